Background: an optimization exercise with open tools, aiming at small area. Do not read the settings as production practice. Where RTL was checked, it was by simulation tests only, not by an equivalence proof against the original. The runs stand in the order in which they began. Some may have run side by side, so a run need not build on the results above it, and the first need not be the original design. The series may have gaps, and a smaller design here may also do less where the tests do not look. For run 12, only the layout was checked, not whether the RTL still works. The clock port is modelled as an ideal driver; clocking choices that lean on that would not hold on a real chip.

## flow/design.v

```verilog
`timescale 1ns / 1ps
module spi_interface(
	input wire	       SCLK,
	input wire	       MOSI,
	input wire	       CSN,
	input wire	       rst_n,
	input wire [15:0]  reg_read_data,
	output reg	       MISO,
	output reg	       MISO_enable,
	output reg [7:0]   reg_addr,
	output reg [15:0]  reg_write_data,
	output reg	       reg_write_enable,
	output reg         reg_read_enable
);
	reg [15:0]			   spi_shift_reg_current;
	reg [2:0]			   state_current;
	reg [5:0]			   bit_count_current;
	reg				       reg_rw_current;   
	reg				       MISO_pos_edge;
	reg				       MISO_enable_pos_edge;
	reg [3:0]              counter;
	reg [15:0]			   spi_shift_reg_next;			       
	reg [2:0]			   state_next;
	reg [5:0]			   bit_count_next;
	reg				       reg_rw_next;
	reg [7:0]			   reg_addr_next;
	reg [15:0]			   reg_write_data_next;
	reg				       reg_write_enable_next;
	reg				       reg_read_enable_next;
	reg				       MISO_next;
	reg				       MISO_enable_next;
	reg [3:0]              counter_next;
	parameter [2:0] S0_IDLE          = 3'd0;
	parameter [2:0] S1_RW            = 3'd1;
	parameter [2:0] S2_8_REG_ADDR    = 3'd2;
	parameter [2:0] S3_DUMMY_STATE   = 3'd3;  
    parameter [2:0] S4_READ          = 3'd4;
	parameter [2:0] S5_REG_DATA      = 3'd5;
	parameter [2:0] S6_DUMMY_STATE   = 3'd6;
    always @(posedge SCLK or negedge rst_n)
    begin
		if (rst_n == 1'b0) begin
			state_current         <= S0_IDLE;
			spi_shift_reg_current <= 15'h0000;
			bit_count_current     <= 6'd33;
			reg_rw_current        <= 1'b0;
			reg_addr              <= 8'h00;
			MISO_pos_edge         <= 1'b0;
			MISO_enable_pos_edge  <= 1'b0;
			reg_write_data        <= 16'h0000;
			reg_write_enable      <= 1'b0;
			reg_read_enable       <= 1'b0;
			counter               <= 4'b0;
		end else begin
			state_current         <= state_next;
			spi_shift_reg_current <= spi_shift_reg_next;
			bit_count_current     <= bit_count_next;
			reg_rw_current        <= reg_rw_next;
			reg_addr              <= reg_addr_next;
			MISO_pos_edge         <= MISO_next;
			MISO_enable_pos_edge  <= MISO_enable_next;
			reg_write_data        <= reg_write_data_next;
			reg_write_enable      <= reg_write_enable_next;
			reg_read_enable       <= reg_read_enable_next;
			counter               <= counter_next;
		end
    end  
    always @(negedge SCLK or negedge rst_n)
    begin
		if (rst_n == 1'b0) begin
			MISO                  <= 1'b0;
			MISO_enable           <= 1'b0;
		end else begin
			MISO                  <= MISO_pos_edge;
			MISO_enable           <= MISO_enable_pos_edge;
		end
    end  
    always @(*)
    begin
		spi_shift_reg_next = {spi_shift_reg_current[14:0], MOSI};
    end
    always @(*)
    begin
		state_next            = state_current;
		bit_count_next        = bit_count_current;
		reg_rw_next           = reg_rw_current;
		reg_addr_next         = reg_addr;
		MISO_next             = 1'b0;
		MISO_enable_next      = 1'b0;
		reg_write_data_next   = reg_write_data;
		reg_write_enable_next = 1'b0;
		reg_read_enable_next  = 1'b0;
		counter_next          = counter;
		case(state_current)
			S0_IDLE: 
			begin
				if (CSN == 1'b0) begin
					state_next     = S1_RW;
					bit_count_next = bit_count_current - 1'b1;
				end
			end
			S1_RW:
			begin
				reg_rw_next    = spi_shift_reg_current[0];
				state_next     = S2_8_REG_ADDR;
				bit_count_next = bit_count_current - 1'b1;
			end
			S2_8_REG_ADDR: 
			begin
				bit_count_next = bit_count_current - 1'b1;
				if(bit_count_current == 6'd24) begin
					reg_addr_next = spi_shift_reg_current[7:0];
					state_next = S3_DUMMY_STATE;
				end
			end
			S3_DUMMY_STATE:
			begin
				bit_count_next = bit_count_current - 1'b1;
				counter_next = 4'd15;
				if(reg_rw_current == 1'b1) begin
					reg_write_enable_next = 1'b1;
					if(bit_count_current == 6'd19) begin
						state_next = S5_REG_DATA;
					end
				end
				if(reg_rw_current == 1'b0) begin
					reg_read_enable_next = 1'b1;
					if(bit_count_current == 6'd21) begin
						state_next = S4_READ;
					end
				end
			end
			S4_READ:
			begin
				reg_read_enable_next = 1'b1;
				MISO_enable_next = 1'b1;
				counter_next = counter - 1;
				MISO_next = reg_read_data[counter];
				bit_count_next = bit_count_current - 1'b1;
				if (counter == 4'd0) begin
					state_next = S6_DUMMY_STATE;
				end
			end
			S5_REG_DATA: 
			begin
				reg_write_enable_next = 1'b1;
				bit_count_next = bit_count_current - 1'b1;
				if (bit_count_current == 6'd3) begin
					state_next = S6_DUMMY_STATE;    
					reg_write_data_next = spi_shift_reg_current[15:0];
				end
			end
			S6_DUMMY_STATE : begin
				bit_count_next = bit_count_current - 1'b1;
				if(bit_count_current == 6'd0) begin
					state_next = S0_IDLE;
					bit_count_next = 6'd33;
				end
			end
		endcase  
    end  
endmodule  
`timescale 1ns / 1ps
module register_array(
    input wire clk,
    input wire rst_n,
    input wire [7:0] reg_addr,
    input wire [15:0] reg_write_data,
    input wire reg_write_enable,
    input wire reg_read_enable,
    output reg [15:0] reg_read_data
);
wire [16*256-1:0] reg_flat;
genvar g;
generate
    for (g = 0; g < 256; g = g + 1) begin : row
        reg [15:0] data;
        always @(posedge clk or negedge rst_n)
        begin
            if (rst_n == 1'b0) begin
                data <= 16'b0;
            end else if (reg_write_enable && reg_addr == g) begin
                data <= reg_write_data;
            end
        end
        assign reg_flat[16*g +: 16] = data;
    end
endgenerate
always @(posedge clk or negedge rst_n)
begin
    if (rst_n == 1'b0) begin
        reg_read_data <= 16'b0;
    end else if (reg_read_enable) begin
        if (reg_write_enable)
            reg_read_data <= reg_write_data;
        else
            reg_read_data <= reg_flat[16*reg_addr +: 16];
    end
end
endmodule
`timescale 1 ns / 1 ps 
module rst_syn(
    input wire clk,
    input wire rst_n,
    output reg rst_n_syn
);
reg out1;
always @(posedge clk or negedge rst_n)
begin
    if(rst_n == 0) begin
        out1 <= 1'b0;
        rst_n_syn <= 1'b0;
    end else begin
        out1 <= 1'b1;
        rst_n_syn <= out1;
    end
end
endmodule
`timescale 1ns / 1ps
module proj9_top(
	input wire  SCLK,
	input wire  MOSI,
	input wire  CSN,
	input wire  rst_n,
	output wire MISO,
	output wire MISO_enable		     
);
   wire [15:0]	reg_read_data;   
   wire [7:0]	reg_addr;   
   wire [15:0]	reg_write_data;
   wire	        reg_write_enable;
   wire		reg_read_enable;
   wire         rst_n_syn;
   spi_interface cmd_interface(			       
		.SCLK(SCLK),
		.MOSI(MOSI),
		.CSN(CSN),
		.rst_n(rst_n_syn),
		.reg_read_data(reg_read_data),
		.MISO(MISO),
		.MISO_enable(MISO_enable),
		.reg_addr(reg_addr),
		.reg_write_data(reg_write_data),
		.reg_write_enable(reg_write_enable),
		.reg_read_enable(reg_read_enable)
	);
   register_array regi_modu(
		.clk(SCLK),
		.rst_n(rst_n_syn),
		.reg_addr(reg_addr),
		.reg_write_data(reg_write_data),
		.reg_write_enable(reg_write_enable),
		.reg_read_enable(reg_read_enable),
		.reg_read_data(reg_read_data)
   );
   rst_syn reset_s(
		.clk(SCLK),
		.rst_n(rst_n),
		.rst_n_syn(rst_n_syn)
   );
endmodule  
```

## flow/run.sh

```bash
#!/bin/bash
# synth_recipe.tcl (not shown) runs the flow's synth.tcl, then flattens the netlist and writes it again
# the make line also repeats each setting of config.mk as NAME=value (left out here)
make -C /OpenROAD-flow-scripts/flow DESIGN_CONFIG=/design/flow/config.mk WORK_HOME=/design/flow/orfs CLKGATE_MAP_FILE= SYNTH_SCRIPT=/design/flow/synth_recipe.tcl finish
```

## flow/config.mk

```make
export PLATFORM = sky130hd
export DESIGN_NAME = proj9_top
export DESIGN_NICKNAME = proj9_top
export VERILOG_FILES = /design/flow/design.v
export SDC_FILE = /design/flow/constraint.sdc
export NUM_CORES = 8
export LEC_CHECK = 0
export CAP_MARGIN = 35
export CORE_MARGIN = 2
export CORE_UTILIZATION = 55
export SLEW_MARGIN = 35
```

## flow/constraint.sdc

```tcl
create_clock -name core_clock -period 10.0 [get_ports {SCLK}]
set_input_delay 2.0000 -clock core_clock [delete_from_list [all_inputs] [get_ports {SCLK}]]
set_output_delay 2.0000 -clock core_clock [all_outputs]
set_load 0.01 [all_outputs]
```

==> results of run 1 <==
[how the worst max path moves through the flow]
stage / startpoint / endpoint / depth (start not counted)
2_1_floorplan: reset_s.rst_n_syn / cmd_interface.MISO / 0
3_3_place_gp: cmd_interface.MISO / MISO / 1
3_5_place_dp: cmd_interface.MISO / MISO / 1
4_1_cts: cmd_interface.MISO / MISO / 1
5_1_grt: cmd_interface.MISO / MISO / 1
6_report: cmd_interface.MISO / MISO / 1
[cell families (layout without fill, tap and decap cells)]
kind of cell / after synthesis / after routing / synth area share
AO/OA/AOI/OAI: 648 / 648 / 0.0239
other: 1 / 16 / 0.0000200
adder cells (fa/ha/maj): 5 / 5 / 0.000333
flip-flops: 4174 / 4174 / 0.557
multiplexers: 5250 / 5250 / 0.382
buffers and inverters: 1130 / 1247 / 0.0270
AND/OR/NAND/NOR: 439 / 439 / 0.0102
XOR/XNOR: 4 / 4 / 0.000187
[through the flow]
step | setup slack [ns] | utilization | instance area, um2
4_1_cts | 1.12 | 0.611 | 208000
6_report | 1.17 | 0.613 | 208000
2_1_floorplan | -33.67 | - | 188000
5_1_grt | 1.11 | 0.613 | 208000
3_5_place_dp | 2.08 | 0.567 | 193000
3_3_place_gp | 2.06 | 0.565 | 192000
[final cells by class]
| type | instances | area (um2) |
|---|---|---|
| fillers | 24800 | 131000 |
| flip-flops and latches | 4174 | 105000 |
| multi-input cells | 6347 | 79000 |
| clock buffers | 682 | 13500 |
| well taps | 4536 | 5680 |
| repair buffers | 418 | 4120 |
| clock inverters | 136 | 1480 |
| inverters | 11 | 41.3 |
| diodes | 15 | 37.5 |
[sequential cells by signal, indices dropped and copies added, names as in the netlist, 3 cells and up]
signal / flops
cmd_interface.reg_write_data: 16
cmd_interface.spi_shift_reg_current: 16
cmd_interface.bit_count_current: 6
cmd_interface.state_current: 3
regi_modu.row.data: 4096
regi_modu.reg_read_data: 16
cmd_interface.counter: 4
cmd_interface.reg_addr: 8
[per-layer routing]
layer / global-route usage / up-vias / share of wire
li1: - / 43100 / -
met1: 0.442 / 59100 / 0.43
met2: 0.491 / 2811 / 0.47
met3: 0.0522 / 832 / 0.058
met4: 0.109 / 8 / 0.037
met5: 0 / - / 0.000099
[cells in the final DEF (no fill, tap or decap), types with 8 or more instances in the layout]
master | synthesis | layout
o41ai_2 | 0 | 9
mux2_2 | 4074 | 4074
mux2_1 | 53 | 53
a21oi_1 | 188 | 180
buf_4 | 99 | 317
nor2b_1 | 13 | 9
clkbuf_1 | 679 | 103
bufinv_16 | 0 | 30
o22a_1 | 11 | 11
diode_2 | 0 | 15
nor2_2 | 10 | 58
buf_12 | 0 | 33
nor3_1 | 11 | 11
o41ai_1 | 45 | 33
mux2i_1 | 8 | 8
dfrtp_1 | 4170 | 4146
nand3_2 | 0 | 13
inv_6 | 0 | 10
buf_6 | 16 | 41
a41oi_1 | 11 | 11
a22oi_1 | 361 | 361
dfrtp_4 | 0 | 21
inv_1 | 10 | 10
nand2_2 | 10 | 72
clkinv_2 | 0 | 93
nand3_1 | 27 | 14
buf_16 | 0 | 19
clkbuf_8 | 0 | 122
nand2_1 | 125 | 63
clkbuf_16 | 0 | 457
nand2b_1 | 11 | 9
mux4_2 | 1115 | 1115
nor2_1 | 200 | 123
nor2_4 | 0 | 29
==> impl_metrics.yaml, run 1 <==
outcome:
  status: "timing/DRC/antenna clean"
timing:
  tightest_slew_ns: 1.06
  maxSlewViolCount: 0
  hold_slack_ns: 0.285
  hold_violations: 0
  skew_ns: 0.0707
  fin_tns_setup_ns: 0
  maxSlewHeadroom: 0.288
  setup_viol: 0
  rsz0062_at_grt: "false"
logic_synthesis:
  syn_area_per_cell_um2: 16.1
  synth_top_area_frac: 0.556
  synth_area_leaders: "dfrtp_1, mux2_2, mux4_2"
  synth_edf_count: 0
  synth_top_area_cell: "dfrtp_1"
  synth-warning-count: 3
  synth.most_common_cell: "dfrtp_1"
  netlist_area_um2: 188000
  synth_common_cells: "dfrtp_1, mux2_2, mux4_2"
  netlist_instances: 11700
  seq_area_frac_synth: 0.557
  synthesis.nets: 11700
  async_flop_share: 1.00
  synth_ff_type: "dfrtp_1"
  ys_ff_latch: 4174
  synth_cell_type_count: 59
critical_path:
  crit_slowest_cell: "clkdlybuf4s50_1"
  reg2reg_slack_ns: 4.32
  r2r-start: "reset_s.rst_n_syn"
  path_buf_inv: 1
  worstSetupPathType: "reg -> out"
  critical-path-max-stage-delay_ns: 0.53
  path_max_fanout: 1
  crit_path_cell_trace: "clkdlybuf4s50_1"
  crit_path_start_kind: "flip-flop"
  r2r_end: "cmd_interface.MISO_enable"
  critPathArrivalTime_ns: 6.83
  required_ns: 8.00
  cp-end-kind: "primary output"
  worst-r2r-cell-count: 0
  critPathTopFamily: "buffers and inverters"
place:
  port_buffers: 5
  dpl.hpwl_mm: 322
  placedCellCount: 15500
  place_congestion: 0.813
clocking:
  cts_tree: "yes"
  cts_root_buf: "clkbuf_16"
  clk-insertion-delay-late_ns: 0.96
  clkSinkCount: 4174
  cts_hold_buffers: 0
  postCtsSetupBuffers: 0
  clkTransAtPathRegs_ns: 0.06
  cts_buffers: 442
  postCtsResizedCells: 0
  clockBufferDepth: 4
  htreeDepth: 5
route:
  drt-pass1-iter-count: 5
  drc: 0
  detail_route.iter0.violations: 8121
  vias_per_cell: 6.49
  routed_wl_mm: 535
  vias: 106000
  ant_nets: 0
  routedWlPerCell_um: 32.8
finish:
  drive_above_1_share: 0.557
  finalNonFillerCells: 16300
  areaGrowthSynthToFinish_pct: 11.0
  layout.nets: 11400
grt:
  grt_pass1_wl_mm: 789
  grt_pass1_vias: 113000
  grt.total_usage: 0.311
  grt_max_degree: 187
  grt_remaining_overflow: 0
  antenna_found_initial: 23
die:
  die_w_um: 588
  std_cell_rows: 214
  die_h_um: 588
  ios: 6
  initial_core_util: 0.552
  core_um2: 340000
  die_area_um2: 346000
flow_run:
  drv_cap: 0
hold_path:
  hold_path_class: "reg -> async"
Power of run 1 is not shown: the default activity estimate is doubtful for this run.
==> inputs of run 2 (changes only) <==
==> flow/design.v (replaced) <==
`timescale 1ns / 1ps
module spi_interface(
	input wire	       SCLK,
	input wire	       MOSI,
	input wire	       CSN,
	input wire	       rst_n,
	input wire         tap,
	output reg	       MISO,
	output reg	       MISO_enable,
	output wire        clr,
	output wire        ins_act,
	output wire        ins_bit,
	output reg [7:0]   wadr,
	output reg [7:0]   radr,
	output wire [1:0]  rq
);
	reg [5:0]  pos;       
	reg        rw;        
	reg [3:0]  ph;        
	reg        done;      
	reg [3:0]  e;         
	reg [3:0]  z;         
	reg [15:0] sr;        
	reg [3:0]  k;         
	reg        wact;      
	wire start    = (pos == 6'd0 || pos == 6'd34) && !CSN;
	wire in_data  = pos >= 6'd14 && pos <= 6'd29;    
	wire win_go   = rw && pos >= 6'd15 && pos <= 6'd30 && ph == 4'd0;
	assign clr     = !done;
	assign ins_act = wact | win_go;
	assign ins_bit = sr[k] & done;
	assign rq      = e[3:2];
	always @(posedge SCLK or negedge rst_n)
	begin
		if (rst_n == 1'b0) begin
			pos  <= 6'd0;
			ph   <= 4'd0;
			done <= 1'b0;
			wact <= 1'b0;
		end else begin
			if (start)
				pos <= 6'd1;
			else if (pos == 6'd0 || pos == 6'd34)
				pos <= 6'd0;
			else
				pos <= pos + 1'b1;
			ph <= ph + 1'b1;
			if (ph == 4'd13)
				done <= 1'b1;
			if (win_go)
				wact <= 1'b1;
			else if (ph == 4'd15)
				wact <= 1'b0;
		end
	end
	always @(posedge SCLK)
	begin
		if (start)
			rw <= MOSI;
		if (pos >= 6'd1 && pos <= 6'd8)
			radr <= {radr[6:0], MOSI};
		if (pos == 6'd9)
			e <= ph + 4'd3;
		if (pos == 6'd14) begin
			k    <= ~ph;
			wadr <= radr;
		end
		sr <= {sr[14:0], in_data ? MOSI : sr[15]};
		z  <= {z[2:0], tap & done};
	end
	always @(negedge SCLK or negedge rst_n)
	begin
		if (rst_n == 1'b0) begin
			MISO        <= 1'b0;
			MISO_enable <= 1'b0;
		end else begin
			MISO_enable <= !rw && pos >= 6'd14 && pos <= 6'd29;
			MISO        <= !rw && pos >= 6'd14 && pos <= 6'd29 && z[e[1:0]];
		end
	end
endmodule  
`timescale 1ns / 1ps
module register_array(
    input wire clk,
    input wire clr,           
    input wire ins_act,       
    input wire ins_bit,       
    input wire [7:0] wadr,
    input wire [7:0] radr,
    input wire [1:0] rq,      
    output wire tap
);
wire [4*256-1:0] taps;
genvar g;
generate
    for (g = 0; g < 256; g = g + 1) begin : row
        reg [15:0] ring;
        wire sel = clr | (ins_act && wadr == g);
        always @(posedge clk)
            ring <= {ring[14:0], sel ? ins_bit : ring[15]};
        assign taps[4*g +: 4] = {ring[12], ring[8], ring[4], ring[0]};
    end
endgenerate
assign tap = taps[{radr, rq}];
endmodule
`timescale 1 ns / 1 ps 
module rst_syn(
    input wire clk,
    input wire rst_n,
    output reg rst_n_syn
);
reg out1;
always @(posedge clk or negedge rst_n)
begin
    if(rst_n == 0) begin
        out1 <= 1'b0;
        rst_n_syn <= 1'b0;
    end else begin
        out1 <= 1'b1;
        rst_n_syn <= out1;
    end
end
endmodule
`timescale 1ns / 1ps
module proj9_top(
	input wire  SCLK,
	input wire  MOSI,
	input wire  CSN,
	input wire  rst_n,
	output wire MISO,
	output wire MISO_enable
);
   wire         rst_n_syn;
   wire         clr;
   wire         ins_act;
   wire         ins_bit;
   wire [7:0]   wadr;
   wire [7:0]   radr;
   wire [1:0]   rq;
   wire         tap;
   spi_interface cmd_interface(
		.SCLK(SCLK),
		.MOSI(MOSI),
		.CSN(CSN),
		.rst_n(rst_n_syn),
		.tap(tap),
		.MISO(MISO),
		.MISO_enable(MISO_enable),
		.clr(clr),
		.ins_act(ins_act),
		.ins_bit(ins_bit),
		.wadr(wadr),
		.radr(radr),
		.rq(rq)
	);
   register_array regi_modu(
		.clk(SCLK),
		.clr(clr),
		.ins_act(ins_act),
		.ins_bit(ins_bit),
		.wadr(wadr),
		.radr(radr),
		.rq(rq),
		.tap(tap)
   );
   rst_syn reset_s(
		.clk(SCLK),
		.rst_n(rst_n),
		.rst_n_syn(rst_n_syn)
   );
endmodule  
==> run 2 against run 1 <==
Highest routed layer unchanged. Register-to-register slack worse by 1.0 ns. Worst hold slack worse by 0.042 ns. Critical endpoint is now MISO_enable. Worst setup slack better by 0.018 ns. Global-route usage is 8.7 points lower. Design area is 45% lower. Clock skew is 0.0014 ns higher. First-iteration DRC count is 63% lower. Via count is 57% lower.
==> impl_metrics.yaml, run 2 <==
outcome:
  status: "timing/DRC/antenna clean"
logic_synthesis:
  async_flop_share: 0.00385
  synth.most_common_cell: "dfxtp_1"
  syn_area_per_cell_um2: 16.0
  synthesis.nets: 6134
  synth_ff_type: "dfxtp_1"
  synth_common_cells: "dfxtp_1, a21oi_1, o21ai_0"
  netlist_instances: 6121
  synth_area_leaders: "dfxtp_1, mux2i_1, mux4_2"
  synth_top_area_cell: "dfxtp_1"
  netlist_area_um2: 98200
  synth-warning-count: 3
  synth_edf_count: 25
  ys_ff_latch: 4157
  seq_area_frac_synth: 0.851
  synth_top_area_frac: 0.839
  synth_cell_type_count: 64
finish:
  layout_common_cells: "dfxtp_1, clkbuf_16, a21oi_1"
  top_regs: "regi_modu.row.ring: 4096 flops, cmd_interface.sr: 16 flops"
  drive_above_1_share: 0.128
  areaGrowthSynthToFinish_pct: 15.7
  final_common_cell: "dfxtp_1"
  largest_reg_flops: 4096
  largest_register: "regi_modu.row.ring"
  layout.nets: 6359
critical_path:
  worstSetupPathDepth: 1
  critPathTopFamily: "buffers and inverters"
  worstSetupPathType: "reg -> out"
  cp-end-kind: "primary output"
  startpoint: "cmd_interface.MISO_enable"
  r2r-start: "cmd_interface.pos[0]"
  critical-path-max-stage-delay_ns: 0.54
  critPathArrivalTime_ns: 6.81
  reg2reg_slack_ns: 3.29
  crit_slowest_cell: "clkdlybuf4s50_1"
  required_ns: 8.00
  r2r_end: "cmd_interface.MISO"
  path_buf_inv: 1
  path_max_fanout: 1
  worst-r2r-cell-count: 8
  crit_path_cell_trace: "clkdlybuf4s50_1"
  worstSetupEndpoint: "MISO_enable"
  crit_path_start_kind: "flip-flop"
place:
  place_congestion: 0.766
  dpl.hpwl_mm: 109
  port_buffers: 5
grt:
  grt_remaining_overflow: 0
  grt.total_usage: 0.225
  antenna_found_initial: 18
  grt_max_degree: 129
  grt_pass1_vias: 46300
  grt_pass1_wl_mm: 300
clocking:
  htreeDepth: 5
  clk-insertion-delay-late_ns: 0.94
  clockBufferDepth: 4
  postCtsSetupBuffers: 0
  postCtsResizedCells: 0
  cts_hold_buffers: 0
  clkSinkCount: 4157
  clkTransAtPathRegs_ns: 0.06
  cts_buffers: 384
  cts_root_buf: "clkbuf_16"
  cts_tree: "yes"
die:
  core_um2: 178000
  std_cell_rows: 155
  initial_core_util: 0.552
  die_area_um2: 182000
  die_h_um: 426
  ios: 6
  die_w_um: 426
timing:
  maxSlewHeadroom: 0.213
  fin_tns_setup_ns: 0
  tightest_slew_ns: 1.17
  skew_ns: 0.0721
  rsz0062_at_grt: "false"
  maxSlewViolCount: 0
  hold_violations: 0
  setup_viol: 0
route:
  detail_route.iter0.violations: 3026
  routedWlPerCell_um: 22.7
  drc: 0
  routed_wl_mm: 204
  vias: 45700
  ant_nets: 0
  vias_per_cell: 5.07
  drt-pass1-iter-count: 5
hold_path:
  hold_path_class: "reg -> async"
flow_run:
  drv_cap: 0
run 2: how the worst min path moves through the flow:
stage / slack [ns] / depth (start not counted) / endpoint
6_report: 0.24 / 0 / cmd_interface.ph[3]
3_5_place_dp: 0.27 / 0 / cmd_interface.pos[1]
5_1_grt: 0.29 / 0 / regi_modu.row[16].ring[10]
3_3_place_gp: 0.26 / 0 / cmd_interface.pos[1]
4_1_cts: 0.27 / 0 / cmd_interface.pos[1]
2_1_floorplan: 0.17 / 0 / cmd_interface.done
run 2: area by class of cell:
type | count | area (um2)
Fill cell | 12700 | 64200
Clock buffer | 552 | 11200
Timing Repair Buffer | 86 | 932
Multi-Input combinational cell | 1705 | 13400
Clock inverter | 128 | 1560
Antenna cell | 11 | 27.5
Tap cell | 2355 | 2950
Sequential cell | 4157 | 83600
Inverter | 12 | 56.3
run 2: kinds of logic after synthesis:
| logic type | synth area share |
|---|---|
| other | 0.0000382 |
| buffers and inverters | 0.0162 |
| AOI/OAI and AO/OA | 0.0464 |
| muxes | 0.0584 |
| DFF | 0.851 |
| and+or+nand+nor | 0.0260 |
| adders and majority gates | 0.00115 |
| xor gates and xnor gates | 0.000714 |
run 2: worst reg2reg max path, cell delays in order (launching register included):
cell,delay [ns]
dfrtp_1,0.48
inv_1,0.12
ha_1,0.23
nor2_1,0.09
nand4_1,0.09
o21ai_0,0.11
nor2_1,0.08
nor2b_1,0.16
and2_1,0.14
run 2: through the flow:
step | hold WS, ns | setup WS (ns) | util | instances | instance area, um2
after CTS | 0.272 | 1.13 | 0.639 | 8995 | 114000
final | 0.244 | 1.19 | 0.639 | 9006 | 114000
after detailed placement | 0.272 | 2.08 | 0.567 | 8315 | 101000
after global routing | 0.295 | 1.13 | 0.639 | 8995 | 114000
after floorplan | 0.173 | 2.59 | - | 6121 | 98200
after global placement | 0.260 | 2.08 | 0.565 | 8302 | 100000
run 2: routing by layer:
layer / GRT usage / vias up / share of wire
met3: 0.0415 / 351 / 0.048
met5: 0 / - / 0.00013
met2: 0.333 / 1068 / 0.43
li1: - / 21300 / -
met1: 0.333 / 23000 / 0.49
met4: 0.0749 / 4 / 0.026
Power of run 2 is not shown: the default activity estimate is doubtful for this run.
==> inputs of run 3 (changes only) <==
==> flow/config.mk (replaced) <==
export PLATFORM = sky130hd
export DESIGN_NAME = proj9_top
export DESIGN_NICKNAME = proj9_top
export VERILOG_FILES = /design/flow/design.v
export SDC_FILE = /design/flow/constraint.sdc
export NUM_CORES = 8
export LEC_CHECK = 0
export CAP_MARGIN = 20
export CORE_MARGIN = 2
export CORE_UTILIZATION = 70
export CTS_BUF_LIST = sky130_fd_sc_hd__clkbuf_8
export CTS_CLUSTER_SIZE = 40
export SLEW_MARGIN = 20
==> run 3 against run 2 <==
Still clean on timing, DRC and antenna. Critical path depth did not move. Worst setup slack improved by 0.013 ns. Count of clock-buffer cells in the layout rose by 196. Sequential share of layout area rose by 1.5 points. Final cell count fell by 2.0%. Routed wire length fell by 1.1%. Largest cell class unchanged. Highest routed layer unchanged.
==> impl_metrics.yaml, run 3 <==
place:
  dpl.hpwl_mm: 107
  dpl_cell_area_um2: 99900
  place_congestion: 0.792
  port_buffers: 5
critical_path:
  crit_path_start_kind: "flip-flop"
  crit_path_cell_trace: "clkdlybuf4s50_1"
  critPathArrivalTime_ns: 6.80
  required_ns: 8.00
  worstSetupPathType: "reg -> out"
  cp-end-kind: "primary output"
  reg2reg_slack_ns: 3.10
  path_max_fanout: 1
  path_buf_inv: 1
  critPathTopFamily: "buffers and inverters"
  crit_slowest_cell: "clkdlybuf4s50_1"
  critical-path-max-stage-delay_ns: 0.53
clocking:
  cts_root_buf: "clkbuf_8"
  htreeDepth: 6
  cts_hold_buffers: 0
  clkTransAtPathRegs_ns: 0.06
  postCtsSetupBuffers: 0
  clk-insertion-delay-late_ns: 1.00
  postCtsResizedCells: 0
  cts_buffers: 589
  cts_tree: "yes"
  clockBufferDepth: 4
  clkSinkCount: 4157
route:
  ant_nets: 0
  met1_length_mm: 95.0
  dr_wl_met3_mm: 11.7
  routed_wl_mm: 202
  detail_route.iter0.violations: 3535
  top_layer: "met5"
  vias: 47000
  drt-pass1-iter-count: 5
  routedWlPerCell_um: 22.9
  vias_per_cell: 5.32
  drc: 0
  route.met2.wl_mm: 90.4
timing:
  setup_viol: 0
  hold_violations: 0
  skew_ns: 0.124
  maxSlewHeadroom: 0.194
  rsz0062_at_grt: "false"
  maxSlewViolCount: 0
  fin_tns_setup_ns: 0
  tightest_slew_ns: 1.20
finish:
  areaGrowthSynthToFinish_pct: 13.4
  final_common_cell: "dfxtp_1"
  largest_register: "regi_modu.row.ring"
  fin_area_um2: 111000
  fin_util: 0.799
  layout_common_cells: "dfxtp_1, clkbuf_8, a21oi_1"
  top_regs: "regi_modu.row.ring: 4096 flops, cmd_interface.sr: 16 flops"
  layout.nets: 6557
  largest_reg_flops: 4096
  drive_above_1_share: 0.149
logic_synthesis:
  synth_common_cells: "dfxtp_1, a21oi_1, o21ai_0"
  synth_top_area_frac: 0.839
  synth-warning-count: 3
  synth.most_common_cell: "dfxtp_1"
  ys_ff_latch: 4157
  synthesis.nets: 6134
  synth_edf_count: 25
  synth_ff_type: "dfxtp_1"
  synth_cell_type_count: 64
  synth_top_area_cell: "dfxtp_1"
  netlist_instances: 6121
  netlist_area_um2: 98200
  async_flop_share: 0.00385
  seq_area_frac_synth: 0.851
  syn_area_per_cell_um2: 16.0
  synth_area_leaders: "dfxtp_1, mux2i_1, mux4_2"
grt:
  grt_pass1_vias: 48000
  grt.total_usage: 0.284
  grt_remaining_overflow: 0
  grt_max_degree: 86
  grt_pass1_wl_mm: 299
  antenna_found_initial: 20
die:
  die_w_um: 378
  ios: 6
  die_h_um: 378
  initial_core_util: 0.704
  std_cell_rows: 137
  die_area_um2: 143000
  core_um2: 139000
flow_run:
  drv_cap: 0
outcome:
  status: "timing/DRC/antenna clean"
hold_path:
  hold_path_class: "reg -> async"
==> run 3: cell counts after synthesis <==
Identical to the previous run, type by type.
==> run 3: cell type report <==
class / instances / area (um2)
diodes: 4 / 10.0
clock buffers: 748 / 10300
clock inverters: 241 / 1100
fillers: 7798 / 28000
inverters: 12 / 55.1
multi-input cells: 1705 / 13300
flip-flops and latches: 4157 / 83600
well taps: 1876 / 2350
repair buffers: 79 / 713
==> run 3: worst paths after layout <==
kind                                                  start                           to  cells past startpoint
worst max register to register         cmd_interface.pos[0]           cmd_interface.MISO                      8
worst min register to register            reset_s.rst_n_syn         cmd_interface.pos[0]                      0
max in group asynchronous                 reset_s.rst_n_syn    cmd_interface.MISO_enable                      0
min in group core_clock         regi_modu.row[159].ring[10]  regi_modu.row[159].ring[11]                      0
worst min-delay path                      reset_s.rst_n_syn         cmd_interface.pos[0]                      0
worst max-delay path              cmd_interface.MISO_enable                  MISO_enable                      1
==> run 3: kinds of logic (layout without fill, tap and decap cells) <==
group | count (synthesis) | count (layout) | share of synthesized area
fa+ha+maj | 9 | 9 | 0.00115
buf+inv | 259 | 1080 | 0.0162
xor+xnor | 8 | 8 | 0.000714
other cells | 1 | 5 | 0.0000382
mux | 391 | 391 | 0.0584
simple gates | 499 | 499 | 0.0260
flops | 4157 | 4157 | 0.851
compound gates | 797 | 797 | 0.0464
==> run 3: through the flow <==
stage	instances	hold WS, ns	worst slack [ns]
5_1_grt	8820	0.301	1.14
3_5_place_dp	7829	0.246	2.09
3_3_place_gp	7827	0.238	2.09
6_report	8822	0.226	1.20
4_1_cts	8818	0.246	1.14
2_1_floorplan	6121	0.173	2.59
==> run 3: routing by layer <==
layer	GRT usage	vias up
met5	0	-
met3	0.0575	342
met2	0.428	1449
met4	0.100	4
met1	0.414	23400
li1	-	21700
Power of run 3 is not shown: the default activity estimate is doubtful for this run.
==> inputs of run 4 (changes only) <==
--- a/flow/config.mk
+++ b/flow/config.mk
@@ -8,6 +8,6 @@
 export CAP_MARGIN = 20
 export CORE_MARGIN = 2
 export CORE_UTILIZATION = 70
-export CTS_BUF_LIST = sky130_fd_sc_hd__clkbuf_8
-export CTS_CLUSTER_SIZE = 40
+export CTS_BUF_LIST = sky130_fd_sc_hd__clkbuf_4
+export CTS_CLUSTER_SIZE = 20
 export SLEW_MARGIN = 20
==> run 4 against run 3 <==
Global-route usage grew 0.061 points. Non-clock buffer count is the same. First-iteration DRC count shrank 8.7%. Sequential cell count is the same. Clock skew grew 0.065 ns. Worst hold slack lost 0.0071 ns. Core utilization is essentially flat. Worst setup slack lost 0.25 ns. Register-to-register slack is essentially flat. Die area is the same. Synthesized area is the same. Still clean. Via count grew 4.1%. Largest cell class unchanged.
==> impl_metrics.yaml, run 4 <==
outcome:
  status: "timing/DRC/antenna clean"
finish:
  areaGrowthSynthToFinish_pct: 13.4
  fin_area_um2: 111000
  largest_register: "regi_modu.row.ring"
  layout.nets: 6866
  drive_above_1_share: 0.222
  largest_reg_flops: 4096
  layout_common_cells: "dfxtp_1, clkbuf_4, a21oi_1"
  fin_util: 0.799
  final_common_cell: "dfxtp_1"
  top_regs: "regi_modu.row.ring: 4096 flops, cmd_interface.sr: 16 flops"
clocking:
  clkSinkCount: 4157
  cts_tree: "yes"
  clkTransAtPathRegs_ns: 0.07
  cts_root_buf: "clkbuf_4"
  htreeDepth: 6
  clk-insertion-delay-late_ns: 1.32
  clockBufferDepth: 4
  cts_buffers: 898
  cts_hold_buffers: 0
  postCtsResizedCells: 0
  postCtsSetupBuffers: 0
logic_synthesis:
  synth_cell_type_count: 64
  synth_edf_count: 25
  netlist_area_um2: 98200
  synth_ff_type: "dfxtp_1"
  synth_common_cells: "dfxtp_1, a21oi_1, o21ai_0"
  synth.most_common_cell: "dfxtp_1"
  async_flop_share: 0.00385
  synth_top_area_cell: "dfxtp_1"
  synth_area_leaders: "dfxtp_1, mux2i_1, mux4_2"
  synthesis.nets: 6134
  synth_top_area_frac: 0.839
  ys_ff_latch: 4157
  syn_area_per_cell_um2: 16.0
  netlist_instances: 6121
  synth-warning-count: 3
  seq_area_frac_synth: 0.851
critical_path:
  cp-end-kind: "primary output"
  path_buf_inv: 1
  r2r-start: "cmd_interface.pos[0]"
  reg2reg_slack_ns: 3.11
  critPathTopFamily: "buffers and inverters"
  critical-path-max-stage-delay_ns: 0.53
  crit_path_start_kind: "flip-flop"
  crit_path_cell_trace: "clkdlybuf4s50_1"
  startpoint: "cmd_interface.MISO_enable"
  crit_slowest_cell: "clkdlybuf4s50_1"
  critPathArrivalTime_ns: 7.05
  worst-r2r-cell-count: 8
  worstSetupPathType: "reg -> out"
  required_ns: 8.00
  r2r_end: "cmd_interface.MISO"
  path_max_fanout: 1
grt:
  antenna_found_initial: 18
  grt_max_degree: 86
  grt_remaining_overflow: 0
  grt_pass1_wl_mm: 302
  grt.total_usage: 0.285
  grt_pass1_vias: 50200
die:
  die_w_um: 378
  core_um2: 139000
  ios: 6
  std_cell_rows: 137
  initial_core_util: 0.704
  die_area_um2: 143000
  die_h_um: 378
timing:
  skew_ns: 0.189
  fin_tns_setup_ns: 0
  hold_slack_ns: 0.219
  setup_viol: 0
  tightest_slew_ns: 1.17
  hold_violations: 0
  rsz0062_at_grt: "false"
  maxSlewHeadroom: 0.217
  maxSlewViolCount: 0
place:
  dpl.hpwl_mm: 107
  port_buffers: 5
  dpl_cell_area_um2: 99900
  place_congestion: 0.792
route:
  routedWlPerCell_um: 21.5
  drc: 0
  vias: 48900
  vias_per_cell: 5.20
  drt-pass1-iter-count: 6
  routed_wl_mm: 202
  detail_route.iter0.violations: 3227
  ant_nets: 0
hold_path:
  hold_path_class: "reg -> async"
flow_run:
  drv_cap: 0
==> run 4: layer usage <==
metal | global-route usage | up-vias | wire length [um] | share of wire
met5 | 0 | - | 0 | 0
met4 | 0.106 | 0 | 4520 | 0.022
met3 | 0.0612 | 286 | 10800 | 0.053
met2 | 0.425 | 1455 | 90600 | 0.45
met1 | 0.413 | 24300 | 96400 | 0.48
li1 | - | 22800 | - | -
==> run 4: cell families after synthesis <==
family | count (synthesis) | share of synthesized area
adder cells (fa/ha/maj) | 9 | 0.00115
XOR/XNOR | 8 | 0.000714
buffers and inverters | 259 | 0.0162
AND/OR/NAND/NOR | 499 | 0.0260
AO/OA/AOI/OAI | 797 | 0.0464
other | 1 | 0.0000382
multiplexers | 391 | 0.0584
flip-flops | 4157 | 0.851
==> run 4: stage by stage <==
step | cells | worst slack [ns]
2_1_floorplan | 6121 | 2.59
3_3_place_gp | 7827 | 2.09
3_5_place_dp | 7829 | 2.09
4_1_cts | 9397 | 0.860
5_1_grt | 9402 | 0.867
6_report | 9409 | 0.954
==> run 4: how the worst max path moves through the flow <==
stage | end | cells after the start
floorplan | MISO | 0
global placement | MISO_enable | 1
detailed placement | MISO_enable | 1
CTS | MISO_enable | 1
global route | MISO | 1
finish | MISO_enable | 1
==> run 4: area by class of cell <==
cell class / instances / area (um2)
repair buffers: 79 / 713
clock inverters: 170 / 833
fillers: 8144 / 28100
multi-input cells: 1705 / 13300
well taps: 1876 / 2350
inverters: 12 / 55.1
diodes: 12 / 30.0
clock buffers: 1398 / 10500
flip-flops and latches: 4157 / 83600
Power of run 4 is not shown: the default activity estimate is doubtful for this run.
==> inputs of run 5 (changes only) <==
==> flow/design.v (replaced) <==
`timescale 1ns / 1ps
module spi_interface(
	input wire	       SCLK,
	input wire	       MOSI,
	input wire	       CSN,
	input wire	       rst_n,
	input wire         tap_e,
	input wire         tap_o,
	output reg	       MISO,
	output reg	       MISO_enable,
	output wire [15:0] set_hi,
	output wire [15:0] clr_hi,
	output wire [15:0] sel_lo,
	output wire [7:0]  ra,
	output wire        rq
);
	reg [5:0]  pos;       
	reg        rw;        
	reg [7:0]  radr;      
	reg [3:0]  ph;        
	reg        done;      
	reg [3:0]  e;         
	reg [7:0]  wadr;      
	reg [6:0]  z;         
	reg        co;        
	reg [15:0] sr;        
	reg [3:0]  k;         
	reg        wact;      
	reg        cact;      
	wire start    = (pos == 6'd0 || pos == 6'd34) && !CSN;
	wire in_data  = pos >= 6'd14 && pos <= 6'd29;    
	wire win_go   = rw && pos >= 6'd15 && pos <= 6'd30 && ph == 4'd0;
	wire rd_on    = !rw && pos >= 6'd14 && pos <= 6'd29;
	assign ra      = {radr[7:2], pos == 6'd7 ? MOSI : radr[1], pos == 6'd8 ? MOSI : radr[0]};
	assign rq      = e[3];
	wire ins_act = wact | win_go;
	wire ins_bit = sr[k];
	assign set_hi = (ins_act & ins_bit & done) ? (16'd1 << wadr[7:4]) : 16'd0;
	assign clr_hi = done ? (cact ? (16'd1 << wadr[7:4]) : 16'd0) : 16'hffff;
	assign sel_lo = done ? (16'd1 << wadr[3:0]) : 16'hffff;
	wire tap = ra[0] ? tap_o : tap_e;
	wire z0_in = (pos == 6'd7 ? tap_e : tap) & done;
	wire z1_in = (pos == 6'd8 && MOSI) ? co : z[0];
	wire rd_bit = e[2:0] == 3'd0 ? (tap & done) : z[e[2:0] - 3'd1];
	always @(posedge SCLK or negedge rst_n)
	begin
		if (rst_n == 1'b0) begin
			pos  <= 6'd0;
			ph   <= 4'd0;
			done <= 1'b0;
			wact <= 1'b0;
			cact <= 1'b0;
		end else begin
			if (start)
				pos <= 6'd1;
			else if (pos == 6'd0 || pos == 6'd34)
				pos <= 6'd0;
			else
				pos <= pos + 1'b1;
			ph <= ph + 1'b1;
			if (ph == 4'd13)
				done <= 1'b1;
			if (win_go)
				wact <= 1'b1;
			else if (ph == 4'd15)
				wact <= 1'b0;
			cact <= ins_act & !ins_bit;
		end
	end
	integer i;
	always @(posedge SCLK)
	begin
		if (start)
			rw <= MOSI;
		for (i = 0; i < 8; i = i + 1)
			if (pos == 6'd8 - i)
				radr[i] <= MOSI;
		if (pos == 6'd6)
			e <= ph;
		if (pos == 6'd14) begin
			k    <= ~ph;
			wadr <= radr;
		end
		sr <= {sr[14:0], in_data ? MOSI : sr[15]};
		z  <= {z[5:1], z1_in, z0_in};
		co <= tap_o & done;
	end
	always @(negedge SCLK or negedge rst_n)
	begin
		if (rst_n == 1'b0) begin
			MISO        <= 1'b0;
			MISO_enable <= 1'b0;
		end else begin
			MISO_enable <= rd_on;
			MISO        <= rd_on && rd_bit;
		end
	end
endmodule  
`timescale 1ns / 1ps
module register_array(
    input wire clk,
    input wire [15:0] set_hi,     
    input wire [15:0] clr_hi,     
    input wire [15:0] sel_lo,
    input wire [7:0] ra,          
    input wire rq,                
    output wire tap_e,            
    output wire tap_o             
);
wire [7:0] rl = 8'd1 << {rq, ra[7:6]};
wire [63:0] grp;
genvar g;
generate
    for (g = 0; g < 256; g = g + 1) begin : row
        reg [15:0] ring;
        always @(posedge clk) begin
            ring[0]    <= ~(ring[15] | (set_hi[g / 16] & sel_lo[g % 16]));
            ring[1]    <= ~(ring[0]  | (clr_hi[g / 16] & sel_lo[g % 16]));
            ring[15:2] <= ring[14:1];
        end
    end
    for (g = 0; g < 64; g = g + 1) begin : grp_or
        assign grp[g] = (rl[0] & row[g      ].ring[7])  | (rl[1] & row[g +  64].ring[7])  |
                        (rl[2] & row[g + 128].ring[7])  | (rl[3] & row[g + 192].ring[7])  |
                        (rl[4] & row[g      ].ring[15]) | (rl[5] & row[g +  64].ring[15]) |
                        (rl[6] & row[g + 128].ring[15]) | (rl[7] & row[g + 192].ring[15]);
    end
endgenerate
wire [3:0] v = grp[ra[5:2] * 4 +: 4];
assign tap_e = ra[1] ? v[2] : v[0];
assign tap_o = ra[1] ? v[3] : v[1];
endmodule
`timescale 1 ns / 1 ps 
module rst_syn(
    input wire clk,
    input wire rst_n,
    output reg rst_n_syn
);
reg out1;
always @(posedge clk or negedge rst_n)
begin
    if(rst_n == 0) begin
        out1 <= 1'b0;
        rst_n_syn <= 1'b0;
    end else begin
        out1 <= 1'b1;
        rst_n_syn <= out1;
    end
end
endmodule
`timescale 1ns / 1ps
module proj9_top(
	input wire  SCLK,
	input wire  MOSI,
	input wire  CSN,
	input wire  rst_n,
	output wire MISO,
	output wire MISO_enable
);
   wire         rst_n_syn;
   wire [15:0]  set_hi;
   wire [15:0]  clr_hi;
   wire [15:0]  sel_lo;
   wire [7:0]   ra;
   wire         rq;
   wire         tap_e;
   wire         tap_o;
   spi_interface cmd_interface(
		.SCLK(SCLK),
		.MOSI(MOSI),
		.CSN(CSN),
		.rst_n(rst_n_syn),
		.tap_e(tap_e),
		.tap_o(tap_o),
		.MISO(MISO),
		.MISO_enable(MISO_enable),
		.set_hi(set_hi),
		.clr_hi(clr_hi),
		.sel_lo(sel_lo),
		.ra(ra),
		.rq(rq)
	);
   register_array regi_modu(
		.clk(SCLK),
		.set_hi(set_hi),
		.clr_hi(clr_hi),
		.sel_lo(sel_lo),
		.ra(ra),
		.rq(rq),
		.tap_e(tap_e),
		.tap_o(tap_o)
   );
   rst_syn reset_s(
		.clk(SCLK),
		.rst_n(rst_n),
		.rst_n_syn(rst_n_syn)
   );
endmodule  
--- a/flow/config.mk
+++ b/flow/config.mk
@@ -8,6 +8,7 @@
 export CAP_MARGIN = 20
 export CORE_MARGIN = 2
 export CORE_UTILIZATION = 70
-export CTS_BUF_LIST = sky130_fd_sc_hd__clkbuf_4
-export CTS_CLUSTER_SIZE = 20
+export CTS_BUF_LIST = sky130_fd_sc_hd__clkbuf_16
+export CTS_CLUSTER_DIAMETER = 50
+export CTS_CLUSTER_SIZE = 36
 export SLEW_MARGIN = 20
==> run 5 against run 4 <==
Via count is 21% lower. First-iteration DRC count is 3.9% lower. Routed wire length shrank 16%. Critical path depth is 9 higher. Worst setup slack improved by 0.075 ns. Largest cell class unchanged. Core utilization shrank 2.4 points. Count of clock-buffer cells in the layout decreased by 1208. Design area fell by 8.6%.
==> impl_metrics.yaml, run 5 <==
outcome:
  status: "timing/DRC/antenna clean"
finish:
  multi_input_area_um2: 8170
  fin_util: 0.775
  layout.nets: 5611
  final_common_cell: "dfxtp_1"
  n_fill_cell: 7394
  top_regs: "regi_modu.row.ring: 4096 flops, cmd_interface.sr: 16 flops"
  largest_register: "regi_modu.row.ring"
  areaGrowthSynthToFinish_pct: 9.96
  drive_above_1_share: 0.101
  largest_reg_flops: 4096
  regArea_um2: 83600
  layout_common_cells: "dfxtp_1, a21oi_1, clkbuf_16"
clocking:
  clkSinkCount: 4162
  clkTransAtPathRegs_ns: 0.11
  cts_buffers: 184
  clk-insertion-delay-late_ns: 0.83
  postCtsSetupBuffers: 0
  htreeDepth: 4
  cts_tree: "yes"
  cts_hold_buffers: 0
  postCtsResizedCells: 0
  clockBufferDepth: 3
  cts_root_buf: "clkbuf_16"
logic_synthesis:
  synth_top_area_cell: "dfxtp_1"
  synth_area_leaders: "dfxtp_1, a21oi_1, mux4_2"
  synth_edf_count: 23
  seq_area_frac_synth: 0.904
  syn_area_per_cell_um2: 16.9
  synth_top_area_frac: 0.892
  netlist_instances: 5487
  ys_ff_latch: 4162
  synth-warning-count: 3
  synth.most_common_cell: "dfxtp_1"
  synth_cell_type_count: 78
  synth_common_cells: "dfxtp_1, a21oi_1, clkbuf_1"
  async_flop_share: 0.00408
  netlist_area_um2: 92500
  synthesis.nets: 5501
  synth_ff_type: "dfxtp_1"
critical_path:
  critical-path-max-stage-delay_ns: 0.90
  worstSetupPathType: "reg -> reg"
  r2r_end: "cmd_interface.MISO"
  path_max_fanout: 14
  crit_path_start_kind: "flip-flop"
  cp-end-kind: "flip-flop"
  path_buf_inv: 2
  r2r-start: "cmd_interface.radr[7]"
  worst-r2r-cell-count: 10
  crit_slowest_cell: "nor3b_2"
  required_ns: 5.74
  crit_path_cell_trace: "buf_4 -> nor3b_2 -> buf_4 -> a22oi_1 -> o211ai_1 -> a32oi_1 -> o2111ai_1 -> o311a_2 -> mux2i_1 -> a31oi_1"
  critPathTopFamily: "compound AO/OA/AOI/OAI gates"
  critPathArrivalTime_ns: 4.71
  reg2reg_slack_ns: 1.03
  cpMostUsedCell: "buf_4"
timing:
  skew_ns: 0.112
  maxSlewViolCount: 0
  rsz0062_at_grt: "false"
  setup_viol: 0
  maxSlewHeadroom: 0.275
  hold_violations: 0
  tightest_slew_ns: 1.08
  fin_tns_setup_ns: 0
die:
  core_um2: 131000
  die_area_um2: 135000
  std_cell_rows: 133
  die_h_um: 367
  ios: 6
  initial_core_util: 0.704
  die_w_um: 367
grt:
  grt_max_degree: 64
  grt.total_usage: 0.253
  grt_remaining_overflow: 0
  grt_pass1_vias: 38000
  grt_pass1_wl_mm: 248
  antenna_found_initial: 0
place:
  place_congestion: 0.832
  dpl.hpwl_mm: 101
  port_buffers: 5
route:
  detail_route.iter0.violations: 3102
  vias: 38500
  drc: 0
  ant_nets: 0
  vias_per_cell: 5.13
  drt-pass1-iter-count: 5
  routed_wl_mm: 170
  routedWlPerCell_um: 22.7
flow_run:
  drv_cap: 0
hold_path:
  min_path_cells: 0
  hp-start: "regi_modu.row[71].ring[5]"
  hold_path_class: "reg -> reg"
  worstHoldEndpoint: "regi_modu.row[71].ring[6]"
==> run 5: changes by cell type in the layout (fill, tap and decap cells not counted), sizes merged, moves of 96 or more <==
cell    previous run  this run
clkinv           146        50
mux2i            254        28
nand3            287        21
o21ai            299        61
a21oi            310       544
mux4             136        40
clkbuf          1398       190
==> run 5: logic make-up (layout without fill, tap and decap cells) <==
kind of cell | after synthesis | count (layout) | share of synthesized area
DFF | 4162 | 4162 | 0.904
AOI/OAI and AO/OA | 797 | 797 | 0.0501
and+or+nand+nor | 197 | 197 | 0.0123
buffers and inverters | 182 | 450 | 0.0105
muxes | 132 | 132 | 0.0208
adders and majority gates | 10 | 10 | 0.00135
xor gates and xnor gates | 6 | 6 | 0.000568
other | 1 | 2 | 0.0000405
==> run 5: cell type report <==
cell class                 count  share of cell area
clock buffer                 190              0.0468
inverter                      19            0.000726
sequential                  4162               0.822
multi-input combinational   1143              0.0803
tap                         1755              0.0216
antenna                        1           0.0000246
timing repair buffer          87             0.00736
clock inverter               154              0.0209
==> run 5: worst max path at each step <==
stage / slack [ns] / cells after the start / from / end
6_report: 1.03 / 10 / cmd_interface.radr[7] / cmd_interface.MISO
3_5_place_dp: 0.63 / 9 / MOSI / cmd_interface.MISO
2_1_floorplan: 1.65 / 8 / MOSI / cmd_interface.MISO
3_3_place_gp: 0.63 / 9 / MOSI / cmd_interface.MISO
4_1_cts: 1.03 / 1 / cmd_interface.MISO / MISO
5_1_grt: 1.05 / 10 / cmd_interface.radr[7] / cmd_interface.MISO
==> run 5: per-layer routing <==
layer,GRT usage,share of wire
met1,0.372,0.47
met2,0.386,0.44
met3,0.0435,0.054
met4,0.0815,0.030
met5,0,0
==> run 5: through the flow <==
step           worst slack [ns]  cells  area, um2  hold WS [ns]
2_1_floorplan              1.65   5487      92500         0.187
3_3_place_gp              0.629   7165      94800         0.309
3_5_place_dp              0.629   7165      94800         0.312
4_1_cts                    1.03   7509     102000         0.297
5_1_grt                    1.05   7510     102000         0.303
6_report                   1.03   7511     102000         0.301
Power of run 5 is not shown: the default activity estimate is doubtful for this run.
==> inputs of run 6 (changes only) <==
--- a/flow/config.mk
+++ b/flow/config.mk
@@ -9,6 +9,6 @@
 export CORE_MARGIN = 2
 export CORE_UTILIZATION = 70
 export CTS_BUF_LIST = sky130_fd_sc_hd__clkbuf_16
-export CTS_CLUSTER_DIAMETER = 50
-export CTS_CLUSTER_SIZE = 36
+export CTS_CLUSTER_DIAMETER = 60
+export CTS_CLUSTER_SIZE = 30
 export SLEW_MARGIN = 20
==> run 6 against run 5 <==
Still clean. Die area unchanged. Synthesized area stayed put. Worst setup slack got worse by 0.015 ns. Sequential cell count is the same. Sequential share of layout area rose by 1.5 points. Global-route usage shrank 0.42 points. Worst hold slack improved by 0.014 ns. First-iteration DRC count down 3.5%.
==> impl_metrics.yaml, run 6 <==
critical_path:
  worstSetupPathType: "reg -> reg"
  reg2reg_slack_ns: 1.01
  cp-end-kind: "flip-flop"
  crit_path_start_kind: "flip-flop"
  worst-r2r-cell-count: 10
  required_ns: 5.75
  critPathArrivalTime_ns: 4.74
  path_max_fanout: 14
logic_synthesis:
  netlist_area_um2: 92500
  synth_top_area_frac: 0.892
  synth.most_common_cell: "dfxtp_1"
  synth_ff_type: "dfxtp_1"
  seq_area_frac_synth: 0.904
  synth_cell_type_count: 78
  synth_top_area_cell: "dfxtp_1"
  synth_area_leaders: "dfxtp_1, a21oi_1, mux4_2"
  synth_edf_count: 23
  synth-warning-count: 3
  synth_common_cells: "dfxtp_1, a21oi_1, clkbuf_1"
  async_flop_share: 0.00408
  ys_ff_latch: 4162
  syn_area_per_cell_um2: 16.9
  netlist_instances: 5487
  synthesis.nets: 5501
route:
  detail_route.iter0.violations: 2992
  vias_per_cell: 5.13
  routed_wl_mm: 168
  vias: 38000
  ant_nets: 0
  drt-pass1-iter-count: 5
  routedWlPerCell_um: 22.6
  drc: 0
place:
  place_congestion: 0.832
  dp_slack_ns: 0.629
  dpl.hpwl_mm: 101
  port_buffers: 5
die:
  initial_core_util: 0.704
  die_area_um2: 135000
  ios: 6
  die_h_um: 367
  die_w_um: 367
  core_um2: 131000
  std_cell_rows: 133
clocking:
  htreeDepth: 4
  clk-insertion-delay-late_ns: 0.82
  postCtsResizedCells: 0
  clkTransAtPathRegs_ns: 0.10
  clockBufferDepth: 3
  clkSinkCount: 4162
  cts_hold_buffers: 0
  cts_tree: "yes"
  cts_root_buf: "clkbuf_16"
  cts_buffers: 166
  postCtsSetupBuffers: 0
timing:
  rsz0062_at_grt: "false"
  layout_setup_ws_ns: 1.01
  skew_ns: 0.0906
  maxSlewHeadroom: 0.239
  hold_violations: 0
  setup_viol: 0
  fin_tns_setup_ns: 0
  maxSlewViolCount: 0
  hold_slack_ns: 0.316
  tightest_slew_ns: 1.14
grt:
  use_met1: 0.371
  grt_remaining_overflow: 0
  grt.total_usage: 0.249
  antenna_found_initial: 0
  grt_pass1_vias: 37500
  gr-max-usage-layer: "met2"
  grt_pass1_wl_mm: 244
  grtUsageMet2: 0.373
  grt_max_degree: 64
  globalRouteMet3Util: 0.0413
finish:
  largest_register: "regi_modu.row.ring"
  largest_reg_flops: 4096
  final_common_cell: "dfxtp_1"
  layout.nets: 5593
  drive_above_1_share: 0.0830
  n_fill_cell: 7643
  areaGrowthSynthToFinish_pct: 7.99
  fin_util: 0.761
  top_regs: "regi_modu.row.ring: 4096 flops, cmd_interface.sr: 16 flops"
  layout_common_cells: "dfxtp_1, a21oi_1, clkbuf_16"
hold_path:
  min_path_cells: 0
  hold_path_class: "reg -> reg"
flow_run:
  drv_cap: 0
outcome:
  status: "timing/DRC/antenna clean"
## run 6: cells by family (layout without fill, tap and decap cells)
family	count (synthesis)	count (layout)	synth area share
flip-flops	4162	4162	0.904
AO/OA/AOI/OAI	797	797	0.0501
AND/OR/NAND/NOR	197	197	0.0123
buffers and inverters	182	347	0.0105
multiplexers	132	132	0.0208
adder cells (fa/ha/maj)	10	10	0.00135
XOR/XNOR	6	6	0.000568
other	1	2	0.0000405
## run 6: through the flow
stage | area [um2] | instances
4_1_cts | 99900 | 7406
6_report | 99900 | 7408
3_3_place_gp | 94800 | 7165
2_1_floorplan | 92500 | 5487
5_1_grt | 99900 | 7407
3_5_place_dp | 94800 | 7165
## run 6: path summary, 6_finish.rpt
check,start,to
worst min register to register,regi_modu.row[225].ring[10],regi_modu.row[225].ring[11]
worst min-delay path,regi_modu.row[225].ring[10],regi_modu.row[225].ring[11]
min in group asynchronous,reset_s.rst_n_syn,cmd_interface.cact
max in group asynchronous,reset_s.rst_n_syn,cmd_interface.MISO
worst max-delay path,cmd_interface.radr[7],cmd_interface.MISO
worst max register to register,cmd_interface.radr[7],cmd_interface.MISO
## run 6: final cells by class
cell class	count	area [um2]	area share
sequential	4162	83600	0.837
antenna	1	2.50	0.0000251
timing repair buffer	87	748	0.00749
clock inverter	67	704	0.00705
tap	1755	2200	0.0220
clock buffer	174	4350	0.0436
multi-input combinational	1143	8170	0.0818
inverter	19	73.8	0.000739
## run 6: worst max-delay path: stages (launching register included)
cell and delay (ns):
edfxtp_1 0.73, buf_4 0.36, nor3b_2 0.91, buf_4 0.38, a22oi_1 0.15, o211ai_1 0.16
a32oi_1 0.32, o2111ai_1 0.35, o311a_2 0.25, mux2i_1 0.09, a31oi_1 0.19
## run 6: metal layers
| layer | wire length (um) | vias to the layer above |
|---|---|---|
| met5 | 0 | - |
| met4 | 5260 | 0 |
| met3 | 7890 | 283 |
| met2 | 73300 | 851 |
| met1 | 81200 | 18800 |
| li1 | - | 18100 |
Power of run 6 is not shown: the default activity estimate is doubtful for this run.
==> inputs of run 7 (changes only) <==
--- a/flow/config.mk
+++ b/flow/config.mk
@@ -8,7 +8,7 @@
 export CAP_MARGIN = 20
 export CORE_MARGIN = 2
 export CORE_UTILIZATION = 70
-export CTS_BUF_LIST = sky130_fd_sc_hd__clkbuf_16
-export CTS_CLUSTER_DIAMETER = 60
-export CTS_CLUSTER_SIZE = 30
+export CTS_BUF_LIST = sky130_fd_sc_hd__clkbuf_4
+export CTS_CLUSTER_DIAMETER = 30
+export CTS_CLUSTER_SIZE = 10
 export SLEW_MARGIN = 20
==> run 7 against run 6 <==
Synthesized area stayed put. Critical path depth decreased by 9. Count of clock-buffer cells in the layout up 486. Die area did not move. Design area increased by 1.7%. Sequential share of layout area fell by 1.4 points. Final cell count rose by 8.4%. Register-to-register slack lost 0.05 ns. Global-route usage increased by 0.37 points. Worst setup slack lost 0.28 ns. Non-clock buffer count did not move. Clock skew up 0.097 ns. Critical endpoint is now MISO.
==> impl_metrics.yaml, run 7 <==
logic_synthesis:
  ys_ff_latch: 4162
  synth.most_common_cell: "dfxtp_1"
  synth_common_cells: "dfxtp_1, a21oi_1, clkbuf_1"
  synth_fa_ha_area_frac: 0.00135
  synth_edf_count: 23
  synth-warning-count: 3
  synth_ff_type: "dfxtp_1"
  netlist_area_um2: 92500
  seq_area_frac_synth: 0.904
  synth-compound-area-share: 0.0501
  synth_top_area_cell: "dfxtp_1"
  synth_top_family_by_area: "compound AO/OA/AOI/OAI gates"
  synth_top_area_frac: 0.892
  async_flop_share: 0.00408
  synthesis.nets: 5501
  netlist_instances: 5487
  synth_area_leaders: "dfxtp_1, a21oi_1, mux4_2"
  synth_cell_type_count: 78
  synthMuxAreaShare: 0.0208
  synth-xor-area-share: 0.000568
  yosys.area_share.simple: 0.0123
  syn_area_per_cell_um2: 16.9
timing:
  fin_tns_setup_ns: 0
  rsz0062_at_grt: "false"
  setup_viol: 0
  tightest_slew_ns: 1.12
  maxSlewHeadroom: 0.254
  hold_violations: 0
  skew_ns: 0.187
  maxSlewViolCount: 0
grt:
  grt_pass1_vias: 40800
  grt_max_degree: 64
  grt.total_usage: 0.253
  grt_pass1_wl_mm: 249
  antenna_found_initial: 2
  grt_remaining_overflow: 0
critical_path:
  crit_path_cell_trace: "clkdlybuf4s50_1"
  crit_path_start_kind: "flip-flop"
  critPathArrivalTime_ns: 7.26
  reg2reg_slack_ns: 0.96
  critical-path-max-stage-delay_ns: 0.61
  worstSetupPathType: "reg -> out"
  r2r_end: "cmd_interface.MISO"
  cp-end-kind: "primary output"
  required_ns: 8.00
  worst-r2r-cell-count: 10
  path_max_fanout: 1
  crit_slowest_cell: "clkdlybuf4s50_1"
  path_buf_inv: 1
  critPathTopFamily: "buffers and inverters"
  r2r-start: "cmd_interface.radr[7]"
finish:
  largest_reg_flops: 4096
  layout_common_cells: "dfxtp_1, clkbuf_4, a21oi_1"
  top_regs: "regi_modu.row.ring: 4096 flops, cmd_interface.sr: 16 flops"
  final_common_cell: "dfxtp_1"
  layout.nets: 5992
  drive_above_1_share: 0.163
  largest_register: "regi_modu.row.ring"
  areaGrowthSynthToFinish_pct: 9.79
clocking:
  clkTransAtPathRegs_ns: 0.10
  cts_hold_buffers: 0
  cts_buffers: 565
  postCtsResizedCells: 0
  clkSinkCount: 4162
  cts_tree: "yes"
  clk-insertion-delay-late_ns: 1.31
  htreeDepth: 6
  postCtsSetupBuffers: 0
  clockBufferDepth: 4
  cts_root_buf: "clkbuf_4"
hold_path:
  hold_path_class: "reg -> reg"
  min_path_cells: 0
  hp-start: "regi_modu.row[153].ring[3]"
  worstHoldEndpoint: "regi_modu.row[153].ring[4]"
place:
  place_congestion: 0.832
  dpl.hpwl_mm: 101
  port_buffers: 5
die:
  ios: 6
  die_h_um: 367
  initial_core_util: 0.704
  die_w_um: 367
  core_um2: 131000
  std_cell_rows: 133
  die_area_um2: 135000
route:
  drc: 0
  vias_per_cell: 5.04
  drt-pass1-iter-count: 5
  detail_route.iter0.violations: 2757
  vias: 40500
  ant_nets: 0
  routed_wl_mm: 169
  routedWlPerCell_um: 21.1
outcome:
  status: "timing/DRC/antenna clean"
flow_run:
  drv_cap: 0
-- run 7: cell counts after synthesis --
Identical to the previous run, type by type.
-- run 7: worst max-delay path by stage --
stage                  startpoint                  to  slack (ns)  cells after the start
6_report       cmd_interface.MISO                MISO        0.74                      1
5_1_grt        cmd_interface.MISO                MISO        0.63                      1
4_1_cts        cmd_interface.MISO                MISO        0.59                      1
3_5_place_dp                 MOSI  cmd_interface.MISO        0.63                      9
3_3_place_gp                 MOSI  cmd_interface.MISO        0.63                      9
2_1_floorplan                MOSI  cmd_interface.MISO        1.65                      8
-- run 7: cells by family (layout without fill, tap and decap cells) --
group,after synthesis,in the layout
flip-flops,4162,4162
AO/OA/AOI/OAI,797,797
AND/OR/NAND/NOR,197,197
buffers and inverters,182,959
multiplexers,132,132
adder cells (fa/ha/maj),10,10
XOR/XNOR,6,6
other,1,15
-- run 7: routing by layer --
| metal | vias up | wire, um | GRT usage |
|---|---|---|---|
| met5 | - | 0 | 0 |
| met4 | 0 | 4980 | 0.105 |
| met3 | 311 | 9870 | 0.0558 |
| met2 | 1172 | 74100 | 0.371 |
| met1 | 19700 | 80300 | 0.366 |
| li1 | 19300 | - | - |
-- run 7: through the flow --
| stage | utilization | hold WS (ns) | cells | setup WS [ns] | area [um2] |
|---|---|---|---|---|---|
| finish | 0.773 | 0.303 | 8033 | 0.738 | 102000 |
| detailed placement | 0.722 | 0.312 | 7165 | 0.629 | 94800 |
| global placement | 0.722 | 0.309 | 7165 | 0.629 | 94800 |
| global route | 0.773 | 0.270 | 8028 | 0.635 | 102000 |
| CTS | 0.773 | 0.293 | 8018 | 0.591 | 101000 |
| floorplan | - | 0.187 | 5487 | 1.65 | 92500 |
-- run 7: layout make-up --
cell class                      instances  area [um2]
Tap cell                             1755        2200
Fill cell                            7715       29800
Timing Repair Buffer                   87         748
Clock inverter                        193        1730
Antenna cell                           14        35.0
Inverter                               19        73.8
Sequential cell                      4162       83600
Clock buffer                          660        4950
Multi-Input combinational cell       1143        8170
-- run 7: worst register-to-register path: cells and delay by family, from the launching register on --
family          cells  cell delay, ns
simple gates        1            0.91
mux                 1            0.09
flops               1            0.72
buf+inv             2            0.74
compound gates      6            1.44
Power of run 7 is not shown: the default activity estimate is doubtful for this run.
==> inputs of run 8 (changes only) <==
==> flow/config.mk (replaced) <==
export PLATFORM = sky130hd
export DESIGN_NAME = proj9_top
export DESIGN_NICKNAME = proj9_top
export VERILOG_FILES = /design/flow/design.v
export SDC_FILE = /design/flow/constraint.sdc
export NUM_CORES = 8
export LEC_CHECK = 0
export CAP_MARGIN = 20
export CORE_MARGIN = 2
export CORE_UTILIZATION = 80
export CTS_BUF_LIST = sky130_fd_sc_hd__clkbuf_8
export CTS_CLUSTER_DIAMETER = 45
export CTS_CLUSTER_SIZE = 20
export PLACE_DENSITY = 0.85
export SLEW_MARGIN = 20
==> run 8 against run 7 <==
The flow now stops in clock tree synthesis (4_1_cts). Synthesized cell count did not move. Synthesized area did not move.
==> impl_metrics.yaml, run 8 <==
outcome:
  status: "did not finish"
  haltStage: "clock tree synthesis (4_1_cts)"
  error_line: "[ERROR DPL-0033] detailed placement checks failed during check placement."
die:
  std_cell_rows: 124
  ios: 6
  initial_core_util: 0.808
  die_w_um: 344
  die_h_um: 344
logic_synthesis:
  syn_area_per_cell_um2: 16.9
  yosys.area_share.simple: 0.0123
  synth_common_cells: "dfxtp_1, a21oi_1, clkbuf_1"
  synth_edf_count: 23
  synth_top_area_cell: "dfxtp_1"
  synth_top_family_by_area: "compound AO/OA/AOI/OAI gates"
  synth-compound-area-share: 0.0501
  seq_area_frac_synth: 0.904
  synth_top_area_frac: 0.892
  ys_ff_latch: 4162
  synth_cell_type_count: 78
  synth-xor-area-share: 0.000568
  synth_ff_type: "dfxtp_1"
  synth_area_leaders: "dfxtp_1, a21oi_1, mux4_2"
  synthMuxAreaShare: 0.0208
  async_flop_share: 0.00408
  synthesis.nets: 5501
  netlist_area_um2: 92500
  synth.most_common_cell: "dfxtp_1"
  netlist_instances: 5487
  synth-warning-count: 3
  synth_fa_ha_area_frac: 0.00135
clocking:
  cts_buffers: 232
  postCtsResizedCells: 0
  cts_root_buf: "clkbuf_8"
  htreeDepth: 4
  clkSinkCount: 4162
  cts_hold_buffers: 0
  clockBufferDepth: 3
  postCtsSetupBuffers: 0
place:
  dp_slack_ns: 0.441
  dpl_cell_area_um2: 94300
  dpl.hpwl_mm: 128
  port_buffers: 5
  place_congestion: 0.933
run 8: how the worst max path moves through the flow:
| stage | from | endpoint | slack [ns] | depth (start not counted) |
|---|---|---|---|---|
| 2_1_floorplan | MOSI | cmd_interface.MISO | 1.65 | 8 |
| 3_3_place_gp | MOSI | cmd_interface.MISO | 0.81 | 9 |
| 3_5_place_dp | MOSI | cmd_interface.MISO | 0.44 | 9 |
run 8: cells by family after synthesis:
logic type                 Yosys count
DFF                               4162
and+or+nand+nor                    197
AOI/OAI and AO/OA                  797
xor gates and xnor gates             6
buffers and inverters              182
muxes                              132
adders and majority gates           10
other                                1
run 8: stage by stage:
step | cells | utilization | hold slack [ns]
after floorplan | 5487 | - | 0.187
after global placement | 6915 | 0.824 | 0.309
after detailed placement | 6917 | 0.824 | 0.312
==> inputs of run 9 (changes only) <==
--- a/flow/config.mk
+++ b/flow/config.mk
@@ -7,9 +7,8 @@
 export LEC_CHECK = 0
 export CAP_MARGIN = 20
 export CORE_MARGIN = 2
-export CORE_UTILIZATION = 80
+export CORE_UTILIZATION = 70
 export CTS_BUF_LIST = sky130_fd_sc_hd__clkbuf_8
 export CTS_CLUSTER_DIAMETER = 45
 export CTS_CLUSTER_SIZE = 20
-export PLACE_DENSITY = 0.85
 export SLEW_MARGIN = 20
==> run 9 against run 8 <==
The run now finishes clean. Synthesized cell count unchanged. Synthesized area unchanged.
==> impl_metrics.yaml, run 9 <==
place:
  port_buffers: 5
  dpl.hpwl_mm: 101
  place_congestion: 0.832
die:
  die_area_um2: 135000
  initial_core_util: 0.704
  die_w_um: 367
  std_cell_rows: 133
  core_um2: 131000
  die_h_um: 367
  ios: 6
logic_synthesis:
  synthesis.nets: 5501
  ys_ff_latch: 4162
  syn_area_per_cell_um2: 16.9
  async_flop_share: 0.00408
  synth_edf_count: 23
  synth_cell_type_count: 78
  synth_ff_type: "dfxtp_1"
  netlist_area_um2: 92500
  synth.most_common_cell: "dfxtp_1"
  netlist_instances: 5487
  synth_top_area_frac: 0.892
  synth_common_cells: "dfxtp_1, a21oi_1, clkbuf_1"
  synth_top_area_cell: "dfxtp_1"
  synth_area_leaders: "dfxtp_1, a21oi_1, mux4_2"
  synth-warning-count: 3
  seq_area_frac_synth: 0.904
flow_run:
  drv_cap: 0
finish:
  drive_above_1_share: 0.0946
  largest_reg_flops: 4096
  final_common_cell: "dfxtp_1"
  largest_register: "regi_modu.row.ring"
  layout.nets: 5663
  top_regs: "regi_modu.row.ring: 4096 flops, cmd_interface.sr: 16 flops"
  areaGrowthSynthToFinish_pct: 6.98
  layout_common_cells: "dfxtp_1, a21oi_1, clkbuf_8"
clocking:
  clk-insertion-delay-late_ns: 0.98
  cts_tree: "yes"
  cts_root_buf: "clkbuf_8"
  htreeDepth: 4
  clockBufferDepth: 3
  postCtsSetupBuffers: 0
  clkSinkCount: 4162
  cts_buffers: 236
  clkTransAtPathRegs_ns: 0.12
  postCtsResizedCells: 0
  cts_hold_buffers: 0
hold_path:
  min_path_cells: 0
  hold_path_class: "reg -> reg"
route:
  top_layer: "met4"
  detail_route.iter0.violations: 2861
  vias: 38200
  ant_nets: 0
  routed_wl_mm: 164
  drc: 0
  dr_wl_met3_mm: 8.77
  vias_per_cell: 5.09
  met1_length_mm: 80.1
  drt-pass1-iter-count: 7
  route.met2.wl_mm: 70.7
  routedWlPerCell_um: 21.9
outcome:
  status: "timing/DRC/antenna clean"
grt:
  grt.total_usage: 0.244
  grt_pass1_vias: 37400
  antenna_found_initial: 1
  grt_remaining_overflow: 0
  grt_pass1_wl_mm: 240
  grt_max_degree: 64
timing:
  hold_violations: 0
  setup_viol: 0
  maxSlewHeadroom: 0.256
  tightest_slew_ns: 1.11
  fin_tns_setup_ns: 0
  rsz0062_at_grt: "false"
  skew_ns: 0.180
  maxSlewViolCount: 0
critical_path:
  cp-end-kind: "flip-flop"
  worstSetupPathType: "reg -> reg"
  required_ns: 5.82
  path_max_fanout: 14
  critPathArrivalTime_ns: 4.88
  worst-r2r-cell-count: 10
  crit_path_start_kind: "flip-flop"
-- run 9: final cells by class --
type	count	area [um2]
flip-flops and latches	4162	83600
fillers	7889	32300
clock inverters	70	571
repair buffers	87	748
well taps	1755	2200
multi-input cells	1143	8170
inverters	19	73.8
clock buffers	258	3550
diodes	2	5.00
-- run 9: critical path, cell delays in order, from the launching register on --
cell and delay, ns:
edfxtp_1 0.73, buf_4 0.36, nor3b_2 0.92, buf_4 0.37, a22oi_1 0.14, o211ai_1 0.16, a32oi_1 0.34, o2111ai_1 0.36
o311a_2 0.25, mux2i_1 0.09, a31oi_1 0.19
-- run 9: final timing paths --
check,startpoint,end,slack [ns]
worst max-delay path,cmd_interface.radr[7],cmd_interface.MISO,0.94
worst min-delay path,regi_modu.row[71].ring[5],regi_modu.row[71].ring[6],0.31
worst max register to register,cmd_interface.radr[7],cmd_interface.MISO,0.94
worst min register to register,regi_modu.row[71].ring[5],regi_modu.row[71].ring[6],0.31
max in group asynchronous,reset_s.rst_n_syn,cmd_interface.MISO,3.99
min in group asynchronous,reset_s.rst_n_syn,cmd_interface.pos[2],0.39
-- run 9: per-stage QoR --
stage | setup slack (ns) | hold WS, ns | utilization | cell area, um2 | instances
final | 0.936 | 0.306 | 0.754 | 98900 | 7496
after detailed placement | 0.629 | 0.312 | 0.722 | 94800 | 7165
after CTS | 0.909 | 0.304 | 0.753 | 98900 | 7493
after global placement | 0.629 | 0.309 | 0.722 | 94800 | 7165
after global routing | 0.948 | 0.315 | 0.754 | 98900 | 7495
after floorplan | 1.65 | 0.187 | - | 92500 | 5487
-- run 9: cell families (layout without fill, tap and decap cells) --
logic type | after synthesis | in the layout | synth area share
simple gates | 197 | 197 | 0.0123
fa+ha+maj | 10 | 10 | 0.00135
compound gates | 797 | 797 | 0.0501
buf+inv | 182 | 434 | 0.0105
mux | 132 | 132 | 0.0208
flops | 4162 | 4162 | 0.904
other cells | 1 | 3 | 0.0000405
xor+xnor | 6 | 6 | 0.000568
-- run 9: per-layer routing --
| layer | track usage | up-vias |
|---|---|---|
| met5 | 0 | - |
| met1 | 0.367 | 18700 |
| met4 | 0.0799 | 0 |
| met2 | 0.362 | 917 |
| met3 | 0.0443 | 292 |
| li1 | - | 18200 |
Power of run 9 is not shown: the default activity estimate is doubtful for this run.
==> inputs of run 10 (changes only) <==
==> flow/flow/run.sh (new file) <==
#!/bin/bash
# Own layout flow: the standard ORFS flow (standard.sh) with two changes:
#  - synthesis maps the combinational logic with ABC's area-oriented default
#    mapping (flow/abc_map.script) instead of ORFS's delay-oriented script;
#    registers are mapped exactly as in the standard synthesis;
#  - clock tree synthesis inserts no dummy loads.
# ORFS writes each step's full log under orfs/logs/; make's output for each
# phase goes to logs/ here.
set -euo pipefail
W=$PWD
mkdir -p "$W/logs"
rm -rf "$W/scripts_mod"
cp -r "$FLOW_HOME/scripts" "$W/scripts_mod"
cp "$W/flow/abc_map.script" "$W/scripts_mod/abc_speed.script"
bash standard.sh SCRIPTS_DIR="$W/scripts_mod" synth > "$W/logs/synth.log" 2>&1
export CTS_ARGS="-sink_clustering_enable -repair_clock_nets -sink_clustering_size 20 -sink_clustering_max_diameter 45 -buf_list sky130_fd_sc_hd__clkbuf_8 -dont_use_dummy_load"
bash standard.sh finish > "$W/logs/finish.log" 2>&1
==> flow/flow/abc_map.script (new file) <==
strash
&get -n
&fraig -x
&put
scorr
dc2
strash
&get -n
&dch -f
&nf
&put
==> flow/standard.sh (new file) <==
#!/bin/bash
# synth_recipe.tcl (not shown) runs the flow's synth.tcl, then flattens the netlist and writes it again
# the make line also repeats each setting of config.mk as NAME=value (left out here)
make -C /OpenROAD-flow-scripts/flow DESIGN_CONFIG=/design/flow/config.mk WORK_HOME=/design/flow/orfs CLKGATE_MAP_FILE= SYNTH_SCRIPT=/design/flow/synth_recipe.tcl "${@:-finish}"
removed: flow/run.sh
==> run 10 against run 9 <==
Still clean. Clock skew increased by 0.0083 ns. Sequential cell count did not move. Register-to-register slack lost 0.41 ns. Via count down 2.3%. Die area is 2.7% lower. Non-clock buffer count increased by 1. Critical endpoint unchanged. Largest cell class unchanged.
==> impl_metrics.yaml, run 10 <==
clocking:
  postCtsResizedCells: 0
  postCtsSetupBuffers: 0
  cts_buffers: 234
  cts_root_buf: "clkbuf_8"
  cts_hold_buffers: 0
  clk-insertion-delay-late_ns: 0.96
  cts_tree: "yes"
  clockBufferDepth: 3
  htreeDepth: 4
  clkSinkCount: 4162
  clkTransAtPathRegs_ns: 0.11
finish:
  largest_reg_flops: 4096
  finalNonFillerCells: 7170
  top_regs: "regi_modu.row.ring: 4096 flops, cmd_interface.sr: 16 flops"
  largest_register: "regi_modu.row.ring"
  fin_util: 0.756
  drive_above_1_share: 0.0688
  layout.nets: 5522
  regArea_um2: 83600
  areaGrowthSynthToFinish_pct: 7.16
  multi_input_area_um2: 6640
  n_fill_cell: 7562
  layout_common_cells: "dfxtp_1, a21oi_1, clkbuf_8"
  final_common_cell: "dfxtp_1"
critical_path:
  required_ns: 5.73
  path_max_fanout: 44
  cp-end-kind: "flip-flop"
  crit_path_start_kind: "flip-flop"
  worstSetupPathType: "reg -> reg"
  critPathArrivalTime_ns: 5.21
route:
  detail_route.iter0.violations: 3860
  ant_nets: 0
  routed_wl_mm: 153
  drt-pass1-iter-count: 9
  routedWlPerCell_um: 21.4
  vias_per_cell: 5.20
  vias: 37300
  drc: 0
die:
  die_w_um: 362
  die_area_um2: 131000
  ios: 6
  std_cell_rows: 131
  initial_core_util: 0.705
  core_um2: 128000
  die_h_um: 362
grt:
  grt_pass1_wl_mm: 224
  grt.total_usage: 0.233
  grt_remaining_overflow: 0
  grt_pass1_vias: 36500
  grt_max_degree: 65
  antenna_found_initial: 3
place:
  place_congestion: 0.801
  placedCellCount: 6932
  port_buffers: 5
  dpl.hpwl_mm: 91.0
outcome:
  status: "timing/DRC/antenna clean"
logic_synthesis:
  synth_top_area_cell: "dfxtp_1"
  synth.most_common_cell: "dfxtp_1"
  async_flop_share: 0.00408
  synth_top_area_frac: 0.917
  synthesis.nets: 5198
  synth_edf_count: 23
  synth_area_leaders: "dfxtp_1, a21oi_1, a222oi_1"
  netlist_area_um2: 90000
  ys_ff_latch: 4162
  netlist_instances: 5184
  synth_common_cells: "dfxtp_1, a21oi_1, a222oi_1"
  syn_area_per_cell_um2: 17.4
  synth_ff_type: "dfxtp_1"
  synth_cell_type_count: 55
  synth-warning-count: 3
  seq_area_frac_synth: 0.930
timing:
  hold_slack_ns: 0.301
  fin_tns_setup_ns: 0
  hold_violations: 0
  maxSlewHeadroom: 0.330
  maxSlewViolCount: 0
  setup_viol: 0
  skew_ns: 0.188
  tightest_slew_ns: 0.998
  rsz0062_at_grt: "false"
flow_run:
  drv_cap: 0
hold_path:
  hold_path_class: "reg -> reg"
==> run 10: cell count changes after synthesis, moves of 16 or more <==
cell,delta
a21oi_1,-16
a222oi_1,+113
a22oi_1,-22
buf_2,-48
clkbuf_1,-84
clkinv_1,+22
inv_1,-17
mux2_2,-58
mux2i_1,-27
mux4_2,-32
nand3_1,+31
nor2_1,-23
o211ai_1,-16
o21ai_1,-35
==> run 10: cell type report <==
cell class	count	share of cell area
antenna	2	0.0000519
clock buffer	234	0.0334
inverter	22	0.000870
multi-input combinational	1000	0.0689
sequential	4162	0.868
tap	1662	0.0216
timing repair buffer	88	0.00761
==> run 10: per-stage QoR <==
| stage | setup WS, ns | area (um2) |
|---|---|---|
| 2_1_floorplan | 0.707 | 90000 |
| 3_3_place_gp | 0.952 | 93100 |
| 3_5_place_dp | 0.843 | 93100 |
| 4_1_cts | 0.617 | 96400 |
| 5_1_grt | 0.201 | 96400 |
| 6_report | 0.524 | 96400 |
==> run 10: routing by layer <==
metal	wire, um	up-vias	global-route usage	part of all wire
li1	-	17800	-	-
met1	72700	18000	0.343	0.47
met4	4960	0	0.0870	0.032
met2	65900	1174	0.347	0.43
met5	0	-	0	0
met3	9810	367	0.0452	0.064
==> run 10: final timing paths <==
path,startpoint,endpoint,slack [ns],cells after the start
setup / recovery,cmd_interface.radr[7],cmd_interface.MISO,0.52,11
min in group asynchronous,reset_s.rst_n_syn,cmd_interface.ph[2],0.34,0
max in group asynchronous,reset_s.rst_n_syn,cmd_interface.MISO,4.08,0
hold reg to reg,regi_modu.row[14].ring[6],regi_modu.row[14].ring[7],0.30,0
hold / removal,regi_modu.row[14].ring[6],regi_modu.row[14].ring[7],0.30,0
setup reg to reg,cmd_interface.radr[7],cmd_interface.MISO,0.52,11
==> run 10: critical path: stages (launching register included) <==
cell and delay (ns):
edfxtp_1 0.64, and3_4 0.91, buf_4 0.33, a222oi_1 0.11, a31oi_1 0.18, nand2_1 0.14, a311oi_1 0.88, buf_4 0.26
a211oi_1 0.05, a31oi_1 0.22, o211ai_1 0.12, a2111oi_0 0.44
==> run 10: logic make-up after synthesis <==
family,Yosys count,synth area share
mux,8,0.00161
fa+ha+maj,10,0.00139
compound gates,809,0.0564
simple gates,167,0.00949
buf+inv,22,0.000918
flops,4162,0.930
other cells,1,0.0000417
xor+xnor,5,0.000487
Power of run 10 is not shown: the default activity estimate is doubtful for this run.
==> inputs of run 11 (changes only) <==
==> flow/config.mk (replaced) <==
export PLATFORM = sky130hd
export DESIGN_NAME = proj9_top
export DESIGN_NICKNAME = proj9_top
export VERILOG_FILES = /design/flow/design.v
export SDC_FILE = /design/flow/constraint.sdc
export NUM_CORES = 8
export LEC_CHECK = 0
export CAP_MARGIN = 5
export CORE_MARGIN = 2
export CORE_UTILIZATION = 75
export SLEW_MARGIN = 5
==> run 11 against run 10 <==
Sequential share of layout area up 0.099 points. Routed wire length is 4.4% higher. Design area is 0.11% lower. Synthesized area is the same. Worst hold slack got worse by 0.0051 ns. Register-to-register slack better by 0.17 ns. Via count up 1.3%. Core utilization is 5.0 points higher. Synthesized cell count stayed put. Clock skew shrank 0.00060 ns.
==> impl_metrics.yaml, run 11 <==
finish:
  n_fill_cell: 6084
  areaGrowthSynthToFinish_pct: 7.03
  largest_register: "regi_modu.row.ring"
  layout_common_cells: "dfxtp_1, a21oi_1, clkbuf_8"
  fin_area_um2: 96300
  largest_reg_flops: 4096
  final_common_cell: "dfxtp_1"
  layout.nets: 5522
  drive_above_1_share: 0.0681
  top_regs: "regi_modu.row.ring: 4096 flops, cmd_interface.sr: 16 flops"
critical_path:
  required_ns: 5.72
  worstSetupPathType: "reg -> reg"
  critical-path-max-stage-delay_ns: 0.70
  path_buf_inv: 2
  critPathArrivalTime_ns: 5.03
  path_max_fanout: 23
  crit_path_start_kind: "flip-flop"
  reg2reg_slack_ns: 0.69
  critPathTopFamily: "compound AO/OA/AOI/OAI gates"
  worst-r2r-cell-count: 11
  crit_path_cell_trace: "nor3b_4 -> buf_4 -> a221oi_1 -> a31oi_1 -> a221oi_1 -> a311oi_1 -> buf_4 -> a211oi_1 -> a31oi_1 -> o211ai_1 -> a2111oi_0"
  crit_slowest_cell: "nor3b_4"
  r2r_end: "cmd_interface.MISO"
  cp-end-kind: "flip-flop"
  r2r-start: "cmd_interface.radr[6]"
clocking:
  htreeDepth: 4
  postCtsResizedCells: 0
  cts_tree: "yes"
  cts_buffers: 233
  clkTransAtPathRegs_ns: 0.10
  postCtsSetupBuffers: 0
  clkSinkCount: 4162
  cts_root_buf: "clkbuf_8"
  clk-insertion-delay-late_ns: 0.97
  cts_hold_buffers: 0
  clockBufferDepth: 3
flow_run:
  drv_cap: 0
route:
  routed_wl_mm: 160
  vias_per_cell: 5.31
  drt-pass1-iter-count: 9
  routedWlPerCell_um: 22.5
  drc: 0
  ant_nets: 0
  detail_route.iter0.violations: 3560
  vias: 37800
place:
  place_congestion: 0.809
  dpl_cell_area_um2: 93100
  port_buffers: 5
  dpl.hpwl_mm: 94.5
grt:
  grt.total_usage: 0.262
  grt_remaining_overflow: 0
  grt_pass1_vias: 37800
  antenna_found_initial: 4
  grt_pass1_wl_mm: 234
  grt_max_degree: 45
die:
  die_w_um: 350
  ios: 6
  die_h_um: 350
  std_cell_rows: 127
  core_um2: 119000
  initial_core_util: 0.753
  die_area_um2: 123000
timing:
  skew_ns: 0.187
  fin_tns_setup_ns: 0
  maxSlewViolCount: 0
  setup_viol: 0
  rsz0062_at_grt: "false"
  hold_violations: 0
  tightest_slew_ns: 1.17
  maxSlewHeadroom: 0.222
logic_synthesis:
  syn_area_per_cell_um2: 17.4
  synth.most_common_cell: "dfxtp_1"
  synth_common_cells: "dfxtp_1, a21oi_1, a222oi_1"
  seq_area_frac_synth: 0.930
  synth_cell_type_count: 55
  netlist_instances: 5184
  async_flop_share: 0.00408
  synth_edf_count: 23
  synth_ff_type: "dfxtp_1"
  netlist_area_um2: 90000
  synth-warning-count: 3
  synth_top_area_frac: 0.917
  synth_area_leaders: "dfxtp_1, a21oi_1, a222oi_1"
  ys_ff_latch: 4162
  synth_top_area_cell: "dfxtp_1"
  synthesis.nets: 5198
hold_path:
  worstHoldEndpoint: "regi_modu.row[78].ring[3]"
  hp-start: "regi_modu.row[78].ring[2]"
  min_path_cells: 0
  hold_path_class: "reg -> reg"
outcome:
  status: "timing/DRC/antenna clean"
-- run 11: final cells by class --
class | count | area (um2) | area share
Sequential cell | 4162 | 83600 | 0.869
Multi-Input combinational cell | 1000 | 6630 | 0.0688
Clock buffer | 233 | 3210 | 0.0333
Tap cell | 1612 | 2020 | 0.0209
Timing Repair Buffer | 89 | 718 | 0.00746
Inverter | 22 | 82.6 | 0.000858
Antenna cell | 2 | 5.00 | 0.0000520
-- run 11: routing by layer --
metal	up-vias	GRT usage	share of wire
met1	18300	0.373	0.46
met4	4	0.105	0.037
met2	1319	0.409	0.45
met3	382	0.0436	0.055
li1	17800	-	-
met5	-	0	0.00015
-- run 11: how the worst max path moves through the flow --
stage / start / to / slack [ns] / depth (start not counted)
2_1_floorplan: cmd_interface.radr[6] / cmd_interface.MISO / 0.71 / 9
3_3_place_gp: MOSI / cmd_interface.MISO / 0.92 / 7
4_1_cts: cmd_interface.radr[6] / cmd_interface.MISO / 0.76 / 11
6_report: cmd_interface.radr[6] / cmd_interface.MISO / 0.69 / 11
3_5_place_dp: MOSI / cmd_interface.MISO / 0.83 / 7
5_1_grt: cmd_interface.radr[6] / cmd_interface.MISO / 0.51 / 11
-- run 11: kinds of logic (layout without fill, tap and decap cells) --
logic type,Yosys count,count (layout),share of synthesized area
other,1,3,0.0000417
XOR/XNOR,5,5,0.000487
multiplexers,8,8,0.00161
flip-flops,4162,4162,0.930
adder cells (fa/ha/maj),10,10,0.00139
AO/OA/AOI/OAI,809,809,0.0564
buffers and inverters,22,344,0.000918
AND/OR/NAND/NOR,167,167,0.00949
-- run 11: metrics by stage --
step	hold slack, ns	std cells	setup slack [ns]	util
2_1_floorplan	0.187	5184	0.707	-
3_3_place_gp	0.309	6885	0.916	0.779
3_5_place_dp	0.312	6885	0.828	0.779
4_1_cts	0.290	7118	0.760	0.806
5_1_grt	0.294	7119	0.506	0.806
6_report	0.296	7120	0.693	0.806
Power of run 11 is not shown: the default activity estimate is doubtful for this run.
==> inputs of run 12 (changes only) <==
--- a/flow/design.v
+++ b/flow/design.v
@@ -19,7 +19,6 @@
 	reg [7:0]  radr;      
 	reg [3:0]  ph;        
 	reg        done;      
-	reg [3:0]  e;         
 	reg [7:0]  wadr;      
 	reg [6:0]  z;         
 	reg        co;        
@@ -28,9 +27,9 @@
 	reg        wact;      
 	reg        cact;      
 	wire start    = (pos == 6'd0 || pos == 6'd34) && !CSN;
-	wire in_data  = pos >= 6'd14 && pos <= 6'd29;    
 	wire win_go   = rw && pos >= 6'd15 && pos <= 6'd30 && ph == 4'd0;
 	wire rd_on    = !rw && pos >= 6'd14 && pos <= 6'd29;
+	wire [3:0] e  = ph - pos[3:0] + 4'd6;
 	assign ra      = {radr[7:2], pos == 6'd7 ? MOSI : radr[1], pos == 6'd8 ? MOSI : radr[0]};
 	assign rq      = e[3];
 	wire ins_act = wact | win_go;
@@ -75,13 +74,11 @@
 		for (i = 0; i < 8; i = i + 1)
 			if (pos == 6'd8 - i)
 				radr[i] <= MOSI;
-		if (pos == 6'd6)
-			e <= ph;
 		if (pos == 6'd14) begin
 			k    <= ~ph;
 			wadr <= radr;
 		end
-		sr <= {sr[14:0], in_data ? MOSI : sr[15]};
+		sr <= {sr[14:0], MOSI};
 		z  <= {z[5:1], z1_in, z0_in};
 		co <= tap_o & done;
 	end
==> run 12 against run 11 <==
Critical path depth is 8 higher. Sequential cell count is 4 lower. Critical endpoint unchanged. Via count is 1.6% higher. Critical path type unchanged. Worst hold slack worse by 0.016 ns. Worst setup slack worse by 0.60 ns. Routed wire length is 7.6% higher. Core utilization is 0.18 points higher. Highest routed layer is now met4. Synthesized cell count is 0.14% higher. First-iteration DRC count is 5.9% higher. Die area hardly changed.
==> impl_metrics.yaml, run 12 <==
die:
  die_w_um: 350
  initial_core_util: 0.753
  core_um2: 119000
  die_h_um: 350
  die_area_um2: 123000
  ios: 6
  std_cell_rows: 127
place:
  port_buffers: 5
  dpl.hpwl_mm: 104
  dp_slack_ns: 0.139
  place_congestion: 0.849
  placedCellCount: 6887
finish:
  finalNonFillerCells: 7134
  largest_reg_flops: 4096
  areaGrowthSynthToFinish_pct: 7.32
  layout_common_cells: "dfxtp_1, a21oi_1, clkbuf_8"
  layout.nets: 5538
  final_common_cell: "dfxtp_1"
  top_regs: "regi_modu.row.ring: 4096 flops, cmd_interface.sr: 16 flops"
  drive_above_1_share: 0.0716
  n_fill_cell: 5974
  fin_util: 0.808
  largest_register: "regi_modu.row.ring"
logic_synthesis:
  synth_ff_type: "dfxtp_1"
  async_flop_share: 0.00409
  synth_top_area_frac: 0.918
  synthesis.nets: 5210
  ys_ff_latch: 4158
  synth_cell_type_count: 50
  synth-warning-count: 3
  netlist_area_um2: 89900
  synth_area_leaders: "dfxtp_1, a21oi_1, a222oi_1"
  synth.most_common_cell: "dfxtp_1"
  netlist_instances: 5191
  seq_area_frac_synth: 0.929
  synth_top_area_cell: "dfxtp_1"
  synth_edf_count: 19
  syn_area_per_cell_um2: 17.3
  synth_common_cells: "dfxtp_1, a21oi_1, a222oi_1"
timing:
  maxSlewViolCount: 0
  skew_ns: 0.181
  hold_violations: 0
  layout_setup_ws_ns: 0.0880
  maxSlewHeadroom: 0.166
  setup_viol: 0
  tightest_slew_ns: 1.25
  fin_tns_setup_ns: 0
grt:
  grt.total_usage: 0.282
  grt_remaining_overflow: 0
  grt_max_degree: 47
  grt_pass1_vias: 38800
  antenna_found_initial: 9
  grt_pass1_wl_mm: 250
critical_path:
  critical-path-max-stage-delay_ns: 0.44
  path_max_fanout: 18
  r2r-start: "cmd_interface.ph[1]"
  crit_path_cell_trace: "inv_2 -> ha_1 -> clkinv_1 -> ha_1 -> clkinv_1 -> fa_1 -> xor2_2 -> xnor2_1 -> buf_4 -> nor2_4 -> buf_4 -> a222oi_1 -> nand3_1 -> a32oi_2 -> a221oi_2 -> a311o_1 -> nand3b_1 -> a21oi_1 -> o211a_1"
  worst-r2r-cell-count: 19
  crit_path_start_kind: "flip-flop"
  reg2reg_slack_ns: 0.09
  worstSetupPathType: "reg -> reg"
  cp-end-kind: "flip-flop"
  crit_slowest_cell: "a32oi_2"
  critPathArrivalTime_ns: 5.58
  required_ns: 5.67
  r2r_end: "cmd_interface.MISO"
hold_path:
  min_path_cells: 0
  worstHoldEndpoint: "regi_modu.row[25].ring[5]"
  hold_path_class: "reg -> reg"
  hp-start: "regi_modu.row[25].ring[4]"
clocking:
  clockBufferDepth: 3
  clk-insertion-delay-late_ns: 1.00
  clkSinkCount: 4158
  cts_tree: "yes"
  cts_buffers: 235
  htreeDepth: 4
  clkTransAtPathRegs_ns: 0.11
  cts_root_buf: "clkbuf_8"
outcome:
  status: "timing/DRC/antenna clean"
route:
  detail_route.iter0.violations: 3770
  routedWlPerCell_um: 24.1
  ant_nets: 0
  drt-pass1-iter-count: 9
  vias: 38400
  vias_per_cell: 5.38
  drc: 0
  routed_wl_mm: 172
flow_run:
  drv_cap: 0
## run 12: cell count changes in the layout (fill, tap and decap cells not counted), sizes merged, moves of 7 or more
cell	delta
a22oi	+9
and3	-10
nand4	+7
nor2	+9
## run 12: final cells by class
type | count | area (um2) | share of cell area
inverter | 22 | 82.6 | 0.000856
tap | 1612 | 2020 | 0.0209
antenna | 5 | 12.5 | 0.000130
clock buffer | 235 | 3230 | 0.0335
multi-input combinational | 1012 | 6840 | 0.0709
timing repair buffer | 90 | 806 | 0.00835
sequential | 4158 | 83500 | 0.865
## run 12: per-layer routing
metal,track usage,part of all wire,up-vias
li1,-,-,17800
met1,0.401,0.45,18800
met2,0.434,0.45,1415
met3,0.0546,0.063,393
met4,0.112,0.036,0
met5,0,0,-
## run 12: worst max-delay path by stage
stage / start / endpoint
2_1_floorplan: cmd_interface.ph[1] / cmd_interface.MISO
3_3_place_gp: cmd_interface.ph[1] / cmd_interface.MISO
3_5_place_dp: cmd_interface.ph[1] / cmd_interface.MISO
4_1_cts: cmd_interface.ph[1] / cmd_interface.MISO
5_1_grt: cmd_interface.ph[1] / cmd_interface.MISO
6_report: cmd_interface.ph[1] / cmd_interface.MISO
## run 12: per-stage QoR
stage,hold slack [ns],instance area [um2]
2_1_floorplan,0.187,89900
3_5_place_dp,0.312,93100
6_report,0.281,96500
3_3_place_gp,0.309,93100
5_1_grt,0.283,96500
4_1_cts,0.282,96400
## run 12: kinds of logic (layout without fill, tap and decap cells)
logic type,after synthesis,after routing,share of synthesized area
buf+inv,22,347,0.000918
simple gates,170,171,0.00918
mux,8,8,0.00175
other cells,1,6,0.0000417
flops,4158,4158,0.929
compound gates,807,807,0.0562
xor+xnor,10,10,0.000974
fa+ha+maj,15,15,0.00217
## run 12: timing repair
action,CTS,global route
hold buffers,0,0
endpoints found under the setup margin,1,1
cloned,0,2
buffers inserted,0,5
pin swaps,0,11
resized for setup,5,12
## run 12: critical path: cells and delay by family, from the launching register on
kind | cells | cell delay [ns]
AND/OR/NAND/NOR | 3 | 0.40
buffers and inverters | 5 | 0.67
adder cells (fa/ha/maj) | 3 | 0.83
XOR/XNOR | 2 | 0.44
flip-flops | 1 | 0.40
AO/OA/AOI/OAI | 6 | 1.82
Power of run 12 is not shown: the default activity estimate is doubtful for this run.
==> inputs of run 13 (changes only) <==
--- a/flow/design.v
+++ b/flow/design.v
@@ -19,6 +19,7 @@
 	reg [7:0]  radr;      
 	reg [3:0]  ph;        
 	reg        done;      
+	reg [3:0]  e;         
 	reg [7:0]  wadr;      
 	reg [6:0]  z;         
 	reg        co;        
@@ -29,7 +30,6 @@
 	wire start    = (pos == 6'd0 || pos == 6'd34) && !CSN;
 	wire win_go   = rw && pos >= 6'd15 && pos <= 6'd30 && ph == 4'd0;
 	wire rd_on    = !rw && pos >= 6'd14 && pos <= 6'd29;
-	wire [3:0] e  = ph - pos[3:0] + 4'd6;
 	assign ra      = {radr[7:2], pos == 6'd7 ? MOSI : radr[1], pos == 6'd8 ? MOSI : radr[0]};
 	assign rq      = e[3];
 	wire ins_act = wact | win_go;
@@ -74,6 +74,8 @@
 		for (i = 0; i < 8; i = i + 1)
 			if (pos == 6'd8 - i)
 				radr[i] <= MOSI;
+		if (pos == 6'd6)
+			e <= ph;
 		if (pos == 6'd14) begin
 			k    <= ~ph;
 			wadr <= radr;
==> flow/flow/run.sh (replaced) <==
#!/bin/bash
# Own layout flow: the standard ORFS flow (standard.sh) with two changes:
#  - synthesis maps the combinational logic with ABC's area-oriented default
#    mapping (flow/abc_map.script) instead of ORFS's delay-oriented script;
#    registers are mapped exactly as in the standard synthesis;
#  - clock tree synthesis uses buf_6 leaf buffers and inserts no dummy loads;
#    flow/post_cts.tcl then upsizes the leaf buffers whose flip-flop clock
#    pins would see too slow a slew.
# ORFS writes each step's full log under orfs/logs/; make's output for each
# phase goes to logs/ here.
set -euo pipefail
W=$PWD
mkdir -p "$W/logs"
rm -rf "$W/scripts_mod"
cp -r "$FLOW_HOME/scripts" "$W/scripts_mod"
cp "$W/flow/abc_map.script" "$W/scripts_mod/abc_speed.script"
bash standard.sh SCRIPTS_DIR="$W/scripts_mod" synth > "$W/logs/synth.log" 2>&1
export CTS_ARGS="-sink_clustering_enable -repair_clock_nets -sink_clustering_size 18 -sink_clustering_max_diameter 42 -buf_list sky130_fd_sc_hd__buf_6 -dont_use_dummy_load"
export POST_CTS_TCL="$W/flow/post_cts.tcl"
bash standard.sh finish > "$W/logs/finish.log" 2>&1
==> flow/flow/post_cts.tcl (new file) <==
# Sourced by ORFS's cts.tcl after clock tree synthesis (POST_CTS_TCL).
# Upsizes each clock-tree leaf buffer whose worst flip-flop clock-pin slew,
# estimated from placement, is above a threshold, then legalizes again.
proc clk_leaf_upsize { thr bigger } {
  set_propagated_clock [all_clocks]
  estimate_parasitics -placement
  set n 0
  foreach inst [get_cells -filter "ref_name =~ sky130_fd_sc_hd__buf_*"] {
    set out [get_pins -of_objects $inst -filter "direction==output"]
    set net [get_nets -of_objects $out]
    set w 0
    set clk 0
    foreach ld [get_pins -of_objects $net -filter "direction==input"] {
      if { [get_name $ld] eq "CLK" || [get_name $ld] eq "CLK_N" } {
        set clk 1
        foreach p {slew_max_rise slew_max_fall} {
          set w [expr { max($w, [get_property $ld $p]) }]
        }
      }
    }
    if { $clk && $w > $thr } {
      replace_cell $inst $bigger
      incr n
    }
  }
  puts "clk_leaf_upsize: $n leaf buffers upsized to $bigger"
}

clk_leaf_upsize 0.115 sky130_fd_sc_hd__buf_8
detailed_placement
check_placement -verbose
estimate_parasitics -placement
==> run 13 against run 12 <==
Still clean. Clock skew is 0.032 ns higher. Non-clock buffer count is 3 lower. Global-route usage is 1.9 points lower. Routed wire length is 7.2% lower. Die area hardly changed. Largest cell class unchanged.
==> impl_metrics.yaml, run 13 <==
logic_synthesis:
  synth-compound-area-share: 0.0563
  syn_area_per_cell_um2: 17.4
  synth_area_leaders: "dfxtp_1, a21oi_1, a222oi_1"
  synth_cell_type_count: 53
  ys_ff_latch: 4162
  seq_area_frac_synth: 0.930
  synth_fa_ha_area_frac: 0.00139
  synth-xor-area-share: 0.000584
  netlist_instances: 5176
  yosys.area_share.simple: 0.00926
  synth-warning-count: 3
  synth.most_common_cell: "dfxtp_1"
  synthMuxAreaShare: 0.00174
  synth_common_cells: "dfxtp_1, a21oi_1, a222oi_1"
  synth_edf_count: 23
  synth_top_family_by_area: "compound AO/OA/AOI/OAI gates"
  async_flop_share: 0.00408
  synth_top_area_frac: 0.917
  netlist_area_um2: 89900
  synth_ff_type: "dfxtp_1"
  synthesis.nets: 5190
  synth_top_area_cell: "dfxtp_1"
finish:
  largest_register: "regi_modu.row.ring"
  layout.nets: 5567
  multi_input_area_um2: 6600
  layout_common_cells: "dfxtp_1, a21oi_1, buf_6"
  final_common_cell: "dfxtp_1"
  regArea_um2: 83600
  top_regs: "regi_modu.row.ring: 4096 flops, cmd_interface.sr: 16 flops"
  drive_above_1_share: 0.0767
  fin_util: 0.806
  areaGrowthSynthToFinish_pct: 7.08
  largest_reg_flops: 4096
  n_fill_cell: 6274
die:
  die_area_um2: 123000
  die_w_um: 350
  core_um2: 119000
  std_cell_rows: 127
  initial_core_util: 0.753
  die_h_um: 350
  ios: 6
timing:
  skew_ns: 0.214
  setup_viol: 0
  tightest_slew_ns: 1.32
  hold_violations: 0
  maxSlewViolCount: 0
  rsz0062_at_grt: "false"
  maxSlewHeadroom: 0.116
  fin_tns_setup_ns: 0
route:
  routedWlPerCell_um: 22.3
  drt-pass1-iter-count: 10
  detail_route.iter0.violations: 3456
  ant_nets: 0
  routed_wl_mm: 160
  vias: 38400
  vias_per_cell: 5.36
  drc: 0
clocking:
  clkTransAtPathRegs_ns: 0.11
  clkSinkCount: 4162
  clk-insertion-delay-late_ns: 0.95
  cts_tree: "yes"
grt:
  grt_pass1_wl_mm: 234
  grt_max_degree: 65
  antenna_found_initial: 5
  grt_remaining_overflow: 0
  grt.total_usage: 0.262
  grt_pass1_vias: 38300
outcome:
  status: "timing/DRC/antenna clean"
critical_path:
  crit_path_cell_trace: "and3b_4 -> buf_4 -> a22oi_1 -> and4_1 -> a311oi_1 -> o221ai_1 -> o211ai_1 -> a21oi_1 -> a211oi_1 -> o311a_1"
  path_max_fanout: 33
  crit_slowest_cell: "and3b_4"
  reg2reg_slack_ns: 0.80
  critical-path-max-stage-delay_ns: 0.96
  startpoint: "cmd_interface.e[3]"
  r2r-start: "cmd_interface.e[3]"
  required_ns: 5.77
  crit_path_start_kind: "flip-flop"
  worstSetupPathType: "reg -> reg"
  cp-end-kind: "flip-flop"
  critPathArrivalTime_ns: 4.97
flow_run:
  drv_cap: 0
place:
  port_buffers: 5
  place_congestion: 0.814
  dpl.hpwl_mm: 93.6
hold_path:
  hold_path_class: "reg -> async"
## run 13: changes by cell type in the layout (fill, tap and decap cells not counted), moves of 6 or more
cell,delta
nand2_1,-6
buf_6,+281
a21oi_1,+6
clkbuf_8,-235
## run 13: layout make-up
class,instances,share of cell area
antenna,1,0.0000260
timing repair buffer,87,0.00743
inverter,20,0.000779
multi-input combinational,994,0.0686
sequential,4162,0.868
tap,1612,0.0209
clock buffer,288,0.0339
## run 13: per-layer routing
layer | GRT usage | routed length [um] | vias to the layer above
met4 | 0.104 | 5340 | 0
met3 | 0.0418 | 9120 | 407
li1 | - | - | 18000
met5 | 0 | 0 | -
met2 | 0.397 | 70500 | 1384
met1 | 0.386 | 74900 | 18600
## run 13: logic make-up after synthesis
family | after synthesis
buffers and inverters | 20
adders and majority gates | 10
AOI/OAI and AO/OA | 807
and+or+nand+nor | 162
other | 1
muxes | 8
xor gates and xnor gates | 6
DFF | 4162
## run 13: final timing paths
path	endpoint	depth (start not counted)
max in group asynchronous	cmd_interface.MISO	1
min in group core_clock	regi_modu.row[25].ring[11]	0
hold reg to reg	cmd_interface.ph[3]	1
setup reg to reg	cmd_interface.MISO	10
hold / removal	cmd_interface.ph[3]	1
setup / recovery	cmd_interface.MISO	10
## run 13: worst max-delay path, delay by kind of cell, from the launching register on
family	cells	cell delay (ns)
buffers and inverters	1	0.39
AND/OR/NAND/NOR	2	1.16
AO/OA/AOI/OAI	7	1.91
flip-flops	1	0.59
## run 13: metrics by stage
stage          instance area [um2]  hold WS, ns  worst slack [ns]  cells
3_3_place_gp                 93000        0.246             0.762   6875
3_5_place_dp                 93000        0.235             0.711   6875
5_1_grt                      96300        0.282             0.619   7164
2_1_floorplan                90000        0.187             0.768   5176
6_report                     96300        0.245             0.802   7164
Power of run 13 is not shown: the default activity estimate is doubtful for this run.
==> inputs of run 14 (changes only) <==
==> flow/flow/run.sh (replaced) <==
#!/bin/bash
# Own layout flow: the standard ORFS flow (standard.sh) with two changes:
#  - synthesis maps the combinational logic with ABC's area-oriented default
#    mapping (flow/abc_map.script) instead of ORFS's delay-oriented script;
#    registers are mapped exactly as in the standard synthesis;
#  - clock tree synthesis inserts no dummy loads.
# ORFS writes each step's full log under orfs/logs/; make's output for each
# phase goes to logs/ here.
set -euo pipefail
W=$PWD
mkdir -p "$W/logs"
rm -rf "$W/scripts_mod"
cp -r "$FLOW_HOME/scripts" "$W/scripts_mod"
cp "$W/flow/abc_map.script" "$W/scripts_mod/abc_speed.script"
bash standard.sh SCRIPTS_DIR="$W/scripts_mod" synth > "$W/logs/synth.log" 2>&1
export CTS_ARGS="-sink_clustering_enable -repair_clock_nets -sink_clustering_size 20 -sink_clustering_max_diameter 45 -buf_list sky130_fd_sc_hd__clkbuf_8 -dont_use_dummy_load"
bash standard.sh finish > "$W/logs/finish.log" 2>&1
==> flow/flow/abc_map.script (replaced) <==
strash
&get -n
&fraig -x
&put
scorr
dc2
strash
&get -n
&dch -f
&nf -R 1000
&put
--- a/flow/config.mk
+++ b/flow/config.mk
@@ -8,4 +8,5 @@
 export CAP_MARGIN = 5
 export CORE_MARGIN = 2
 export CORE_UTILIZATION = 75
+export GPL_TIMING_DRIVEN = 0
 export SLEW_MARGIN = 5
removed: flow/flow/post_cts.tcl
==> run 14 against run 13 <==
Worst hold slack better by 0.027 ns. Worst setup slack lost 0.61 ns. Sequential share of layout area decreased by 1.2 points. Count of clock-buffer cells in the layout is 55 lower. Synthesized cell count is essentially flat.
==> impl_metrics.yaml, run 14 <==
route:
  drc: 0
  vias_per_cell: 5.32
  ant_nets: 0
  routedWlPerCell_um: 22.1
  detail_route.iter0.violations: 3260
  vias: 38100
  routed_wl_mm: 158
  drt-pass1-iter-count: 7
timing:
  rsz0062_at_grt: "false"
  layout_setup_ws_ns: 0.192
  hold_violations: 0
  tightest_slew_ns: 1.40
  maxSlewHeadroom: 0.0640
  maxSlewViolCount: 0
  skew_ns: 0.188
  setup_viol: 0
logic_synthesis:
  synth.most_common_cell: "dfxtp_1"
  netlist_area_um2: 89900
  synth_edf_count: 23
  netlist_instances: 5178
  synth_ff_type: "dfxtp_1"
  synthesis.nets: 5192
  synth_area_leaders: "dfxtp_1, a21oi_1, a222oi_1"
  synth_cell_type_count: 45
  async_flop_share: 0.00408
  seq_area_frac_synth: 0.930
  synth_common_cells: "dfxtp_1, a21oi_1, a222oi_1"
  syn_area_per_cell_um2: 17.4
  synth-warning-count: 3
  ys_ff_latch: 4162
  synth_top_area_frac: 0.918
  synth_top_area_cell: "dfxtp_1"
die:
  core_um2: 119000
  die_area_um2: 123000
  die_h_um: 350
  ios: 6
  initial_core_util: 0.753
  die_w_um: 350
  std_cell_rows: 127
clocking:
  htreeDepth: 4
  cts_buffers: 233
  cts_root_buf: "clkbuf_8"
  postCtsResizedCells: 0
  clk-insertion-delay-late_ns: 0.98
  postCtsSetupBuffers: 0
  clkTransAtPathRegs_ns: 0.12
  cts_tree: "yes"
  clockBufferDepth: 3
  clkSinkCount: 4162
  cts_hold_buffers: 0
place:
  dp_slack_ns: 0.243
  dpl_cell_area_um2: 94400
  dpl.hpwl_mm: 99.3
  port_buffers: 5
  place_congestion: 0.761
grt:
  gr-max-usage-layer: "met2"
  globalRouteMet3Util: 0.0446
  use_met1: 0.366
  grt_pass1_wl_mm: 233
  grt_max_degree: 36
  grt_pass1_vias: 38400
  grtUsageMet2: 0.407
  grt_remaining_overflow: 0
  grt.total_usage: 0.260
  antenna_found_initial: 2
finish:
  fin_area_um2: 97600
  drive_above_1_share: 0.0770
  largest_reg_flops: 4096
  layout_common_cells: "dfxtp_1, a21oi_1, clkbuf_8"
  final_common_cell: "dfxtp_1"
  areaGrowthSynthToFinish_pct: 8.62
  top_regs: "regi_modu.row.ring: 4096 flops, cmd_interface.sr: 16 flops"
  largest_register: "regi_modu.row.ring"
  layout.nets: 5563
critical_path:
  startpoint: "cmd_interface.radr[6]"
  path_max_fanout: 9
  worstSetupPathType: "reg -> reg"
  r2r-start: "cmd_interface.radr[6]"
  cp-end-kind: "flip-flop"
  critPathArrivalTime_ns: 5.59
  required_ns: 5.78
  crit_path_start_kind: "flip-flop"
  reg2reg_slack_ns: 0.19
flow_run:
  drv_cap: 0
outcome:
  status: "timing/DRC/antenna clean"
hold_path:
  hp-start: "regi_modu.row[204].ring[14]"
  hold_path_class: "reg -> reg"
## run 14: changes by cell type after synthesis, sizes merged, moves of 4 or more
cell / delta
a221oi: +8
a31o: -5
o21ai: +4
nand3: +10
a22o: -4
a311oi: +4
clkinv: -4
## run 14: per-stage QoR
stage | utilization | hold slack [ns] | instances | setup TNS, ns
floorplan | - | 0.187 | 5178 | 0
global placement | 0.771 | 0.304 | 6795 | -7.62
detailed placement | 0.791 | 0.296 | 6926 | 0
CTS | 0.818 | 0.261 | 7159 | 0
global route | 0.818 | 0.288 | 7160 | 0
finish | 0.818 | 0.272 | 7160 | 0
## run 14: worst paths after layout
path | to | depth (start not counted)
worst max-delay path | cmd_interface.MISO | 15
worst min-delay path | regi_modu.row[204].ring[15] | 0
worst max register to register | cmd_interface.MISO | 15
worst min register to register | regi_modu.row[204].ring[15] | 0
max in group asynchronous | cmd_interface.MISO_enable | 0
min in group asynchronous | cmd_interface.cact | 0
## run 14: worst max-delay path: stages, from the launching register on
cell and delay, ns:
edfxtp_1 0.66, nor3b_4 0.85, buf_16 0.24, buf_16 0.17, buf_16 0.16, buf_8 0.16
a222oi_1 0.08, nand4_1 0.13, a21oi_1 0.06, nor3_1 0.46, a311oi_1 0.24, nor3_1 0.51
o32ai_1 0.22, mux2i_1 0.23, a21boi_0 0.13, nor3b_1 0.35
## run 14: routing by layer
metal | share of wire | up-vias | routed length [um]
met4 | 0.038 | 2 | 5940
met2 | 0.45 | 1091 | 71300
met1 | 0.46 | 18800 | 72200
li1 | - | 17900 | -
met5 | 0.000082 | - | 13
met3 | 0.054 | 390 | 8610
## run 14: area by class of cell
| class | count | area, um2 |
|---|---|---|
| flip-flops and latches | 4162 | 83600 |
| fillers | 6050 | 21700 |
| multi-input cells | 1000 | 6610 |
| clock buffers | 233 | 3210 |
| repair buffers | 136 | 2110 |
| well taps | 1612 | 2020 |
| inverters | 16 | 61.3 |
| diodes | 1 | 2.50 |
## run 14: logic make-up (layout without fill, tap and decap cells)
group,count (synthesis),in the layout,share of synthesized area
XOR/XNOR,6,6,0.000585
AO/OA/AOI/OAI,800,800,0.0553
adder cells (fa/ha/maj),10,10,0.00139
multiplexers,9,9,0.00187
flip-flops,4162,4162,0.930
buffers and inverters,16,385,0.000668
AND/OR/NAND/NOR,174,174,0.00977
other,1,2,0.0000417
Power of run 14 is not shown: the default activity estimate is doubtful for this run.
==> inputs of run 15 (changes only) <==
--- a/flow/config.mk
+++ b/flow/config.mk
@@ -8,5 +8,4 @@
 export CAP_MARGIN = 5
 export CORE_MARGIN = 2
 export CORE_UTILIZATION = 75
-export GPL_TIMING_DRIVEN = 0
 export SLEW_MARGIN = 5
==> run 15 against run 14 <==
Routed wire length rose by 0.20%. Critical path depth fell by 5. Synthesized area did not move. Core utilization fell by 1.2 points. Global-route usage fell by 0.10 points. Highest routed layer is now met4. Die area did not move.
==> impl_metrics.yaml, run 15 <==
clocking:
  cts_tree: "yes"
  clockBufferDepth: 3
  cts_hold_buffers: 0
  htreeDepth: 4
  postCtsSetupBuffers: 0
  postCtsResizedCells: 0
  clkTransAtPathRegs_ns: 0.11
  cts_buffers: 232
  clkSinkCount: 4162
  clk-insertion-delay-late_ns: 0.97
  cts_root_buf: "clkbuf_8"
logic_synthesis:
  synth.most_common_cell: "dfxtp_1"
  synth_top_area_frac: 0.918
  seq_area_frac_synth: 0.930
  async_flop_share: 0.00408
  synth_cell_type_count: 45
  synthesis.nets: 5192
  syn_area_per_cell_um2: 17.4
  synth_common_cells: "dfxtp_1, a21oi_1, a222oi_1"
  synth_area_leaders: "dfxtp_1, a21oi_1, a222oi_1"
  netlist_area_um2: 89900
  synth-warning-count: 3
  netlist_instances: 5178
  synth_top_area_cell: "dfxtp_1"
  ys_ff_latch: 4162
  synth_edf_count: 23
  synth_ff_type: "dfxtp_1"
die:
  die_w_um: 350
  die_h_um: 350
  ios: 6
  die_area_um2: 123000
  std_cell_rows: 127
  core_um2: 119000
  initial_core_util: 0.753
place:
  placedCellCount: 6883
  port_buffers: 5
  place_congestion: 0.810
  dpl.hpwl_mm: 97.1
critical_path:
  cp-end-kind: "flip-flop"
  worstSetupPathType: "reg -> reg"
  crit_slowest_cell: "nor3b_4"
  path_max_fanout: 14
  crit_path_cell_trace: "nor3b_4 -> buf_4 -> a222oi_1 -> a31oi_1 -> a22oi_1 -> a221oi_1 -> o32ai_1 -> mux2i_1 -> a21boi_0 -> nor3b_1"
  path_buf_inv: 1
  critPathArrivalTime_ns: 5.12
  crit_path_start_kind: "flip-flop"
  critPathTopFamily: "compound AO/OA/AOI/OAI gates"
  critical-path-max-stage-delay_ns: 0.96
  required_ns: 5.80
outcome:
  status: "timing/DRC/antenna clean"
route:
  vias_per_cell: 5.30
  vias: 37800
  routedWlPerCell_um: 22.2
  drt-pass1-iter-count: 9
  detail_route.iter0.violations: 3298
  ant_nets: 0
  routed_wl_mm: 158
  drc: 0
timing:
  setup_viol: 0
  maxSlewViolCount: 0
  maxSlewHeadroom: 0.144
  hold_violations: 0
  skew_ns: 0.195
  fin_tns_setup_ns: 0
  tightest_slew_ns: 1.28
  rsz0062_at_grt: "false"
finish:
  top_regs: "regi_modu.row.ring: 4096 flops, cmd_interface.sr: 16 flops"
  n_fill_cell: 6109
  layout.nets: 5519
  finalNonFillerCells: 7120
  largest_reg_flops: 4096
  drive_above_1_share: 0.0678
  layout_common_cells: "dfxtp_1, a21oi_1, clkbuf_8"
  largest_register: "regi_modu.row.ring"
  areaGrowthSynthToFinish_pct: 7.05
  final_common_cell: "dfxtp_1"
grt:
  antenna_found_initial: 6
  grt_pass1_vias: 37600
  grt.total_usage: 0.259
  grt_max_degree: 49
  grt_pass1_wl_mm: 231
  grt_remaining_overflow: 0
hold_path:
  hold_path_class: "reg -> reg"
flow_run:
  drv_cap: 0
[run 15: cell counts after synthesis]
No cell type changed its count.
[run 15: path summary, 6_finish.rpt]
check	slack [ns]	depth (start not counted)	to	from
worst max-delay path	0.68	10	cmd_interface.MISO	cmd_interface.e[3]
worst min-delay path	0.28	0	regi_modu.row[71].ring[13]	regi_modu.row[71].ring[12]
worst max register to register	0.68	10	cmd_interface.MISO	cmd_interface.e[3]
worst min register to register	0.28	0	regi_modu.row[71].ring[13]	regi_modu.row[71].ring[12]
max in group asynchronous	3.94	0	cmd_interface.MISO	reset_s.rst_n_syn
min in group asynchronous	0.43	0	cmd_interface.pos[4]	reset_s.rst_n_syn
[run 15: through the flow]
stage | setup WS, ns | util | area (um2) | hold slack, ns
floorplan | 0.887 | - | 89900 | 0.187
global placement | 0.802 | 0.780 | 93000 | 0.309
detailed placement | 0.804 | 0.780 | 93000 | 0.312
CTS | 0.720 | 0.806 | 96200 | 0.276
global route | 0.526 | 0.806 | 96200 | 0.276
finish | 0.676 | 0.806 | 96200 | 0.284
[run 15: kinds of logic after synthesis]
group,share of synthesized area
compound gates,0.0553
simple gates,0.00977
other cells,0.0000417
mux,0.00187
xor+xnor,0.000585
buf+inv,0.000668
flops,0.930
fa+ha+maj,0.00139
[run 15: area by class of cell]
cell class | count | area, um2 | area share
flip-flops and latches | 4162 | 83600 | 0.869
well taps | 1612 | 2020 | 0.0210
repair buffers | 93 | 748 | 0.00778
clock buffers | 232 | 3190 | 0.0332
diodes | 5 | 12.5 | 0.000130
multi-input cells | 1000 | 6570 | 0.0682
inverters | 16 | 60.1 | 0.000624
[run 15: layer usage]
| layer | vias up | GRT usage | part of all wire |
|---|---|---|---|
| met3 | 381 | 0.0488 | 0.061 |
| li1 | 17800 | - | - |
| met4 | 0 | 0.110 | 0.039 |
| met5 | - | 0 | 0 |
| met1 | 18300 | 0.366 | 0.45 |
| met2 | 1251 | 0.400 | 0.45 |
Power of run 15 is not shown: the default activity estimate is doubtful for this run.
==> inputs of run 16 (changes only) <==
--- a/flow/config.mk
+++ b/flow/config.mk
@@ -5,7 +5,7 @@
 export SDC_FILE = /design/flow/constraint.sdc
 export NUM_CORES = 8
 export LEC_CHECK = 0
-export CAP_MARGIN = 5
+export CAP_MARGIN = 0
 export CORE_MARGIN = 2
 export CORE_UTILIZATION = 75
-export SLEW_MARGIN = 5
+export SLEW_MARGIN = 0
==> run 16 against run 15 <==
Final cell count stayed put. Register-to-register slack hardly changed. Via count unchanged. Sequential share of layout area stayed put. Critical path type unchanged. Sequential cell count unchanged. Design area unchanged. Core utilization is the same. Worst setup slack unchanged.
==> impl_metrics.yaml, run 16 <==
logic_synthesis:
  ys_ff_latch: 4162
  synth_ff_type: "dfxtp_1"
  synth_cell_type_count: 45
  synthesis.nets: 5192
  synth_top_area_cell: "dfxtp_1"
  synth-warning-count: 3
  synthMuxAreaShare: 0.00187
  synth_top_area_frac: 0.918
  yosys.area_share.simple: 0.00977
  async_flop_share: 0.00408
  synth-compound-area-share: 0.0553
  synth_area_leaders: "dfxtp_1, a21oi_1, a222oi_1"
  synth_edf_count: 23
  synth_top_family_by_area: "compound AO/OA/AOI/OAI gates"
  synth-xor-area-share: 0.000585
  synth_common_cells: "dfxtp_1, a21oi_1, a222oi_1"
  netlist_area_um2: 89900
  synth_fa_ha_area_frac: 0.00139
  synth.most_common_cell: "dfxtp_1"
  seq_area_frac_synth: 0.930
  syn_area_per_cell_um2: 17.4
  netlist_instances: 5178
clocking:
  cts_tree: "yes"
  clkSinkCount: 4162
  postCtsSetupBuffers: 0
  clk-insertion-delay-late_ns: 0.97
  clockBufferDepth: 3
  htreeDepth: 4
  cts_root_buf: "clkbuf_8"
  cts_hold_buffers: 0
  postCtsResizedCells: 0
  clkTransAtPathRegs_ns: 0.11
  cts_buffers: 232
critical_path:
  critPathArrivalTime_ns: 5.12
  reg2reg_slack_ns: 0.68
  cp-end-kind: "flip-flop"
  required_ns: 5.80
  crit_path_start_kind: "flip-flop"
  startpoint: "cmd_interface.e[3]"
  worstSetupEndpoint: "cmd_interface.MISO"
  worstSetupPathType: "reg -> reg"
  r2r_end: "cmd_interface.MISO"
  path_max_fanout: 14
  r2r-start: "cmd_interface.e[3]"
  worst-r2r-cell-count: 10
grt:
  antenna_found_initial: 6
  grt_max_degree: 49
  grt_remaining_overflow: 0
  grt_pass1_wl_mm: 231
  grt_pass1_vias: 37600
  grt.total_usage: 0.259
route:
  drt-pass1-iter-count: 9
  drc: 0
  vias_per_cell: 5.30
  routedWlPerCell_um: 22.2
  ant_nets: 0
  detail_route.iter0.violations: 3298
  routed_wl_mm: 158
  vias: 37800
place:
  place_congestion: 0.810
  dpl_cell_area_um2: 93000
  port_buffers: 5
  dpl.hpwl_mm: 97.1
finish:
  top_regs: "regi_modu.row.ring: 4096 flops, cmd_interface.sr: 16 flops"
  layout.nets: 5519
  final_common_cell: "dfxtp_1"
  n_fill_cell: 6109
  fin_area_um2: 96200
  drive_above_1_share: 0.0678
  largest_reg_flops: 4096
  areaGrowthSynthToFinish_pct: 7.05
  largest_register: "regi_modu.row.ring"
  layout_common_cells: "dfxtp_1, a21oi_1, clkbuf_8"
die:
  initial_core_util: 0.753
  die_area_um2: 123000
  ios: 6
  std_cell_rows: 127
  die_w_um: 350
  die_h_um: 350
  core_um2: 119000
outcome:
  status: "timing/DRC/antenna clean"
timing:
  skew_ns: 0.195
  fin_tns_setup_ns: 0
  tightest_slew_ns: 1.28
  hold_violations: 0
  maxSlewViolCount: 0
  maxSlewHeadroom: 0.144
  setup_viol: 0
  rsz0062_at_grt: "false"
flow_run:
  drv_cap: 0
hold_path:
  hold_path_class: "reg -> reg"
run 16: cell counts in the layout (fill, tap and decap cells not counted):
No cell type changed its count.
run 16: per-layer routing:
layer  share of wire  routed length, um  GRT usage  up-vias
met5               0                  0          0        -
met4           0.039               6240      0.110        0
met3           0.061               9630     0.0488      381
met2            0.45              71100      0.400     1251
met1            0.45              71400      0.366    18300
li1                -                  -          -    17800
run 16: metrics by stage:
step	hold WS, ns	util	worst slack (ns)	cells
after detailed placement	0.312	0.780	0.804	6883
after floorplan	0.187	-	0.887	5178
after global routing	0.276	0.806	0.526	7119
final	0.284	0.806	0.676	7120
after CTS	0.276	0.806	0.720	7115
after global placement	0.309	0.780	0.802	6883
run 16: final cells by class:
cell class / instances / area (um2) / area share
Sequential cell: 4162 / 83600 / 0.869
Multi-Input combinational cell: 1000 / 6570 / 0.0682
Clock buffer: 232 / 3190 / 0.0332
Tap cell: 1612 / 2020 / 0.0210
Timing Repair Buffer: 93 / 748 / 0.00778
Inverter: 16 / 60.1 / 0.000624
Antenna cell: 5 / 12.5 / 0.000130
run 16: critical path, stage by stage, from the launching register on:
cell,delay [ns]
edfxtp_1,0.66
nor3b_4,0.96
buf_4,0.44
a222oi_1,0.14
a31oi_1,0.24
a22oi_1,0.18
a221oi_1,0.86
o32ai_1,0.22
mux2i_1,0.20
a21boi_0,0.10
nor3b_1,0.22
run 16: worst min path at each step:
stage / cells past startpoint / from / to
floorplan: 0 / reset_s.rst_n_syn / cmd_interface.cact
global placement: 0 / regi_modu.row[171].ring[11] / regi_modu.row[171].ring[12]
detailed placement: 0 / regi_modu.row[131].ring[12] / regi_modu.row[131].ring[13]
CTS: 0 / regi_modu.row[71].ring[12] / regi_modu.row[71].ring[13]
global route: 0 / regi_modu.row[71].ring[12] / regi_modu.row[71].ring[13]
finish: 0 / regi_modu.row[71].ring[12] / regi_modu.row[71].ring[13]
run 16: logic make-up (layout without fill, tap and decap cells):
logic type	after synthesis	after routing
xor gates and xnor gates	6	6
adders and majority gates	10	10
DFF	4162	4162
and+or+nand+nor	174	174
buffers and inverters	16	341
muxes	9	9
AOI/OAI and AO/OA	800	800
other	1	6
Power of run 16 is not shown: the default activity estimate is doubtful for this run.
==> inputs of run 17 (changes only) <==
--- a/flow/flow/run.sh
+++ b/flow/flow/run.sh
@@ -14,4 +14,5 @@
 cp "$W/flow/abc_map.script" "$W/scripts_mod/abc_speed.script"
 bash standard.sh SCRIPTS_DIR="$W/scripts_mod" synth > "$W/logs/synth.log" 2>&1
 export CTS_ARGS="-sink_clustering_enable -repair_clock_nets -sink_clustering_size 20 -sink_clustering_max_diameter 45 -buf_list sky130_fd_sc_hd__clkbuf_8 -dont_use_dummy_load"
+export BUFFER_PORTS_ARGS="-buffer_cell sky130_fd_sc_hd__buf_2"
 bash standard.sh finish > "$W/logs/finish.log" 2>&1
--- a/flow/config.mk
+++ b/flow/config.mk
@@ -5,7 +5,7 @@
 export SDC_FILE = /design/flow/constraint.sdc
 export NUM_CORES = 8
 export LEC_CHECK = 0
-export CAP_MARGIN = 0
+export CAP_MARGIN = 5
 export CORE_MARGIN = 2
 export CORE_UTILIZATION = 75
-export SLEW_MARGIN = 0
+export SLEW_MARGIN = 5
==> run 17 against run 16 <==
Core utilization barely moved. Sequential cell count did not move. Routed wire length fell by 0.98%. Worst hold slack worse by 0.0018 ns. Highest routed layer is now met5. Sequential share of layout area about the same. Synthesized area did not move. Via count is 0.24% lower. Count of clock-buffer cells in the layout up 3. Worst setup slack worse by 0.062 ns. Non-clock buffer count down 9. Final cell count hardly changed. Synthesized cell count stayed put.
==> impl_metrics.yaml, run 17 <==
place:
  dpl.hpwl_mm: 98.2
  port_buffers: 5
  place_congestion: 0.829
finish:
  top_regs: "regi_modu.row.ring: 4096 flops, cmd_interface.sr: 16 flops"
  largest_register: "regi_modu.row.ring"
  areaGrowthSynthToFinish_pct: 7.02
  fin_util: 0.806
  layout.nets: 5513
  drive_above_1_share: 0.0695
  final_common_cell: "dfxtp_1"
  largest_reg_flops: 4096
  layout_common_cells: "dfxtp_1, a21oi_1, clkbuf_8"
timing:
  fin_tns_setup_ns: 0
  hold_violations: 0
  setup_viol: 0
  maxSlewHeadroom: 0.157
  skew_ns: 0.203
  maxSlewViolCount: 0
  tightest_slew_ns: 1.26
  rsz0062_at_grt: "false"
critical_path:
  reg2reg_slack_ns: 0.61
  cp-end-kind: "flip-flop"
  path_max_fanout: 33
  crit_slowest_cell: "a221oi_1"
  critPathArrivalTime_ns: 5.00
  crit_path_cell_trace: "and3_4 -> buf_4 -> a22oi_1 -> nand4_1 -> a21oi_1 -> a31oi_1 -> a221oi_1 -> nor3_1 -> a31oi_1 -> a21o_1 -> mux2i_1 -> a21boi_0 -> nor3b_1"
  critical-path-max-stage-delay_ns: 0.75
  critPathTopFamily: "compound AO/OA/AOI/OAI gates"
  path_buf_inv: 1
  cpMostUsedCell: "a31oi_1"
  worstSetupPathType: "reg -> reg"
  required_ns: 5.61
  startpoint: "cmd_interface.e[3]"
  r2r-start: "cmd_interface.e[3]"
  crit_path_start_kind: "flip-flop"
hold_path:
  hold_path_class: "reg -> reg"
  hp-start: "regi_modu.row[242].ring[9]"
die:
  initial_core_util: 0.753
  die_area_um2: 123000
  std_cell_rows: 127
  die_w_um: 350
  die_h_um: 350
  ios: 6
  core_um2: 119000
route:
  drt-pass1-iter-count: 9
  routedWlPerCell_um: 22.0
  ant_nets: 0
  detail_route.iter0.violations: 3526
  routed_wl_mm: 157
  drc: 0
  vias: 37700
  vias_per_cell: 5.30
logic_synthesis:
  seq_area_frac_synth: 0.930
  synth_top_area_frac: 0.918
  synth_edf_count: 23
  synth-warning-count: 3
  async_flop_share: 0.00408
  synth_cell_type_count: 45
  synthesis.nets: 5192
  synth.most_common_cell: "dfxtp_1"
  ys_ff_latch: 4162
  syn_area_per_cell_um2: 17.4
  netlist_instances: 5178
  netlist_area_um2: 89900
  synth_area_leaders: "dfxtp_1, a21oi_1, a222oi_1"
  synth_top_area_cell: "dfxtp_1"
  synth_common_cells: "dfxtp_1, a21oi_1, a222oi_1"
  synth_ff_type: "dfxtp_1"
clocking:
  htreeDepth: 4
  cts_root_buf: "clkbuf_8"
  cts_tree: "yes"
  postCtsResizedCells: 0
  clkTransAtPathRegs_ns: 0.11
  cts_buffers: 235
  clkSinkCount: 4162
  clk-insertion-delay-late_ns: 0.98
  cts_hold_buffers: 0
  clockBufferDepth: 3
  postCtsSetupBuffers: 0
grt:
  grt_remaining_overflow: 0
  grt_pass1_wl_mm: 228
  grt_pass1_vias: 37000
  grt_max_degree: 48
  antenna_found_initial: 5
  grt.total_usage: 0.256
outcome:
  status: "timing/DRC/antenna clean"
flow_run:
  drv_cap: 0
[run 17: final cells by class]
class,instances,area (um2)
sequential,4162,83600
fill,6047,23100
multi-input combinational,1000,6600
clock buffer,235,3230
tap,1612,2020
timing repair buffer,84,643
inverter,16,60.1
antenna,4,10.0
[run 17: worst paths after layout]
kind	to	depth (start not counted)
setup / recovery	cmd_interface.MISO	13
hold / removal	regi_modu.row[242].ring[10]	0
setup reg to reg	cmd_interface.MISO	13
hold reg to reg	regi_modu.row[242].ring[10]	0
max in group asynchronous	cmd_interface.MISO	0
min in group asynchronous	cmd_interface.pos[5]	0
[run 17: cell families after synthesis]
group,after synthesis,synth area share
XOR/XNOR,6,0.000585
adder cells (fa/ha/maj),10,0.00139
AND/OR/NAND/NOR,174,0.00977
buffers and inverters,16,0.000668
AO/OA/AOI/OAI,800,0.0553
multiplexers,9,0.00187
flip-flops,4162,0.930
other,1,0.0000417
[run 17: through the flow]
step                cell area (um2)  instances  hold WS (ns)  worst slack [ns]
global route                  96200       7111         0.274             0.635
detailed placement            92900       6874         0.312             0.941
CTS                           96200       7109         0.280             0.750
finish                        96200       7113         0.282             0.615
floorplan                     89900       5178         0.187             0.887
global placement              92900       6874         0.309              1.10
[run 17: metal layers]
layer	up-vias	part of all wire	global-route usage
met5	-	0.000077	0
met4	2	0.035	0.101
met3	357	0.059	0.0447
met2	1217	0.43	0.377
met1	18300	0.48	0.384
li1	17800	-	-
Power of run 17 is not shown: the default activity estimate is doubtful for this run.
==> inputs of run 18 (changes only) <==
--- a/flow/config.mk
+++ b/flow/config.mk
@@ -7,5 +7,6 @@
 export LEC_CHECK = 0
 export CAP_MARGIN = 5
 export CORE_MARGIN = 2
-export CORE_UTILIZATION = 75
+export CORE_UTILIZATION = 70
+export PLACE_DENSITY = 0.72
 export SLEW_MARGIN = 5
==> run 18 against run 17 <==
Sequential share of layout area fell by 0.13 points. Critical path type unchanged. Register-to-register slack worse by 0.14 ns. First-iteration DRC count is 13% higher. Count of clock-buffer cells in the layout rose by 1. Synthesized area unchanged. Worst hold slack got worse by 0.025 ns. Routed wire length fell by 0.62%. Non-clock buffer count up 7. Die area rose by 7.1%. Core utilization fell by 5.1 points. Critical path depth is 2 lower. Design area up 0.15%.
==> impl_metrics.yaml, run 18 <==
outcome:
  status: "timing/DRC/antenna clean"
hold_path:
  hold_path_class: "reg -> reg"
critical_path:
  cp-end-kind: "flip-flop"
  worstSetupPathType: "reg -> reg"
  path_max_fanout: 27
  crit_slowest_cell: "nor3b_4"
  cpMostUsedCell: "a311oi_1"
  critical-path-max-stage-delay_ns: 0.93
  crit_path_start_kind: "flip-flop"
  critPathTopFamily: "compound AO/OA/AOI/OAI gates"
  path_buf_inv: 1
  crit_path_cell_trace: "nor3b_4 -> buf_4 -> a222oi_1 -> a31oi_1 -> a221oi_1 -> a311oi_1 -> a311oi_1 -> a21o_1 -> mux2i_1 -> a21boi_0 -> nor3b_1"
  required_ns: 5.79
  critPathArrivalTime_ns: 5.31
clocking:
  postCtsSetupBuffers: 0
  clk-insertion-delay-late_ns: 0.96
  clockBufferDepth: 3
  postCtsResizedCells: 0
  cts_buffers: 236
  cts_tree: "yes"
  cts_hold_buffers: 0
  htreeDepth: 4
  cts_root_buf: "clkbuf_8"
  clkTransAtPathRegs_ns: 0.11
  clkSinkCount: 4162
grt:
  grt_pass1_wl_mm: 228
  grt_pass1_vias: 36600
  grt_remaining_overflow: 0
  grt_max_degree: 50
  antenna_found_initial: 7
  grt.total_usage: 0.237
finish:
  final_common_cell: "dfxtp_1"
  top_regs: "regi_modu.row.ring: 4096 flops, cmd_interface.sr: 16 flops"
  layout_common_cells: "dfxtp_1, a21oi_1, clkbuf_8"
  largest_reg_flops: 4096
  largest_register: "regi_modu.row.ring"
  drive_above_1_share: 0.0699
  layout.nets: 5521
  areaGrowthSynthToFinish_pct: 7.17
die:
  ios: 6
  std_cell_rows: 131
  core_um2: 128000
  die_area_um2: 131000
  initial_core_util: 0.705
  die_w_um: 362
  die_h_um: 362
flow_run:
  drv_cap: 0
route:
  ant_nets: 0
  detail_route.iter0.violations: 4001
  vias: 37800
  vias_per_cell: 5.27
  drt-pass1-iter-count: 7
  drc: 0
  routed_wl_mm: 156
  routedWlPerCell_um: 21.7
logic_synthesis:
  synthesis.nets: 5192
  synth-warning-count: 3
  syn_area_per_cell_um2: 17.4
  synth_ff_type: "dfxtp_1"
  ys_ff_latch: 4162
  synth_edf_count: 23
  synth_cell_type_count: 45
  netlist_instances: 5178
  synth_area_leaders: "dfxtp_1, a21oi_1, a222oi_1"
  netlist_area_um2: 89900
  synth_top_area_frac: 0.918
  synth_common_cells: "dfxtp_1, a21oi_1, a222oi_1"
  synth.most_common_cell: "dfxtp_1"
  synth_top_area_cell: "dfxtp_1"
  seq_area_frac_synth: 0.930
  async_flop_share: 0.00408
timing:
  maxSlewViolCount: 0
  hold_slack_ns: 0.257
  skew_ns: 0.187
  tightest_slew_ns: 1.36
  rsz0062_at_grt: "false"
  maxSlewHeadroom: 0.0925
  hold_violations: 0
  fin_tns_setup_ns: 0
  setup_viol: 0
  layout_setup_ws_ns: 0.471
place:
  dpl.hpwl_mm: 95.9
  place_congestion: 0.810
  port_buffers: 5
  dp_slack_ns: 0.614
==> run 18: area by class of cell <==
type / instances / area (um2)
timing repair buffer: 91 / 733
tap: 1662 / 2080
inverter: 16 / 60.1
sequential: 4162 / 83600
clock buffer: 236 / 3250
fill: 7387 / 31200
antenna: 4 / 10.0
multi-input combinational: 1000 / 6580
==> run 18: worst reg2reg max path, cell delays in order, from the launching register on <==
cell and delay, ns:
edfxtp_1 0.62, nor3b_4 0.93, buf_4 0.56, a222oi_1 0.20, a31oi_1 0.22, a221oi_1 0.20
a311oi_1 0.74, a311oi_1 0.12, a21o_1 0.27, mux2i_1 0.20, a21boi_0 0.12, nor3b_1 0.23
==> run 18: through the flow <==
stage | util | instances | cell area, um2
5_1_grt | 0.756 | 7171 | 96300
3_5_place_dp | 0.730 | 6931 | 93100
3_3_place_gp | 0.730 | 6931 | 93100
2_1_floorplan | - | 5178 | 89900
6_report | 0.756 | 7171 | 96300
4_1_cts | 0.755 | 7167 | 96300
==> run 18: metal layers <==
| metal | wire length, um | vias to the layer above | global-route usage |
|---|---|---|---|
| li1 | - | 17800 | - |
| met4 | 4950 | 0 | 0.0814 |
| met3 | 10700 | 357 | 0.0453 |
| met2 | 65200 | 1307 | 0.340 |
| met5 | 0 | - | 0 |
| met1 | 75100 | 18300 | 0.365 |
==> run 18: cells by family (layout without fill, tap and decap cells) <==
kind of cell | after synthesis | count (layout) | synth area share
multiplexers | 9 | 9 | 0.00187
adder cells (fa/ha/maj) | 10 | 10 | 0.00139
AO/OA/AOI/OAI | 800 | 800 | 0.0553
AND/OR/NAND/NOR | 174 | 174 | 0.00977
other | 1 | 5 | 0.0000417
flip-flops | 4162 | 4162 | 0.930
buffers and inverters | 16 | 343 | 0.000668
XOR/XNOR | 6 | 6 | 0.000585
==> run 18: worst paths after layout <==
kind                                            start                         end  slack (ns)  depth (start not counted)
min reg2reg                regi_modu.row[106].ring[3]  regi_modu.row[106].ring[4]        0.26                          0
min                        regi_modu.row[106].ring[3]  regi_modu.row[106].ring[4]        0.26                          0
max in group asynchronous           reset_s.rst_n_syn          cmd_interface.MISO        4.14                          0
max                             cmd_interface.radr[7]          cmd_interface.MISO        0.47                         11
min in group asynchronous           reset_s.rst_n_syn        cmd_interface.pos[0]        0.31                          0
max reg2reg                     cmd_interface.radr[7]          cmd_interface.MISO        0.47                         11
Power of run 18 is not shown: the default activity estimate is doubtful for this run.
==> inputs of run 19 (changes only) <==
--- a/flow/flow/run.sh
+++ b/flow/flow/run.sh
@@ -1,9 +1,10 @@
 #!/bin/bash
-# Own layout flow: the standard ORFS flow (standard.sh) with two changes:
+# Own layout flow: the standard ORFS flow (standard.sh) with three changes:
 #  - synthesis maps the combinational logic with ABC's area-oriented default
 #    mapping (flow/abc_map.script) instead of ORFS's delay-oriented script;
 #    registers are mapped exactly as in the standard synthesis;
-#  - clock tree synthesis inserts no dummy loads.
+#  - clock tree synthesis inserts no dummy loads;
+#  - the port buffers are buf_2 cells.
 # ORFS writes each step's full log under orfs/logs/; make's output for each
 # phase goes to logs/ here.
 set -euo pipefail
--- a/flow/config.mk
+++ b/flow/config.mk
@@ -7,6 +7,5 @@
 export LEC_CHECK = 0
 export CAP_MARGIN = 5
 export CORE_MARGIN = 2
-export CORE_UTILIZATION = 70
-export PLACE_DENSITY = 0.72
+export CORE_UTILIZATION = 75
 export SLEW_MARGIN = 5
==> run 19 against run 18 <==
Count of clock-buffer cells in the layout fell by 1. Die area decreased by 6.6%. Still clean. Core utilization grew 5.1 points. Critical path type unchanged.
==> impl_metrics.yaml, run 19 <==
place:
  port_buffers: 5
  dpl.hpwl_mm: 98.2
  dp_slack_ns: 0.941
  place_congestion: 0.829
logic_synthesis:
  netlist_instances: 5178
  synth_area_leaders: "dfxtp_1, a21oi_1, a222oi_1"
  synth-warning-count: 3
  async_flop_share: 0.00408
  synthesis.nets: 5192
  synth.most_common_cell: "dfxtp_1"
  ys_ff_latch: 4162
  synth_top_area_cell: "dfxtp_1"
  synth_common_cells: "dfxtp_1, a21oi_1, a222oi_1"
  synth_cell_type_count: 45
  netlist_area_um2: 89900
  synth_edf_count: 23
  synth_top_area_frac: 0.918
  syn_area_per_cell_um2: 17.4
  synth_ff_type: "dfxtp_1"
  seq_area_frac_synth: 0.930
route:
  drc: 0
  vias: 37700
  vias_per_cell: 5.30
  detail_route.iter0.violations: 3526
  ant_nets: 0
  drt-pass1-iter-count: 9
  dr_wl_met3_mm: 9.26
  routed_wl_mm: 157
  top_layer: "met5"
  route.met2.wl_mm: 67.2
  routedWlPerCell_um: 22.0
  met1_length_mm: 74.8
timing:
  setup_viol: 0
  hold_violations: 0
  tightest_slew_ns: 1.26
  maxSlewHeadroom: 0.157
  fin_tns_setup_ns: 0
  rsz0062_at_grt: "false"
  skew_ns: 0.203
  layout_setup_ws_ns: 0.615
  maxSlewViolCount: 0
critical_path:
  r2r_end: "cmd_interface.MISO"
  critPathArrivalTime_ns: 5.00
  crit_path_start_kind: "flip-flop"
  required_ns: 5.61
  r2r-start: "cmd_interface.e[3]"
  reg2reg_slack_ns: 0.61
  path_max_fanout: 33
  worst-r2r-cell-count: 13
  startpoint: "cmd_interface.e[3]"
  cp-end-kind: "flip-flop"
  worstSetupPathType: "reg -> reg"
clocking:
  htreeDepth: 4
  cts_tree: "yes"
  cts_root_buf: "clkbuf_8"
  postCtsResizedCells: 0
  postCtsSetupBuffers: 0
  clk-insertion-delay-late_ns: 0.98
  clockBufferDepth: 3
  clkTransAtPathRegs_ns: 0.11
  clkSinkCount: 4162
  cts_hold_buffers: 0
  cts_buffers: 235
finish:
  largest_register: "regi_modu.row.ring"
  final_common_cell: "dfxtp_1"
  top_regs: "regi_modu.row.ring: 4096 flops, cmd_interface.sr: 16 flops"
  largest_reg_flops: 4096
  drive_above_1_share: 0.0695
  layout_common_cells: "dfxtp_1, a21oi_1, clkbuf_8"
  layout.nets: 5513
  areaGrowthSynthToFinish_pct: 7.02
die:
  initial_core_util: 0.753
  die_area_um2: 123000
  ios: 6
  core_um2: 119000
  std_cell_rows: 127
  die_w_um: 350
  die_h_um: 350
grt:
  grt_pass1_vias: 37000
  grt.total_usage: 0.256
  antenna_found_initial: 5
  grt_max_degree: 48
  grt_remaining_overflow: 0
  grt_pass1_wl_mm: 228
flow_run:
  drv_cap: 0
hold_path:
  hp-start: "regi_modu.row[242].ring[9]"
  min_path_cells: 0
  hold_path_class: "reg -> reg"
  worstHoldEndpoint: "regi_modu.row[242].ring[10]"
outcome:
  status: "timing/DRC/antenna clean"
==> run 19: cell counts after synthesis <==
No cell type changed its count.
==> run 19: critical path, cell delays in order (launching register included) <==
cell	delay (ns)
edfxtp_1	0.60
and3_4	0.47
buf_4	0.32
a22oi_1	0.21
nand4_1	0.10
a21oi_1	0.15
a31oi_1	0.06
a221oi_1	0.75
nor3_1	0.28
a31oi_1	0.51
a21o_1	0.22
mux2i_1	0.09
a21boi_0	0.20
nor3b_1	0.07
==> run 19: per-stage QoR <==
step	hold slack (ns)	area [um2]	instances	util
after floorplan	0.187	89900	5178	-
after global placement	0.309	92900	6874	0.779
after detailed placement	0.312	92900	6874	0.779
after CTS	0.280	96200	7109	0.806
after global routing	0.274	96200	7111	0.806
final	0.282	96200	7113	0.806
==> run 19: layout make-up <==
cell class | count | area [um2]
timing repair buffer | 84 | 643
antenna | 4 | 10.0
fill | 6047 | 23100
multi-input combinational | 1000 | 6600
clock buffer | 235 | 3230
tap | 1612 | 2020
inverter | 16 | 60.1
sequential | 4162 | 83600
==> run 19: per-layer routing <==
metal  vias to the layer above  global-route usage
met5                         -                   0
met4                         2               0.101
met3                       357              0.0447
met2                      1217               0.377
met1                     18300               0.384
li1                      17800                   -
==> run 19: cells by family after synthesis <==
family	after synthesis	share of synthesized area
AOI/OAI and AO/OA	800	0.0553
xor gates and xnor gates	6	0.000585
adders and majority gates	10	0.00139
buffers and inverters	16	0.000668
DFF	4162	0.930
muxes	9	0.00187
other	1	0.0000417
and+or+nand+nor	174	0.00977
==> run 19: worst max-delay path by stage <==
stage / end / slack [ns] / depth (start not counted)
detailed placement: cmd_interface.MISO / 0.94 / 14
finish: cmd_interface.MISO / 0.61 / 13
floorplan: cmd_interface.MISO / 0.89 / 12
global placement: cmd_interface.MISO / 1.10 / 13
global route: cmd_interface.MISO / 0.64 / 11
CTS: cmd_interface.MISO / 0.75 / 14
Power of run 19 is not shown: the default activity estimate is doubtful for this run.
==> inputs of run 20 (changes only) <==
--- a/flow/flow/run.sh
+++ b/flow/flow/run.sh
@@ -16,4 +16,5 @@
 bash standard.sh SCRIPTS_DIR="$W/scripts_mod" synth > "$W/logs/synth.log" 2>&1
 export CTS_ARGS="-sink_clustering_enable -repair_clock_nets -sink_clustering_size 20 -sink_clustering_max_diameter 45 -buf_list sky130_fd_sc_hd__clkbuf_8 -dont_use_dummy_load"
 export BUFFER_PORTS_ARGS="-buffer_cell sky130_fd_sc_hd__buf_2"
+export RECOVER_POWER=100
 bash standard.sh finish > "$W/logs/finish.log" 2>&1
==> run 20 against run 19 <==
Now fails the layout checks on capacitance limit, slew limit. Register-to-register slack gained 0.09 ns. Synthesized area is the same. Die area is the same. Final cell count is the same. Critical path type unchanged.
==> impl_metrics.yaml, run 20 <==
outcome:
  status: "failed layout checks"
  so.violations: "capacitance limit, slew limit"
logic_synthesis:
  seq_area_frac_synth: 0.930
  netlist_instances: 5178
  netlist_area_um2: 89900
  synth.most_common_cell: "dfxtp_1"
  async_flop_share: 0.00408
  syn_area_per_cell_um2: 17.4
  synthesis.nets: 5192
  synth_common_cells: "dfxtp_1, a21oi_1, a222oi_1"
  synth_ff_type: "dfxtp_1"
  synth-warning-count: 3
  synth_cell_type_count: 45
  synth_area_leaders: "dfxtp_1, a21oi_1, a222oi_1"
  ys_ff_latch: 4162
  synth_top_area_frac: 0.918
  synth_edf_count: 23
  synth_top_area_cell: "dfxtp_1"
grt:
  grt_pass1_vias: 37000
  grtUsageMet2: 0.377
  use_met1: 0.384
  gr-max-usage-layer: "met1"
  antenna_found_initial: 5
  grt_pass1_wl_mm: 228
  grt_max_degree: 48
  globalRouteMet3Util: 0.0447
  grt_remaining_overflow: 0
  grt.total_usage: 0.256
critical_path:
  reg2reg_slack_ns: 0.70
  cpMostUsedCell: "a31oi_1"
  critical-path-max-stage-delay_ns: 0.72
  path_max_fanout: 33
  r2r-start: "cmd_interface.e[3]"
  critPathTopFamily: "compound AO/OA/AOI/OAI gates"
  crit_slowest_cell: "a221oi_1"
  crit_path_cell_trace: "and3_4 -> buf_4 -> a22oi_1 -> nand4_1 -> a21oi_1 -> a31oi_1 -> a221oi_1 -> nor3_1 -> a31oi_1 -> a21o_1 -> mux2i_1 -> a21boi_0 -> nor3b_1"
  path_buf_inv: 1
  worstSetupPathType: "reg -> reg"
  r2r_end: "cmd_interface.MISO"
  required_ns: 5.62
  worst-r2r-cell-count: 13
  critPathArrivalTime_ns: 4.92
  crit_path_start_kind: "flip-flop"
  cp-end-kind: "flip-flop"
finish:
  layout_common_cells: "dfxtp_1, a21oi_1, clkbuf_8"
  largest_reg_flops: 4096
  largest_register: "regi_modu.row.ring"
  n_fill_cell: 6122
  areaGrowthSynthToFinish_pct: 6.66
  layout.nets: 5513
  top_regs: "regi_modu.row.ring: 4096 flops, cmd_interface.sr: 16 flops"
  multi_input_area_um2: 6420
  regArea_um2: 83600
  final_common_cell: "dfxtp_1"
  drive_above_1_share: 0.0577
  fin_area_um2: 95900
hold_path:
  hp-start: "regi_modu.row[242].ring[9]"
  worstHoldEndpoint: "regi_modu.row[242].ring[10]"
  hold_path_class: "reg -> reg"
  min_path_cells: 0
place:
  dpl.hpwl_mm: 98.2
  place_congestion: 0.829
  dpl_cell_area_um2: 92900
  port_buffers: 5
flow_run:
  drv_cap: 30
timing:
  rsz0062_at_grt: "false"
  hold_violations: 0
  setup_viol: 0
  hold_slack_ns: 0.284
  maxSlewViolCount: 635
  skew_ns: 0.201
  fin_tns_setup_ns: 0
  maxSlewHeadroom: -2.17
  tightest_slew_ns: 4.71
clocking:
  postCtsSetupBuffers: 0
  clk-insertion-delay-late_ns: 0.98
  cts_buffers: 235
  clkSinkCount: 4162
  cts_hold_buffers: 0
  postCtsResizedCells: 0
  cts_tree: "yes"
  htreeDepth: 4
  clkTransAtPathRegs_ns: 0.11
  clockBufferDepth: 3
  cts_root_buf: "clkbuf_8"
die:
  ios: 6
  die_h_um: 350
  die_w_um: 350
  core_um2: 119000
  std_cell_rows: 127
  die_area_um2: 123000
  initial_core_util: 0.753
route:
  vias_per_cell: 5.31
  routedWlPerCell_um: 22.0
  ant_nets: 0
  drc: 0
  vias: 37700
  detail_route.iter0.violations: 3592
  routed_wl_mm: 157
  drt-pass1-iter-count: 9
==> run 20: worst max path at each step <==
stage                           from            endpoint  slack [ns]  cells after the start
6_report          cmd_interface.e[3]  cmd_interface.MISO        0.70                     13
5_1_grt        cmd_interface.radr[3]  cmd_interface.MISO        0.43                      9
4_1_cts        cmd_interface.radr[6]  cmd_interface.MISO        0.75                     14
3_5_place_dp   cmd_interface.radr[6]  cmd_interface.MISO        0.94                     14
3_3_place_gp      cmd_interface.e[3]  cmd_interface.MISO        1.10                     13
2_1_floorplan  cmd_interface.radr[6]  cmd_interface.MISO        0.89                     12
==> run 20: layout make-up <==
cell class,instances,area share
repair buffers,84,0.00521
clock buffers,235,0.0337
multi-input cells,1000,0.0670
well taps,1612,0.0210
diodes,4,0.000104
inverters,16,0.000626
flip-flops and latches,4162,0.872
==> run 20: routing by layer <==
metal / wire (um) / share of wire
met5: 12 / 0.000077
met4: 5590 / 0.036
met3: 9880 / 0.063
met2: 67000 / 0.43
met1: 74100 / 0.47
==> run 20: logic make-up after synthesis <==
group                    synth area share
XOR/XNOR                         0.000585
adder cells (fa/ha/maj)           0.00139
buffers and inverters            0.000668
AND/OR/NAND/NOR                   0.00977
AO/OA/AOI/OAI                      0.0553
other                           0.0000417
multiplexers                      0.00187
flip-flops                          0.930
==> run 20: through the flow <==
step / utilization / cells / setup slack, ns
after floorplan: - / 5178 / 0.887
after global placement: 0.779 / 6874 / 1.10
after detailed placement: 0.779 / 6874 / 0.941
after CTS: 0.806 / 7109 / 0.750
after global routing: 0.803 / 7111 / 0.432
final: 0.803 / 7113 / 0.702
Power of run 20 is not shown: the default activity estimate is doubtful for this run.
==> inputs of run 21 (changes only) <==
--- a/flow/flow/run.sh
+++ b/flow/flow/run.sh
@@ -17,4 +17,5 @@
 export CTS_ARGS="-sink_clustering_enable -repair_clock_nets -sink_clustering_size 20 -sink_clustering_max_diameter 45 -buf_list sky130_fd_sc_hd__clkbuf_8 -dont_use_dummy_load"
 export BUFFER_PORTS_ARGS="-buffer_cell sky130_fd_sc_hd__buf_2"
 export RECOVER_POWER=100
+export POST_GLOBAL_ROUTE_TCL="$W/flow/post_grt.tcl"
 bash standard.sh finish > "$W/logs/finish.log" 2>&1
==> flow/flow/post_grt.tcl (new file) <==
# Sourced by ORFS's global_route.tcl at its end (POST_GLOBAL_ROUTE_TCL): after
# power recovery has downsized non-critical cells, repair max slew and max
# capacitance again, legalize, and route the changed nets incrementally.
global_route -start_incremental
estimate_parasitics -global_routing
repair_design_helper
detailed_placement
global_route -end_incremental
estimate_parasitics -global_routing
report_check_types -max_slew -max_capacitance
==> run 21 against run 20 <==
Still fails the layout checks on capacitance limit, slew limit. Worst hold slack better by 0.00098 ns. First-iteration DRC count down 1.1%. Final cell count up 0.27%. Worst setup slack worse by 0.058 ns. Register-to-register slack worse by 0.06 ns. Design area up 0.41%. Synthesized area unchanged. Synthesized cell count unchanged. Die area unchanged. Clock skew up 0.0026 ns. Global-route usage unchanged. Critical endpoint unchanged. Largest cell class unchanged. Highest routed layer unchanged.
==> impl_metrics.yaml, run 21 <==
clocking:
  clockBufferDepth: 3
  clkSinkCount: 4162
  cts_buffers: 235
  cts_tree: "yes"
  postCtsResizedCells: 0
  clkTransAtPathRegs_ns: 0.11
  postCtsSetupBuffers: 0
  cts_root_buf: "clkbuf_8"
  clk-insertion-delay-late_ns: 0.98
  htreeDepth: 4
  cts_hold_buffers: 0
logic_synthesis:
  synth.most_common_cell: "dfxtp_1"
  synth_top_family_by_area: "compound AO/OA/AOI/OAI gates"
  netlist_area_um2: 89900
  synth-compound-area-share: 0.0553
  synth-xor-area-share: 0.000585
  synth-warning-count: 3
  synth_common_cells: "dfxtp_1, a21oi_1, a222oi_1"
  async_flop_share: 0.00408
  synth_ff_type: "dfxtp_1"
  seq_area_frac_synth: 0.930
  synth_cell_type_count: 45
  synth_fa_ha_area_frac: 0.00139
  synthMuxAreaShare: 0.00187
  yosys.area_share.simple: 0.00977
  ys_ff_latch: 4162
  synthesis.nets: 5192
  synth_area_leaders: "dfxtp_1, a21oi_1, a222oi_1"
  netlist_instances: 5178
  syn_area_per_cell_um2: 17.4
  synth_top_area_cell: "dfxtp_1"
  synth_top_area_frac: 0.918
  synth_edf_count: 23
critical_path:
  critPathTopFamily: "compound AO/OA/AOI/OAI gates"
  worstSetupPathDepth: 13
  worstSetupPathType: "reg -> reg"
  worst-r2r-cell-count: 13
  startpoint: "cmd_interface.e[3]"
  crit_path_cell_trace: "and3_4 -> buf_4 -> a22oi_1 -> nand4_1 -> a21oi_1 -> a31oi_1 -> a221oi_1 -> nor3_1 -> a31oi_1 -> a21o_1 -> mux2i_1 -> a21boi_0 -> nor3b_1"
  worstSetupEndpoint: "cmd_interface.MISO"
  r2r-start: "cmd_interface.e[3]"
  r2r_end: "cmd_interface.MISO"
  reg2reg_slack_ns: 0.64
  crit_slowest_cell: "a221oi_1"
  critical-path-max-stage-delay_ns: 0.74
  cpMostUsedCell: "a31oi_1"
  crit_path_start_kind: "flip-flop"
  cp-end-kind: "flip-flop"
  critPathArrivalTime_ns: 4.97
  path_buf_inv: 1
  path_max_fanout: 33
  required_ns: 5.62
grt:
  grt.total_usage: 0.256
  grt_max_degree: 48
  antenna_found_initial: 5
  grt_pass1_wl_mm: 228
  grt_remaining_overflow: 0
  grt_pass1_vias: 37000
route:
  ant_nets: 0
  drt-pass1-iter-count: 9
  drc: 0
  detail_route.iter0.violations: 3551
  vias: 37800
  vias_per_cell: 5.30
  routedWlPerCell_um: 22.1
  routed_wl_mm: 157
outcome:
  so.violations: "capacitance limit, slew limit"
  status: "failed layout checks"
finish:
  n_fill_cell: 6054
  fin_util: 0.807
  largest_register: "regi_modu.row.ring"
  drive_above_1_share: 0.0658
  final_common_cell: "dfxtp_1"
  largest_reg_flops: 4096
  layout.nets: 5531
  top_regs: "regi_modu.row.ring: 4096 flops, cmd_interface.sr: 16 flops"
  areaGrowthSynthToFinish_pct: 7.10
  layout_common_cells: "dfxtp_1, a21oi_1, clkbuf_8"
die:
  die_area_um2: 123000
  initial_core_util: 0.753
  die_w_um: 350
  core_um2: 119000
  ios: 6
  std_cell_rows: 127
  die_h_um: 350
timing:
  maxSlewViolCount: 16
  setup_viol: 0
  fin_tns_setup_ns: 0
  skew_ns: 0.204
  tightest_slew_ns: 1.50
  hold_violations: 0
  maxSlewHeadroom: -0.00283
place:
  place_congestion: 0.829
  port_buffers: 5
  dpl.hpwl_mm: 98.2
flow_run:
  drv_cap: 1
hold_path:
  hold_path_class: "reg -> reg"
-- run 21: stage by stage --
step	cells	setup WS (ns)	hold slack (ns)	cell area (um2)
after floorplan	5178	0.887	0.187	89900
after global placement	6874	1.10	0.309	92900
after detailed placement	6874	0.941	0.312	92900
after CTS	7109	0.750	0.280	96200
final	7132	0.645	0.285	96300
-- run 21: how the worst min path moves through the flow --
stage | start | to | slack, ns | cells past startpoint
6_report | regi_modu.row[51].ring[1] | regi_modu.row[51].ring[2] | 0.28 | 0
4_1_cts | regi_modu.row[51].ring[1] | regi_modu.row[51].ring[2] | 0.28 | 0
3_5_place_dp | regi_modu.row[115].ring[14] | regi_modu.row[115].ring[15] | 0.31 | 0
3_3_place_gp | regi_modu.row[160].ring[5] | regi_modu.row[160].ring[6] | 0.31 | 0
2_1_floorplan | reset_s.rst_n_syn | cmd_interface.cact | 0.19 | 0
-- run 21: area by class of cell --
class	count	area (um2)	area share
clock buffer	235	3230	0.0336
tap	1612	2020	0.0209
multi-input combinational	1000	6470	0.0672
antenna	5	12.5	0.000130
timing repair buffer	102	847	0.00880
inverter	16	60.1	0.000624
sequential	4162	83600	0.869
-- run 21: routing by layer --
layer / vias up / routed length, um / global-route usage
li1: 17800 / - / -
met1: 18400 / 75000 / 0.384
met2: 1263 / 67300 / 0.377
met3: 363 / 9280 / 0.0447
met4: 2 / 5890 / 0.101
met5: - / 12 / 0
-- run 21: worst reg2reg max path, stage by stage (launching register included) --
cell and delay [ns]:
edfxtp_1 0.61, and3_4 0.48, buf_4 0.34, a22oi_1 0.21, nand4_1 0.11, a21oi_1 0.15
a31oi_1 0.06, a221oi_1 0.74, nor3_1 0.28, a31oi_1 0.48, a21o_1 0.22, mux2i_1 0.09
a21boi_0 0.21, nor3b_1 0.07
-- run 21: cells by family after synthesis --
kind of cell             after synthesis
AO/OA/AOI/OAI                        800
XOR/XNOR                               6
adder cells (fa/ha/maj)               10
buffers and inverters                 16
flip-flops                          4162
multiplexers                           9
other                                  1
AND/OR/NAND/NOR                      174
Power of run 21 is not shown: the default activity estimate is doubtful for this run.
